This is an optimization exercise on Yosys and OpenROAD, whose aim is small area, not a production implementation.
Where RTL was checked, it was by simulation tests only, not by an equivalence proof against the original.
Order is by start time. A run may have started before the one above it ended, and the first run may already hold edits.
The series may have gaps, and a smaller design here may also do less where the tests do not look.
For runs 1 to 3 and 11 to 13, only the layout was checked, not whether the RTL still works.
The clock port is modelled as an ideal driver; clocking choices that lean on that would not hold on a real chip.
Power and IR drop assume default switching activity.

### design/flow/design.v
module speed_select(
                input wire clk,      
                input wire rst_n,
                input wire bps_start,
                output wire clk_bps
            );
        reg[12:0] cnt;            
        reg clk_bps_r;            
        reg[2:0] uart_ctrl;    
        assign clk_bps = clk_bps_r;
        always @ (posedge clk or negedge rst_n)
        begin
            if(!rst_n) 
                cnt <= 13'd0;
            else if((cnt == 5207) || !bps_start) 
                cnt <= 13'd0;    
            else 
                cnt <= cnt+1'b1;            
        end
        always @ (posedge clk or negedge rst_n)
        begin
            if(!rst_n) 
                clk_bps_r <= 1'b0;              
            else if(cnt == 2603 && bps_start) 
                clk_bps_r <= 1'b1;              
            else 
                clk_bps_r <= 1'b0;
        end
endmodule
module my_uart_rx(
				clk,
                rst_n,
				rs232_rx,
                rx_data,
                rx_int,
				clk_bps,
                bps_start
			);
input clk;		
input rst_n;	
input rs232_rx;	
input clk_bps;	
output bps_start;		
output[7:0] rx_data;	
output rx_int;	
reg rs232_rx0,rs232_rx1,rs232_rx2,rs232_rx3;	
wire neg_rs232_rx;	
always @ (posedge clk or negedge rst_n) begin
	if(!rst_n) begin
			rs232_rx0 <= 1'b0;
			rs232_rx1 <= 1'b0;
			rs232_rx2 <= 1'b0;
			rs232_rx3 <= 1'b0;
	end
	else begin
			rs232_rx0 <= rs232_rx;
			rs232_rx1 <= rs232_rx0;
			rs232_rx2 <= rs232_rx1;
			rs232_rx3 <= rs232_rx2;
	end
end
assign neg_rs232_rx = rs232_rx3 & rs232_rx2 & ~rs232_rx1 & ~rs232_rx0;	
reg bps_start_r;
reg[3:0] num;	
reg rx_int;		
always @ (posedge clk or negedge rst_n)
	if(!rst_n) begin
			bps_start_r <= 1'b0;
			rx_int <= 1'b0;
		end
	else if(neg_rs232_rx) begin		
			bps_start_r <= 1'b1;	
			rx_int <= 1'b1;			
		end
	else if(num==4'd11) begin		
			bps_start_r <= 1'b0;	
			rx_int <= 1'b0;			
		end
assign bps_start = bps_start_r;
reg[7:0] rx_data_r;		
reg[7:0] rx_temp_data;	
always @ (posedge clk or negedge rst_n)
	if(!rst_n) begin
			rx_temp_data <= 8'd0;
			num <= 4'd0;
			rx_data_r <= 8'd0;
		end
	else if(rx_int) begin	
		if(clk_bps) begin	
				num <= num+1'b1;
				case (num)
						4'd1: rx_temp_data[0] <= rs232_rx;	 
						4'd2: rx_temp_data[1] <= rs232_rx;	 
						4'd3: rx_temp_data[2] <= rs232_rx;	 
						4'd4: rx_temp_data[3] <= rs232_rx;	 
						4'd5: rx_temp_data[4] <= rs232_rx;	 
						4'd6: rx_temp_data[5] <= rs232_rx;	 
						4'd7: rx_temp_data[6] <= rs232_rx;	 
						4'd8: rx_temp_data[7] <= rs232_rx;	 
						default: ;
					endcase
			end
		else if(num == 4'd11) begin		 
				num <= 4'd0;			 
				rx_data_r <= rx_temp_data;	
			end
		end
assign rx_data = rx_data_r;	
endmodule
module my_uart_tx(
				clk,
                rst_n,
				rx_data,
                rx_int,
                rs232_tx,
				clk_bps,
                bps_start
			);
input clk;			 
input rst_n;		
input clk_bps;		 
input[7:0] rx_data;	
input rx_int;		
output rs232_tx;	
output bps_start;	
reg rx_int0,rx_int1,rx_int2;	
wire neg_rx_int;	
assign rs232_tx = rs232_tx_r;
always @ (posedge clk or negedge rst_n) begin
	if(!rst_n) begin
			rx_int0 <= 1'b0;
			rx_int1 <= 1'b0;
			rx_int2 <= 1'b0;
		end
	else begin
			rx_int0 <= rx_int;
			rx_int1 <= rx_int0;
			rx_int2 <= rx_int1;
		end
end
assign neg_rx_int =  ~rx_int1 & rx_int2;	
reg[7:0] tx_data;	
reg bps_start_r;
reg tx_en;	
reg[3:0] num;
always @ (posedge clk or negedge rst_n) begin
	if(!rst_n) begin
			bps_start_r <= 1'b0;
			tx_en <= 1'b0;
			tx_data <= 8'd0;
		end
	else if(neg_rx_int) begin	
			bps_start_r <= 1'b1;
			tx_data <= rx_data;	
			tx_en <= 1'b1;		
		end
	else if(num==4'd11) begin	
			bps_start_r <= 1'b0;
			tx_en <= 1'b0;
		end
end
assign bps_start = bps_start_r;
reg rs232_tx_r;
always @ (posedge clk or negedge rst_n) begin
	if(!rst_n) begin
			num <= 4'd0;
			rs232_tx_r <= 1'b1;
		end
	else if(tx_en) begin
			if(clk_bps)	begin
					num <= num+1'b1;
					case (num)
						4'd0: rs232_tx_r <= 1'b0; 	 
						4'd1: rs232_tx_r <= tx_data[0];	 
						4'd2: rs232_tx_r <= tx_data[1];	 
						4'd3: rs232_tx_r <= tx_data[2];	 
						4'd4: rs232_tx_r <= tx_data[3];	 
						4'd5: rs232_tx_r <= tx_data[4];	 
						4'd6: rs232_tx_r <= tx_data[5];	 
						4'd7: rs232_tx_r <= tx_data[6];	 
						4'd8: rs232_tx_r <= tx_data[7];	 
						4'd9: rs232_tx_r <= 1'b1;	 
					 	default: rs232_tx_r <= 1'b1;
						endcase
				end
			else if(num==4'd11) num <= 4'd0;
		end
end
endmodule
module my_uart_top(
                clk,rst_n,
                rs232_rx,rs232_tx
                );
input clk;            
input rst_n;        
input rs232_rx;        
output rs232_tx;    
wire bps_start1,bps_start2;    
wire clk_bps1,clk_bps2;        
wire[7:0] rx_data;    
wire rx_int;        
speed_select        speed_rx(    
                            .clk(clk),    
                            .rst_n(rst_n),
                            .bps_start(bps_start1),
                            .clk_bps(clk_bps1)
                        );
my_uart_rx            my_uart_rx(        
                            .clk(clk),    
                            .rst_n(rst_n),
                            .rs232_rx(rs232_rx),
                            .rx_data(rx_data),
                            .rx_int(rx_int),
                            .clk_bps(clk_bps1),
                            .bps_start(bps_start1)
                        );
speed_select        speed_tx(    
                            .clk(clk),    
                            .rst_n(rst_n),
                            .bps_start(bps_start2),
                            .clk_bps(clk_bps2)
                        );
my_uart_tx            my_uart_tx(        
                            .clk(clk),    
                            .rst_n(rst_n),
                            .rx_data(rx_data),
                            .rx_int(rx_int),
                            .rs232_tx(rs232_tx),
                            .clk_bps(clk_bps2),
                            .bps_start(bps_start2)
                        );
endmodule
module led_twinkle(
        input clk,
        input rst_n,
        output reg [3:0] led );
    reg[24:0] counter;  
    always@(posedge clk or negedge rst_n)
    begin 
        if(!rst_n)
        begin
            counter<=0;
            led<=4'b0000;
        end
        else
        begin
        counter<=counter+1;  
        if(counter==25'd390625)
        begin    
            led<=~led;    
            counter<=0;   
        end   
        end
    end
endmodule
module sled(
    input wire clock,
    input wire rst_n,
    output reg [7:0] seg,
    output reg [3:0] dig );
    reg [3:0] disp_dat; 
    reg [36:0] count; 
    always @ (posedge clock or negedge rst_n)
    begin 
        if (!rst_n)
        begin
            count <= 37'd0;
            dig <= 4'b0000;
        end
        else
        begin
        count <= count + 1'b1;
        dig <= 4'b0000;
        end
    end
    always @ (*)
    begin
        disp_dat = {count[22:19]};
    end
    always @ (*)
    begin 
        case (disp_dat)
            4'h0 : seg = 8'hc0; 
            4'h1 : seg = 8'hf9; 
            4'h2 : seg = 8'ha4; 
            4'h3 : seg = 8'hb0; 
            4'h4 : seg = 8'h99; 
            4'h5 : seg = 8'h92; 
            4'h6 : seg = 8'h82; 
            4'h7 : seg = 8'hf8; 
            4'h8 : seg = 8'h80; 
            4'h9 : seg = 8'h90; 
            4'ha : seg = 8'h88; 
            4'hb : seg = 8'h83; 
            4'hc : seg = 8'hc6; 
            4'hd : seg = 8'ha1; 
            4'he : seg = 8'h86; 
            4'hf : seg = 8'h8e; 
        endcase
    end
endmodule
module    beep(
    input    wire clk,
    input    wire rst_n,
    output   wire beep );
    reg beep_r;
    reg[27:0]count;
    assign beep = beep_r;
    always@(posedge clk or negedge rst_n)
    begin
        if(!rst_n)
            count <= 28'd0;
        else
            count <= count + 1'b1;
    end
    always @(*)
    begin
        beep_r = !(count[7] & count[18] & count[21]);
    end
endmodule
module top_ep4ce6 (
                input wire resetn,
                input wire clk50m,
                input wire uart_rx,
                input wire [3:0] sw,
                output wire uart_tx,
                output wire beep_o,
                output wire [4:0] led,
                output wire [7:0] seg7,
                output wire [3:0] seg_cs );
        wire beep_r;
        assign beep_o = sw[0]?beep_r:1'b0;
        assign led[4] = 1'b0;
    led_twinkle led_twinkle0( clk50m, resetn, led[3:0] );
    sled sled0( clk50m, resetn, seg7, seg_cs );
    beep beep0( clk50m, resetn, beep_r );
    my_uart_top uart0(
                .clk(clk50m),
                .rst_n(resetn),
                .rs232_rx(uart_rx),
                .rs232_tx(uart_tx)
                );
endmodule
### design/flow/config.mk
export PLATFORM = sky130hd
export DESIGN_NAME = top_ep4ce6
export DESIGN_NICKNAME = top_ep4ce6
export VERILOG_FILES = /design/flow/design.v
export SDC_FILE = /design/flow/constraint.sdc
export NUM_CORES = 4
export LEC_CHECK = 0
export CAP_MARGIN = 20
export CORE_MARGIN = 2
export CORE_UTILIZATION = 40
export SLEW_MARGIN = 20
### design/flow/run.sh
#!/bin/bash
# synth_recipe.tcl (not shown) runs the flow's synth.tcl, then flattens the netlist and writes it again
# the make line also repeats each setting of config.mk as NAME=value (left out here)
make -C /OpenROAD-flow-scripts/flow DESIGN_CONFIG=/design/flow/config.mk WORK_HOME=/design/flow/orfs CLKGATE_MAP_FILE= SYNTH_SCRIPT=/design/flow/synth_recipe.tcl finish
### design/flow/constraint.sdc
create_clock -name core_clock -period 20.0 [get_ports {clk50m}]
set_input_delay 4.0000 -clock core_clock [delete_from_list [all_inputs] [get_ports {clk50m}]]
set_output_delay 4.0000 -clock core_clock [all_outputs]
set_load 0.01 [all_outputs]
==> results of run 1 <==
[cells in the final DEF (no fill, tap or decap), types with 4 or more instances in the layout]
cell / count
inv_1: 25
or3_1: 4
nand3_1: 42
and3_1: 9
clkinv_2: 4
nand2_1: 42
ha_1: 20
bufinv_16: 4
xnor2_1: 60
dfrtp_1: 143
clkbuf_16: 17
nor3_1: 21
conb_1: 6
a21oi_1: 6
clkbuf_8: 4
o21ai_0: 12
xor2_1: 29
clkdlybuf4s50_1: 15
nor4_1: 14
mux2_2: 24
nor2_1: 60
nand4_1: 22
[stage by stage]
step	setup WS, ns	cell area [um2]
2_1_floorplan	11.75	6780
6_report	10.82	7750
5_1_grt	10.79	7750
3_5_place_dp	10.82	7110
3_3_place_gp	10.82	7110
4_1_cts	10.81	7750
[report_power, final]
| group | leakage, nW | switching, W | internal, W |
|---|---|---|---|
| clock network | 0.316 | 0.000116 | 0.000221 |
| logic | 1.17 | 0.0000251 | 0.0000179 |
| registers | 1.89 | 0.0000186 | 0.000306 |
| total | 3.38 | 0.000159 | 0.000545 |
[cell families after synthesis]
logic type,synth area share [%]
AOI/OAI and AO/OA,3.87
xor gates and xnor gates,11.5
adders and majority gates,3.70
buffers and inverters,3.00
DFF,53.3
muxes,4.63
other,0.111
and+or+nand+nor,19.8
[worst register-to-register path, stage by stage, from the launching register on]
cell	delay, ns
dfrtp_1	0.36
ha_1	0.28
nand4b_1	0.12
or4_1	0.43
o21ai_2	0.51
nor2_1	0.16
[registers in the layout (all words and copies together), names as in the netlist, 4 cells and up]
signal / count
led_twinkle0.counter: 25
sled0.count: 23
beep0.count: 22
uart0.speed_rx.cnt: 13
uart0.speed_tx.cnt: 13
uart0.my_uart_rx.rx_data_r: 8
uart0.my_uart_rx.rx_temp_data: 8
uart0.my_uart_tx.tx_data: 8
led_twinkle0.led: 4
uart0.my_uart_rx.num: 4
uart0.my_uart_tx.num: 4
[cell type report]
class / count / area (um2) / area share (%)
sequential: 144 / 3600 / 46.5
clock buffer: 22 / 484 / 6.25
inverter: 25 / 93.8 / 1.21
timing repair buffer: 17 / 169 / 2.18
tap: 220 / 275 / 3.55
multi-input combinational: 429 / 2970 / 38.3
clock inverter: 10 / 156 / 2.02
[worst paths after layout]
kind	end	slack, ns	cells past startpoint
worst min-delay path	uart0.my_uart_tx.rx_int1	0.35	0
worst max-delay path	beep_o	10.82	4
min in group asynchronous	uart0.speed_tx.cnt[9]	3.62	1
max in group asynchronous	uart0.my_uart_tx.tx_data[3]	15.13	2
worst max register to register	uart0.speed_tx.cnt[4]	17.99	5
worst min register to register	uart0.my_uart_tx.rx_int1	0.35	0
[per-layer routing]
layer / track usage (%) / vias up / wire, um
li1: - / 2158 / -
met1: 18.0 / 2234 / 5490
met2: 23.2 / 76 / 5650
met3: 3.44 / 23 / 402
met4: 7.27 / 0 / 267
met5: 0 / - / 0
==> reports/results.md, run 1 <==
- insertion delay of the later-clocked pin in the worst-skew pair: 0.42 ns
- count of placed standard cells including taps: 835
- total iterations of the first detailed-routing run: 4
- Port Buffer Count: 16
- largest net degree at the start of global routing: 85
- routability congestion estimate: 0.858
- count of cell types in the netlist: 58
- number of synthesis warnings: 6
- detailed-route via count: 4491
- Yosys reg bits: 144
- sum of negative setup slack: 0 ns
- share of synthesized flip-flops with an asynchronous set or reset: 100%
- global routing usage summed across all routing layers: 14.3%
- maximum fanout along the worst path: 1
- average instance area after synthesis: 11.1 um2
- Largest delay share family, worst path: buffers and inverters
- DIE HEIGHT: 134 um
- TritonCTS clock tree: built
- start point of the critical path: sw[0]
- count of routing violations after the opening detailed-route iteration: 210
- Congestion Overflow GR: 0
- Worst Skew: 0.00779 ns
- post-route core utilization: 46.9%
- remaining design rule violation count: 0
- maxcap violations: 0
- slew of the pin with the lowest slew margin: 0.783 ns
- maximum clock frequency: 109 MHz
- share of the yosys chip area belonging to registers: 53.3%
- filler-free cell count of the finished design: 867
- Total Power Consumption: 0.000704 W
- commonest register cell after synthesis: dfrtp_1
- final routed wire length divided by cell count: 13.6 um
- cell type of the slowest stage on the worst timing path: clkdlybuf4s50_1
- WP data arrival: 5.18 ns
- initial core utilization: 40.9%
- Max-Slew Margin vs Limit: 47.7%
- number of endpoints with negative hold slack in the final report: 0
- final period demand of the worst path: 9.18 ns
- min-delay worst type: reg -> reg
- hold buffer count at cts: 0
- post-layout net count: 661
- number of H-tree branching levels: 4
- run status: finished clean
- total of endpoints with negative setup slack in the final report: 0
- post_cts resized: 0
- ratio of total power to cell area: 90.8 nW/um2
- worst flop-to-flop path startpoint: uart0.speed_tx.cnt[0]
- site row count: 47
- leading cell type by number of instances after synthesis: dfrtp_1
- total wirelength of the detailed-routed design: 11800 um
- overall die area: 18000 um2
- number of max-slew violations in the final report: 0
- vias per cell: 5.18
- leakage power figure: 3.38 nW
- Die Span X: 134 um
- layout filler cell count: 1507
- post-DP HPWL: 7970 um
- number of antenna violations at the first check in global routing: 0
- core region area: 16500 um2
- library cell occupying the most area in the post-synthesis netlist: dfrtp_1
- clock sink total: 144
- critical path type: in -> out
- layout cells sized above 1: 11.4%
- data required time of the critical path: 16.00 ns
- layout-stage area growth over the synthesis result: 14.7%
- number of synthesized flops with an enable pin: 0
- smallest hold slack: 0.347 ns
- top cells by area, synth: dfrtp_1 53%, xnor2_1 7.8%, mux2_2 4.0%
- CTS buffer count: 17
- Top cell by count, worst path: clkdlybuf4s50_1
- via count of the first global-routing pass: 4538
- capturing element type of the critical path: output port
- ports placed on the boundary: 26
- post-synthesis cell area: 6760 um2
- crit share post-route: 45.9%
- number of buffer and inverter instances along the worst setup path: 3
- launch instance of the worst min-delay path: uart0.my_uart_tx.rx_int0
- Synth top cells by count: 143 x dfrtp_1, 60 x nor2_1, 60 x xnor2_1
- CTS clock-pin slew for the worst setup and hold paths: 0.06 ns
- Yosys top cell area share: 52.9%
- maximum VDD drop: 66.4 uV
- largest buffer count on any clock path: 2
- instance count of the mapped netlist: 610
- Largest stage delay, worst path: 0.55 ns
- # Post-CTS Setup Buffers: 0
- total inserted antenna cells: 0
- antenna-violating nets left: 0
- critical path cell sequence: clkdlybuf4s50_1 -> inv_1 -> a31oi_1 -> clkdlybuf4s50_1
- first-pass GRT wire length: 21000 um
- RSZ-0062 raised after global routing: no
- startpoint class of the critical path: input pin
- buffer type at the clock tree root: clkbuf_16
==> run 2, diff against run 1 <==
==> design/flow/design.v (replaced) <==
module top_ep4ce6 (
                input wire resetn,
                input wire clk50m,
                input wire uart_rx,
                input wire [3:0] sw,
                output wire uart_tx,
                output wire beep_o,
                output wire [4:0] led,
                output wire [7:0] seg7,
                output wire [3:0] seg_cs );
    reg [22:0] c;
    always @(posedge clk50m or negedge resetn)
        if (!resetn) c <= 23'd0;
        else         c <= c + 1'b1;
    reg [7:0] seg;
    always @(*)
        case (c[22:19])
            4'h0 : seg = 8'hc0;
            4'h1 : seg = 8'hf9;
            4'h2 : seg = 8'ha4;
            4'h3 : seg = 8'hb0;
            4'h4 : seg = 8'h99;
            4'h5 : seg = 8'h92;
            4'h6 : seg = 8'h82;
            4'h7 : seg = 8'hf8;
            4'h8 : seg = 8'h80;
            4'h9 : seg = 8'h90;
            4'ha : seg = 8'h88;
            4'hb : seg = 8'h83;
            4'hc : seg = 8'hc6;
            4'hd : seg = 8'ha1;
            4'he : seg = 8'h86;
            4'hf : seg = 8'h8e;
        endcase
    assign seg7   = seg;
    assign seg_cs = 4'b0000;
    assign beep_o = sw[0] & ~(c[7] & c[18] & c[21]);
    reg [18:0] lc;
    reg        ledr;
    wire       lwrap = (lc == 19'd387959);
    always @(posedge clk50m or negedge resetn)
        if (!resetn) begin
            lc   <= 19'd0;
            ledr <= 1'b0;
        end else begin
            lc   <= lwrap ? 19'd0 : {lc[17:0], ~(lc[18] ^ lc[17] ^ lc[16] ^ lc[13])};
            if (lwrap) ledr <= ~ledr;
        end
    assign led = {1'b0, {4{ledr}}};
    reg rx0, rx1, rx2, rx3;
    always @(posedge clk50m or negedge resetn)
        if (!resetn) {rx3, rx2, rx1, rx0} <= 4'b0000;
        else         {rx3, rx2, rx1, rx0} <= {rx2, rx1, rx0, uart_rx};
    wire neg_rx = rx3 & rx2 & ~rx1 & ~rx0;
    reg  [12:0] cnt_r;
    reg         rx_int;
    wire        clk_bps_r = (cnt_r == 13'd2666);
    always @(posedge clk50m)
        cnt_r <= (rx_int && cnt_r != 13'd4586) ? {cnt_r[11:0], ~(cnt_r[12] ^ cnt_r[11] ^ cnt_r[10] ^ cnt_r[7])} : 13'd0;
    reg [3:0] n_r;
    reg [7:0] rx_sh;
    wire      n_r_end = (n_r == 4'd2);
    always @(posedge clk50m or negedge resetn)
        if (!resetn)          rx_int <= 1'b0;
        else if (neg_rx)      rx_int <= 1'b1;
        else if (n_r_end)     rx_int <= 1'b0;
    always @(posedge clk50m or negedge resetn)
        if (!resetn) n_r <= 4'd7;
        else if (rx_int) begin
            if (clk_bps_r)    n_r <= n_r + 1'b1;
            else if (n_r_end) n_r <= 4'd7;
        end
    always @(posedge clk50m)
        if (rx_int && clk_bps_r && n_r[3]) rx_sh <= {uart_rx, rx_sh[7:1]};
    reg i0, i1, i2;
    always @(posedge clk50m or negedge resetn)
        if (!resetn) {i2, i1, i0} <= 3'b000;
        else         {i2, i1, i0} <= {i1, i0, rx_int};
    wire neg_int = ~i1 & i2;
    reg  [12:0] cnt_t;
    reg         tx_en;
    wire        clk_bps_t = (cnt_t == 13'd2666);
    always @(posedge clk50m)
        cnt_t <= (tx_en && cnt_t != 13'd4586) ? {cnt_t[11:0], ~(cnt_t[12] ^ cnt_t[11] ^ cnt_t[10] ^ cnt_t[7])} : 13'd0;
    reg [3:0] n_t;
    reg [7:0] tx_data;
    reg       tx_r;
    wire      n_t_end = (n_t == 4'd2);
    always @(posedge clk50m or negedge resetn)
        if (!resetn)      tx_en <= 1'b0;
        else if (neg_int) tx_en <= 1'b1;
        else if (n_t_end) tx_en <= 1'b0;
    always @(posedge clk50m)
        if (neg_int) tx_data <= rx_sh;
    always @(posedge clk50m or negedge resetn)
        if (!resetn) begin
            n_t  <= 4'd7;
            tx_r <= 1'b1;
        end else if (tx_en) begin
            if (clk_bps_t) begin
                n_t  <= n_t + 1'b1;
                tx_r <= n_t[3] ? tx_data[n_t[2:0]] : ~(n_t == 4'd7);
            end else if (n_t_end) n_t <= 4'd7;
        end
    assign uart_tx = tx_r;
endmodule
--- a/design/flow/config.mk
+++ b/design/flow/config.mk
@@ -10,2 +10,5 @@
 export CORE_UTILIZATION = 40
+export CTS_BUF_LIST = sky130_fd_sc_hd__clkbuf_4 sky130_fd_sc_hd__clkbuf_8
+export CTS_CLUSTER_DIAMETER = 100
+export CTS_CLUSTER_SIZE = 40
 export SLEW_MARGIN = 20
==> run 2 against run 1 <==
Register-to-register slack lost 0.17 ns. Design area is 40% lower. Wire length is 48% lower. Non-clock buffer count did not move. Count of clock-buffer cells in the layout shrank 13. Flip-flop and latch count shrank 41. Sequential share of layout area increased by 8.4 points. Sequential power down 13%. Highest routed layer unchanged. Synthesized cell count shrank 43%.
==> reports/results.md, run 2 <==
- slew of the pin with the lowest slew margin: 0.863 ns
- number of synthesis warnings: 1
- site row count: 37
- overall die area: 11300 um2
- Die Span X: 106 um
- Top Registers: c: 23 flops, lc: 19 flops
- commonest register cell after synthesis: dfrtp_1
- final routed wire length divided by cell count: 12.2 um
- critical path type: in -> out
- Yosys reg bits: 103
- via count of the first global-routing pass: 2360
- cell depth of the worst min-delay path: 0
- count of routing violations after the opening detailed-route iteration: 130
- run status: finished clean
- initial core utilization: 40.9%
- data required time of the critical path: 16.00 ns
- smallest hold slack: 0.359 ns
- combinational group share of total power: 14.5%
- Largest stage delay, worst path: 0.56 ns
- startpoint class of the critical path: input pin
- first-pass GRT wire length: 10700 um
- ports placed on the boundary: 26
- total inserted antenna cells: 0
- Synth top cells by count: 54 x dfrtp_1, 37 x and2_1, 26 x dfxtp_1
- count of cell types in the netlist: 44
- number of antenna violations at the first check in global routing: 0
- ratio of total power to cell area: 105 nW/um2
- largest register by flop count: c
- antenna-violating nets left: 0
- launch instance of the worst min-delay path: i0
- leakage power figure: 1.83 nW
- total of endpoints with negative setup slack in the final report: 0
- remaining design rule violation count: 0
- global routing usage summed across all routing layers: 12.0%
- instance count of the mapped netlist: 350
- share of power burned in the clock network: 27.7%
- number of max-slew violations in the final report: 0
- Hold Path End: i1
- Port Buffer Count: 16
- vias per cell: 4.73
- buffer type at the clock tree root: clkbuf_8
- part of the total power dissipated in sequential elements: 57.9%
- total wirelength of the detailed-routed design: 6090 um
- post-DP HPWL: 4010 um
- maxcap violations: 0
- cell type of the slowest stage on the worst timing path: clkdlybuf4s50_1
- number of cell instances on the worst register-to-register path: 3
- leading cell types in the layout, fill and taps excluded: 54 x dfrtp_1, 37 x and2_1, 26 x dfxtp_1
- hold buffer count at cts: 0
- Max-Slew Margin vs Limit: 42.3%
- WP data arrival: 5.18 ns
- most common cell after layout, fill and taps aside: dfrtp_1
- core region area: 10200 um2
- Worst Skew: 0.0143 ns
- post-synthesis cell area: 4190 um2
- min-delay worst type: reg -> reg
- post-layout net count: 377
- Sw Pwr: 0.000142 W
- largest net degree at the start of global routing: 62
- average instance area after synthesis: 12.0 um2
- Congestion Overflow GR: 0
- TritonCTS clock tree: built
- maximum clock frequency: 109 MHz
- number of flip-flops under the largest register name: 23
- Yosys top cell area share: 32.3%
- post_cts resized: 0
- Int Pwr: 0.000344 W
- RSZ-0062 raised after global routing: no
- number of synthesized flops with an enable pin: 16
- clock sink total: 103
- sum of negative setup slack: 0 ns
- routability congestion estimate: 0.724
- worst flop-to-flop path startpoint: cnt_r[10]
- share of synthesized flip-flops with an asynchronous set or reset: 59.2%
- Worst R2R Setup Slack: 17.82 ns
- largest buffer count on any clock path: 2
- number of endpoints with negative hold slack in the final report: 0
- layout cells sized above 1: 8.24%
- DIE HEIGHT: 106 um
- Top cell by count, worst path: clkdlybuf4s50_1
- share of the yosys chip area belonging to registers: 60.6%
- CTS clock-pin slew for the worst setup and hold paths: 0.11 ns
- capturing element type of the critical path: output port
- layout-stage area growth over the synthesis result: 10.5%
- leading cell type by number of instances after synthesis: dfrtp_1
- fraction of power spent switching nets: 29.1%
- insertion delay of the later-clocked pin in the worst-skew pair: 0.38 ns
- maximum fanout along the worst path: 1
- total iterations of the first detailed-routing run: 4
- top cells by area, synth: dfrtp_1 32%, dfxtp_1 12%, edfxtp_1 11%
- library cell occupying the most area in the post-synthesis netlist: dfrtp_1
- maximum VDD drop: 65.5 uV
- final period demand of the worst path: 9.18 ns
- CTS buffer count: 9
- number of H-tree branching levels: 3
- # Post-CTS Setup Buffers: 0
- critical path cell sequence: clkdlybuf4s50_1 -> inv_1 -> a31oi_1 -> clkdlybuf4s50_1
- detailed-route via count: 2366
- crit share post-route: 45.9%
- r2r endpoint: rx_sh[7]
run 2: changes by cell type in the layout (fill, tap and decap cells not counted), moves of 22 or more:
cell     previous run  this run
nand2_1            42        20
mux2_2             24         0
nand3_1            42        11
dfrtp_1           143        54
dfxtp_1             0        26
xnor2_1            60        21
nor2_1             60        11
and2_1              2        37
run 2: worst max-delay path by stage:
stage	from	end	slack, ns	depth (start not counted)
finish	sw[0]	beep_o	10.82	4
global route	sw[0]	beep_o	10.76	4
CTS	sw[0]	beep_o	10.81	4
detailed placement	sw[0]	beep_o	10.83	4
global placement	sw[0]	beep_o	10.82	4
floorplan	sw[0]	beep_o	11.75	2
run 2: cell type report:
type	instances	area [um2]
clock inverter	7	91.3
sequential	103	2540
timing repair buffer	17	163
inverter	16	60.1
tap	136	170
fill	955	5610
clock buffer	9	124
multi-input combinational	212	1480
run 2: cell families after synthesis:
kind of cell | share of synthesized area, %
buf+inv | 4.57
fa+ha+maj | 3.29
xor+xnor | 6.91
other cells | 0.179
mux | 2.09
flops | 60.6
simple gates | 18.2
compound gates | 4.16
run 2: layer usage:
metal / vias up / track usage, % / share of wire (%)
met5: - / 0 / 0
met4: 0 / 6.48 / 2.3
met3: 11 / 2.58 / 2.2
met2: 20 / 18.3 / 46
met1: 1146 / 16.0 / 49
li1: 1189 / - / -
run 2: through the flow:
step | setup WS [ns] | std cells | instance area [um2] | total power (W) | util (%)
floorplan | 11.75 | 354 | 4200 | 0.000338 | -
global placement | 10.82 | 484 | 4410 | 0.000355 | 43.1
detailed placement | 10.83 | 484 | 4410 | 0.000356 | 43.1
CTS | 10.81 | 500 | 4620 | 0.000493 | 45.2
global route | 10.76 | 500 | 4620 | 0.000516 | 45.2
finish | 10.82 | 500 | 4620 | 0.000486 | 45.2
run 2: power by group through the flow:
stage	Combinational, W	Sequential [W]	Clock [W]
floorplan	0.0000644	0.000273	0
global placement	0.0000694	0.000285	0
detailed placement	0.0000710	0.000285	0
CTS	0.0000719	0.000282	0.000140
global route	0.0000807	0.000288	0.000147
finish	0.0000704	0.000281	0.000134
run 2: critical path, delay by kind of cell:
| kind | cells | cell delay, ns |
|---|---|---|
| AO/OA/AOI/OAI | 1 | 0.13 |
| buffers and inverters | 3 | 1.04 |
==> run 3, diff against run 2 <==
--- a/design/flow/config.mk
+++ b/design/flow/config.mk
@@ -10,5 +10,2 @@
 export CORE_UTILIZATION = 40
-export CTS_BUF_LIST = sky130_fd_sc_hd__clkbuf_4 sky130_fd_sc_hd__clkbuf_8
-export CTS_CLUSTER_DIAMETER = 100
-export CTS_CLUSTER_SIZE = 40
 export SLEW_MARGIN = 20
==> run 3 against run 2 <==
Maximum frequency did not move. Design area did not move. Still clean. Count of clock-buffer cells in the layout did not move. Highest routed layer unchanged. Non-clock buffer count did not move. Worst setup slack did not move. Clock power barely moved. Core utilization did not move. Flip-flop and latch count did not move. Register-to-register slack barely moved. Die area did not move. Area after synthesis did not move. Total power did not move.
==> reports/results.md, run 3 <==
- insertion delay of the later-clocked pin in the worst-skew pair: 0.38 ns
- layout-stage area growth over the synthesis result: 10.5%
- post-layout net count: 377
- WP data arrival: 5.18 ns
- instance count of the mapped netlist: 350
- share of synthesized flip-flops with an asynchronous set or reset: 59.2%
- largest register by flop count: c
- number of max-slew violations in the final report: 0
- leakage power figure: 1.83 nW
- ports placed on the boundary: 26
- Synth top cells by count: 54 x dfrtp_1, 37 x and2_1, 26 x dfxtp_1
- hold buffer count at cts: 0
- layout cells sized above 1: 8.24%
- remaining design rule violation count: 0
- data required time of the critical path: 16.00 ns
- min-delay worst type: reg -> reg
- initial core utilization: 40.9%
- capturing element type of the critical path: output port
- number of endpoints with negative hold slack in the final report: 0
- slew of the pin with the lowest slew margin: 0.863 ns
- # Post-CTS Setup Buffers: 0
- average instance area after synthesis: 12.0 um2
- maximum VDD drop: 65.5 uV
- maxcap violations: 0
- run status: finished clean
- combinational group share of total power: 14.5%
- met1 GRT Util: 16.0%
- maximum clock frequency: 109 MHz
- TritonCTS clock tree: built
- largest net degree at the start of global routing: 62
- startpoint class of the critical path: input pin
- site row count: 37
- total iterations of the first detailed-routing run: 4
- library cell occupying the most area in the post-synthesis netlist: dfrtp_1
- count of cell types in the netlist: 44
- DIE HEIGHT: 106 um
- Yosys top cell area share: 32.3%
- most common cell after layout, fill and taps aside: dfrtp_1
- number of antenna violations at the first check in global routing: 0
- number of synthesis warnings: 1
- met2 global-route usage: 18.3%
- Port Buffer Count: 16
- commonest register cell after synthesis: dfrtp_1
- critical path type: in -> out
- core region area: 10200 um2
- most utilized layer in the global route result: met2
- Top Registers: c: 23 flops, lc: 19 flops
- buffer type at the clock tree root: clkbuf_8
- clock sink total: 103
- leading cell types in the layout, fill and taps excluded: 54 x dfrtp_1, 37 x and2_1, 26 x dfxtp_1
- Die Span X: 106 um
- first-pass GRT wire length: 10700 um
- part of the total power dissipated in sequential elements: 57.9%
- total of endpoints with negative setup slack in the final report: 0
- crit share post-route: 45.9%
- largest buffer count on any clock path: 2
- count of routing violations after the opening detailed-route iteration: 130
- post-synthesis cell area: 4190 um2
- antenna-violating nets left: 0
- sum of negative setup slack: 0 ns
- share of power burned in the clock network: 27.7%
- Int Pwr: 0.000344 W
- layout filler cell count: 955
- Congestion Overflow GR: 0
- global routing usage summed across all routing layers: 12.0%
- top cells by area, synth: dfrtp_1 32%, dfxtp_1 12%, edfxtp_1 11%
- leading cell type by number of instances after synthesis: dfrtp_1
- RSZ-0062 raised after global routing: no
- M3 GR Usage: 2.58%
- number of H-tree branching levels: 3
- total wirelength of the detailed-routed design: 6090 um
- Sw Pwr: 0.000142 W
- overall die area: 11300 um2
- fraction of power spent switching nets: 29.1%
- total inserted antenna cells: 0
- CTS clock-pin slew for the worst setup and hold paths: 0.11 ns
- number of flip-flops under the largest register name: 23
- vias per cell: 4.73
- maximum fanout along the worst path: 1
- routability congestion estimate: 0.724
- final routed wire length divided by cell count: 12.2 um
- CTS buffer count: 9
- via count of the first global-routing pass: 2360
- post-DP HPWL: 4010 um
- share of the yosys chip area belonging to registers: 60.6%
- detailed-route via count: 2366
- Worst Skew: 0.0143 ns
- final period demand of the worst path: 9.18 ns
- ratio of total power to cell area: 105 nW/um2
- post-route core utilization: 45.2%
- Max-Slew Margin vs Limit: 42.3%
- Yosys reg bits: 103
- post_cts resized: 0
- number of synthesized flops with an enable pin: 16
run 3: cell counts in the layout (fill, tap and decap cells not counted):
No cell type changed its count.
run 3: layer usage:
layer,share of wire (%),wire [um]
met1,49,3010
met2,46,2800
met3,2.2,131
met4,2.3,143
met5,0,0
run 3: worst max-delay path, cell delays in order:
cell and delay [ns]:
clkdlybuf4s50_1 0.45, inv_1 0.03, a31oi_1 0.13, clkdlybuf4s50_1 0.56
run 3: cells by family after synthesis:
| logic type | Yosys count | share of synthesized area [%] |
|---|---|---|
| fa+ha+maj | 11 | 3.29 |
| simple gates | 128 | 18.2 |
| xor+xnor | 33 | 6.91 |
| flops | 103 | 60.6 |
| buf+inv | 39 | 4.57 |
| compound gates | 27 | 4.16 |
| mux | 7 | 2.09 |
| other cells | 2 | 0.179 |
run 3: path summary, 6_finish.rpt:
check | startpoint | to | slack (ns) | depth (start not counted)
worst max-delay path | sw[0] | beep_o | 10.82 | 4
worst min-delay path | i0 | i1 | 0.36 | 0
worst max register to register | cnt_r[10] | rx_sh[7] | 17.82 | 3
worst min register to register | i0 | i1 | 0.36 | 0
max in group asynchronous | resetn | lc[14] | 15.74 | 2
min in group asynchronous | resetn | tx_en | 3.77 | 2
run 3: power groups by stage:
stage          combinational [W]  sequential (W)  clock, W
6_report               0.0000704        0.000281  0.000134
3_3_place_gp           0.0000694        0.000285         0
4_1_cts                0.0000719        0.000282  0.000140
5_1_grt                0.0000807        0.000288  0.000147
2_1_floorplan          0.0000644        0.000273         0
3_5_place_dp           0.0000710        0.000285         0
run 3: layout make-up:
type | instances | area, um2 | share of cell area (%)
flip-flops and latches | 103 | 2540 | 54.9
multi-input cells | 212 | 1480 | 32.0
well taps | 136 | 170 | 3.68
repair buffers | 17 | 163 | 3.52
clock buffers | 9 | 124 | 2.68
clock inverters | 7 | 91.3 | 1.98
inverters | 16 | 60.1 | 1.30
run 3: metrics by stage:
stage | std cells | hold slack [ns] | area (um2) | power, W | worst slack, ns
after detailed placement | 484 | 0.337 | 4410 | 0.000356 | 10.83
after floorplan | 354 | 0.331 | 4200 | 0.000338 | 11.75
after global placement | 484 | 0.339 | 4410 | 0.000355 | 10.82
after global routing | 500 | 0.373 | 4620 | 0.000516 | 10.76
final | 500 | 0.359 | 4620 | 0.000486 | 10.82
after CTS | 500 | 0.363 | 4620 | 0.000493 | 10.81
==> run 4, diff against run 3 <==
==> design/flow/design.v (replaced) <==
module top_ep4ce6 (
                input wire resetn,
                input wire clk50m,
                input wire uart_rx,
                input wire [3:0] sw,
                output wire uart_tx,
                output wire beep_o,
                output wire [4:0] led,
                output wire [7:0] seg7,
                output wire [3:0] seg_cs );
    reg [22:0] c;
    always @(posedge clk50m or negedge resetn)
        if (!resetn) c <= 23'd0;
        else         c <= c + 1'b1;
    reg [7:0] seg;
    always @(*)
        case (c[22:19])
            4'h0 : seg = 8'hc0;
            4'h1 : seg = 8'hf9;
            4'h2 : seg = 8'ha4;
            4'h3 : seg = 8'hb0;
            4'h4 : seg = 8'h99;
            4'h5 : seg = 8'h92;
            4'h6 : seg = 8'h82;
            4'h7 : seg = 8'hf8;
            4'h8 : seg = 8'h80;
            4'h9 : seg = 8'h90;
            4'ha : seg = 8'h88;
            4'hb : seg = 8'h83;
            4'hc : seg = 8'hc6;
            4'hd : seg = 8'ha1;
            4'he : seg = 8'h86;
            4'hf : seg = 8'h8e;
        endcase
    assign seg7   = seg;
    assign seg_cs = 4'b0000;
    assign beep_o = sw[0] & ~(c[7] & c[18] & c[21]);
    reg [18:0] lc;
    reg        ledr;
    wire       lhit = (lc == 19'd239229);
    always @(posedge clk50m or negedge resetn)
        if (!resetn) begin
            lc   <= 19'd478459;
            ledr <= 1'b0;
        end else begin
            lc   <= {lc[17:0], ~(lc[18] ^ lc[17] ^ lc[16] ^ lc[13]) ^ lhit};
            ledr <= ledr ^ lhit;
        end
    assign led = {1'b0, {4{ledr}}};
    localparam [12:0] PM = 13'b1010101010101;
    reg rx0, rx1, rx2, rx3;
    always @(posedge clk50m or negedge resetn)
        if (!resetn) {rx3, rx2, rx1, rx0} <= 4'b0000;
        else         {rx3, rx2, rx1, rx0} <= {rx2, rx1, rx0, uart_rx};
    wire neg_rx = rx3 & rx2 & ~rx1 & ~rx0;
    reg  [12:0] tr;
    wire [12:0] sr = tr ^ PM;
    reg         rx_int;
    wire        clk_bps_r = (sr == 13'd2666);
    always @(posedge clk50m)
        tr <= ((rx_int && sr != 13'd4586) ? {sr[11:0], ~(sr[12] ^ sr[11] ^ sr[10] ^ sr[7])} : 13'd0) ^ PM;
    reg [3:0] n_r;
    reg [7:0] rx_sh;
    wire      r_end  = (n_r == 4'd2);
    wire      r_post = (n_r >= 4'd3) && (n_r <= 4'd6);
    always @(posedge clk50m or negedge resetn)
        if (!resetn)          rx_int <= 1'b0;
        else if (neg_rx)      rx_int <= 1'b1;
        else if (r_end)       rx_int <= 1'b0;
    always @(posedge clk50m or negedge resetn)
        if (!resetn) n_r <= 4'd7;
        else if ((rx_int && clk_bps_r) || r_post || (r_end && !neg_rx)) n_r <= n_r + 1'b1;
        else if (r_end) n_r <= 4'd7;
    always @(posedge clk50m)
        if (rx_int && clk_bps_r && n_r[3]) rx_sh <= {uart_rx, rx_sh[7:1]};
    wire load = (n_r == 4'd5);
    reg  [12:0] tt;
    wire [12:0] st = tt ^ PM;
    reg  [3:0]  n_t;
    wire        tx_en = (n_t != 4'd6);
    wire        clk_bps_t = (st == 13'd2666);
    always @(posedge clk50m)
        tt <= ((tx_en && st != 13'd4586) ? {st[11:0], ~(st[12] ^ st[11] ^ st[10] ^ st[7])} : 13'd0) ^ PM;
    reg [7:0] tx_data;
    reg       tx_r;
    wire      t_end = (n_t == 4'd2);
    always @(posedge clk50m)
        if (load) tx_data <= rx_sh;
    always @(posedge clk50m or negedge resetn)
        if (!resetn) begin
            n_t  <= 4'd6;
            tx_r <= 1'b1;
        end else begin
            if (tx_en && clk_bps_t) begin
                n_t  <= n_t + 1'b1;
                tx_r <= n_t[3] ? tx_data[n_t[2:0]] : ~(n_t == 4'd7);
            end else if (load && (!tx_en || t_end)) n_t <= 4'd7;
            else if (t_end) n_t <= 4'd6;
        end
    assign uart_tx = tx_r;
endmodule
==> run 4 against run 3 <==
Worst hold slack gained 0.0040 ns. Wire length down 2.5%. Via count shrank 4.0%. Area after synthesis decreased by 3.7%. Design area decreased by 3.1%. Clock power shrank 4%. Largest power group unchanged. Register-to-register slack better by 0.27 ns. Die area down 3.5%. Still clean on timing, DRC and antenna. Critical path depth stayed put. Global-route usage grew 0.080 points. Cell count decreased by 4.4%. First-iteration DRC count decreased by 55%. Critical endpoint unchanged.
==> reports/results.md, run 4 <==
- largest register by flop count: c
- insertion delay of the later-clocked pin in the worst-skew pair: 0.37 ns
- number of synthesis warnings: 1
- share of power burned in the clock network: 31.9%
- Max-Slew Margin vs Limit: 52.9%
- post-DP HPWL: 3930 um
- critical path cell sequence: clkdlybuf4s50_1 -> inv_1 -> a31oi_1 -> clkdlybuf4s50_1
- Worst Skew: 0.0199 ns
- final routed wire length divided by cell count: 12.4 um
- core region area: 9770 um2
- remaining design rule violation count: 0
- Top Registers: c: 23 flops, lc: 19 flops
- final period demand of the worst path: 9.22 ns
- post_cts resized: 0
- largest net degree at the start of global routing: 58
- global routing usage summed across all routing layers: 12.1%
- site row count: 36
- number of max-slew violations in the final report: 0
- maxcap violations: 0
- hold buffer count at cts: 0
- post-layout net count: 359
- post-synthesis cell area: 4030 um2
- number of flip-flops under the largest register name: 23
- leakage power figure: 1.83 nW
- number of synthesized flops with an enable pin: 16
- buffer type at the clock tree root: clkbuf_8
- WP data arrival: 5.22 ns
- Stages on worst setup path: 4
- count of routing violations after the opening detailed-route iteration: 59
- placed cell areas: 4280 um2
- post-route core utilization: 45.8%
- total wirelength of the detailed-routed design: 5940 um
- maximum clock frequency: 109 MHz
- ratio of total power to cell area: 89.5 nW/um2
- average instance area after synthesis: 12.5 um2
- Largest stage delay, worst path: 0.57 ns
- Die Span X: 104 um
- critical path type: in -> out
- Port Buffer Count: 16
- filler-free cell count of the finished design: 478
- maximum VDD drop: 41.8 uV
- count of cell types in the netlist: 56
- number of endpoints with negative hold slack in the final report: 0
- detailed-route via count: 2272
- top cells by area, synth: dfrtp_1 24%, dfxtp_1 13%, dfstp_2 12%
- number of buffer and inverter instances along the worst setup path: 3
- Sw Pwr: 0.000111 W
- total inserted antenna cells: 0
- area used by multi-input combinational logic: 1460 um2
- Final WS setup: 10.78 ns
- number of antenna violations at the first check in global routing: 0
- cell depth of the worst min-delay path: 0
- Top cell by count, worst path: clkdlybuf4s50_1
- CTS buffer count: 9
- antenna-violating nets left: 0
- largest buffer count on any clock path: 2
- DIE HEIGHT: 104 um
- combinational group share of total power: 10.5%
- Int Pwr: 0.000290 W
- run status: finished clean
- startpoint class of the critical path: input pin
- area occupied by registers: 2450 um2
- Yosys reg bits: 99
- slew of the pin with the lowest slew margin: 0.707 ns
- leading cell type by number of instances after synthesis: dfrtp_1
- most common cell after layout, fill and taps aside: dfrtp_1
- total iterations of the first detailed-routing run: 4
- share of the yosys chip area belonging to registers: 60.8%
- number of H-tree branching levels: 3
- crit share post-route: 46.1%
- clock sink total: 99
- via count of the first global-routing pass: 2264
- layout-stage area growth over the synthesis result: 11.1%
- overall die area: 10900 um2
- commonest register cell after synthesis: dfrtp_1
- first-pass GRT wire length: 10600 um
- CTS clock-pin slew for the worst setup and hold paths: 0.12 ns
- Finished Cell Area: 4480 um2
- vias per cell: 4.75
- leading cell types in the layout, fill and taps excluded: 38 x dfrtp_1, 31 x nand2_1, 26 x dfxtp_1
- Yosys top cell area share: 23.6%
- pre-CTS setup slack: 10.81 ns
- routability congestion estimate: 0.794
- data required time of the critical path: 16.00 ns
- initial core utilization: 41.2%
- maximum fanout along the worst path: 1
- layout cells sized above 1: 15.4%
- Synth top cells by count: 38 x dfrtp_1, 31 x nand2_1, 26 x dfxtp_1
- number of cell instances on the worst register-to-register path: 6
- instance count of the mapped netlist: 323
- cell type of the slowest stage on the worst timing path: clkdlybuf4s50_1
- share of synthesized flip-flops with an asynchronous set or reset: 57.6%
- library cell occupying the most area in the post-synthesis netlist: dfrtp_1
- ports placed on the boundary: 26
- part of the total power dissipated in sequential elements: 57.6%
- capturing element type of the critical path: output port
- count of placed standard cells including taps: 462
- Congestion Overflow GR: 0
- TritonCTS clock tree: built
- Largest delay share family, worst path: buffers and inverters
- min-delay worst type: reg -> reg
- # Post-CTS Setup Buffers: 0
- RSZ-0062 raised after global routing: no
- layout filler cell count: 932
- fraction of power spent switching nets: 27.7%
- total of endpoints with negative setup slack in the final report: 0
- sum of negative setup slack: 0 ns
-- run 4: power groups by stage --
stage               clock, W  sequential (W)  combinational [W]
floorplan                  0        0.000231          0.0000336
global placement           0        0.000234          0.0000415
detailed placement         0        0.000235          0.0000418
CTS                 0.000133        0.000231          0.0000427
global route        0.000142        0.000234          0.0000489
finish              0.000128        0.000231          0.0000422
-- run 4: area by class of cell --
| type | instances | share of cell area, % |
|---|---|---|
| clock inverter | 7 | 1.70 |
| multi-input combinational | 202 | 32.6 |
| sequential | 99 | 54.7 |
| timing repair buffer | 17 | 3.63 |
| inverter | 11 | 0.922 |
| clock buffer | 9 | 2.76 |
| tap | 133 | 3.71 |
-- run 4: final timing paths --
path	startpoint	to	slack [ns]
setup / recovery	sw[0]	beep_o	10.78
hold / removal	lc[4]	lc[5]	0.36
setup reg to reg	n_t[0]	n_t[1]	18.09
hold reg to reg	lc[4]	lc[5]	0.36
max in group asynchronous	resetn	c[22]	15.77
min in group asynchronous	resetn	n_t[0]	3.74
-- run 4: stage by stage --
stage / total power, W / hold slack [ns]
CTS: 0.000407 / 0.369
finish: 0.000401 / 0.363
global placement: 0.000276 / 0.350
global route: 0.000424 / 0.369
detailed placement: 0.000277 / 0.356
floorplan: 0.000265 / 0.346
-- run 4: kinds of logic (layout without fill, tap and decap cells) --
family | count (synthesis) | after routing | share of synthesized area [%]
and+or+nand+nor | 113 | 113 | 17.3
DFF | 99 | 99 | 60.8
xor gates and xnor gates | 33 | 33 | 7.17
AOI/OAI and AO/OA | 32 | 32 | 5.31
buffers and inverters | 26 | 44 | 3.38
adders and majority gates | 12 | 12 | 3.72
muxes | 6 | 6 | 2.14
other | 2 | 6 | 0.186
-- run 4: routing by layer --
metal  up-vias  routed length, um  global-route usage, %
met5         -                  0                      0
met4         0                 89                   4.63
met3         7                163                   4.14
met2        24               2610                   17.3
met1      1103               3080                   16.8
li1       1138                  -                      -
-- run 4: worst register-to-register path, delay by kind of cell, from the launching register on --
family,cells,cell delay (ns)
mux,1,0.19
fa+ha+maj,1,0.23
flops,1,0.52
buf+inv,1,0.08
simple gates,3,0.82
==> run 5, diff against run 4 <==
==> design/flow/flow/run.sh (new file) <==
#!/bin/bash
# Standard ORFS layout with a leaner clock tree (no dummy balancing loads)
# and the smallest buffer on the ports.
set -e
cp standard.sh standard_sh_copy.txt
export CTS_ARGS="-sink_clustering_enable -repair_clock_nets -dont_use_dummy_load"
export BUFFER_PORTS_ARGS="-buffer_cell sky130_fd_sc_hd__buf_1"
bash standard.sh finish > standard.log 2>&1
==> design/flow/standard.sh (new file) <==
#!/bin/bash
# synth_recipe.tcl (not shown) runs the flow's synth.tcl, then flattens the netlist and writes it again
# the make line also repeats each setting of config.mk as NAME=value (left out here)
make -C /OpenROAD-flow-scripts/flow DESIGN_CONFIG=/design/flow/config.mk WORK_HOME=/design/flow/orfs CLKGATE_MAP_FILE= SYNTH_SCRIPT=/design/flow/synth_recipe.tcl "${@:-finish}"
removed: design/flow/run.sh
==> run 5 against run 4 <==
Area after synthesis stayed put. Worst setup slack better by 0.82 ns. Non-clock buffer count stayed put. Total power is 7.6% lower. Core utilization is 1.7 points lower. Global-route usage is 0.41 points lower. Synthesized cell count stayed put. Register-to-register slack better by 0.03 ns. Sequential share of layout area is 2.2 points higher. Clock power is 23% lower. Count of clock-buffer cells in the layout stayed put. Largest cell class unchanged. Sequential power hardly changed.
==> reports/results.md, run 5 <==
- post-synthesis cell area: 4030 um2
- smallest hold slack: 0.360 ns
- area used by multi-input combinational logic: 1460 um2
- data required time of the critical path: 16.00 ns
- total of endpoints with negative setup slack in the final report: 0
- number of cell instances on the worst register-to-register path: 6
- maximum fanout along the worst path: 1
- share of power burned in the clock network: 26.5%
- placed cell areas: 4190 um2
- Port Buffer Count: 16
- number of flip-flops under the largest register name: 23
- min-delay worst type: reg -> reg
- number of synthesized flops with an enable pin: 16
- share of the yosys chip area belonging to registers: 60.8%
- TritonCTS clock tree: built
- worst flop-to-flop path startpoint: n_t[0]
- Worst R2R Setup Slack: 18.12 ns
- Max-Slew Margin vs Limit: 53.8%
- final routed wire length divided by cell count: 12.2 um
- critical path type: in -> out
- Yosys top cell area share: 23.6%
- ratio of total power to cell area: 85.9 nW/um2
- Top cell by count, worst path: buf_1
- ports placed on the boundary: 26
- layout filler cell count: 917
- M3 GR Usage: 2.82%
- Yosys reg bits: 99
- CTS clock-pin slew for the worst setup and hold paths: 0.11 ns
- clock sink total: 99
- post-DP HPWL: 3890 um
- Top Registers: c: 23 flops, lc: 19 flops
- via count of the first global-routing pass: 2266
- vias per cell: 4.88
- Stages on worst setup path: 4
- leakage power figure: 1.76 nW
- top cells by area, synth: dfrtp_1 24%, dfxtp_1 13%, dfstp_2 12%
- post_cts resized: 0
- critical path cell sequence: buf_1 -> inv_1 -> a31oi_1 -> buf_1
- largest net degree at the start of global routing: 58
- cell type of the slowest stage on the worst timing path: buf_1
- number of synthesis warnings: 1
- final period demand of the worst path: 8.40 ns
- count of cell types in the netlist: 56
- library cell occupying the most area in the post-synthesis netlist: dfrtp_1
- count of routing violations after the opening detailed-route iteration: 67
- layout cells sized above 1: 13.6%
- sum of negative setup slack: 0 ns
- Finished Cell Area: 4310 um2
- share of synthesized flip-flops with an asynchronous set or reset: 57.6%
- Total Power Consumption: 0.000370 W
- number of buffer and inverter instances along the worst setup path: 3
- global routing usage summed across all routing layers: 11.7%
- most utilized layer in the global route result: met2
- overall die area: 10900 um2
- start point of the critical path: sw[0]
- Congestion Overflow GR: 0
- met1 GRT Util: 16.0%
- leading cell type by number of instances after synthesis: dfrtp_1
- total inserted antenna cells: 0
- Worst Skew: 0.0207 ns
- launch instance of the worst min-delay path: lc[12]
- core region area: 9770 um2
- insertion delay of the later-clocked pin in the worst-skew pair: 0.37 ns
- cell depth of the worst min-delay path: 0
- most common cell after layout, fill and taps aside: dfrtp_1
- count of placed standard cells including taps: 462
- filler-free cell count of the finished design: 471
- number of endpoints with negative hold slack in the final report: 0
- capturing element type of the critical path: output port
- largest register by flop count: c
- RSZ-0062 raised after global routing: no
- commonest register cell after synthesis: dfrtp_1
- hold buffer count at cts: 0
- Largest stage delay, worst path: 0.17 ns
- DIE HEIGHT: 104 um
- maximum clock frequency: 119 MHz
- Largest delay share family, worst path: buffers and inverters
- # Post-CTS Setup Buffers: 0
- combinational group share of total power: 11.2%
- number of max-slew violations in the final report: 0
- r2r endpoint: n_t[1]
- Worst Setup EP: beep_o
- met2 global-route usage: 17.0%
- total wirelength of the detailed-routed design: 5760 um
- maximum VDD drop: 31.2 uV
- leading cell types in the layout, fill and taps excluded: 38 x dfrtp_1, 31 x nand2_1, 26 x dfxtp_1
- post-layout net count: 359
- instance count of the mapped netlist: 323
- largest buffer count on any clock path: 2
- site row count: 36
- maxcap violations: 0
- buffer type at the clock tree root: clkbuf_8
- startpoint class of the critical path: input pin
- total iterations of the first detailed-routing run: 5
- fraction of power spent switching nets: 24.5%
- CTS buffer count: 9
- Synth top cells by count: 38 x dfrtp_1, 31 x nand2_1, 26 x dfxtp_1
- antenna-violating nets left: 0
- remaining design rule violation count: 0
- Int Pwr: 0.000280 W
- run status: finished clean
- Sw Pwr: 0.0000906 W
- WP data arrival: 4.40 ns
- number of antenna violations at the first check in global routing: 0
- initial core utilization: 41.2%
- detailed-route via count: 2299
- layout-stage area growth over the synthesis result: 6.92%
- area occupied by registers: 2450 um2
- average instance area after synthesis: 12.5 um2
- slew of the pin with the lowest slew margin: 0.694 ns
- routability congestion estimate: 0.771
- crit share post-route: 42.0%
- Die Span X: 104 um
- part of the total power dissipated in sequential elements: 62.3%
- first-pass GRT wire length: 10400 um
- number of H-tree branching levels: 3
-- run 5: cell counts after synthesis --
No cell type changed its count.
-- run 5: metrics by stage --
step                util, %  setup WS (ns)
floorplan                 -          11.75
CTS                    44.1          11.60
finish                 44.1          11.60
global placement       42.8          11.60
global route           44.1          11.56
detailed placement     42.8          11.61
-- run 5: power groups by stage --
stage | Combinational, W | Clock, W | Sequential (W)
6_report | 0.0000416 | 0.0000981 | 0.000231
5_1_grt | 0.0000488 | 0.000111 | 0.000233
4_1_cts | 0.0000426 | 0.000103 | 0.000231
3_5_place_dp | 0.0000426 | 0 | 0.000235
3_3_place_gp | 0.0000409 | 0 | 0.000234
2_1_floorplan | 0.0000336 | 0 | 0.000231
-- run 5: area by class of cell --
cell class | instances | area share, %
clock buffers | 9 | 2.87
inverters | 11 | 0.958
multi-input cells | 202 | 33.8
flip-flops and latches | 99 | 56.9
well taps | 133 | 3.86
repair buffers | 17 | 1.60
-- run 5: how the worst min path moves through the flow --
| stage | to | slack [ns] |
|---|---|---|
| 6_report | lc[13] | 0.36 |
| 5_1_grt | lc[13] | 0.37 |
| 4_1_cts | lc[13] | 0.36 |
| 3_5_place_dp | lc[5] | 0.36 |
| 3_3_place_gp | rx3 | 0.35 |
| 2_1_floorplan | rx3 | 0.35 |
-- run 5: per-layer routing --
layer  part of all wire [%]  vias up
met5                      0        -
met4                    2.4        0
met3                    2.9       12
met2                     44       33
met1                     51     1122
li1                       -     1132
-- run 5: cells by family (layout without fill, tap and decap cells) --
family          count (synthesis)  count (layout)  synth area share [%]
simple gates                  113             113                  17.3
flops                          99              99                  60.8
xor+xnor                       33              33                  7.17
compound gates                 32              32                  5.31
buf+inv                        26              37                  3.38
fa+ha+maj                      12              12                  3.72
mux                             6               6                  2.14
other cells                     2               6                 0.186
-- run 5: worst reg2reg max path: cells and delay by family, from the launching register on --
family	cells	cell delay, ns
mux	1	0.18
simple gates	3	0.83
flops	1	0.50
fa+ha+maj	1	0.23
buf+inv	1	0.08
==> run 6, diff against run 5 <==
--- a/design/flow/config.mk
+++ b/design/flow/config.mk
@@ -7,2 +7,3 @@
 export LEC_CHECK = 0
+export ABC_AREA = 1
 export CAP_MARGIN = 20
==> run 6 against run 5 <==
Still clean on timing, DRC and antenna. Clock power is essentially flat. Core utilization fell by 0.81 points. Maximum frequency is 0.88% higher. Sequential power barely moved. Largest cell class unchanged. Highest routed layer unchanged.
==> reports/results.md, run 6 <==
- maximum clock frequency: 120 MHz
- commonest register cell after synthesis: dfrtp_1
- run status: finished clean
- total iterations of the first detailed-routing run: 4
- post-synthesis xor/xnor area fraction: 5.02%
- maximum VDD drop: 42.1 uV
- site row count: 38
- post-layout net count: 501
- number of endpoints with negative hold slack in the final report: 0
- DIE HEIGHT: 108 um
- via count of the first global-routing pass: 2766
- area fraction in compound gates after synthesis: 1.92%
- number of antenna violations at the first check in global routing: 0
- insertion delay of the later-clocked pin in the worst-skew pair: 0.35 ns
- cell type of the slowest stage on the worst timing path: buf_1
- ports placed on the boundary: 26
- critical path type: in -> out
- startpoint class of the critical path: input pin
- total wirelength of the detailed-routed design: 7000 um
- filler-free cell count of the finished design: 620
- CTS clock-pin slew for the worst setup and hold paths: 0.10 ns
- area occupied by registers: 2450 um2
- count of cell types in the netlist: 30
- Worst Skew: 0.0261 ns
- leading cell type by number of instances after synthesis: nand2_1
- # Post-CTS Setup Buffers: 0
- sum of negative setup slack: 0 ns
- average instance area after synthesis: 9.42 um2
- critical path cell sequence: buf_1 -> o31ai_1 -> inv_1 -> buf_1
- first-pass GRT wire length: 12500 um
- Largest delay share family, worst path: buffers and inverters
- initial core utilization: 40.6%
- crit share post-route: 41.6%
- layout-stage area growth over the synthesis result: 6.72%
- largest register by flop count: c
- Synth top cells by count: 94 x nand2_1, 54 x nor2_1, 53 x inv_1
- combinational family with the most area after synthesis: simple AND/OR/NAND/NOR gates
- area used by multi-input combinational logic: 1630 um2
- Max-Slew Margin vs Limit: 52.2%
- leading cell types in the layout, fill and taps excluded: 94 x nand2_1, 54 x nor2_1, 53 x inv_1
- ratio of total power to cell area: 80.7 nW/um2
- Die Span X: 108 um
- WP data arrival: 4.33 ns
- top cells by area, synth: dfrtp_1 22%, dfxtp_1 12%, dfstp_2 11%
- worst flop-to-flop path startpoint: n_r[0]
- count of placed standard cells including taps: 611
- remaining design rule violation count: 0
- Yosys top cell area share: 21.8%
- largest net degree at the start of global routing: 58
- post-DP HPWL: 5000 um
- post-synthesis cell area: 4360 um2
- global routing usage summed across all routing layers: 13.4%
- maximum fanout along the worst path: 1
- share of the yosys chip area belonging to registers: 56.2%
- slew of the pin with the lowest slew margin: 0.715 ns
- library cell occupying the most area in the post-synthesis netlist: dfrtp_1
- pre-CTS setup slack: 11.67 ns
- min-delay worst type: reg -> reg
- launch instance of the worst min-delay path: lc[6]
- routability congestion estimate: 0.835
- total inserted antenna cells: 0
- number of H-tree branching levels: 3
- final period demand of the worst path: 8.33 ns
- Total Power Consumption: 0.000376 W
- vias per cell: 4.65
- layout cells sized above 1: 11.0%
- Port Buffer Count: 16
- antenna-violating nets left: 0
- leakage power figure: 2.04 nW
- number of max-slew violations in the final report: 0
- Final WS setup: 11.67 ns
- core region area: 10700 um2
- TritonCTS clock tree: built
- overall die area: 11700 um2
- maxcap violations: 0
- Congestion Overflow GR: 0
- portion of netlist area occupied by mux cells: 0%
- RSZ-0062 raised after global routing: no
- clock sink total: 99
- share of synthesized flip-flops with an asynchronous set or reset: 57.6%
- Yosys reg bits: 99
- start point of the critical path: sw[0]
- post_cts resized: 0
- most common cell after layout, fill and taps aside: nand2_1
- number of buffer and inverter instances along the worst setup path: 3
- largest buffer count on any clock path: 2
- smallest hold slack: 0.349 ns
- number of synthesized flops with an enable pin: 16
- capturing element type of the critical path: output port
- post-synthesis share of cell area spent on and, or, nand and nor gates: 26.4%
- number of flip-flops under the largest register name: 23
- adder and majority cell fraction of the synthesized area: 3.44%
- buffer type at the clock tree root: clkbuf_8
- number of synthesis warnings: 1
- instance count of the mapped netlist: 463
- final routed wire length divided by cell count: 11.3 um
- Top Registers: c: 23 flops, lc: 19 flops
- Largest stage delay, worst path: 0.14 ns
- detailed-route via count: 2886
- hold buffer count at cts: 0
- data required time of the critical path: 16.00 ns
- Top cell by count, worst path: buf_1
- count of routing violations after the opening detailed-route iteration: 151
- total of endpoints with negative setup slack in the final report: 0
- layout filler cell count: 1039
- CTS buffer count: 9
-- run 6: cell count changes in the layout (fill, tap and decap cells not counted), moves of 5 or more --
cell / change
nand3_2: +5
nand3_1: +34
nor2_1: +35
nand2_1: +63
nor3_1: +5
nand4b_1: -5
nand4_1: +10
nor2b_1: -6
o22ai_1: -5
inv_1: +42
xnor2_1: -10
-- run 6: area by class of cell --
type,instances,area share (%)
Clock buffer,9,2.66
Inverter,55,4.44
Multi-Input combinational cell,300,35.0
Sequential cell,99,52.7
Tap cell,140,3.77
Timing Repair Buffer,17,1.48
-- run 6: worst paths after layout --
| kind | slack [ns] | to | cells past startpoint |
|---|---|---|---|
| max | 11.67 | beep_o | 4 |
| min | 0.35 | lc[7] | 0 |
| max reg2reg | 18.04 | n_t[2] | 7 |
| min reg2reg | 0.35 | lc[7] | 0 |
| max in group asynchronous | 15.73 | c[5] | 2 |
| min in group asynchronous | 3.78 | rx2 | 2 |
-- run 6: kinds of logic after synthesis --
group / Yosys count
compound gates: 16
other cells: 2
flops: 99
simple gates: 241
xor+xnor: 25
fa+ha+maj: 12
buf+inv: 68
-- run 6: routing by layer --
layer	wire, um	GRT usage [%]	up-vias
li1	-	-	1497
met5	0	0	-
met3	170	3.44	7
met2	3180	20.8	32
met1	3550	18.0	1350
met4	96	5.04	0
-- run 6: power by group --
group	internal [W]	switching, W	total, W
combinational	0.0000164	0.0000290	0.0000455
clock	0.0000405	0.0000577	0.0000982
sequential	0.000220	0.0000118	0.000232
total	0.000277	0.0000985	0.000376
-- run 6: metrics by stage --
stage	util (%)	instance area, um2
2_1_floorplan	-	4370
6_report	43.3	4650
3_5_place_dp	42.1	4530
3_3_place_gp	42.1	4530
4_1_cts	43.3	4650
5_1_grt	43.3	4650
==> run 7, diff against run 6 <==
--- a/design/flow/config.mk
+++ b/design/flow/config.mk
@@ -7,3 +7,3 @@
 export LEC_CHECK = 0
-export ABC_AREA = 1
+export ABC_CLOCK_PERIOD_IN_PS = 1000000
 export CAP_MARGIN = 20
==> run 7 against run 6 <==
Still clean on timing, DRC and antenna. Register-to-register slack better by 0.08 ns. Critical path depth stayed put. Sequential power hardly changed. Flip-flop and latch count stayed put. Non-clock buffer count stayed put. Cell count is 24% lower. Die area is 7.3% lower. Combinational power is 8.6% lower. Maximum frequency is 0.87% lower. Area after synthesis is 7.5% lower. Wire length is 18% lower. Via count is 20% lower. Critical endpoint unchanged. Highest routed layer unchanged.
==> reports/results.md, run 7 <==
- run status: finished clean
- Worst Skew: 0.0207 ns
- routability congestion estimate: 0.771
- average instance area after synthesis: 12.5 um2
- count of routing violations after the opening detailed-route iteration: 67
- overall die area: 10900 um2
- number of synthesized flops with an enable pin: 16
- layout-stage area growth over the synthesis result: 6.92%
- slew of the pin with the lowest slew margin: 0.694 ns
- share of synthesized flip-flops with an asynchronous set or reset: 57.6%
- CTS clock-pin slew for the worst setup and hold paths: 0.11 ns
- instance count of the mapped netlist: 323
- first-pass GRT wire length: 10400 um
- smallest hold slack: 0.360 ns
- number of endpoints with negative hold slack in the final report: 0
- maxcap violations: 0
- post-DP HPWL: 3890 um
- ratio of total power to cell area: 85.9 nW/um2
- leading cell types in the layout, fill and taps excluded: 38 x dfrtp_1, 31 x nand2_1, 26 x dfxtp_1
- Yosys top cell area share: 23.6%
- post_cts resized: 0
- Worst Setup EP: beep_o
- Port Buffer Count: 16
- Congestion Overflow GR: 0
- share of the yosys chip area belonging to registers: 60.8%
- startpoint class of the critical path: input pin
- # Post-CTS Setup Buffers: 0
- leakage power figure: 1.76 nW
- sum of negative setup slack: 0 ns
- insertion delay of the later-clocked pin in the worst-skew pair: 0.37 ns
- vias per cell: 4.88
- site row count: 36
- remaining design rule violation count: 0
- worst flop-to-flop path startpoint: n_t[0]
- DIE HEIGHT: 104 um
- total of endpoints with negative setup slack in the final report: 0
- r2r endpoint: n_t[1]
- count of cell types in the netlist: 56
- Total Power Consumption: 0.000370 W
- total inserted antenna cells: 0
- hold buffer count at cts: 0
- Worst R2R Setup Slack: 18.12 ns
- largest buffer count on any clock path: 2
- maximum fanout along the worst path: 1
- number of antenna violations at the first check in global routing: 0
- critical path type: in -> out
- initial core utilization: 41.2%
- capturing element type of the critical path: output port
- Yosys reg bits: 99
- top cells by area, synth: dfrtp_1 24%, dfxtp_1 13%, dfstp_2 12%
- Final WS setup: 11.60 ns
- global routing usage summed across all routing layers: 11.7%
- detailed-route via count: 2299
- min-delay worst type: reg -> reg
- number of H-tree branching levels: 3
- core region area: 9770 um2
- Top Registers: c: 23 flops, lc: 19 flops
- Max-Slew Margin vs Limit: 53.8%
- final routed wire length divided by cell count: 12.2 um
- total iterations of the first detailed-routing run: 5
- maximum clock frequency: 119 MHz
- pre-CTS setup slack: 11.61 ns
- Die Span X: 104 um
- WP data arrival: 4.40 ns
- layout cells sized above 1: 13.6%
- buffer type at the clock tree root: clkbuf_8
- library cell occupying the most area in the post-synthesis netlist: dfrtp_1
- post-synthesis cell area: 4030 um2
- crit share post-route: 42.0%
- clock sink total: 99
- largest register by flop count: c
- TritonCTS clock tree: built
- number of synthesis warnings: 1
- number of cell instances on the worst register-to-register path: 6
- data required time of the critical path: 16.00 ns
- top routing layer used: met4
- start point of the critical path: sw[0]
- maximum VDD drop: 31.2 uV
- final period demand of the worst path: 8.40 ns
- routed wl met3: 166 um
- most common cell after layout, fill and taps aside: dfrtp_1
- total wirelength of the detailed-routed design: 5760 um
- number of flip-flops under the largest register name: 23
- post-route core utilization: 44.1%
- post-layout net count: 359
- RSZ-0062 raised after global routing: no
- Synth top cells by count: 38 x dfrtp_1, 31 x nand2_1, 26 x dfxtp_1
- via count of the first global-routing pass: 2266
- CTS buffer count: 9
- leading cell type by number of instances after synthesis: dfrtp_1
- ports placed on the boundary: 26
- detailed route wirelength on metal2: 2540 um
- Post-Route M1 WL: 2910 um
- commonest register cell after synthesis: dfrtp_1
- number of max-slew violations in the final report: 0
- antenna-violating nets left: 0
- largest net degree at the start of global routing: 58
## run 7: cell count changes after synthesis, sizes merged, moves of 8 or more
cell   delta
nor3      -9
inv      -44
nand3    -40
nor2     -39
nand4     -8
nand2    -70
xnor2    +10
## run 7: power by group
part | switching (W) | internal (W) | total, W
Sequential | 0.0000102 | 0.000221 | 0.000231
Combinational | 0.0000227 | 0.0000189 | 0.0000416
Clock | 0.0000576 | 0.0000405 | 0.0000981
Total | 0.0000906 | 0.000280 | 0.000370
## run 7: metal layers
metal  vias up  GRT usage, %
met5         -             0
met4         0          6.37
met3        12          2.82
met2        33          17.0
met1      1122          16.0
li1       1132             -
## run 7: kinds of logic (layout without fill, tap and decap cells)
logic type               Yosys count  after routing  synth area share [%]
AND/OR/NAND/NOR                  113            113                  17.3
other                              2              6                 0.186
multiplexers                       6              6                  2.14
flip-flops                        99             99                  60.8
adder cells (fa/ha/maj)           12             12                  3.72
buffers and inverters             26             37                  3.38
AO/OA/AOI/OAI                     32             32                  5.31
XOR/XNOR                          33             33                  7.17
## run 7: per-stage QoR
stage	cell area [um2]	std cells
after floorplan	4050	327
after global placement	4190	462
after detailed placement	4190	462
after CTS	4310	471
after global routing	4310	471
final	4310	471
## run 7: critical path, stage by stage
cell	delay, ns
buf_1	0.07
inv_1	0.03
a31oi_1	0.13
buf_1	0.17
## run 7: final cells by class
class                      count  area (um2)
fill                         917        5460
sequential                    99        2450
multi-input combinational    202        1460
tap                          133         166
clock buffer                   9         124
timing repair buffer          17        68.8
inverter                      11        41.3
## run 7: worst min path at each step
stage | from | endpoint | slack, ns | cells past startpoint
after CTS | lc[12] | lc[13] | 0.36 | 0
after global placement | rx2 | rx3 | 0.35 | 0
after floorplan | rx2 | rx3 | 0.35 | 0
after global routing | lc[12] | lc[13] | 0.37 | 0
after detailed placement | lc[4] | lc[5] | 0.36 | 0
final | lc[12] | lc[13] | 0.36 | 0
==> run 8, diff against run 7 <==
==> design/flow/run.sh (new file) <==
#!/bin/bash
# synth_recipe.tcl (not shown) runs the flow's synth.tcl, then flattens the netlist and writes it again
# the make line also repeats each setting of config.mk as NAME=value (left out here)
make -C /OpenROAD-flow-scripts/flow DESIGN_CONFIG=/design/flow/config.mk WORK_HOME=/design/flow/orfs CLKGATE_MAP_FILE= SYNTH_SCRIPT=/design/flow/synth_recipe.tcl finish
removed: design/flow/flow/run.sh
removed: design/flow/standard.sh
==> run 8 against run 7 <==
Maximum frequency shrank 8.9%. Worst hold slack gained 0.0028 ns. Worst setup slack lost 0.82 ns. Critical path depth is the same. Area after synthesis is the same. Core utilization grew 1.7 points. Flip-flop and latch count is the same. Cell count grew 1.5%. Via count shrank 1.2%. Synthesized cell count is the same.
==> reports/results.md, run 8 <==
- RSZ-0062 raised after global routing: no
- number of H-tree branching levels: 3
- ratio of total power to cell area: 89.5 nW/um2
- CTS clock-pin slew for the worst setup and hold paths: 0.12 ns
- number of antenna violations at the first check in global routing: 0
- total inserted antenna cells: 0
- routability congestion estimate: 0.794
- capturing element type of the critical path: output port
- overall die area: 10900 um2
- # Post-CTS Setup Buffers: 0
- remaining design rule violation count: 0
- post-route core utilization: 45.8%
- leading cell type by number of instances after synthesis: dfrtp_1
- top cells by area, synth: dfrtp_1 24%, dfxtp_1 13%, dfstp_2 12%
- Yosys reg bits: 99
- largest register by flop count: c
- cell type of the slowest stage on the worst timing path: clkdlybuf4s50_1
- commonest register cell after synthesis: dfrtp_1
- Yosys top cell area share: 23.6%
- ports placed on the boundary: 26
- Congestion Overflow GR: 0
- via count of the first global-routing pass: 2264
- share of the yosys chip area belonging to registers: 60.8%
- core region area: 9770 um2
- number of synthesized flops with an enable pin: 16
- DIE HEIGHT: 104 um
- min-delay worst type: reg -> reg
- start point of the critical path: sw[0]
- number of max-slew violations in the final report: 0
- instance count of the mapped netlist: 323
- largest buffer count on any clock path: 2
- number of flip-flops under the largest register name: 23
- Worst Skew: 0.0199 ns
- critical path cell sequence: clkdlybuf4s50_1 -> inv_1 -> a31oi_1 -> clkdlybuf4s50_1
- run status: finished clean
- antenna-violating nets left: 0
- share of synthesized flip-flops with an asynchronous set or reset: 57.6%
- crit share post-route: 46.1%
- slew of the pin with the lowest slew margin: 0.707 ns
- detailed-route via count: 2272
- most common cell after layout, fill and taps aside: dfrtp_1
- first-pass GRT wire length: 10600 um
- library cell occupying the most area in the post-synthesis netlist: dfrtp_1
- post_cts resized: 0
- Port Buffer Count: 16
- number of synthesis warnings: 1
- total wirelength of the detailed-routed design: 5940 um
- Total Power Consumption: 0.000401 W
- Die Span X: 104 um
- total of endpoints with negative setup slack in the final report: 0
- site row count: 36
- count of cell types in the netlist: 56
- maximum clock frequency: 109 MHz
- final routed wire length divided by cell count: 12.4 um
- TritonCTS clock tree: built
- layout-stage area growth over the synthesis result: 11.1%
- data required time of the critical path: 16.00 ns
- maximum fanout along the worst path: 1
- count of placed standard cells including taps: 462
- buffer type at the clock tree root: clkbuf_8
- sum of negative setup slack: 0 ns
- post-layout net count: 359
- worst flop-to-flop path startpoint: n_t[0]
- launch instance of the worst min-delay path: lc[4]
- leakage power figure: 1.83 nW
- WP data arrival: 5.22 ns
- CTS buffer count: 9
- average instance area after synthesis: 12.5 um2
- final period demand of the worst path: 9.22 ns
- Max-Slew Margin vs Limit: 52.9%
- number of endpoints with negative hold slack in the final report: 0
- global routing usage summed across all routing layers: 12.1%
- largest net degree at the start of global routing: 58
- Synth top cells by count: 38 x dfrtp_1, 31 x nand2_1, 26 x dfxtp_1
- Largest stage delay, worst path: 0.57 ns
- clock sink total: 99
- initial core utilization: 41.2%
- maximum VDD drop: 41.8 uV
- filler-free cell count of the finished design: 478
- maxcap violations: 0
- post-DP HPWL: 3930 um
- post-synthesis cell area: 4030 um2
- startpoint class of the critical path: input pin
- leading cell types in the layout, fill and taps excluded: 38 x dfrtp_1, 31 x nand2_1, 26 x dfxtp_1
- count of routing violations after the opening detailed-route iteration: 59
- Top Registers: c: 23 flops, lc: 19 flops
- layout cells sized above 1: 15.4%
- Top cell by count, worst path: clkdlybuf4s50_1
- insertion delay of the later-clocked pin in the worst-skew pair: 0.37 ns
- total iterations of the first detailed-routing run: 4
- vias per cell: 4.75
- critical path type: in -> out
- hold buffer count at cts: 0
run 8: layout make-up:
type	instances	area, um2
repair buffers	17	163
clock buffers	9	124
inverters	11	41.3
clock inverters	7	76.3
well taps	133	166
fillers	932	5290
multi-input cells	202	1460
flip-flops and latches	99	2450
run 8: path summary, 6_finish.rpt:
kind | slack [ns] | to | depth (start not counted)
setup / recovery | 10.78 | beep_o | 4
hold / removal | 0.36 | lc[5] | 0
setup reg to reg | 18.09 | n_t[1] | 6
hold reg to reg | 0.36 | lc[5] | 0
max in group asynchronous | 15.77 | c[22] | 2
min in group asynchronous | 3.74 | n_t[0] | 2
run 8: routing by layer:
layer  routed length, um  track usage (%)  share of wire, %  vias to the layer above
li1                    -                -                 -                     1138
met1                3080             16.8                52                     1103
met2                2610             17.3                44                       24
met3                 163             4.14               2.7                        7
met4                  89             4.63               1.5                        0
met5                   0                0                 0                        -
run 8: power by group:
group / internal, W / switching, W
clock network: 0.0000504 / 0.0000775
logic: 0.0000192 / 0.0000230
registers: 0.000220 / 0.0000105
total: 0.000290 / 0.000111
run 8: cell families after synthesis:
kind of cell	synth area share [%]
flops	60.8
mux	2.14
simple gates	17.3
buf+inv	3.38
fa+ha+maj	3.72
xor+xnor	7.17
other cells	0.186
compound gates	5.31
run 8: critical path, delay by kind of cell:
kind	cells	cell delay [ns]
buffers and inverters	3	1.07
AO/OA/AOI/OAI	1	0.15
run 8: metrics by stage:
step                      hold slack, ns  setup WS (ns)  area (um2)
final                              0.363          10.78        4480
after global placement             0.350          10.82        4280
after floorplan                    0.346          11.75        4050
after global routing               0.369          10.75        4480
after CTS                          0.369          10.79        4480
after detailed placement           0.356          10.81        4280
==> run 9, diff against run 8 <==
==> design/flow/flow/run.sh (new file) <==
#!/bin/bash
# Layout flow: the standard ORFS flow (standard.sh), with two changes to
# how the gates are made, none to the registers:
#  - synthesis maps the logic with an area-oriented ABC script (flow/area.abc)
#    and without the half-adder extraction (ADDER_MAP_FILE empty);
#  - CTS does not add dummy balancing loads, and the ports get the smallest
#    buffer (buf_1) instead of a delay buffer.
# Each tool's output goes to a log file in this folder.
set -euo pipefail
here=$(pwd)
abc_script="$here/flow/area.abc"

# Synthesis script: synth_recipe.tcl with the ABC call redirected to area.abc.
{
  echo "proc abc {args} {"
  echo "  set i [lsearch -exact \$args -script]"
  echo "  if {\$i >= 0} { set args [lreplace \$args \$i [expr {\$i + 1}]] }"
  echo "  set i [lsearch -exact \$args -D]"
  echo "  if {\$i >= 0} { set args [lreplace \$args \$i [expr {\$i + 1}]] }"
  echo "  yosys abc -script $abc_script -D 20000 {*}\$args"
  echo "}"
  cat synth_recipe.tcl
} > area_synth.tcl

sed -e "s#SYNTH_SCRIPT=[^ ]*synth_recipe.tcl#SYNTH_SCRIPT=$here/area_synth.tcl ADDER_MAP_FILE=#" standard.sh > area_standard.sh
grep -q "area_synth.tcl ADDER_MAP_FILE=" area_standard.sh

export CTS_ARGS="-sink_clustering_enable -repair_clock_nets -dont_use_dummy_load"
export BUFFER_PORTS_ARGS="-buffer_cell sky130_fd_sc_hd__buf_1"
bash area_standard.sh finish > orfs_flow.log 2>&1
==> design/flow/flow/area.abc (new file) <==
strash
dc2
strash
&get -n
&dch -f
&nf -R 1000
&put
strash
&get -n
&dch -f
&nf -R 1000
&put
==> design/flow/standard.sh (new file) <==
#!/bin/bash
# synth_recipe.tcl (not shown) runs the flow's synth.tcl, then flattens the netlist and writes it again
# the make line also repeats each setting of config.mk as NAME=value (left out here)
make -C /OpenROAD-flow-scripts/flow DESIGN_CONFIG=/design/flow/config.mk WORK_HOME=/design/flow/orfs CLKGATE_MAP_FILE= SYNTH_SCRIPT=/design/flow/synth_recipe.tcl "${@:-finish}"
--- a/design/flow/config.mk
+++ b/design/flow/config.mk
@@ -7,3 +7,2 @@
 export LEC_CHECK = 0
-export ABC_CLOCK_PERIOD_IN_PS = 1000000
 export CAP_MARGIN = 20
removed: design/flow/run.sh
==> run 9 against run 8 <==
Still clean. Design area shrank 13%. Total power down 14%. Flip-flop and latch count unchanged. Highest routed layer unchanged.
==> reports/results.md, run 9 <==
- number of flip-flops under the largest register name: 23
- Max-Slew Margin vs Limit: 50.6%
- min-delay worst type: reg -> reg
- post-DP HPWL: 3380 um
- first-pass GRT wire length: 9160 um
- critical path type: in -> out
- number of antenna violations at the first check in global routing: 0
- Synth top cells by count: 41 x nand2_1, 38 x dfrtp_1, 31 x nor2_1
- Yosys top cell area share: 26.4%
- WP data arrival: 4.42 ns
- largest register by flop count: c
- startpoint class of the critical path: input pin
- overall die area: 9780 um2
- number of endpoints with negative hold slack in the final report: 0
- detailed-route via count: 2145
- post-synthesis cell area: 3600 um2
- clock sink total: 99
- count of cell types in the netlist: 36
- leading cell types in the layout, fill and taps excluded: 41 x nand2_1, 38 x dfrtp_1, 31 x nor2_1
- maxcap violations: 0
- routability congestion estimate: 0.784
- Largest stage delay, worst path: 0.17 ns
- Yosys reg bits: 99
- commonest register cell after synthesis: dfrtp_1
- Congestion Overflow GR: 0
- core region area: 8720 um2
- total of endpoints with negative setup slack in the final report: 0
- # Post-CTS Setup Buffers: 0
- number of H-tree branching levels: 3
- instance count of the mapped netlist: 301
- insertion delay of the later-clocked pin in the worst-skew pair: 0.36 ns
- global routing usage summed across all routing layers: 11.7%
- CTS buffer count: 9
- number of synthesized flops with an enable pin: 16
- area occupied by registers: 2450 um2
- Top cell by count, worst path: buf_1
- share of the yosys chip area belonging to registers: 68.0%
- CTS clock-pin slew for the worst setup and hold paths: 0.09 ns
- largest net degree at the start of global routing: 58
- pre-CTS setup slack: 11.58 ns
- cell depth of the worst min-delay path: 0
- ports placed on the boundary: 26
- Total Power Consumption: 0.000344 W
- number of synthesis warnings: 1
- Finished Cell Area: 3880 um2
- Top Registers: c: 23 flops, lc: 19 flops
- maximum clock frequency: 119 MHz
- post_cts resized: 0
- post-layout net count: 331
- antenna-violating nets left: 0
- Die Span X: 98.9 um
- TritonCTS clock tree: built
- buffer type at the clock tree root: clkbuf_8
- remaining design rule violation count: 0
- top cells by area, synth: dfrtp_1 26%, dfxtp_1 14%, dfstp_2 14%
- smallest hold slack: 0.371 ns
- leakage power figure: 1.61 nW
- placed cell areas: 3750 um2
- total wirelength of the detailed-routed design: 5220 um
- total inserted antenna cells: 0
- DIE HEIGHT: 98.9 um
- most common cell after layout, fill and taps aside: nand2_1
- Port Buffer Count: 16
- leading cell type by number of instances after synthesis: nand2_1
- share of synthesized flip-flops with an asynchronous set or reset: 57.6%
- Final WS setup: 11.58 ns
- ratio of total power to cell area: 88.8 nW/um2
- hold buffer count at cts: 0
- site row count: 34
- layout-stage area growth over the synthesis result: 7.64%
- sum of negative setup slack: 0 ns
- crit share post-route: 42.1%
- layout filler cell count: 804
- critical path cell sequence: buf_1 -> clkinv_1 -> a31oi_1 -> buf_1
- slew of the pin with the lowest slew margin: 0.733 ns
- maximum VDD drop: 63.0 uV
- data required time of the critical path: 16.00 ns
- via count of the first global-routing pass: 2016
- vias per cell: 4.99
- area used by multi-input combinational logic: 1070 um2
- count of routing violations after the opening detailed-route iteration: 116
- largest buffer count on any clock path: 2
- cell type of the slowest stage on the worst timing path: buf_1
- final period demand of the worst path: 8.42 ns
- layout cells sized above 1: 9.63%
- average instance area after synthesis: 12.0 um2
- number of max-slew violations in the final report: 0
- run status: finished clean
- initial core utilization: 41.3%
- capturing element type of the critical path: output port
- total iterations of the first detailed-routing run: 4
- final routed wire length divided by cell count: 12.1 um
- library cell occupying the most area in the post-synthesis netlist: dfrtp_1
- maximum fanout along the worst path: 1
- RSZ-0062 raised after global routing: no
- Worst Skew: 0.0190 ns
- number of cell instances on the worst register-to-register path: 10
run 9: cell types whose count changed in the layout (fill, tap and decap cells not counted), sizes merged, moves of 11 or more:
cell	before	now
clkdlybuf4s50	15	0
ha	12	0
inv	16	0
buf	2	17
a21oi	4	15
nor2	19	31
run 9: layout make-up:
type	count	area share, %
clock buffers	9	3.19
multi-input cells	191	27.7
repair buffers	18	1.97
inverters	5	0.484
flip-flops and latches	99	63.2
well taps	108	3.49
run 9: path summary, 6_finish.rpt:
path                         from  endpoint  slack (ns)
max in group asynchronous  resetn    n_t[0]       15.75
hold / removal             lc[12]    lc[13]        0.37
setup / recovery            sw[0]    beep_o       11.58
setup reg to reg             c[0]     c[22]       17.11
hold reg to reg            lc[12]    lc[13]        0.37
min in group asynchronous  resetn     c[16]        3.76
run 9: through the flow:
stage	instances	util [%]
6_report	430	44.5
3_5_place_dp	421	43.0
4_1_cts	430	44.5
5_1_grt	430	44.5
3_3_place_gp	421	43.0
2_1_floorplan	305	-
run 9: power by group:
group          leakage (nW)  internal (W)  switching (W)  total [W]
registers              1.05      0.000217     0.00000922   0.000227
logic                 0.494     0.0000103     0.00000924  0.0000195
clock network        0.0647     0.0000404      0.0000577  0.0000981
run 9: logic make-up (layout without fill, tap and decap cells):
group                     after synthesis  after routing  share of synthesized area [%]
DFF                                    99             99                           68.0
muxes                                   2              2                          0.556
xor gates and xnor gates               26             26                           6.32
other                                   2              6                          0.208
buffers and inverters                  15             32                           2.61
AOI/OAI and AO/OA                      45             45                           7.43
and+or+nand+nor                       112            112                           14.8
run 9: worst max-delay path: cells and delay by family:
kind            cells  cell delay (ns)
compound gates      1             0.13
buf+inv             3             0.29
run 9: per-layer routing:
| metal | vias up | global-route usage [%] | part of all wire [%] |
|---|---|---|---|
| met1 | 1033 | 16.1 | 51 |
| li1 | 1073 | - | - |
| met3 | 11 | 4.04 | 3.6 |
| met2 | 28 | 16.8 | 44 |
| met4 | 0 | 5.06 | 1.6 |
| met5 | - | 0 | 0 |
==> run 10, diff against run 9 <==
--- a/design/flow/config.mk
+++ b/design/flow/config.mk
@@ -9,3 +9,4 @@
 export CORE_MARGIN = 2
-export CORE_UTILIZATION = 40
+export CORE_UTILIZATION = 70
+export PLACE_DENSITY = 0.8
 export SLEW_MARGIN = 20
==> run 10 against run 9 <==
Clock skew is 0.0030 ns lower. Combinational power is 6% higher. Cell count is 8.8% lower. Still clean. Sequential power hardly changed. Global-route usage is 9.7 points higher. Flip-flop and latch count stayed put. Largest cell class unchanged. Via count is 2.3% higher. Synthesized cell count stayed put. Maximum frequency is 0.73% lower.
==> reports/results.md, run 10 <==
- run status: finished clean
- total of endpoints with negative setup slack in the final report: 0
- startpoint class of the critical path: input pin
- sum of negative setup slack: 0 ns
- Port Buffer Count: 16
- insertion delay of the later-clocked pin in the worst-skew pair: 0.35 ns
- Worst R2R Setup Slack: 17.09 ns
- Hold Path End: tr[4]
- maximum VDD drop: 66.0 uV
- launch instance of the worst min-delay path: tr[3]
- number of endpoints with negative hold slack in the final report: 0
- total wirelength of the detailed-routed design: 5530 um
- data required time of the critical path: 16.00 ns
- routability congestion estimate: 0.834
- cell depth of the worst min-delay path: 1
- leading cell type by number of instances after synthesis: nand2_1
- critical path cell sequence: buf_1 -> clkinv_1 -> a31oi_1 -> buf_1
- part of the total power dissipated in sequential elements: 65.9%
- vias per cell: 5.60
- # Post-CTS Setup Buffers: 0
- detailed-route via count: 2195
- via count of the first global-routing pass: 2033
- Top Registers: c: 23 flops, lc: 19 flops
- site row count: 26
- Yosys top cell area share: 26.4%
- global routing usage summed across all routing layers: 21.4%
- Worst Skew: 0.0160 ns
- share of the yosys chip area belonging to registers: 68.0%
- number of H-tree branching levels: 3
- leading cell types in the layout, fill and taps excluded: 41 x nand2_1, 38 x dfrtp_1, 31 x nor2_1
- Top cell by count, worst path: buf_1
- combinational group share of total power: 6.0%
- post-route core utilization: 76.0%
- critical path type: in -> out
- share of synthesized flip-flops with an asynchronous set or reset: 57.6%
- largest net degree at the start of global routing: 36
- placed cell areas: 3710 um2
- Final WS setup: 11.52 ns
- Sw Pwr: 0.0000761 W
- total inserted antenna cells: 0
- final routed wire length divided by cell count: 14.1 um
- CTS clock-pin slew for the worst setup and hold paths: 0.08 ns
- pre-CTS setup slack: 11.53 ns
- Largest stage delay, worst path: 0.17 ns
- Largest delay share family, worst path: buffers and inverters
- fraction of power spent switching nets: 22.1%
- top cells by area, synth: dfrtp_1 26%, dfxtp_1 14%, dfstp_2 14%
- number of synthesized flops with an enable pin: 16
- largest register by flop count: c
- worst flop-to-flop path startpoint: c[0]
- post-DP HPWL: 3710 um
- RSZ-0062 raised after global routing: no
- final period demand of the worst path: 8.48 ns
- layout-stage area growth over the synthesis result: 6.32%
- cell type of the slowest stage on the worst timing path: a31oi_1
- layout filler cell count: 328
- r2r endpoint: c[22]
- layout cells sized above 1: 9.63%
- instance count of the mapped netlist: 301
- ports placed on the boundary: 26
- DIE HEIGHT: 75.7 um
- initial core utilization: 71.4%
- Total Power Consumption: 0.000344 W
- overall die area: 5740 um2
- buffer type at the clock tree root: clkbuf_8
- most common cell after layout, fill and taps aside: nand2_1
- post-layout net count: 331
- Max-Slew Margin vs Limit: 56.2%
- hold buffer count at cts: 0
- average instance area after synthesis: 12.0 um2
- number of synthesis warnings: 1
- ratio of total power to cell area: 89.9 nW/um2
- Finished Cell Area: 3830 um2
- number of max-slew violations in the final report: 0
- count of cell types in the netlist: 36
- Congestion Overflow GR: 0
- maximum fanout along the worst path: 1
- maximum clock frequency: 118 MHz
- min-delay worst type: reg -> reg
- clock sink total: 99
- WP data arrival: 4.48 ns
- Int Pwr: 0.000268 W
- crit share post-route: 42.4%
- core region area: 5040 um2
- number of flip-flops under the largest register name: 23
- commonest register cell after synthesis: dfrtp_1
- number of buffer and inverter instances along the worst setup path: 3
- total iterations of the first detailed-routing run: 4
- first-pass GRT wire length: 9000 um
- antenna-violating nets left: 0
- CTS buffer count: 9
- maxcap violations: 0
- remaining design rule violation count: 0
- library cell occupying the most area in the post-synthesis netlist: dfrtp_1
- slew of the pin with the lowest slew margin: 0.650 ns
- share of power burned in the clock network: 28.1%
- Synth top cells by count: 41 x nand2_1, 38 x dfrtp_1, 31 x nor2_1
- number of antenna violations at the first check in global routing: 0
- number of cell instances on the worst register-to-register path: 10
- Yosys reg bits: 99
- Die Span X: 75.7 um
- post_cts resized: 0
- capturing element type of the critical path: output port
- leakage power figure: 1.61 nW
- TritonCTS clock tree: built
- post-synthesis cell area: 3600 um2
- count of routing violations after the opening detailed-route iteration: 95
- largest buffer count on any clock path: 2
## run 10: logic make-up (layout without fill, tap and decap cells)
logic type | count (synthesis) | in the layout | share of synthesized area [%]
AOI/OAI and AO/OA | 45 | 45 | 7.43
xor gates and xnor gates | 26 | 26 | 6.32
buffers and inverters | 15 | 32 | 2.61
DFF | 99 | 99 | 68.0
muxes | 2 | 2 | 0.556
other | 2 | 6 | 0.208
and+or+nand+nor | 112 | 112 | 14.8
## run 10: metrics by stage
step | hold WS, ns | std cells
6_report | 0.371 | 392
3_3_place_gp | 0.355 | 383
3_5_place_dp | 0.357 | 383
4_1_cts | 0.368 | 392
5_1_grt | 0.380 | 392
2_1_floorplan | 0.353 | 305
## run 10: power groups by stage
stage | Combinational [W] | Clock [W] | Sequential, W
after global routing | 0.0000242 | 0.000106 | 0.000228
after detailed placement | 0.0000210 | 0 | 0.000231
after CTS | 0.0000214 | 0.000100 | 0.000227
after global placement | 0.0000197 | 0 | 0.000230
after floorplan | 0.0000164 | 0 | 0.000228
final | 0.0000206 | 0.0000966 | 0.000227
## run 10: final cells by class
class	instances	area [um2]	share of cell area, %
sequential	99	2450	64.0
multi-input combinational	191	1070	28.0
clock buffer	9	124	3.23
tap	70	87.6	2.29
timing repair buffer	18	76.3	1.99
inverter	5	18.8	0.490
## run 10: worst max path at each step
stage | from | endpoint | slack, ns | depth (start not counted)
after floorplan | sw[0] | beep_o | 11.73 | 2
after global placement | sw[0] | beep_o | 11.59 | 4
after detailed placement | sw[0] | beep_o | 11.53 | 4
after CTS | sw[0] | beep_o | 11.53 | 4
after global routing | sw[0] | beep_o | 11.47 | 4
final | sw[0] | beep_o | 11.52 | 4
## run 10: metal layers
metal  GRT usage (%)  up-vias  wire length (um)
li1                -     1076                 -
met1            26.3     1080              2460
met2            35.3       30              2820
met3            6.61        9               155
met4            9.36        0                87
met5               0        -                 0
==> run 11, diff against run 10 <==
--- a/design/flow/design.v
+++ b/design/flow/design.v
@@ -52,4 +52,6 @@
     always @(posedge clk50m or negedge resetn)
-        if (!resetn) {rx3, rx2, rx1, rx0} <= 4'b0000;
-        else         {rx3, rx2, rx1, rx0} <= {rx2, rx1, rx0, uart_rx};
+        if (!resetn) {rx2, rx1, rx0} <= 3'b000;
+        else         {rx2, rx1, rx0} <= {rx1, rx0, uart_rx};
+    always @(posedge clk50m)
+        rx3 <= rx2;
     wire neg_rx = rx3 & rx2 & ~rx1 & ~rx0;
@@ -61,3 +63,4 @@
         tr <= ((rx_int && sr != 13'd4586) ? {sr[11:0], ~(sr[12] ^ sr[11] ^ sr[10] ^ sr[7])} : 13'd0) ^ PM;
-    reg [3:0] n_r;
+    reg [3:0] n_rs;                  
+    wire [3:0] n_r = n_rs ^ 4'd7;
     reg [7:0] rx_sh;
@@ -70,5 +73,5 @@
     always @(posedge clk50m or negedge resetn)
-        if (!resetn) n_r <= 4'd7;
-        else if ((rx_int && clk_bps_r) || r_post || (r_end && !neg_rx)) n_r <= n_r + 1'b1;
-        else if (r_end) n_r <= 4'd7;
+        if (!resetn) n_rs <= 4'd0;
+        else if ((rx_int && clk_bps_r) || r_post || (r_end && !neg_rx)) n_rs <= (n_r + 1'b1) ^ 4'd7;
+        else if (r_end) n_rs <= 4'd0;
     always @(posedge clk50m)
@@ -78,3 +81,4 @@
     wire [12:0] st = tt ^ PM;
-    reg  [3:0]  n_t;
+    reg  [3:0]  n_ts;                
+    wire [3:0]  n_t = n_ts ^ 4'd6;
     wire        tx_en = (n_t != 4'd6);
@@ -90,3 +94,3 @@
         if (!resetn) begin
-            n_t  <= 4'd6;
+            n_ts <= 4'd0;
             tx_r <= 1'b1;
@@ -94,6 +98,6 @@
             if (tx_en && clk_bps_t) begin
-                n_t  <= n_t + 1'b1;
+                n_ts <= (n_t + 1'b1) ^ 4'd6;
                 tx_r <= n_t[3] ? tx_data[n_t[2:0]] : ~(n_t == 4'd7);
-            end else if (load && (!tx_en || t_end)) n_t <= 4'd7;
-            else if (t_end) n_t <= 4'd6;
+            end else if (load && (!tx_en || t_end)) n_ts <= 4'd1;
+            else if (t_end) n_ts <= 4'd0;
         end
--- a/design/flow/flow/run.sh
+++ b/design/flow/flow/run.sh
@@ -5,4 +5,8 @@
 #    and without the half-adder extraction (ADDER_MAP_FILE empty);
-#  - CTS does not add dummy balancing loads, and the ports get the smallest
-#    buffer (buf_1) instead of a delay buffer.
+#  - CTS does not add dummy balancing loads, and after CTS each clock buffer
+#    is downsized where the register clock pins keep a slew well below the
+#    limit (flow/downsize_clock.tcl);
+#  - the ports get the smallest buffer (buf_1) instead of a delay buffer;
+#  - the constant outputs share synthesis's single tie-low/tie-high cell
+#    (SKIP_REPAIR_TIE_FANOUT).
 # Each tool's output goes to a log file in this folder.
@@ -29,2 +33,4 @@
 export BUFFER_PORTS_ARGS="-buffer_cell sky130_fd_sc_hd__buf_1"
+export POST_CTS_TCL="$here/flow/downsize_clock.tcl"
+export SKIP_REPAIR_TIE_FANOUT=1
 bash area_standard.sh finish > orfs_flow.log 2>&1
==> design/flow/flow/downsize_clock.tcl (new file) <==
# POST_CTS hook: try a smaller cell for each clock buffer CTS placed and keep
# it only if every register clock pin still sees a slew below the limit
# (placement parasitics, with a margin for the routed layout).
set clk_slew_limit 0.105
proc clk_max_slew {} {
  estimate_parasitics -placement
  set mx 0
  foreach p [get_pins -hierarchical */CLK] {
    set s [get_property $p slew_max]
    if {$s > $mx} { set mx $s }
  }
  return $mx
}
set db [ord::get_db]
set before [clk_max_slew]
puts "downsize_clock: max clock pin slew before [format %.4f $before]"
set bufs {}
foreach inst [[ord::get_db_block] getInsts] {
  set m [[$inst getMaster] getName]
  if {[string match "sky130_fd_sc_hd__clkbuf_*" $m] && [string match "clkbuf_*" [$inst getName]]} {
    lappend bufs $inst
  }
}
foreach inst $bufs {
  set orig [[$inst getMaster] getName]
  foreach smaller {sky130_fd_sc_hd__clkbuf_2 sky130_fd_sc_hd__clkbuf_4} {
    if {$smaller eq $orig} { break }
    $inst swapMaster [$db findMaster $smaller]
    set s [clk_max_slew]
    if {$s <= $clk_slew_limit} {
      puts "downsize_clock: [$inst getName] $orig -> $smaller (max slew [format %.4f $s])"
      break
    }
    $inst swapMaster [$db findMaster $orig]
  }
}
puts "downsize_clock: max clock pin slew after [format %.4f [clk_max_slew]]"
detailed_placement
--- a/design/flow/config.mk
+++ b/design/flow/config.mk
@@ -9,4 +9,3 @@
 export CORE_MARGIN = 2
-export CORE_UTILIZATION = 70
-export PLACE_DENSITY = 0.8
+export CORE_UTILIZATION = 40
 export SLEW_MARGIN = 20
==> run 11 against run 10 <==
Still clean. Non-clock buffer count fell by 1. Flip-flop and latch count stayed put. Die area increased by 70%. Largest cell class unchanged.
==> reports/results.md, run 11 <==
- Die Span X: 98.8 um
- number of buffer and inverter instances along the worst setup path: 3
- Worst Skew: 0.0322 ns
- most common cell after layout, fill and taps aside: dfrtp_1
- share of synthesized flip-flops with an asynchronous set or reset: 56.6%
- library cell occupying the most area in the post-synthesis netlist: dfrtp_1
- Congestion Overflow GR: 0
- total iterations of the first detailed-routing run: 4
- pre-CTS setup slack: 11.58 ns
- largest net degree at the start of global routing: 57
- number of synthesized flops with an enable pin: 16
- number of synthesis warnings: 1
- leading cell type by number of instances after synthesis: dfrtp_1
- number of flip-flops under the largest register name: 23
- maximum fanout along the worst path: 1
- leakage power figure: 1.59 nW
- critical path cell sequence: buf_1 -> clkinv_1 -> a31oi_1 -> buf_1
- core region area: 8720 um2
- data required time of the critical path: 16.00 ns
- detailed-route via count: 2054
- Yosys top cell area share: 29.2%
- Max-Slew Margin vs Limit: 36.5%
- Top cell by count, worst path: buf_1
- Finished Cell Area: 3840 um2
- first-pass GRT wire length: 9100 um
- maximum VDD drop: 55.6 uV
- Synth top cells by count: 42 x dfrtp_1, 33 x nor2_1, 31 x nand2_1
- largest register by flop count: c
- global routing usage summed across all routing layers: 11.5%
- number of max-slew violations in the final report: 0
- smallest hold slack: 0.360 ns
- Yosys reg bits: 99
- sum of negative setup slack: 0 ns
- instance count of the mapped netlist: 290
- Final WS setup: 11.59 ns
- TritonCTS clock tree: built
- final period demand of the worst path: 8.41 ns
- via count of the first global-routing pass: 2063
- overall die area: 9760 um2
- maxcap violations: 0
- Port Buffer Count: 16
- post-layout net count: 315
- site row count: 34
- placed cell areas: 3730 um2
- vias per cell: 4.96
- antenna-violating nets left: 0
- cell type of the slowest stage on the worst timing path: buf_1
- count of routing violations after the opening detailed-route iteration: 112
- Top Registers: c: 23 flops, lc: 19 flops
- average instance area after synthesis: 12.4 um2
- initial core utilization: 41.2%
- slew of the pin with the lowest slew margin: 0.950 ns
- commonest register cell after synthesis: dfrtp_1
- routability congestion estimate: 0.852
- critical path type: in -> out
- startpoint class of the critical path: input pin
- number of antenna violations at the first check in global routing: 0
- ports placed on the boundary: 26
- run status: finished clean
- layout cells sized above 1: 9.15%
- insertion delay of the later-clocked pin in the worst-skew pair: 0.51 ns
- Largest delay share family, worst path: buffers and inverters
- layout-stage area growth over the synthesis result: 6.79%
- post-synthesis cell area: 3590 um2
- min-delay worst type: reg -> reg
- total wirelength of the detailed-routed design: 4990 um
- number of endpoints with negative hold slack in the final report: 0
- remaining design rule violation count: 0
- RSZ-0062 raised after global routing: no
- capturing element type of the critical path: output port
- post-route core utilization: 44.0%
- top cells by area, synth: dfrtp_1 29%, dfxtp_1 15%, edfxtp_1 13%
- count of cell types in the netlist: 39
- maximum clock frequency: 119 MHz
- clock sink total: 99
- post-DP HPWL: 3320 um
- share of the yosys chip area belonging to registers: 67.9%
- total inserted antenna cells: 0
- ratio of total power to cell area: 101 nW/um2
- total of endpoints with negative setup slack in the final report: 0
- Largest stage delay, worst path: 0.17 ns
- final routed wire length divided by cell count: 12.1 um
- CTS clock-pin slew for the worst setup and hold paths: 0.09 ns
- crit share post-route: 42.1%
- leading cell types in the layout, fill and taps excluded: 42 x dfrtp_1, 33 x nor2_1, 31 x nand2_1
- DIE HEIGHT: 98.8 um
- WP data arrival: 4.41 ns
-- run 11: changes by cell type after synthesis, moves of 4 or more --
cell / before / now
nand2_1: 41 / 31
dfstp_2: 19 / 14
dfrtp_1: 38 / 42
a21oi_1: 15 / 10
-- run 11: cell type report --
cell class | instances | area (um2)
flip-flops and latches | 99 | 2440
fillers | 820 | 4880
well taps | 108 | 135
inverters | 4 | 15.0
multi-input cells | 177 | 1070
clock buffers | 9 | 109
repair buffers | 17 | 68.8
-- run 11: through the flow --
step,total power (W),instances
2_1_floorplan,0.000288,290
3_3_place_gp,0.000301,405
3_5_place_dp,0.000302,405
5_1_grt,0.000412,414
6_report,0.000386,414
-- run 11: path summary, 6_finish.rpt --
| kind | from | endpoint | slack, ns | cells past startpoint |
|---|---|---|---|---|
| max in group asynchronous | resetn | n_ts[2] | 15.92 | 2 |
| max | sw[0] | beep_o | 11.59 | 4 |
| min reg2reg | lc[5] | lc[6] | 0.36 | 0 |
| min | lc[5] | lc[6] | 0.36 | 0 |
| max reg2reg | c[0] | c[22] | 16.91 | 11 |
| min in group asynchronous | resetn | c[13] | 3.60 | 2 |
-- run 11: metal layers --
metal  GRT usage, %  wire length [um]  part of all wire (%)  vias up
met4           3.58                51                   1.0        0
met3           3.83               186                   3.7        7
met5              0                 0                     0        -
met2           18.1              2300                    46       27
met1           15.1              2460                    49      998
li1               -                 -                     -     1022
-- run 11: cell families after synthesis --
| group | Yosys count | synth area share, % |
|---|---|---|
| buffers and inverters | 14 | 2.51 |
| muxes | 3 | 1.57 |
| AOI/OAI and AO/OA | 31 | 5.29 |
| and+or+nand+nor | 113 | 15.7 |
| xor gates and xnor gates | 28 | 6.82 |
| DFF | 99 | 67.9 |
| other | 2 | 0.209 |
-- run 11: power by group --
part / switching, W / total, W / internal, W
logic: 0.0000248 / 0.0000474 / 0.0000226
registers: 0.0000183 / 0.000250 / 0.000232
clock network: 0.0000549 / 0.0000892 / 0.0000343
==> run 12, diff against run 11 <==
--- a/design/flow/flow/downsize_clock.tcl
+++ b/design/flow/flow/downsize_clock.tcl
@@ -3,3 +3,3 @@
 # (placement parasitics, with a margin for the routed layout).
-set clk_slew_limit 0.105
+set clk_slew_limit 0.118
 proc clk_max_slew {} {
--- a/design/flow/config.mk
+++ b/design/flow/config.mk
@@ -9,3 +9,4 @@
 export CORE_MARGIN = 2
-export CORE_UTILIZATION = 40
+export CORE_UTILIZATION = 70
+export PLACE_DENSITY = 0.8
 export SLEW_MARGIN = 20
==> run 12 against run 11 <==
Register-to-register slack hardly changed. Critical path depth stayed put. Wire length is 6.5% higher. Count of clock-buffer cells in the layout stayed put. Global-route usage is 9.5 points higher. Largest power group unchanged. Still clean. Critical endpoint unchanged. Non-clock buffer count stayed put. Sequential power hardly changed.
==> reports/results.md, run 12 <==
- count of cell types in the netlist: 39
- crit share post-route: 42.0%
- Yosys top cell area share: 29.2%
- ratio of total power to cell area: 101 nW/um2
- number of max-slew violations in the final report: 0
- average instance area after synthesis: 12.4 um2
- Worst R2R Setup Slack: 16.91 ns
- number of buffer and inverter instances along the worst setup path: 3
- r2r endpoint: c[22]
- startpoint class of the critical path: input pin
- maximum clock frequency: 119 MHz
- number of endpoints with negative hold slack in the final report: 0
- share of the yosys chip area belonging to registers: 67.9%
- count of routing violations after the opening detailed-route iteration: 75
- initial core utilization: 71.3%
- clock sink total: 99
- largest register by flop count: c
- number of cell instances on the worst register-to-register path: 11
- start point of the critical path: sw[0]
- top cells by area, synth: dfrtp_1 29%, dfxtp_1 15%, edfxtp_1 13%
- Top Registers: c: 23 flops, lc: 19 flops
- cell type of the slowest stage on the worst timing path: buf_1
- ports placed on the boundary: 26
- post-synthesis cell area: 3590 um2
- post-layout net count: 315
- Largest delay share family, worst path: buffers and inverters
- Max-Slew Margin vs Limit: 37.7%
- vias per cell: 5.61
- DIE HEIGHT: 75.7 um
- maximum fanout along the worst path: 1
- count of placed standard cells including taps: 367
- via count of the first global-routing pass: 1968
- layout cells sized above 1: 9.15%
- TritonCTS clock tree: built
- most common cell after layout, fill and taps aside: dfrtp_1
- site row count: 26
- number of synthesis warnings: 1
- Synth top cells by count: 42 x dfrtp_1, 33 x nor2_1, 31 x nand2_1
- Port Buffer Count: 16
- capturing element type of the critical path: output port
- maximum VDD drop: 82.6 uV
- antenna-violating nets left: 0
- Yosys reg bits: 99
- Die Span X: 75.7 um
- routability congestion estimate: 0.708
- largest net degree at the start of global routing: 31
- overall die area: 5720 um2
- run status: finished clean
- total of endpoints with negative setup slack in the final report: 0
- leading cell type by number of instances after synthesis: dfrtp_1
- post-DP HPWL: 3660 um
- commonest register cell after synthesis: dfrtp_1
- remaining design rule violation count: 0
- global routing usage summed across all routing layers: 21.0%
- Finished Cell Area: 3770 um2
- critical path type: in -> out
- number of flip-flops under the largest register name: 23
- data required time of the critical path: 16.00 ns
- total inserted antenna cells: 0
- layout-stage area growth over the synthesis result: 4.94%
- Largest stage delay, worst path: 0.16 ns
- number of synthesized flops with an enable pin: 16
- final period demand of the worst path: 8.41 ns
- Congestion Overflow GR: 0
- Stages on worst setup path: 4
- RSZ-0062 raised after global routing: no
- filler-free cell count of the finished design: 376
- min-delay worst type: reg -> reg
- final routed wire length divided by cell count: 14.1 um
- library cell occupying the most area in the post-synthesis netlist: dfrtp_1
- leading cell types in the layout, fill and taps excluded: 42 x dfrtp_1, 33 x nor2_1, 31 x nand2_1
- Worst Setup EP: beep_o
- CTS clock-pin slew for the worst setup and hold paths: 0.10 ns
- maxcap violations: 0
- placed cell areas: 3680 um2
- total iterations of the first detailed-routing run: 4
- critical path cell sequence: buf_1 -> clkinv_1 -> a31oi_1 -> buf_1
- insertion delay of the later-clocked pin in the worst-skew pair: 0.51 ns
- core region area: 5040 um2
- leakage power figure: 1.58 nW
- instance count of the mapped netlist: 290
- total wirelength of the detailed-routed design: 5320 um
- sum of negative setup slack: 0 ns
- detailed-route via count: 2111
- number of antenna violations at the first check in global routing: 0
- first-pass GRT wire length: 8660 um
- worst flop-to-flop path startpoint: c[0]
- WP data arrival: 4.41 ns
- Top cell by count, worst path: buf_1
- Worst Skew: 0.0358 ns
- slew of the pin with the lowest slew margin: 0.932 ns
- layout filler cell count: 356
- share of synthesized flip-flops with an asynchronous set or reset: 56.6%
run 12: cell counts after synthesis:
No cell type changed its count.
run 12: cells by family (layout without fill, tap and decap cells):
family          after synthesis  in the layout  synth area share [%]
xor+xnor                     28             28                  6.82
buf+inv                      14             30                  2.51
other cells                   2              2                 0.209
simple gates                113            113                  15.7
flops                        99             99                  67.9
compound gates               31             31                  5.29
mux                           3              3                  1.57
run 12: worst register-to-register path, stage by stage (launching register included):
cell     delay [ns]
dfrtp_1        0.41
and3_1         0.25
and3_1         0.24
and3_1         0.21
and2_0         0.28
and4_1         0.32
and3_1         0.26
and3_1         0.23
and3_1         0.26
nand3_1        0.20
nor2_1         0.21
xor2_1         0.17
run 12: worst min path at each step:
stage           start      to  slack, ns  cells past startpoint
2_1_floorplan     rx2     rx3       0.35                      0
3_3_place_gp      rx2     rx3       0.35                      0
3_5_place_dp      rx2     rx3       0.36                      0
5_1_grt         lc[6]   lc[7]       0.36                      0
6_report       lc[10]  lc[11]       0.36                      0
run 12: layout make-up:
cell class	count	area (um2)	area share, %
clock buffers	9	90.1	2.39
inverters	4	15.0	0.398
multi-input cells	177	1070	28.4
flip-flops and latches	99	2440	64.7
well taps	70	87.6	2.32
repair buffers	17	68.8	1.82
run 12: layer usage:
metal / global-route usage (%) / wire length [um] / up-vias / part of all wire (%)
li1: - / - / 1023 / -
met1: 26.4 / 2440 / 1043 / 46
met2: 32.7 / 2590 / 31 / 49
met3: 8.20 / 162 / 14 / 3.0
met4: 9.16 / 120 / 0 / 2.3
met5: 0 / 0 / - / 0
run 12: power breakdown:
part | switching [W] | internal [W]
logic | 0.0000252 | 0.0000226
registers | 0.0000191 | 0.000232
clock network | 0.0000544 | 0.0000281
total | 0.0000988 | 0.000282
run 12: stage by stage:
step / worst slack, ns / hold slack (ns) / power, W / utilization [%]
after floorplan: 11.73 / 0.347 / 0.000288 / -
after global placement: 11.59 / 0.353 / 0.000299 / 73.0
after detailed placement: 11.59 / 0.360 / 0.000303 / 73.0
after global routing: 11.46 / 0.357 / 0.000403 / 74.8
final: 11.59 / 0.356 / 0.000381 / 74.8
==> run 13, diff against run 12 <==
--- a/design/flow/config.mk
+++ b/design/flow/config.mk
@@ -9,4 +9,3 @@
 export CORE_MARGIN = 2
-export CORE_UTILIZATION = 70
-export PLACE_DENSITY = 0.8
+export CORE_UTILIZATION = 40
 export SLEW_MARGIN = 20
==> run 13 against run 12 <==
Cell count is 10% higher. Still clean on timing, DRC and antenna. Die area is 71% higher. Sequential share of layout area is 0.91 points lower. Clock power is 2% higher. Worst setup slack worse by 0.0050 ns. Wire length is 6.1% lower. Critical endpoint unchanged. Combinational power is 0.8% lower.
==> reports/results.md, run 13 <==
- maximum VDD drop: 55.2 uV
- capturing element type of the critical path: output port
- total wirelength of the detailed-routed design: 4990 um
- count of placed standard cells including taps: 405
- data required time of the critical path: 16.00 ns
- crit share post-route: 42.1%
- CTS clock-pin slew for the worst setup and hold paths: 0.09 ns
- Hold Path End: lc[6]
- number of max-slew violations in the final report: 0
- total of endpoints with negative setup slack in the final report: 0
- cell depth of the worst min-delay path: 0
- via count of the first global-routing pass: 2063
- DIE HEIGHT: 98.8 um
- sum of negative setup slack: 0 ns
- layout-stage area growth over the synthesis result: 6.44%
- Worst Skew: 0.0262 ns
- average instance area after synthesis: 12.4 um2
- slew of the pin with the lowest slew margin: 0.950 ns
- insertion delay of the later-clocked pin in the worst-skew pair: 0.50 ns
- largest net degree at the start of global routing: 57
- WP data arrival: 4.41 ns
- final period demand of the worst path: 8.41 ns
- min-delay worst type: reg -> reg
- post-synthesis cell area: 3590 um2
- maximum clock frequency: 119 MHz
- detailed-route via count: 2056
- number of endpoints with negative hold slack in the final report: 0
- Congestion Overflow GR: 0
- RSZ-0062 raised after global routing: no
- post-layout net count: 315
- first-pass GRT wire length: 9100 um
- total inserted antenna cells: 0
- layout filler cell count: 824
- maximum fanout along the worst path: 1
- Worst R2R Setup Slack: 16.91 ns
- Synth top cells by count: 42 x dfrtp_1, 33 x nor2_1, 31 x nand2_1
- Yosys top cell area share: 29.2%
- final routed wire length divided by cell count: 12.1 um
- ratio of total power to cell area: 99.7 nW/um2
- number of synthesis warnings: 1
- remaining design rule violation count: 0
- largest register by flop count: c
- maxcap violations: 0
- Total Power Consumption: 0.000382 W
- layout cells sized above 1: 9.15%
- most common cell after layout, fill and taps aside: dfrtp_1
- total iterations of the first detailed-routing run: 4
- initial core utilization: 41.2%
- leakage power figure: 1.58 nW
- share of the yosys chip area belonging to registers: 67.9%
- area occupied by registers: 2440 um2
- critical path type: in -> out
- worst flop-to-flop path startpoint: c[0]
- core region area: 8720 um2
- count of routing violations after the opening detailed-route iteration: 103
- Top Registers: c: 23 flops, lc: 19 flops
- routability congestion estimate: 0.852
- r2r endpoint: c[22]
- clock sink total: 99
- number of synthesized flops with an enable pin: 16
- filler-free cell count of the finished design: 414
- antenna-violating nets left: 0
- commonest register cell after synthesis: dfrtp_1
- count of cell types in the netlist: 39
- top cells by area, synth: dfrtp_1 29%, dfxtp_1 15%, edfxtp_1 13%
- number of antenna violations at the first check in global routing: 0
- Die Span X: 98.8 um
- instance count of the mapped netlist: 290
- library cell occupying the most area in the post-synthesis netlist: dfrtp_1
- area used by multi-input combinational logic: 1070 um2
- number of flip-flops under the largest register name: 23
- number of cell instances on the worst register-to-register path: 11
- global routing usage summed across all routing layers: 11.5%
- startpoint class of the critical path: input pin
- leading cell types in the layout, fill and taps excluded: 42 x dfrtp_1, 33 x nor2_1, 31 x nand2_1
- Port Buffer Count: 16
- Yosys reg bits: 99
- launch instance of the worst min-delay path: lc[5]
- Max-Slew Margin vs Limit: 36.5%
- ports placed on the boundary: 26
- share of synthesized flip-flops with an asynchronous set or reset: 56.6%
- site row count: 34
- TritonCTS clock tree: built
- post-DP HPWL: 3320 um
- run status: finished clean
- leading cell type by number of instances after synthesis: dfrtp_1
- vias per cell: 4.97
- overall die area: 9760 um2
-- run 13: cell families after synthesis --
family	share of synthesized area, %
compound gates	5.29
xor+xnor	6.82
buf+inv	2.51
flops	67.9
mux	1.57
other cells	0.209
simple gates	15.7
-- run 13: final cells by class --
type / instances / area share [%]
flip-flops and latches: 99 / 63.8
multi-input cells: 177 / 28.0
well taps: 108 / 3.53
clock buffers: 9 / 2.52
repair buffers: 17 / 1.80
inverters: 4 / 0.392
-- run 13: worst max path at each step --
stage | to | from | slack, ns | cells after the start
2_1_floorplan | beep_o | sw[0] | 11.73 | 2
3_3_place_gp | beep_o | sw[0] | 11.58 | 4
3_5_place_dp | beep_o | sw[0] | 11.58 | 4
5_1_grt | beep_o | sw[0] | 11.52 | 4
6_report | beep_o | sw[0] | 11.59 | 4
-- run 13: through the flow --
step | instance area, um2 | hold WS [ns] | utilization [%] | setup slack (ns)
after floorplan | 3590 | 0.347 | - | 11.73
after global placement | 3730 | 0.354 | 42.8 | 11.58
after detailed placement | 3730 | 0.357 | 42.8 | 11.58
after global routing | 3830 | 0.362 | 43.9 | 11.52
final | 3830 | 0.361 | 43.9 | 11.59
-- run 13: routing by layer --
layer	wire length (um)	GRT usage, %	up-vias
li1	-	-	1024
met1	2440	15.1	998
met2	2310	18.1	27
met3	186	3.83	7
met4	51	3.58	0
met5	0	0	-
-- run 13: where the power goes --
part / switching, W / leakage [nW] / internal (W) / total (W)
clock: 0.0000542 / 0.0539 / 0.0000302 / 0.0000844
sequential: 0.0000183 / 1.06 / 0.000232 / 0.000250
combinational: 0.0000248 / 0.474 / 0.0000226 / 0.0000474
total: 0.0000973 / 1.58 / 0.000284 / 0.000382
-- run 13: worst max-delay path, stage by stage --
cell and delay (ns):
buf_1 0.07, clkinv_1 0.05, a31oi_1 0.12, buf_1 0.17
==> run 14, diff against run 13 <==
--- a/design/flow/design.v
+++ b/design/flow/design.v
@@ -39,9 +39,9 @@
     reg        ledr;
-    wire       lhit = (lc == 19'd239229);
+    wire       lhit = ((lc & 19'd524287) == 19'd215888);
     always @(posedge clk50m or negedge resetn)
         if (!resetn) begin
-            lc   <= 19'd478459;
+            lc   <= 19'd431776;
             ledr <= 1'b0;
         end else begin
-            lc   <= {lc[17:0], ~(lc[18] ^ lc[17] ^ lc[16] ^ lc[13]) ^ lhit};
+            lc   <= {lc[17:0], ~(lc[18] ^ lc[17] ^ lc[14] ^ lc[12]) ^ lhit};
             ledr <= ledr ^ lhit;
@@ -60,5 +60,5 @@
     reg         rx_int;
-    wire        clk_bps_r = (sr == 13'd2666);
+    wire        clk_bps_r = (sr == 13'd4474);
     always @(posedge clk50m)
-        tr <= ((rx_int && sr != 13'd4586) ? {sr[11:0], ~(sr[12] ^ sr[11] ^ sr[10] ^ sr[7])} : 13'd0) ^ PM;
+        tr <= ((rx_int && sr != 13'd7386) ? {sr[11:0], ~(sr[12] ^ sr[6] ^ sr[2] ^ sr[0])} : 13'd0) ^ PM;
     reg [3:0] n_rs;                  
@@ -84,5 +84,5 @@
     wire        tx_en = (n_t != 4'd6);
-    wire        clk_bps_t = (st == 13'd2666);
+    wire        clk_bps_t = (st == 13'd4474);
     always @(posedge clk50m)
-        tt <= ((tx_en && st != 13'd4586) ? {st[11:0], ~(st[12] ^ st[11] ^ st[10] ^ st[7])} : 13'd0) ^ PM;
+        tt <= ((tx_en && st != 13'd7386) ? {st[11:0], ~(st[12] ^ st[6] ^ st[2] ^ st[0])} : 13'd0) ^ PM;
     reg [7:0] tx_data;
--- a/design/flow/flow/downsize_clock.tcl
+++ b/design/flow/flow/downsize_clock.tcl
@@ -3,3 +3,3 @@
 # (placement parasitics, with a margin for the routed layout).
-set clk_slew_limit 0.118
+set clk_slew_limit 0.112
 proc clk_max_slew {} {
--- a/design/flow/config.mk
+++ b/design/flow/config.mk
@@ -9,3 +9,4 @@
 export CORE_MARGIN = 2
-export CORE_UTILIZATION = 40
+export CORE_UTILIZATION = 70
+export PLACE_DENSITY = 0.8
 export SLEW_MARGIN = 20
==> run 14 against run 13 <==
Still clean on timing, DRC and antenna. Wire length is 2.6% higher. First-iteration DRC count is 14% higher. Total power is 2.3% higher. Sequential power is 2% lower. Global-route usage is 8.1 points higher. Clock power is 1% higher. Clock skew is 0.00080 ns higher. Maximum frequency hardly changed. Worst setup slack better by 0.0051 ns. Critical path type unchanged.
==> reports/results.md, run 14 <==
- CTS clock-pin slew for the worst setup and hold paths: 0.10 ns
- leading cell type by number of instances after synthesis: dfrtp_1
- start point of the critical path: sw[0]
- part of the total power dissipated in sequential elements: 63.1%
- run status: finished clean
- remaining design rule violation count: 0
- portion of netlist area occupied by mux cells: 0.280%
- pre-CTS setup slack: 11.59 ns
- routability congestion estimate: 0.756
- total of endpoints with negative setup slack in the final report: 0
- post-synthesis share of cell area spent on and, or, nand and nor gates: 15.9%
- fraction of power spent switching nets: 26.8%
- Largest stage delay, worst path: 0.17 ns
- antenna-violating nets left: 0
- Yosys top cell area share: 32.9%
- Yosys reg bits: 99
- WP data arrival: 4.41 ns
- number of endpoints with negative hold slack in the final report: 0
- Total Power Consumption: 0.000390 W
- TritonCTS clock tree: built
- average instance area after synthesis: 12.0 um2
- layout-stage area growth over the synthesis result: 5.35%
- post-synthesis xor/xnor area fraction: 7.35%
- share of the yosys chip area belonging to registers: 68.1%
- site row count: 26
- instance count of the mapped netlist: 297
- combinational family with the most area after synthesis: simple AND/OR/NAND/NOR gates
- overall die area: 5700 um2
- global routing usage summed across all routing layers: 19.6%
- maximum VDD drop: 77.3 uV
- Synth top cells by count: 47 x dfrtp_1, 38 x nor2_1, 37 x nand2_1
- number of flip-flops under the largest register name: 23
- most common cell after layout, fill and taps aside: dfrtp_1
- insertion delay of the later-clocked pin in the worst-skew pair: 0.52 ns
- share of synthesized flip-flops with an asynchronous set or reset: 56.6%
- RSZ-0062 raised after global routing: no
- largest register by flop count: c
- launch instance of the worst min-delay path: lc[9]
- critical path cell sequence: buf_1 -> clkinv_1 -> a31oi_1 -> buf_1
- count of cell types in the netlist: 42
- slew of the pin with the lowest slew margin: 0.681 ns
- leading cell types in the layout, fill and taps excluded: 47 x dfrtp_1, 38 x nor2_1, 37 x nand2_1
- maxcap violations: 0
- final period demand of the worst path: 8.41 ns
- cell type of the slowest stage on the worst timing path: buf_1
- commonest register cell after synthesis: dfrtp_1
- area fraction in compound gates after synthesis: 5.84%
- Die Span X: 75.5 um
- clock sink total: 99
- maximum fanout along the worst path: 1
- data required time of the critical path: 16.00 ns
- post-synthesis cell area: 3580 um2
- Top cell by count, worst path: buf_1
- sum of negative setup slack: 0 ns
- Max-Slew Margin vs Limit: 54.1%
- Top Registers: c: 23 flops, lc: 19 flops
- share of power burned in the clock network: 21.9%
- detailed-route via count: 2113
- layout cells sized above 1: 6.69%
- post-DP HPWL: 3570 um
- number of synthesis warnings: 1
- library cell occupying the most area in the post-synthesis netlist: dfrtp_1
- leakage power figure: 1.53 nW
- final routed wire length divided by cell count: 13.3 um
- largest net degree at the start of global routing: 57
- critical path type: in -> out
- total iterations of the first detailed-routing run: 4
- Int Pwr: 0.000285 W
- number of antenna violations at the first check in global routing: 0
- Sw Pwr: 0.000105 W
- core region area: 5010 um2
- total inserted antenna cells: 0
- min-delay worst type: reg -> reg
- crit share post-route: 42.0%
- ports placed on the boundary: 26
- ratio of total power to cell area: 104 nW/um2
- vias per cell: 5.50
- post-layout net count: 323
- top cells by area, synth: dfrtp_1 33%, dfxtp_1 15%, edfxtp_1 13%
- DIE HEIGHT: 75.5 um
- initial core utilization: 71.4%
- Worst Skew: 0.0270 ns
- Final WS setup: 11.59 ns
- count of routing violations after the opening detailed-route iteration: 117
- first-pass GRT wire length: 8130 um
- Port Buffer Count: 16
- capturing element type of the critical path: output port
- Congestion Overflow GR: 0
- via count of the first global-routing pass: 1896
- number of synthesized flops with an enable pin: 16
- total wirelength of the detailed-routed design: 5120 um
- number of max-slew violations in the final report: 0
- combinational group share of total power: 15.0%
- startpoint class of the critical path: input pin
- adder and majority cell fraction of the synthesized area: 0%
- worst flop-to-flop path startpoint: c[0]
- maximum clock frequency: 119 MHz
-- run 14: cell families (layout without fill, tap and decap cells) --
logic type	Yosys count	count (layout)
compound gates	32	32
xor+xnor	30	30
buf+inv	13	30
flops	99	99
mux	1	1
other cells	2	2
simple gates	120	120
-- run 14: routing by layer --
metal	part of all wire (%)	vias to the layer above	global-route usage (%)
li1	-	1047	-
met1	45	1029	24.0
met2	50	29	32.4
met3	3.3	8	7.28
met4	1.3	0	6.43
met5	0	-	0
-- run 14: path summary, 6_finish.rpt --
check / slack, ns / cells past startpoint / to
worst max-delay path: 11.59 / 4 / beep_o
worst min-delay path: 0.34 / 0 / lc[10]
worst max register to register: 16.86 / 12 / c[22]
worst min register to register: 0.34 / 0 / lc[10]
max in group asynchronous: 15.93 / 2 / c[10]
min in group asynchronous: 3.61 / 2 / n_ts[3]
-- run 14: area by class of cell --
cell class	instances	area, um2
fill	362	1240
timing repair buffer	18	76.3
inverter	3	11.3
clock buffer	9	103
tap	70	87.6
sequential	99	2430
multi-input combinational	185	1060
-- run 14: worst max-delay path, delay by kind of cell --
kind | cells | cell delay [ns]
AO/OA/AOI/OAI | 1 | 0.12
buffers and inverters | 3 | 0.29
-- run 14: power groups by stage --
stage | clock network [W] | registers, W | logic, W
2_1_floorplan | 0 | 0.000246 | 0.0000467
3_3_place_gp | 0 | 0.000249 | 0.0000558
3_5_place_dp | 0 | 0.000250 | 0.0000592
5_1_grt | 0.0000971 | 0.000249 | 0.0000664
6_report | 0.0000854 | 0.000246 | 0.0000587
-- run 14: per-stage QoR --
step / utilization, % / area, um2 / std cells / hold WS (ns)
3_5_place_dp: 73.2 / 3660 / 375 / 0.361
2_1_floorplan: - / 3580 / 297 / 0.347
6_report: 75.2 / 3770 / 384 / 0.343
3_3_place_gp: 73.2 / 3660 / 375 / 0.351
5_1_grt: 75.2 / 3770 / 384 / 0.350
==> run 15, diff against run 14 <==
--- a/design/flow/design.v
+++ b/design/flow/design.v
@@ -37,12 +37,12 @@
     assign beep_o = sw[0] & ~(c[7] & c[18] & c[21]);
-    reg [18:0] lc;
+    reg [17:0] lc;
     reg        ledr;
-    wire       lhit = ((lc & 19'd524287) == 19'd215888);
+    wire       lhit = ((lc & 18'd262143) == 18'd134035);
     always @(posedge clk50m or negedge resetn)
         if (!resetn) begin
-            lc   <= 19'd431776;
+            lc   <= 18'd5927;
             ledr <= 1'b0;
         end else begin
-            lc   <= {lc[17:0], ~(lc[18] ^ lc[17] ^ lc[14] ^ lc[12]) ^ lhit};
-            ledr <= ledr ^ lhit;
+            lc   <= {lc[16:0], ~(lc[17] ^ lc[10]) ^ lhit};
+            ledr <= ledr ^ (lhit & c[0]);
         end
@@ -60,5 +60,5 @@
     reg         rx_int;
-    wire        clk_bps_r = (sr == 13'd4474);
+    wire        clk_bps_r = (sr == 13'd1519);
     always @(posedge clk50m)
-        tr <= ((rx_int && sr != 13'd7386) ? {sr[11:0], ~(sr[12] ^ sr[6] ^ sr[2] ^ sr[0])} : 13'd0) ^ PM;
+        tr <= ((rx_int && sr != 13'd2255) ? {sr[11:0], ~(sr[12] ^ sr[9])} : 13'd0) ^ PM;
     reg [3:0] n_rs;                  
@@ -84,5 +84,5 @@
     wire        tx_en = (n_t != 4'd6);
-    wire        clk_bps_t = (st == 13'd4474);
+    wire        clk_bps_t = (st == 13'd1519);
     always @(posedge clk50m)
-        tt <= ((tx_en && st != 13'd7386) ? {st[11:0], ~(st[12] ^ st[6] ^ st[2] ^ st[0])} : 13'd0) ^ PM;
+        tt <= ((tx_en && st != 13'd2255) ? {st[11:0], ~(st[12] ^ st[9])} : 13'd0) ^ PM;
     reg [7:0] tx_data;
==> run 15 against run 14 <==
Count of clock-buffer cells in the layout unchanged. Clock power down 2.6%. Largest cell class unchanged. Core utilization up 1.9 points. Wire length down 3.4%. Combinational power down 14%. Synthesized cell count down 2.0%. Critical path type unchanged. Register-to-register slack better by 0.06 ns. Sequential power down 3%. Non-clock buffer count down 1. Still clean. Worst setup slack worse by 0.039 ns. Via count down 2.5%.
==> reports/results.md, run 15 <==
- commonest register cell after synthesis: dfrtp_1
- M3 GR Usage: 8.30%
- DIE HEIGHT: 74.8 um
- filler-free cell count of the finished design: 374
- startpoint class of the critical path: input pin
- Max-Slew Margin vs Limit: 39.6%
- critical path type: in -> out
- slew of the pin with the lowest slew margin: 0.903 ns
- run status: finished clean
- maximum fanout along the worst path: 1
- layout cells sized above 1: 7.49%
- library cell occupying the most area in the post-synthesis netlist: dfrtp_1
- number of endpoints with negative hold slack in the final report: 0
- count of cell types in the netlist: 38
- maximum VDD drop: 80.5 uV
- TritonCTS clock tree: built
- Die Span X: 74.8 um
- Congestion Overflow GR: 0
- clock sink total: 98
- total of endpoints with negative setup slack in the final report: 0
- most common cell after layout, fill and taps aside: dfrtp_1
- leading cell types in the layout, fill and taps excluded: 46 x dfrtp_1, 35 x nand2_1, 35 x nor2_1
- number of flip-flops under the largest register name: 23
- post-layout net count: 316
- layout-stage area growth over the synthesis result: 5.14%
- share of the yosys chip area belonging to registers: 68.7%
- ratio of total power to cell area: 101 nW/um2
- overall die area: 5590 um2
- initial core utilization: 73.3%
- met1 GRT Util: 27.6%
- global routing usage summed across all routing layers: 20.8%
- crit share post-route: 42.2%
- met2 global-route usage: 31.9%
- final period demand of the worst path: 8.45 ns
- antenna-violating nets left: 0
- average instance area after synthesis: 12.1 um2
- Yosys top cell area share: 32.8%
- post-route core utilization: 77.1%
- RSZ-0062 raised after global routing: no
- core region area: 4790 um2
- largest register by flop count: c
- Worst Skew: 0.0296 ns
- top cells by area, synth: dfrtp_1 33%, dfxtp_1 15%, edfxtp_1 14%
- capturing element type of the critical path: output port
- min-delay worst type: reg -> reg
- Total Power Consumption: 0.000373 W
- share of synthesized flip-flops with an asynchronous set or reset: 56.1%
- instance count of the mapped netlist: 291
- number of max-slew violations in the final report: 0
- via count of the first global-routing pass: 1971
- Top Registers: c: 23 flops, lc: 18 flops
- remaining design rule violation count: 0
- total iterations of the first detailed-routing run: 4
- CTS clock-pin slew for the worst setup and hold paths: 0.11 ns
- detailed-route via count: 2061
- total wirelength of the detailed-routed design: 4950 um
- maximum clock frequency: 118 MHz
- routability congestion estimate: 0.776
- insertion delay of the later-clocked pin in the worst-skew pair: 0.50 ns
- data required time of the critical path: 16.00 ns
- number of antenna violations at the first check in global routing: 0
- vias per cell: 5.51
- leakage power figure: 1.55 nW
- count of placed standard cells including taps: 365
- ports placed on the boundary: 26
- Synth top cells by count: 46 x dfrtp_1, 35 x nand2_1, 35 x nor2_1
- number of synthesized flops with an enable pin: 16
- number of synthesis warnings: 1
- count of routing violations after the opening detailed-route iteration: 97
- sum of negative setup slack: 0 ns
- post-synthesis cell area: 3510 um2
- post-DP HPWL: 3400 um
- Port Buffer Count: 16
- first-pass GRT wire length: 8510 um
- Yosys reg bits: 98
- leading cell type by number of instances after synthesis: dfrtp_1
- WP data arrival: 4.45 ns
- most utilized layer in the global route result: met2
- largest net degree at the start of global routing: 56
- site row count: 25
- maxcap violations: 0
- total inserted antenna cells: 0
- final routed wire length divided by cell count: 13.2 um
run 15: changes by cell type after synthesis, sizes merged, moves of 3 or more:
cell    delta
xor2       -3
and4       -3
xnor2      -6
nor2       -3
o21ai      +3
clkinv     +5
a21oi      +4
and2       -3
run 15: per-layer routing:
metal,part of all wire (%),vias to the layer above
met2,47,40
met1,48,991
met5,0,-
li1,-,1026
met3,4.1,4
met4,0.75,0
run 15: layout make-up:
cell class                      instances  area (um2)
Clock buffer                            9        96.3
Multi-Input combinational cell        175        1000
Timing Repair Buffer                   17        68.8
Fill cell                             318        1100
Inverter                                8        30.0
Tap cell                               67        83.8
Sequential cell                        98        2410
run 15: worst paths after layout:
check	endpoint	slack, ns	depth (start not counted)	from
max	beep_o	11.55	4	sw[0]
min in group asynchronous	n_rs[1]	3.62	2	resetn
min	lc[10]	0.34	0	lc[9]
min reg2reg	lc[10]	0.34	0	lc[9]
max in group asynchronous	c[15]	15.92	2	resetn
max reg2reg	c[20]	16.92	11	c[0]
run 15: logic make-up after synthesis:
| family | synth area share, % |
|---|---|
| compound gates | 5.53 |
| xor+xnor | 5.24 |
| buf+inv | 3.00 |
| flops | 68.7 |
| mux | 1.60 |
| other cells | 0.214 |
| simple gates | 15.8 |
run 15: power breakdown:
group / switching, W / internal (W) / leakage, nW
clock: 0.0000530 / 0.0000302 / 0.0539
combinational: 0.0000296 / 0.0000210 / 0.448
sequential: 0.0000168 / 0.000223 / 1.05
run 15: per-stage QoR:
stage | hold WS [ns] | cell area, um2 | setup slack (ns)
global route | 0.349 | 3690 | 11.53
finish | 0.342 | 3690 | 11.55
global placement | 0.351 | 3590 | 11.59
floorplan | 0.345 | 3510 | 11.73
detailed placement | 0.358 | 3590 | 11.55
run 15: worst max-delay path, stage by stage:
cell and delay [ns]:
buf_1 0.08, clkinv_1 0.06, a31oi_1 0.14, buf_1 0.17
==> run 16, diff against run 15 <==
--- a/design/flow/config.mk
+++ b/design/flow/config.mk
@@ -9,4 +9,4 @@
 export CORE_MARGIN = 2
-export CORE_UTILIZATION = 70
-export PLACE_DENSITY = 0.8
+export CORE_UTILIZATION = 80
+export PLACE_DENSITY = 0.95
 export SLEW_MARGIN = 20
==> run 16 against run 15 <==
Still clean. Cell count is 4.0% lower. Count of clock-buffer cells in the layout stayed put. First-iteration DRC count is 85% higher. Sequential share of layout area is 0.45 points higher. Area after synthesis stayed put. Clock power is 2% lower. Worst hold slack better by 0.022 ns. Via count is 4.9% higher. Synthesized cell count stayed put. Core utilization is 8.2 points higher. Maximum frequency is 0.29% lower. Critical endpoint unchanged. Highest routed layer unchanged.
==> reports/results.md, run 16 <==
- run status: finished clean
- layout filler cell count: 221
- CTS clock-pin slew for the worst setup and hold paths: 0.11 ns
- average instance area after synthesis: 12.1 um2
- share of synthesized flip-flops with an asynchronous set or reset: 56.1%
- number of synthesized flops with an enable pin: 16
- commonest register cell after synthesis: dfrtp_1
- maximum clock frequency: 118 MHz
- via count of the first global-routing pass: 2204
- critical path cell sequence: buf_1 -> clkinv_1 -> a31oi_1 -> buf_1
- most common cell after layout, fill and taps aside: dfrtp_1
- capturing element type of the critical path: output port
- Largest stage delay, worst path: 0.18 ns
- antenna-violating nets left: 0
- Top cell by count, worst path: buf_1
- maximum fanout along the worst path: 1
- count of routing violations after the opening detailed-route iteration: 179
- layout cells sized above 1: 7.49%
- number of max-slew violations in the final report: 0
- final routed wire length divided by cell count: 16.4 um
- layout-stage area growth over the synthesis result: 4.42%
- first-pass GRT wire length: 10000 um
- data required time of the critical path: 16.00 ns
- most utilized layer in the global route result: met2
- detailed-route via count: 2163
- TritonCTS clock tree: built
- leakage power figure: 1.55 nW
- Worst Skew: 0.0367 ns
- number of buffer and inverter instances along the worst setup path: 3
- Largest delay share family, worst path: buffers and inverters
- routability congestion estimate: 0.827
- global routing usage summed across all routing layers: 26.6%
- number of flip-flops under the largest register name: 23
- maxcap violations: 0
- number of endpoints with negative hold slack in the final report: 0
- total of endpoints with negative setup slack in the final report: 0
- largest net degree at the start of global routing: 56
- area used by multi-input combinational logic: 1000 um2
- met2 global-route usage: 43.1%
- number of synthesis warnings: 1
- start point of the critical path: sw[0]
- largest register by flop count: c
- critical path type: in -> out
- final period demand of the worst path: 8.47 ns
- worst flop-to-flop path startpoint: c[0]
- DIE HEIGHT: 70.2 um
- leading cell type by number of instances after synthesis: dfrtp_1
- Max-Slew Margin vs Limit: 35.6%
- ratio of total power to cell area: 102 nW/um2
- share of the yosys chip area belonging to registers: 68.7%
- leading cell types in the layout, fill and taps excluded: 46 x dfrtp_1, 35 x nand2_1, 35 x nor2_1
- startpoint class of the critical path: input pin
- clock sink total: 98
- WP data arrival: 4.47 ns
- area occupied by registers: 2410 um2
- Yosys reg bits: 98
- Yosys top cell area share: 32.8%
- cell type of the slowest stage on the worst timing path: buf_1
- Die Span X: 70.2 um
- total wirelength of the detailed-routed design: 5900 um
- core region area: 4290 um2
- total iterations of the first detailed-routing run: 4
- M3 GR Usage: 4.76%
- ports placed on the boundary: 26
- slew of the pin with the lowest slew margin: 0.963 ns
- total inserted antenna cells: 0
- Worst R2R Setup Slack: 16.62 ns
- insertion delay of the later-clocked pin in the worst-skew pair: 0.47 ns
- Congestion Overflow GR: 0
- met1 GRT Util: 35.3%
- library cell occupying the most area in the post-synthesis netlist: dfrtp_1
- RSZ-0062 raised after global routing: no
- maximum VDD drop: 91.0 uV
- number of antenna violations at the first check in global routing: 0
- Synth top cells by count: 46 x dfrtp_1, 35 x nand2_1, 35 x nor2_1
- Top Registers: c: 23 flops, lc: 18 flops
- instance count of the mapped netlist: 291
- Port Buffer Count: 16
- top cells by area, synth: dfrtp_1 33%, dfxtp_1 15%, edfxtp_1 14%
- crit share post-route: 42.4%
- sum of negative setup slack: 0 ns
- launch instance of the worst min-delay path: rx2
- site row count: 24
- post-layout net count: 316
- post-DP HPWL: 3990 um
- vias per cell: 6.03
- overall die area: 4930 um2
- initial core utilization: 81.7%
- min-delay worst type: reg -> reg
- count of cell types in the netlist: 38
- remaining design rule violation count: 0
- smallest hold slack: 0.363 ns
- post-synthesis cell area: 3510 um2
run 16: metrics by stage:
| step | instance area [um2] | setup WS, ns | util (%) | total power (W) | std cells |
|---|---|---|---|---|---|
| 2_1_floorplan | 3510 | 11.73 | - | 0.000279 | 291 |
| 3_5_place_dp | 3570 | 11.59 | 83.2 | 0.000295 | 350 |
| 6_report | 3660 | 11.53 | 85.3 | 0.000372 | 359 |
| 5_1_grt | 3660 | 11.47 | 85.3 | 0.000392 | 359 |
| 3_3_place_gp | 3570 | 11.59 | 83.2 | 0.000290 | 350 |
run 16: power breakdown:
group	total (W)	leakage, nW	switching [W]	internal [W]
combinational	0.0000511	0.448	0.0000301	0.0000210
clock	0.0000813	0.0513	0.0000532	0.0000282
sequential	0.000240	1.05	0.0000173	0.000223
total	0.000372	1.55	0.000101	0.000272
run 16: layout make-up:
class                   instances  area share [%]
flip-flops and latches         98            65.7
well taps                      52            1.78
multi-input cells             175            27.3
inverters                       8           0.820
clock buffers                   9            2.46
repair buffers                 17            1.88
run 16: routing by layer:
| layer | routed length, um | part of all wire [%] |
|---|---|---|
| met5 | 0 | 0 |
| met3 | 182 | 3.1 |
| met4 | 94 | 1.6 |
| met1 | 2550 | 43 |
| met2 | 3080 | 52 |
run 16: worst paths after layout:
| path | end | cells after the start |
|---|---|---|
| min in group asynchronous | n_rs[0] | 2 |
| max in group asynchronous | c[22] | 2 |
| setup / recovery | beep_o | 4 |
| setup reg to reg | c[20] | 11 |
| hold reg to reg | rx3 | 0 |
| hold / removal | rx3 | 0 |
run 16: worst register-to-register path, delay by kind of cell (launching register included):
family | cells | cell delay [ns]
simple gates | 10 | 2.56
flops | 1 | 0.45
xor+xnor | 1 | 0.26
run 16: kinds of logic after synthesis:
logic type             share of synthesized area, %
AND/OR/NAND/NOR                                15.8
flip-flops                                     68.7
AO/OA/AOI/OAI                                  5.53
XOR/XNOR                                       5.24
buffers and inverters                          3.00
multiplexers                                   1.60
other                                         0.214
==> run 17, diff against run 16 <==
--- a/design/flow/config.mk
+++ b/design/flow/config.mk
@@ -7,6 +7,6 @@
 export LEC_CHECK = 0
-export CAP_MARGIN = 20
+export CAP_MARGIN = 5
 export CORE_MARGIN = 2
-export CORE_UTILIZATION = 80
-export PLACE_DENSITY = 0.95
-export SLEW_MARGIN = 20
+export CORE_UTILIZATION = 70
+export PLACE_DENSITY = 0.8
+export SLEW_MARGIN = 5
==> run 17 against run 16 <==
Cell count up 4.2%. Still clean on timing, DRC and antenna. Maximum frequency up 0.29%. Flip-flop and latch count unchanged. Sequential share of layout area down 0.45 points. Register-to-register slack better by 0.30 ns. Count of clock-buffer cells in the layout unchanged. Largest power group unchanged. Worst hold slack worse by 0.022 ns. Core utilization down 8.2 points. Via count down 4.7%.
==> reports/results.md, run 17 <==
- sum of negative setup slack: 0 ns
- top cells by area, synth: dfrtp_1 33%, dfxtp_1 15%, edfxtp_1 14%
- final routed wire length divided by cell count: 13.2 um
- Synth top cells by count: 46 x dfrtp_1, 35 x nand2_1, 35 x nor2_1
- worst flop-to-flop path startpoint: c[0]
- largest net degree at the start of global routing: 56
- number of antenna violations at the first check in global routing: 0
- WP data arrival: 4.45 ns
- final period demand of the worst path: 8.45 ns
- Worst Skew: 0.0296 ns
- ratio of total power to cell area: 101 nW/um2
- filler-free cell count of the finished design: 374
- average instance area after synthesis: 12.1 um2
- routability congestion estimate: 0.776
- maximum clock frequency: 118 MHz
- post-synthesis cell area: 3510 um2
- critical path type: in -> out
- leading cell type by number of instances after synthesis: dfrtp_1
- number of max-slew violations in the final report: 0
- remaining design rule violation count: 0
- leading cell types in the layout, fill and taps excluded: 46 x dfrtp_1, 35 x nand2_1, 35 x nor2_1
- fraction of power spent switching nets: 26.6%
- overall die area: 5590 um2
- number of synthesis warnings: 1
- cell type of the slowest stage on the worst timing path: buf_1
- library cell occupying the most area in the post-synthesis netlist: dfrtp_1
- count of routing violations after the opening detailed-route iteration: 97
- insertion delay of the later-clocked pin in the worst-skew pair: 0.50 ns
- first-pass GRT wire length: 8510 um
- via count of the first global-routing pass: 1971
- DIE HEIGHT: 74.8 um
- Total Power Consumption: 0.000373 W
- total of endpoints with negative setup slack in the final report: 0
- area occupied by registers: 2410 um2
- maximum VDD drop: 80.5 uV
- share of synthesized flip-flops with an asynchronous set or reset: 56.1%
- slew of the pin with the lowest slew margin: 0.903 ns
- clock sink total: 98
- share of power burned in the clock network: 22.3%
- instance count of the mapped netlist: 291
- maxcap violations: 0
- Int Pwr: 0.000274 W
- Yosys reg bits: 98
- count of placed standard cells including taps: 365
- TritonCTS clock tree: built
- antenna-violating nets left: 0
- post-route core utilization: 77.1%
- Port Buffer Count: 16
- part of the total power dissipated in sequential elements: 64.1%
- total wirelength of the detailed-routed design: 4950 um
- initial core utilization: 73.3%
- Sw Pwr: 0.0000994 W
- share of the yosys chip area belonging to registers: 68.7%
- leakage power figure: 1.55 nW
- Congestion Overflow GR: 0
- count of cell types in the netlist: 38
- number of flip-flops under the largest register name: 23
- pre-CTS setup slack: 11.55 ns
- capturing element type of the critical path: output port
- combinational group share of total power: 13.6%
- vias per cell: 5.51
- Top cell by count, worst path: buf_1
- layout filler cell count: 318
- post-DP HPWL: 3400 um
- number of endpoints with negative hold slack in the final report: 0
- data required time of the critical path: 16.00 ns
- Die Span X: 74.8 um
- RSZ-0062 raised after global routing: no
- commonest register cell after synthesis: dfrtp_1
- launch instance of the worst min-delay path: lc[9]
- largest register by flop count: c
- Yosys top cell area share: 32.8%
- Final WS setup: 11.55 ns
- ports placed on the boundary: 26
- area used by multi-input combinational logic: 1000 um2
- critical path cell sequence: buf_1 -> clkinv_1 -> a31oi_1 -> buf_1
- detailed-route via count: 2061
- maximum fanout along the worst path: 1
- crit share post-route: 42.2%
- post-layout net count: 316
- core region area: 4790 um2
- total iterations of the first detailed-routing run: 4
- startpoint class of the critical path: input pin
- Top Registers: c: 23 flops, lc: 18 flops
- number of synthesized flops with an enable pin: 16
- min-delay worst type: reg -> reg
- run status: finished clean
- Largest stage delay, worst path: 0.17 ns
- site row count: 25
- CTS clock-pin slew for the worst setup and hold paths: 0.11 ns
- start point of the critical path: sw[0]
- global routing usage summed across all routing layers: 20.8%
- Max-Slew Margin vs Limit: 39.6%
- most common cell after layout, fill and taps aside: dfrtp_1
- layout-stage area growth over the synthesis result: 5.14%
- layout cells sized above 1: 7.49%
- total inserted antenna cells: 0
run 17: cell families after synthesis:
logic type                Yosys count  synth area share, %
DFF                                98                 68.7
other                               2                0.214
xor gates and xnor gates           21                 5.24
muxes                               3                 1.60
buffers and inverters              18                 3.00
and+or+nand+nor                   117                 15.8
AOI/OAI and AO/OA                  32                 5.53
run 17: routing by layer:
layer | vias up | part of all wire, % | global-route usage [%]
li1 | 1026 | - | -
met1 | 991 | 48 | 27.6
met2 | 40 | 47 | 31.9
met3 | 4 | 4.1 | 8.30
met4 | 0 | 0.75 | 6.75
met5 | - | 0 | 0
run 17: metrics by stage:
| stage | hold WS, ns | instance area [um2] |
|---|---|---|
| 2_1_floorplan | 0.345 | 3510 |
| 3_3_place_gp | 0.351 | 3590 |
| 3_5_place_dp | 0.358 | 3590 |
| 5_1_grt | 0.349 | 3690 |
| 6_report | 0.342 | 3690 |
run 17: cell type report:
class                      count  area share [%]
clock buffer                   9            2.61
multi-input combinational    175            27.1
sequential                    98            65.3
timing repair buffer          17            1.87
tap                           67            2.27
inverter                       8           0.814
run 17: power by group through the flow:
stage	clock network (W)	logic (W)	registers (W)
2_1_floorplan	0	0.0000409	0.000238
3_3_place_gp	0	0.0000486	0.000242
3_5_place_dp	0	0.0000510	0.000243
5_1_grt	0.0000953	0.0000584	0.000242
6_report	0.0000832	0.0000507	0.000239
run 17: path summary, 6_finish.rpt:
check | to | slack [ns] | cells after the start
max reg2reg | c[20] | 16.92 | 11
max in group asynchronous | c[15] | 15.92 | 2
min reg2reg | lc[10] | 0.34 | 0
min | lc[10] | 0.34 | 0
max | beep_o | 11.55 | 4
min in group asynchronous | n_rs[1] | 3.62 | 2
run 17: worst max-delay path, delay by kind of cell:
kind	cells	cell delay (ns)
buffers and inverters	3	0.31
AOI/OAI and AO/OA	1	0.14
==> run 18, diff against run 17 <==
--- a/design/flow/design.v
+++ b/design/flow/design.v
@@ -60,5 +60,5 @@
     reg         rx_int;
-    wire        clk_bps_r = (sr == 13'd1519);
+    wire        clk_bps_r = (sr == 13'd1337);
     always @(posedge clk50m)
-        tr <= ((rx_int && sr != 13'd2255) ? {sr[11:0], ~(sr[12] ^ sr[9])} : 13'd0) ^ PM;
+        tr <= ((rx_int && sr != 13'd313) ? {sr[11:0], ~(sr[12] ^ sr[9])} : 13'd248) ^ PM;
     reg [3:0] n_rs;                  
@@ -84,5 +84,5 @@
     wire        tx_en = (n_t != 4'd6);
-    wire        clk_bps_t = (st == 13'd1519);
+    wire        clk_bps_t = (st == 13'd1337);
     always @(posedge clk50m)
-        tt <= ((tx_en && st != 13'd2255) ? {st[11:0], ~(st[12] ^ st[9])} : 13'd0) ^ PM;
+        tt <= ((tx_en && st != 13'd313) ? {st[11:0], ~(st[12] ^ st[9])} : 13'd248) ^ PM;
     reg [7:0] tx_data;
--- a/design/flow/config.mk
+++ b/design/flow/config.mk
@@ -7,3 +7,3 @@
 export LEC_CHECK = 0
-export CAP_MARGIN = 5
+export CAP_MARGIN = 20
 export CORE_MARGIN = 2
@@ -11,2 +11,2 @@
 export PLACE_DENSITY = 0.8
-export SLEW_MARGIN = 5
+export SLEW_MARGIN = 20
==> run 18 against run 17 <==
Area after synthesis shrank 0.57%. Global-route usage is 0.59 points lower. Wire length decreased by 3.9%. Critical path depth unchanged. Core utilization grew 0.11 points. Worst hold slack improved by 0.023 ns.
==> reports/results.md, run 18 <==
- start point of the critical path: sw[0]
- insertion delay of the later-clocked pin in the worst-skew pair: 0.54 ns
- vias per cell: 5.45
- number of synthesized flops with an enable pin: 16
- largest net degree at the start of global routing: 56
- slew of the pin with the lowest slew margin: 0.722 ns
- leading cell types in the layout, fill and taps excluded: 46 x dfrtp_1, 36 x nand2_1, 33 x nor2_1
- number of cell instances on the worst register-to-register path: 13
- count of cell types in the netlist: 38
- post-layout net count: 318
- commonest register cell after synthesis: dfrtp_1
- startpoint class of the critical path: input pin
- Worst R2R Setup Slack: 16.74 ns
- placed cell areas: 3570 um2
- Max-Slew Margin vs Limit: 51.9%
- most common cell after layout, fill and taps aside: dfrtp_1
- detailed-route via count: 2049
- Worst Skew: 0.0287 ns
- sum of negative setup slack: 0 ns
- instance count of the mapped netlist: 292
- post-DP HPWL: 3180 um
- final routed wire length divided by cell count: 12.6 um
- number of endpoints with negative hold slack in the final report: 0
- critical path cell sequence: buf_1 -> clkinv_1 -> a31oi_1 -> buf_1
- number of max-slew violations in the final report: 0
- number of flip-flops under the largest register name: 23
- Port Buffer Count: 16
- first-pass GRT wire length: 8180 um
- global routing usage summed across all routing layers: 20.2%
- layout cells sized above 1: 6.80%
- worst flop-to-flop path startpoint: c[0]
- cell type of the slowest stage on the worst timing path: buf_1
- routability congestion estimate: 0.720
- count of routing violations after the opening detailed-route iteration: 144
- overall die area: 5560 um2
- maximum clock frequency: 119 MHz
- Top Registers: c: 23 flops, lc: 18 flops
- ports placed on the boundary: 26
- top cells by area, synth: dfrtp_1 33%, dfxtp_1 15%, edfxtp_1 14%
- largest register by flop count: c
- post-synthesis cell area: 3490 um2
- Stages on worst setup path: 4
- via count of the first global-routing pass: 1919
- Largest stage delay, worst path: 0.17 ns
- Synth top cells by count: 46 x dfrtp_1, 36 x nand2_1, 33 x nor2_1
- library cell occupying the most area in the post-synthesis netlist: dfrtp_1
- number of buffer and inverter instances along the worst setup path: 3
- maximum VDD drop: 86.0 uV
- leading cell type by number of instances after synthesis: dfrtp_1
- number of synthesis warnings: 1
- antenna-violating nets left: 0
- CTS clock-pin slew for the worst setup and hold paths: 0.10 ns
- initial core utilization: 73.4%
- layout-stage area growth over the synthesis result: 5.20%
- maxcap violations: 0
- TritonCTS clock tree: built
- layout filler cell count: 332
- critical path type: in -> out
- total iterations of the first detailed-routing run: 4
- Die Span X: 74.6 um
- DIE HEIGHT: 74.6 um
- total wirelength of the detailed-routed design: 4750 um
- average instance area after synthesis: 11.9 um2
- Total Power Consumption: 0.000402 W
- crit share post-route: 42.1%
- post-route core utilization: 77.2%
- total inserted antenna cells: 0
- share of the yosys chip area belonging to registers: 69.0%
- clock sink total: 98
- ratio of total power to cell area: 110 nW/um2
- maximum fanout along the worst path: 1
- Largest delay share family, worst path: buffers and inverters
- remaining design rule violation count: 0
- total of endpoints with negative setup slack in the final report: 0
- RSZ-0062 raised after global routing: no
- final period demand of the worst path: 8.41 ns
- Top cell by count, worst path: buf_1
- share of synthesized flip-flops with an asynchronous set or reset: 56.1%
- min-delay worst type: reg -> reg
- Yosys reg bits: 98
- core region area: 4750 um2
- number of antenna violations at the first check in global routing: 0
- run status: finished clean
- area occupied by registers: 2410 um2
- r2r endpoint: c[22]
- capturing element type of the critical path: output port
- Worst Setup EP: beep_o
- WP data arrival: 4.41 ns
- data required time of the critical path: 16.00 ns
- site row count: 25
- leakage power figure: 1.55 nW
- Congestion Overflow GR: 0
- area used by multi-input combinational logic: 975 um2
- smallest hold slack: 0.364 ns
- Finished Cell Area: 3670 um2
- Yosys top cell area share: 33.0%
-- run 18: power breakdown --
group	internal, W	switching [W]	total (W)
Clock	0.0000301	0.0000537	0.0000838
Combinational	0.0000274	0.0000343	0.0000617
Sequential	0.000236	0.0000206	0.000257
-- run 18: layout make-up --
class | count | area share [%]
clock buffers | 9 | 2.63
inverters | 8 | 0.818
multi-input cells | 176 | 26.6
flip-flops and latches | 98 | 65.6
well taps | 67 | 2.28
repair buffers | 18 | 2.08
-- run 18: layer usage --
| layer | wire, um | share of wire, % | vias up | GRT usage, % |
|---|---|---|---|---|
| met5 | 0 | 0 | - | 0 |
| met4 | 69 | 1.5 | 0 | 9.33 |
| met3 | 206 | 4.3 | 6 | 7.45 |
| met2 | 2200 | 46 | 36 | 30.1 |
| met1 | 2270 | 48 | 994 | 26.7 |
| li1 | - | - | 1013 | - |
-- run 18: worst register-to-register path, cell delays in order, from the launching register on --
cell and delay, ns:
dfrtp_1 0.42, and3_1 0.26, and3_1 0.25, and3_1 0.22, and2_0 0.24, and3_1 0.27
and3_1 0.26, nand3_1 0.14, nor2_1 0.21, nand2_1 0.12, nor2_1 0.27, nand3_1 0.20
nor2_1 0.19, xor2_1 0.15
-- run 18: stage by stage --
stage	setup slack (ns)	instances
global placement	11.58	367
finish	11.59	376
floorplan	11.73	292
global route	11.54	376
detailed placement	11.58	367
-- run 18: logic make-up (layout without fill, tap and decap cells) --
group | Yosys count | in the layout | share of synthesized area, %
muxes | 1 | 1 | 0.287
DFF | 98 | 98 | 69.0
AOI/OAI and AO/OA | 38 | 38 | 6.71
other | 2 | 2 | 0.215
buffers and inverters | 18 | 35 | 3.01
and+or+nand+nor | 113 | 113 | 15.2
xor gates and xnor gates | 22 | 22 | 5.52
-- run 18: how the worst min path moves through the flow --
stage / cells past startpoint / endpoint / slack (ns) / startpoint
2_1_floorplan: 0 / lc[7] / 0.35 / lc[6]
3_3_place_gp: 0 / lc[7] / 0.35 / lc[6]
3_5_place_dp: 0 / lc[9] / 0.36 / lc[8]
5_1_grt: 0 / lc[8] / 0.38 / lc[7]
6_report: 1 / tr[8] / 0.36 / tr[7]
==> run 19, diff against run 18 <==
==> design/flow/flow/area.abc (replaced) <==
strash
dc2
strash
&get -n
&dch -f
&nf -R 1000
&put
strash
&get -n
&dch -f
&nf -R 1000
&put
strash
&get -n
&dch -f
&nf -R 1000
&put
==> run 19 against run 18 <==
Sequential power is essentially flat. Clock power up 2%. Register-to-register slack worse by 0.29 ns. Flip-flop and latch count stayed put. Highest routed layer unchanged.
==> reports/results.md, run 19 <==
- count of cell types in the netlist: 37
- antenna-violating nets left: 0
- total of endpoints with negative setup slack in the final report: 0
- min-delay worst type: reg -> reg
- crit share post-route: 42.1%
- site row count: 25
- Worst Skew: 0.0273 ns
- vias per cell: 5.28
- remaining design rule violation count: 0
- run status: finished clean
- first-pass GRT wire length: 7870 um
- library cell occupying the most area in the post-synthesis netlist: dfrtp_1
- maximum clock frequency: 119 MHz
- Yosys top cell area share: 33.2%
- share of synthesized flip-flops with an asynchronous set or reset: 56.1%
- final period demand of the worst path: 8.42 ns
- total wirelength of the detailed-routed design: 4620 um
- slew of the pin with the lowest slew margin: 0.915 ns
- initial core utilization: 72.9%
- global routing usage summed across all routing layers: 19.1%
- layout-stage area growth over the synthesis result: 5.38%
- leakage power figure: 1.57 nW
- commonest register cell after synthesis: dfrtp_1
- core region area: 4750 um2
- largest net degree at the start of global routing: 56
- number of flip-flops under the largest register name: 23
- Congestion Overflow GR: 0
- Top Registers: c: 23 flops, lc: 18 flops
- CTS clock-pin slew for the worst setup and hold paths: 0.10 ns
- number of cell instances on the worst register-to-register path: 13
- Finished Cell Area: 3650 um2
- placed cell areas: 3550 um2
- Port Buffer Count: 16
- count of routing violations after the opening detailed-route iteration: 125
- DIE HEIGHT: 74.4 um
- post-route core utilization: 76.8%
- sum of negative setup slack: 0 ns
- WP data arrival: 4.42 ns
- total inserted antenna cells: 0
- Max-Slew Margin vs Limit: 38.8%
- area occupied by registers: 2410 um2
- critical path type: in -> out
- average instance area after synthesis: 12.2 um2
- overall die area: 5530 um2
- clock sink total: 98
- number of endpoints with negative hold slack in the final report: 0
- share of the yosys chip area belonging to registers: 69.5%
- maximum VDD drop: 85.3 uV
- layout filler cell count: 328
- via count of the first global-routing pass: 1851
- RSZ-0062 raised after global routing: no
- Die Span X: 74.4 um
- capturing element type of the critical path: output port
- Yosys reg bits: 98
- post-layout net count: 309
- startpoint class of the critical path: input pin
- ports placed on the boundary: 26
- total iterations of the first detailed-routing run: 4
- cell depth of the worst min-delay path: 0
- layout cells sized above 1: 7.00%
- maximum fanout along the worst path: 1
- largest register by flop count: c
- number of synthesized flops with an enable pin: 16
- number of synthesis warnings: 1
- data required time of the critical path: 16.00 ns
- post-synthesis cell area: 3470 um2
- leading cell type by number of instances after synthesis: dfrtp_1
- post-DP HPWL: 3130 um
- final routed wire length divided by cell count: 12.6 um
- area used by multi-input combinational logic: 973 um2
- Synth top cells by count: 46 x dfrtp_1, 30 x nand2_1, 28 x nor2_1
- number of antenna violations at the first check in global routing: 0
- most common cell after layout, fill and taps aside: dfrtp_1
- instance count of the mapped netlist: 284
- top cells by area, synth: dfrtp_1 33%, dfxtp_1 16%, edfxtp_1 14%
- routability congestion estimate: 0.751
- TritonCTS clock tree: built
- number of max-slew violations in the final report: 0
- insertion delay of the later-clocked pin in the worst-skew pair: 0.50 ns
- ratio of total power to cell area: 110 nW/um2
- maxcap violations: 0
- leading cell types in the layout, fill and taps excluded: 46 x dfrtp_1, 30 x nand2_1, 28 x nor2_1
- detailed-route via count: 1938
-- run 19: power by group --
group	internal [W]	switching (W)	total (W)
Sequential	0.000237	0.0000220	0.000259
Clock	0.0000322	0.0000534	0.0000857
Combinational	0.0000282	0.0000302	0.0000584
-- run 19: cells by family (layout without fill, tap and decap cells) --
kind of cell | Yosys count | after routing | share of synthesized area [%]
AND/OR/NAND/NOR | 111 | 111 | 15.8
buffers and inverters | 14 | 30 | 2.60
other | 2 | 2 | 0.217
XOR/XNOR | 19 | 19 | 4.80
flip-flops | 98 | 98 | 69.5
AO/OA/AOI/OAI | 40 | 40 | 7.11
-- run 19: routing by layer --
| layer | share of wire, % | GRT usage (%) | vias up | wire, um |
|---|---|---|---|---|
| met2 | 45 | 28.1 | 25 | 2080 |
| met1 | 50 | 26.7 | 907 | 2330 |
| met5 | 0 | 0 | - | 0 |
| met3 | 2.9 | 5.83 | 8 | 136 |
| li1 | - | - | 998 | - |
| met4 | 1.6 | 8.53 | 0 | 74 |
-- run 19: layout make-up --
type / count / share of cell area [%]
tap: 67 / 2.30
inverter: 4 / 0.411
clock buffer: 9 / 2.81
sequential: 98 / 65.9
multi-input combinational: 172 / 26.7
timing repair buffer: 17 / 1.88
-- run 19: path summary, 6_finish.rpt --
| kind | endpoint | start | slack, ns |
|---|---|---|---|
| worst max-delay path | beep_o | sw[0] | 11.58 |
| worst min-delay path | lc[12] | lc[11] | 0.36 |
| worst max register to register | c[22] | c[0] | 16.45 |
| worst min register to register | lc[12] | lc[11] | 0.36 |
| max in group asynchronous | c[13] | resetn | 15.95 |
| min in group asynchronous | n_ts[3] | resetn | 3.60 |
-- run 19: metrics by stage --
stage          cells  total power, W  hold WS, ns  worst slack, ns
3_3_place_gp     358        0.000320        0.350            11.59
6_report         367        0.000403        0.359            11.58
5_1_grt          367        0.000428        0.360            11.54
2_1_floorplan    284        0.000305        0.345            11.73
3_5_place_dp     358        0.000323        0.353            11.59
-- run 19: worst max-delay path, cell delays in order --
cell,delay (ns)
buf_1,0.08
clkinv_1,0.05
a31oi_1,0.13
buf_1,0.16
==> run 20, diff against run 19 <==
--- a/design/flow/flow/area.abc
+++ b/design/flow/flow/area.abc
@@ -17 +17,11 @@
 &put
+strash
+&get -n
+&dch -f
+&nf -R 1000
+&put
+strash
+&get -n
+&dch -f
+&nf -R 1000
+&put
==> run 20 against run 19 <==
Still clean. Flip-flop and latch count unchanged. Core utilization down 0.13 points. Critical path depth unchanged. Largest power group unchanged. Highest routed layer unchanged.
==> reports/results.md, run 20 <==
- run status: finished clean
- post-DP HPWL: 3580 um
- top cells by area, synth: dfrtp_1 33%, dfxtp_1 16%, edfxtp_1 14%
- overall die area: 5520 um2
- Top cell by count, worst path: buf_1
- maximum VDD drop: 91.2 uV
- largest register by flop count: c
- largest net degree at the start of global routing: 56
- vias per cell: 5.51
- filler-free cell count of the finished design: 367
- ports placed on the boundary: 26
- TritonCTS clock tree: built
- critical path cell sequence: buf_1 -> clkinv_1 -> a31oi_1 -> buf_1
- insertion delay of the later-clocked pin in the worst-skew pair: 0.50 ns
- post-synthesis cell area: 3460 um2
- number of endpoints with negative hold slack in the final report: 0
- DIE HEIGHT: 74.3 um
- post-layout net count: 309
- total wirelength of the detailed-routed design: 5280 um
- maximum clock frequency: 118 MHz
- commonest register cell after synthesis: dfrtp_1
- number of antenna violations at the first check in global routing: 0
- Yosys reg bits: 98
- Congestion Overflow GR: 0
- smallest hold slack: 0.364 ns
- antenna-violating nets left: 0
- min-delay worst type: reg -> reg
- share of the yosys chip area belonging to registers: 69.6%
- number of max-slew violations in the final report: 0
- count of routing violations after the opening detailed-route iteration: 122
- ratio of total power to cell area: 112 nW/um2
- slew of the pin with the lowest slew margin: 1.08 ns
- routability congestion estimate: 0.841
- detailed-route via count: 2022
- RSZ-0062 raised after global routing: no
- total inserted antenna cells: 0
- total of endpoints with negative setup slack in the final report: 0
- global routing usage summed across all routing layers: 21.1%
- site row count: 25
- critical path type: in -> out
- count of placed standard cells including taps: 358
- count of cell types in the netlist: 36
- leading cell type by number of instances after synthesis: dfrtp_1
- core region area: 4750 um2
- final routed wire length divided by cell count: 14.4 um
- leading cell types in the layout, fill and taps excluded: 46 x dfrtp_1, 32 x nor2_1, 31 x nand2_1
- share of synthesized flip-flops with an asynchronous set or reset: 56.1%
- remaining design rule violation count: 0
- cell type of the slowest stage on the worst timing path: buf_1
- instance count of the mapped netlist: 284
- most common cell after layout, fill and taps aside: dfrtp_1
- maxcap violations: 0
- startpoint class of the critical path: input pin
- final period demand of the worst path: 8.45 ns
- Port Buffer Count: 16
- crit share post-route: 42.2%
- layout cells sized above 1: 7.33%
- data required time of the critical path: 16.00 ns
- capturing element type of the critical path: output port
- library cell occupying the most area in the post-synthesis netlist: dfrtp_1
- sum of negative setup slack: 0 ns
- Synth top cells by count: 46 x dfrtp_1, 32 x nor2_1, 31 x nand2_1
- total iterations of the first detailed-routing run: 4
- Yosys top cell area share: 33.3%
- WP data arrival: 4.45 ns
- Die Span X: 74.3 um
- layout-stage area growth over the synthesis result: 5.39%
- Max-Slew Margin vs Limit: 27.7%
- initial core utilization: 72.8%
- Largest stage delay, worst path: 0.17 ns
- number of synthesized flops with an enable pin: 16
- first-pass GRT wire length: 8500 um
- CTS clock-pin slew for the worst setup and hold paths: 0.08 ns
- clock sink total: 98
- maximum fanout along the worst path: 1
- average instance area after synthesis: 12.2 um2
- Top Registers: c: 23 flops, lc: 18 flops
- via count of the first global-routing pass: 1894
- number of synthesis warnings: 1
- Worst Skew: 0.0340 ns
- leakage power figure: 1.58 nW
- number of flip-flops under the largest register name: 23
run 20: cell types whose count changed after synthesis, moves of 2 or more:
| cell | delta |
|---|---|
| nor2b_1 | -4 |
| nand3_1 | +2 |
| nor2_1 | +4 |
| and2_0 | +2 |
| nand2b_1 | +2 |
| o21ai_0 | -3 |
| xnor2_1 | -2 |
run 20: per-stage QoR:
stage / total power (W) / instance area (um2) / util, % / setup slack (ns)
after global placement: 0.000319 / 3540 / 74.5 / 11.59
after detailed placement: 0.000325 / 3540 / 74.5 / 11.55
after floorplan: 0.000306 / 3460 / - / 11.73
after global routing: 0.000431 / 3650 / 76.7 / 11.49
final: 0.000408 / 3650 / 76.7 / 11.55
run 20: final timing paths:
kind                            startpoint       to  slack, ns  cells past startpoint
worst min-delay path                 lc[0]    lc[1]       0.36                      0
worst max-delay path                 sw[0]   beep_o      11.55                      4
min in group asynchronous           resetn  n_ts[1]       3.60                      2
worst max register to register        c[0]    c[22]      16.44                     13
max in group asynchronous           resetn    lc[7]      15.92                      2
worst min register to register       lc[0]    lc[1]       0.36                      0
run 20: report_power, final:
| part | switching (W) | leakage, nW | internal (W) |
|---|---|---|---|
| sequential | 0.0000225 | 1.05 | 0.000237 |
| clock | 0.0000545 | 0.0565 | 0.0000322 |
| combinational | 0.0000339 | 0.475 | 0.0000277 |
run 20: cell families (layout without fill, tap and decap cells):
group                  count (synthesis)  count (layout)  synth area share, %
other                                  2               2                0.217
AND/OR/NAND/NOR                      116             116                 16.2
flip-flops                            98              98                 69.6
AO/OA/AOI/OAI                         35              35                 6.11
XOR/XNOR                              18              18                 4.56
multiplexers                           1               1                0.651
buffers and inverters                 14              30                 2.60
run 20: area by class of cell:
| cell class | count | area [um2] |
|---|---|---|
| well taps | 67 | 83.8 |
| multi-input cells | 172 | 967 |
| fillers | 305 | 1110 |
| flip-flops and latches | 98 | 2410 |
| repair buffers | 17 | 68.8 |
| clock buffers | 9 | 103 |
| inverters | 4 | 15.0 |
run 20: critical path: cells and delay by family:
family / cells / cell delay [ns]
buffers and inverters: 3 / 0.31
AOI/OAI and AO/OA: 1 / 0.13
run 20: routing by layer:
| metal | vias up | GRT usage, % | wire, um | share of wire [%] |
|---|---|---|---|---|
| met5 | - | 0 | 0 | 0 |
| met4 | 0 | 8.53 | 68 | 1.3 |
| met3 | 9 | 4.07 | 131 | 2.5 |
| met2 | 29 | 34.6 | 2680 | 51 |
| met1 | 997 | 28.3 | 2400 | 45 |
| li1 | 987 | - | - | - |

## separate check: timing with driven ports
In the flow no input, the clock included, has a driving cell. The finished layouts below were timed again as built, in two steps.
Step 1 sets driving cells, clkbuf_16 on the clock port and buf_2 on the other inputs (assumed; they add their load-dependent delay and slew).
Step 2 also shifts input and output timing later by t, the mid clock arrival at the registers, as if the neighbouring blocks saw the same clock.
Slacks: ideal ports / drivers / drivers and shift; pairs: ideal ports / drivers.
run	t (ns)	setup WS [ns]	worst data-port slew with drivers (ns)
run 1	0.454	10.818 / 10.797 / 10.797	0.04
run 2	0.402	10.825 / 10.801 / 10.801	0.03
run 3	0.402	10.825 / 10.801 / 10.801	0.03
run 4	0.391	10.783 / 10.762 / 10.762	0.03
run 5	0.377	11.602 / 11.581 / 11.581	0.03
run 6	0.370	11.675 / 11.651 / 11.651	0.03
run 7	0.377	11.602 / 11.581 / 11.581	0.03
run 8	0.391	10.783 / 10.762 / 10.762	0.03
run 9	0.379	11.584 / 11.558 / 11.558	0.03
run 10	0.367	11.522 / 11.497 / 11.497	0.03
run 11	0.524	11.585 / 11.563 / 11.563	0.03
run 12	0.519	11.590 / 11.569 / 11.569	0.03
run 13	0.510	11.585 / 11.563 / 11.563	0.03
run 14	0.526	11.590 / 11.567 / 11.567	0.03
run 15	0.506	11.552 / 11.529 / 11.529	0.03
run 16	0.483	11.527 / 11.498 / 11.498	0.03
run 17	0.506	11.552 / 11.529 / 11.529	0.03
run 18	0.548	11.586 / 11.563 / 11.563	0.03
run 19	0.512	11.577 / 11.556 / 11.556	0.03
run 20	0.512	11.552 / 11.529 / 11.529	0.03
After both steps every run listed still meets setup and hold. For run 16, which loses most, drivers alone change the setup slack by -0.029 ns; drivers and shift together by -0.029 ns.
